Context: an optimization exercise on an open-source flow, tuned for a short achievable clock period and few clock cycles. The choices shown serve that exercise and are no tape-out recipe.
RTL that was checked went through simulation tests only; none was proved equivalent to the original.
The runs stand in the order in which they began. Some may have run side by side, so a run need not build on the results above it, and the first need not be the original design.
The series may have gaps, and a smaller design here may also do less where the tests do not look.
Only the layout flow was run in run 4; the RTL was not checked for function there.
The flow treats the clock pin as an ideal source, which a real chip does not have.
No activity file was given, so power comes from the tool's default toggle rates.

[run.sh]
#!/bin/bash
# synth_recipe.tcl (not shown) runs the flow's synth.tcl, then flattens the netlist and writes it again
# the make line also repeats each setting of config.mk as NAME=value (left out here)
make -C /OpenROAD-flow-scripts/flow DESIGN_CONFIG=/design/flow/config.mk WORK_HOME=/design/flow/orfs CLKGATE_MAP_FILE= SYNTH_SCRIPT=/design/flow/synth_recipe.tcl finish
[config.mk]
export PLATFORM = sky130hd
export DESIGN_NAME = ARMcore_top
export DESIGN_NICKNAME = ARMcore_top
export VERILOG_FILES = /design/flow/design.v
export SDC_FILE = /design/flow/constraint.sdc
export NUM_CORES = 4
export LEC_CHECK = 0
export CAP_MARGIN = 20
export CORE_MARGIN = 2
export CORE_UTILIZATION = 40
export SLEW_MARGIN = 20
[constraint.sdc]
create_clock -name core_clock -period 28.0 [get_ports {CLK}]
set_input_delay 5.6000 -clock core_clock [delete_from_list [all_inputs] [get_ports {CLK}]]
set_output_delay 5.6000 -clock core_clock [all_outputs]
set_load 0.01 [all_outputs]
[design.v]
module ALU(
    input [31:0] A,
    input [31:0] B,
    input [2:0] ALUControl,
    input CLK,
    input MReset,
    output Busy,
    output reg [31:0] Result,
    output [3:0] ALUFlags
  );
  reg [31:0] AddInA, AddInB;
  wire [31:0] Sum;
  wire Cout;
  reg Cin;
  FullAdder32 fulladder(AddInA, AddInB, Cin, Sum, Cout);
  wire [31:0] MResult, MAddInA, MAddInB;
  wire MCin, MULOp, MUL_EN;
  Multiplier multiplier(
               .CLK(CLK),
               .Reset(MReset),
               .MUL_EN(MUL_EN),
               .MULOp(MULOp),
               .Operand1(A),
               .Operand2(B),
               .Sum(Sum),
               .MAddInA(MAddInA),
               .MAddInB(MAddInB),
               .MCin(MCin),
               .Result(MResult),
               .Busy(Busy)
             );
  assign MUL_EN = ALUControl[2:1] == 2'b10;
  assign MULOp = ALUControl[0];
  always @(*)
    begin
      if (MUL_EN)
        begin
          AddInA = MAddInA;
          AddInB = MAddInB;
          Cin = MCin;
        end
      else
        begin
          Cin = ALUControl[0];
          AddInA = A;
          if (Cin)
            AddInB = ~B;
          else
            AddInB = B;
        end
    end
  always  @(*)
    begin: Result_Define
      case (ALUControl)
        3'b011:
          Result = A | B;
        3'b010:
          Result = A & B;
        3'b100:
          Result = MResult;
        3'b101:
          Result = MResult;
        default:
          Result = Sum;
      endcase
    end
  reg N, Z, C, V;
  always @(*)
    begin: Flags_Set
      Z = ~(|Result);
      N = Result[31];
      C = ~ALUControl[1] & Cout;
      V = ~ALUControl[1] & (A[31] ^ Sum[31]) & ~(A[31] ^ B[31] ^ Cin);
    end
  assign ALUFlags = {N, Z, C, V};
endmodule
module FullAdder1(
    input A,
    input B,
    input Cin,
    output Sum,
    output Cout);
  assign Sum = A ^ B ^ Cin;
  assign Cout = (A & B) | (A ^ B) & Cin;
endmodule
module FullAdder32 (
    input [31:0] A,
    input [31:0] B,
    input Cin,
    output [31:0] Sum,
    output Cout);
  wire [31:0] Cout_tmp;
  FullAdder1 fulladder0(
               A[0],
               B[0],
               Cin,
               Sum[0],
               Cout_tmp[0]);
  genvar i;
  generate
    for(i = 1; i <= 31; i = i + 1)
      begin: adder_gen
        FullAdder1  fulladder(
                      .A(A[i]),
                      .B(B[i]),
                      .Cin(Cout_tmp[i - 1]),
                      .Sum(Sum[i]),
                      .Cout(Cout_tmp[i]))
                    ;
      end
  endgenerate
  assign Cout = Cout_tmp[31];
endmodule
module Multiplier(
    input CLK,  
    input Reset,  
    input MUL_EN,  
    input MULOp,  
    input [31:0] Operand1,  
    input [31:0] Operand2,  
    input [31:0] Sum,  
    output [31:0] MAddInA,  
    output [31:0] MAddInB,
    output MCin,  
    output [31:0] Result,  
    output Busy  
  );
  reg [5:0] counter;
  reg Running;  
  reg Done;  
  reg [63:0] Product;
  always @(posedge CLK)
    if (Reset)
      begin
        Running <= 1'b0;
        Done <= 1'b0;
        counter <= 6'b000000;
        Product <= 64'b0;
      end
    else if (Done)
      Done <= 1'b0;
    else if (Running)
      begin
        Product <= {{MULOp & Operand1[31]}, Sum, Product[31:1]};
        counter <= counter + 6'b000001;
        if (&counter[4:0])
          begin
            Running <= 1'b0;
            Done <= 1'b1;
          end
      end
    else if (MUL_EN)
      begin
        Running <= 1'b1;
        Product <= {{32'b0}, Operand2};
        counter <= 6'b000000;
      end
  assign Busy = MUL_EN & ~Done;
  assign MAddInA = Product[63:32];
  assign MAddInB = ({32{&counter[4:0] & MULOp & Operand2[31]}}) ^ (Operand1 & {32{Product[0]}});
  assign MCin = &counter[4:0] & MULOp & Operand2[31];
  assign Result = Product[31:0];
endmodule
module Extend(
    input [23:0] InstrImm,
    input [1:0] ImmSrc,
    output reg [31:0] ExtImm
  );
  always @(*)
    case (ImmSrc)
      2'b00 :
        ExtImm = {24'b0, InstrImm[7:0]};
      2'b01 :
        ExtImm = {20'b0, InstrImm[11:0]};
      default:
        ExtImm = {{6{InstrImm[23]}}, InstrImm[23:0], 2'b0};
    endcase
endmodule   
module Decoder(
    input [31:0] Instr,
    output reg MemtoReg,
    output reg MemW,
    output reg ALUSrc,
    output reg [1:0] ImmSrc,
    output reg RegW,
    output reg [1:0] RegSrc,
    output reg [2:0] ALUControl,
    output reg [1:0] FlagW,
    output reg PCS
  );
  reg ALUOp;
  reg Branch;
  reg [9:0] Main;
  always @(*)
    begin
      casex ({Instr[27:25], Instr[20]})  
        4'b000x :
          Main = 10'b0000001001;  
        4'b001x :
          Main = 10'b0001001001;  
        4'b01x0 :
          Main = 10'b0011010100;  
        4'b01x1 :
          Main = 10'b0101011000;  
        default:
          Main = 10'b1001100110;  
      endcase
      {Branch, MemtoReg, MemW, ALUSrc, ImmSrc, RegW, RegSrc, ALUOp} = Main;
    end
  reg [4:0] ALU;
  always @(*)
    begin
      case ({ALUOp, Instr[24:20]})  
        6'b101000 :
          ALU = 5'b00000;  
        6'b101001 :
          ALU = 5'b00011;  
        6'b100100 :
          ALU = 5'b00100;  
        6'b100101 :
          ALU = 5'b00111;  
        6'b100000 :
          ALU = 5'b01000;  
        6'b100001 :
          ALU = 5'b01010;  
        6'b111000 :
          ALU = 5'b01100;  
        6'b111001 :
          ALU = 5'b01110;  
        6'b111100:
          ALU = 5'b10100;  
        6'b111101:
          ALU = 5'b10110;  
        6'b101110:
          ALU = 5'b10000;  
        6'b101111:
          ALU = 5'b10010;  
        default:
          ALU = 5'b00000;  
      endcase
      {ALUControl, FlagW} = ALU;
    end
  always @(*)
    PCS = Branch;
endmodule
module CondLogic(
    input CLK,
    input Reset,
    input Stall,  
    input PCS,
    input RegW,
    input MemW,
    input [1:0] FlagW,
    input [3:0] Cond,
    input [3:0] ALUFlags,
    output PCSrc,
    output RegWrite,
    output MemWrite);
  reg CondEx;
  reg N, Z, C, V;
  wire [1:0] FlagWrite = FlagW[1:0] & {2{CondEx & ~Stall}};
  assign {PCSrc, RegWrite, MemWrite} = {PCS, RegW & ~Stall, MemW} & {3{CondEx}};
  always @(posedge CLK)
    begin
      if (Reset)
        {N, Z, C, V} <= 4'b0000;
      else
        begin
          if (FlagWrite[1])
            {N, Z} <= ALUFlags[3:2];
          if (FlagWrite[0])
            {C, V} <= ALUFlags[1:0];
        end
    end
  always @(*)
    case (Cond)
      4'b0000:
        CondEx = Z;  
      4'b0001 :
        CondEx = !Z;  
      4'b0010 :
        CondEx = C;  
      4'b0011 :
        CondEx = !C;  
      4'b0100 :
        CondEx = N;  
      4'b0101 :
        CondEx = !N;  
      4'b0110 :
        CondEx = V;  
      4'b0111 :
        CondEx = !V;  
      4'b1000 :
        CondEx = !V & C;  
      4'b1001 :
        CondEx = Z | !C;  
      4'b1010 :
        CondEx = !(N ^ V);  
      4'b1011 :
        CondEx = N ^ V;  
      4'b1100 :
        CondEx = !Z & !(N ^ V);  
      4'b1101 :
        CondEx = Z | (N ^ V);  
      default:
        CondEx = 1'b1;  
    endcase
endmodule
module ControlUnit(
    input [31:0] Instr,
    input [3:0] ALUFlags,
    input CLK,
    input Reset,
    input Stall,
    output MemtoReg,
    output MemWrite,
    output ALUSrc,
    output [1:0] ImmSrc,
    output RegWrite,
    output [1:0] RegSrc,
    output [2:0] ALUControl,
    output PCSrc);
  wire [3:0] Cond = Instr[31:28];
  wire PCS, RegW, MemW;
  wire [1:0] FlagW;
  CondLogic condLogic(
              CLK,
              Reset,
              Stall,
              PCS,
              RegW,
              MemW,
              FlagW,
              Cond,
              ALUFlags,
              PCSrc,
              RegWrite,
              MemWrite);
  Decoder decoder(
            Instr,
            MemtoReg,
            MemW,
            ALUSrc,
            ImmSrc,
            RegW,
            RegSrc,
            ALUControl,
            FlagW,
            PCS);
endmodule
module ProgramCounter (
    input CLK,
    input Reset,  
    input PCSrc,  
    input [31:0] Result,  
    input Busy,  
    output reg [31:0] PC,
    output [31:0] PC_Plus_4
  );
  reg [31:0] next_PC;
  assign PC_Plus_4 = PC + 4;
  reg [31:0] PC_tmp;
  always @(posedge CLK)
    if (Reset)
      PC <= 0;
    else if (~Busy)
      PC <= next_PC;
  always @(*)
    if (PCSrc == 1'b0)
      next_PC = PC_Plus_4;
    else
      next_PC = Result;
endmodule
module RegisterFile(
    input CLK,
    input WE3,  
    input [3:0] A1,  
    input [3:0] A2,  
    input [3:0] A3,  
    input [31:0] WD3, 
    input [31:0] R15,  
    output reg [31:0] RD1,  
    output reg [31:0] RD2  
  );
  reg [31:0] RegBankCore[0:14];
  always @(posedge CLK)
    if (WE3 && (A3 != 4'b1111))
      RegBankCore[A3] <= WD3;
  always @(*)
    if (A1 == 4'b1111)
      RD1 = R15;
    else
      RD1 = RegBankCore[A1];
  always @(*)
    if (A2 == 4'b1111)
      RD2 = R15;
    else
      RD2 = RegBankCore[A2];
endmodule
module ARMcore_top(
    input wire CLK,
    input wire Reset,  
    output wire [31:0] PC,
    input wire [31:0] Instr,
    output wire [31:0] DataAddr,
    output wire [31:0] WriteData,
    output wire MemWrite,
    input wire [31:0] ReadData
  );
  reg [31:0] SrcA, SrcB;
  wire [2:0] ALUControl;
  wire [31:0] ALUResult;
  wire [3:0] ALUFlags;
  wire Busy;
  ALU alu(
        .A(SrcA),
        .B(SrcB),
        .ALUControl(ALUControl),
        .Result(ALUResult),
        .ALUFlags(ALUFlags),
        .MReset(Reset),
        .CLK(CLK),
        .Busy(Busy)
      );
  wire MemtoReg, ALUSrc;
  wire [1:0] ImmSrc;
  wire RegWrite;
  wire [1:0] RegSrc;
  wire PCSrc;
  ControlUnit controlUnit(
                .Instr(Instr),
                .ALUFlags(ALUFlags),
                .CLK(CLK),
                .Reset(Reset),
                .Stall(Busy),
                .MemtoReg(MemtoReg),
                .MemWrite(MemWrite),
                .ALUSrc(ALUSrc),
                .ImmSrc(ImmSrc),
                .RegWrite(RegWrite),
                .RegSrc(RegSrc),
                .ALUControl(ALUControl),
                .PCSrc(PCSrc)
              );
  wire [23:0] InstrImm = Instr[23:0];
  wire [31:0] ExtImm;
  Extend extend(
           .InstrImm(InstrImm),
           .ImmSrc(ImmSrc),
           .ExtImm(ExtImm)
         );
  wire [31:0] PCPlus4;
  reg [31:0] Result;
  ProgramCounter programCounter(
                   .CLK(CLK),
                   .Reset(Reset),
                   .PCSrc(PCSrc),
                   .Result(Result),
                   .Busy(Busy),
                   .PC(PC),
                   .PC_Plus_4(PCPlus4)
                 );
  reg [3:0] A1, A2;
  wire [3:0] A3 = Instr[15:12];
  wire [31:0] PCPlus8 = PCPlus4 + 4;
  wire [31:0] RD1, RD2;
  RegisterFile registerFile(
                 .CLK(CLK),
                 .WE3(RegWrite),
                 .A1(A1),
                 .A2(A2),
                 .A3(A3),
                 .WD3(Result),
                 .R15(PCPlus8),
                 .RD1(RD1),
                 .RD2(RD2)
               );
  always @(*)
    begin
      if (RegSrc[0])
        A1 = 4'b1111;
      else
        A1 = Instr[19:16];
      if (RegSrc[1])
        A2 = Instr[15:12];
      else
        A2 = Instr[3:0];
      if (ALUSrc)
        SrcB = ExtImm;
      else
        SrcB = RD2;
      SrcA = RD1;
    end
  assign DataAddr = ALUResult;
  assign WriteData = RD2;
  wire [31:0] RD = ReadData;
  always @(*)
    if (MemtoReg)
      Result = RD;
    else
      Result = ALUResult;
endmodule
==> run_results.csv, run 1 <==
group,metric,value,unit
pwr,cellPowerDensity,67.1,nW/µm²
global_route,grt_pass1_vias,32100,
timing,relSlewSlack,0.197,
global_route,grt-ovfl-total,0,
clock_tree,postCtsHoldBufs,0,
timing,min_period_over_period,0.977,
place,hpwl,124,mm
pwr,p_leak,14.2,nW
synth,ys.flop_type,"edfxtp_1",
pwr,peakVddDrop,0.0000434,V
worst_setup_path,rrSetupSlack,8780,ps
layout,finalNetCount,3930,
worst_setup_path,start_kind,"input port",
synth,synth_edf_count,480,
synth,syn_nets,3844,
synth,synth_area_per_cell,9.66,µm²
routing,drt_iter0_drc,5880,
worst_setup_path,crit_slowest_cell,"clkdlybuf4s50_1",
routing,wl_per_cell,35.4,µm
clock_tree,cts_setup_buffers,0,
floorplanning,io_pins,163,
layout,final_common_cell,"edfxtp_1",
global_route,grt_usage,0.374,
layout,n_fill_cell,8392,
pwr,p_sw_frac,0.350,
routing,first_pass_iters,6,
clock_tree,path_clk_slew,50,ps
routing,drc_errors,0,
routing,routed_wl,179,mm
global_route,grt_max_degree,64,
layout,drive_above_1_share,0.124,
run_status,status,"complete, no violations",
layout,area_delta_synth_final,16.1,%
synth,synth_cells,3737,
floorplanning,die_h,304,µm
worst_setup_path,crit_fanout,21,
pwr,pwr-share-seq,0.380,
synth,yosysWarnings,8,
timing,rsz0062_at_grt,"no",
clock_tree,cts_max_path_buffers,3,
clock_tree,clk-insertion-delay-late,660,ps
floorplanning,die-area,92700,µm²
synth,synth_top_family_by_area,"compound AO/OA/AOI/OAI gates",
layout,final_cell_mix,"edfxtp_1 (480), nand2_1 (407), o21ai_0 (259), nor2_1 (258), a21oi_1 (243)",
synth,synth_compound_area_frac,0.213,
pwr,power_frac_comb,0.272,
timing,finalSetupViolations,0,
timing,layout_min_cycle_time,27340,ps
clock_tree,cts_buffers,70,
floorplanning,initial_utilization,0.402,
timing,fin_tns_setup,0,ps
min_path,hp-class,"flop to flop",
synth,synth_simple_gate_area_frac,0.160,
place,io_buffers,162,
routing,ant_nets,0,
worst_setup_path,required,22400,ps
synth,async_reset_ff_frac,0,
global_route,grt_pass1_wl,249,mm
place,gp_congestion,1.05,
synth,seq_area_frac_synth,0.458,
timing,drv_slew,0,
global_route,antenna_found_initial,10,
pwr,p_int,0.00183,W
place,placed_cell_area,39400,µm²
worst_setup_path,cpPeakStageDelay,580,ps
run,maxCapViolCount,0,
routing,vias,35300,
clock_tree,clk_root_buffer_cell,"clkbuf_16",
synth,synth_adder_area_share,0.0234,
timing,timing.fmax,36.6,MHz
pwr,clkPwrFrac,0.347,
synth,synth-xor-area-share,0.0263,
synth,synthMuxAreaShare,0.0751,
worst_setup_path,path_class,"input port to primary output",
worst_setup_path,critical_path.endpoint_type,"primary output",
synth,synth.distinct_cells,104,
floorplanning,rows,110,
timing,tightest_slew,1190,ps
floorplanning,die_x,304,µm
clock_tree,htree_levels,3,
worst_setup_path,crit_arrival,21740,ps
timing,finalHoldViolCount,0,
synth,ys_ff_latch,587,
clock_tree,cts_resized,0,
floorplanning,coreArea,89700,µm²
synth,synth_area,36100,µm²
clock_tree,cts_tree,"done",
pwr,power_switching,0.000984,W
routing,routed_via_density,6.97,
layout,register_area,16600,µm²
layout,final_cell_area,41900,µm²
pwr,p_total,0.00281,W
worst_setup_path,crit_top_cell,"fa_1",
clock_tree,clock-sinks,587,
timing,clock_skew,41.4,ps
layout,multi_input_comb_area,18300,µm²
-- flip-flops by register name, summed over array words and instances, names as in the netlist --
register / count
registerFile.RegBankCore: 480
alu.multiplier.Running: 1
alu.multiplier.counter: 5
alu.multiplier.Product: 64
alu.multiplier.Done: 1
controlUnit.condLogic.V: 1
controlUnit.condLogic.C: 1
controlUnit.condLogic.Z: 1
controlUnit.condLogic.N: 1
programCounter.PC: 32
-- cell type report --
type | count | area share
multi-input combinational | 2764 | 0.436
sequential | 587 | 0.395
timing repair buffer | 335 | 0.0701
clock buffer | 80 | 0.0434
tap | 1176 | 0.0351
clock inverter | 46 | 0.0140
inverter | 65 | 0.00582
antenna | 4 | 0.000239
-- power groups by stage --
stage | Sequential [W] | Combinational, W | Clock, W
final | 0.00107 | 0.000766 | 0.000978
after floorplan | 0.00107 | 0.000357 | 0
after detailed placement | 0.00109 | 0.000728 | 0
after global placement | 0.00109 | 0.000727 | 0
after global routing | 0.00107 | 0.000783 | 0.00101
after CTS | 0.00107 | 0.000730 | 0.000977
-- routing by layer --
| layer | GRT usage | vias to the layer above | share of wire |
|---|---|---|---|
| met4 | 0.255 | 14 | 0.081 |
| met3 | 0.113 | 644 | 0.14 |
| li1 | - | 14400 | - |
| met2 | 0.531 | 3009 | 0.41 |
| met1 | 0.487 | 17200 | 0.37 |
| met5 | 0 | - | 0.00047 |
-- kinds of logic after synthesis --
group	Yosys count
compound gates	1156
flops	587
xor+xnor	106
buf+inv	386
fa+ha+maj	50
mux	241
simple gates	1211
-- worst max-delay path: cells and delay by family --
| kind | cells | cell delay (ps) |
|---|---|---|
| xor+xnor | 1 | 180 |
| buf+inv | 10 | 2310 |
| compound gates | 5 | 980 |
| simple gates | 6 | 980 |
| fa+ha+maj | 32 | 11650 |
-- cells in the mapped netlist (37+ instances only) --
cell type | instances | share of area
a211oi_1 | 109 | 0.023
a31oi_1 | 78 | 0.014
clkbuf_1 | 206 | 0.021
edfxtp_1 | 480 | 0.40
nor3_1 | 43 | 0.0060
and3_1 | 67 | 0.012
nand2_1 | 412 | 0.043
nor2_1 | 282 | 0.029
a22oi_1 | 42 | 0.0087
mux2_2 | 64 | 0.020
inv_1 | 64 | 0.0067
xnor2_1 | 78 | 0.019
o21ai_0 | 260 | 0.036
nand3_1 | 191 | 0.026
dfxtp_1 | 107 | 0.059
mux2i_1 | 159 | 0.044
o221ai_1 | 51 | 0.012
o22ai_1 | 37 | 0.0064
a21oi_1 | 246 | 0.034
buf_2 | 72 | 0.010
-- final timing paths --
kind,startpoint,cells past startpoint,to
worst max register to register,programCounter.PC[2],59,controlUnit.condLogic.Z
worst min-delay path,programCounter.PC[31],2,programCounter.PC[31]
worst min register to register,programCounter.PC[31],2,programCounter.PC[31]
worst max-delay path,Instr[26],54,DataAddr[31]
-- through the flow --
stage	hold WS [ps]	cells	utilization	worst slack, ps
6_report	484	5057	0.467	657
4_1_cts	486	5052	0.466	468
5_1_grt	514	5053	0.467	0.526
3_5_place_dp	479	4926	0.440	544
3_3_place_gp	468	4925	0.439	601
2_1_floorplan	449	3737	-	1470
Testbench counts, summed over its fixed seeds: cycles 41,980.
==> run 2, diff against run 1 <==
==> design.v (replaced) <==
module Multiplier(
    input [31:0] a,
    input [31:0] b,
    output [31:0] s,
    output [31:0] c);
  wire t1 = a[0]&b[0];
  wire t2 = a[0]&b[1];
  wire t3 = a[1]&b[0];
  wire t4 = a[0]&b[2];
  wire t5 = a[1]&b[1];
  wire t6 = a[2]&b[0];
  wire t7 = a[0]&b[3];
  wire t8 = a[1]&b[2];
  wire t9 = a[2]&b[1];
  wire t10 = a[3]&b[0];
  wire t11 = a[0]&b[4];
  wire t12 = a[1]&b[3];
  wire t13 = a[2]&b[2];
  wire t14 = a[3]&b[1];
  wire t15 = a[4]&b[0];
  wire t16 = a[0]&b[5];
  wire t17 = a[1]&b[4];
  wire t18 = a[2]&b[3];
  wire t19 = a[3]&b[2];
  wire t20 = a[4]&b[1];
  wire t21 = a[5]&b[0];
  wire t22 = a[0]&b[6];
  wire t23 = a[1]&b[5];
  wire t24 = a[2]&b[4];
  wire t25 = a[3]&b[3];
  wire t26 = a[4]&b[2];
  wire t27 = a[5]&b[1];
  wire t28 = a[6]&b[0];
  wire t29 = a[0]&b[7];
  wire t30 = a[1]&b[6];
  wire t31 = a[2]&b[5];
  wire t32 = a[3]&b[4];
  wire t33 = a[4]&b[3];
  wire t34 = a[5]&b[2];
  wire t35 = a[6]&b[1];
  wire t36 = a[7]&b[0];
  wire t37 = a[0]&b[8];
  wire t38 = a[1]&b[7];
  wire t39 = a[2]&b[6];
  wire t40 = a[3]&b[5];
  wire t41 = a[4]&b[4];
  wire t42 = a[5]&b[3];
  wire t43 = a[6]&b[2];
  wire t44 = a[7]&b[1];
  wire t45 = a[8]&b[0];
  wire t46 = a[0]&b[9];
  wire t47 = a[1]&b[8];
  wire t48 = a[2]&b[7];
  wire t49 = a[3]&b[6];
  wire t50 = a[4]&b[5];
  wire t51 = a[5]&b[4];
  wire t52 = a[6]&b[3];
  wire t53 = a[7]&b[2];
  wire t54 = a[8]&b[1];
  wire t55 = a[9]&b[0];
  wire t56 = a[0]&b[10];
  wire t57 = a[1]&b[9];
  wire t58 = a[2]&b[8];
  wire t59 = a[3]&b[7];
  wire t60 = a[4]&b[6];
  wire t61 = a[5]&b[5];
  wire t62 = a[6]&b[4];
  wire t63 = a[7]&b[3];
  wire t64 = a[8]&b[2];
  wire t65 = a[9]&b[1];
  wire t66 = a[10]&b[0];
  wire t67 = a[0]&b[11];
  wire t68 = a[1]&b[10];
  wire t69 = a[2]&b[9];
  wire t70 = a[3]&b[8];
  wire t71 = a[4]&b[7];
  wire t72 = a[5]&b[6];
  wire t73 = a[6]&b[5];
  wire t74 = a[7]&b[4];
  wire t75 = a[8]&b[3];
  wire t76 = a[9]&b[2];
  wire t77 = a[10]&b[1];
  wire t78 = a[11]&b[0];
  wire t79 = a[0]&b[12];
  wire t80 = a[1]&b[11];
  wire t81 = a[2]&b[10];
  wire t82 = a[3]&b[9];
  wire t83 = a[4]&b[8];
  wire t84 = a[5]&b[7];
  wire t85 = a[6]&b[6];
  wire t86 = a[7]&b[5];
  wire t87 = a[8]&b[4];
  wire t88 = a[9]&b[3];
  wire t89 = a[10]&b[2];
  wire t90 = a[11]&b[1];
  wire t91 = a[12]&b[0];
  wire t92 = a[0]&b[13];
  wire t93 = a[1]&b[12];
  wire t94 = a[2]&b[11];
  wire t95 = a[3]&b[10];
  wire t96 = a[4]&b[9];
  wire t97 = a[5]&b[8];
  wire t98 = a[6]&b[7];
  wire t99 = a[7]&b[6];
  wire t100 = a[8]&b[5];
  wire t101 = a[9]&b[4];
  wire t102 = a[10]&b[3];
  wire t103 = a[11]&b[2];
  wire t104 = a[12]&b[1];
  wire t105 = a[13]&b[0];
  wire t106 = a[0]&b[14];
  wire t107 = a[1]&b[13];
  wire t108 = a[2]&b[12];
  wire t109 = a[3]&b[11];
  wire t110 = a[4]&b[10];
  wire t111 = a[5]&b[9];
  wire t112 = a[6]&b[8];
  wire t113 = a[7]&b[7];
  wire t114 = a[8]&b[6];
  wire t115 = a[9]&b[5];
  wire t116 = a[10]&b[4];
  wire t117 = a[11]&b[3];
  wire t118 = a[12]&b[2];
  wire t119 = a[13]&b[1];
  wire t120 = a[14]&b[0];
  wire t121 = a[0]&b[15];
  wire t122 = a[1]&b[14];
  wire t123 = a[2]&b[13];
  wire t124 = a[3]&b[12];
  wire t125 = a[4]&b[11];
  wire t126 = a[5]&b[10];
  wire t127 = a[6]&b[9];
  wire t128 = a[7]&b[8];
  wire t129 = a[8]&b[7];
  wire t130 = a[9]&b[6];
  wire t131 = a[10]&b[5];
  wire t132 = a[11]&b[4];
  wire t133 = a[12]&b[3];
  wire t134 = a[13]&b[2];
  wire t135 = a[14]&b[1];
  wire t136 = a[15]&b[0];
  wire t137 = a[0]&b[16];
  wire t138 = a[1]&b[15];
  wire t139 = a[2]&b[14];
  wire t140 = a[3]&b[13];
  wire t141 = a[4]&b[12];
  wire t142 = a[5]&b[11];
  wire t143 = a[6]&b[10];
  wire t144 = a[7]&b[9];
  wire t145 = a[8]&b[8];
  wire t146 = a[9]&b[7];
  wire t147 = a[10]&b[6];
  wire t148 = a[11]&b[5];
  wire t149 = a[12]&b[4];
  wire t150 = a[13]&b[3];
  wire t151 = a[14]&b[2];
  wire t152 = a[15]&b[1];
  wire t153 = a[16]&b[0];
  wire t154 = a[0]&b[17];
  wire t155 = a[1]&b[16];
  wire t156 = a[2]&b[15];
  wire t157 = a[3]&b[14];
  wire t158 = a[4]&b[13];
  wire t159 = a[5]&b[12];
  wire t160 = a[6]&b[11];
  wire t161 = a[7]&b[10];
  wire t162 = a[8]&b[9];
  wire t163 = a[9]&b[8];
  wire t164 = a[10]&b[7];
  wire t165 = a[11]&b[6];
  wire t166 = a[12]&b[5];
  wire t167 = a[13]&b[4];
  wire t168 = a[14]&b[3];
  wire t169 = a[15]&b[2];
  wire t170 = a[16]&b[1];
  wire t171 = a[17]&b[0];
  wire t172 = a[0]&b[18];
  wire t173 = a[1]&b[17];
  wire t174 = a[2]&b[16];
  wire t175 = a[3]&b[15];
  wire t176 = a[4]&b[14];
  wire t177 = a[5]&b[13];
  wire t178 = a[6]&b[12];
  wire t179 = a[7]&b[11];
  wire t180 = a[8]&b[10];
  wire t181 = a[9]&b[9];
  wire t182 = a[10]&b[8];
  wire t183 = a[11]&b[7];
  wire t184 = a[12]&b[6];
  wire t185 = a[13]&b[5];
  wire t186 = a[14]&b[4];
  wire t187 = a[15]&b[3];
  wire t188 = a[16]&b[2];
  wire t189 = a[17]&b[1];
  wire t190 = a[18]&b[0];
  wire t191 = a[0]&b[19];
  wire t192 = a[1]&b[18];
  wire t193 = a[2]&b[17];
  wire t194 = a[3]&b[16];
  wire t195 = a[4]&b[15];
  wire t196 = a[5]&b[14];
  wire t197 = a[6]&b[13];
  wire t198 = a[7]&b[12];
  wire t199 = a[8]&b[11];
  wire t200 = a[9]&b[10];
  wire t201 = a[10]&b[9];
  wire t202 = a[11]&b[8];
  wire t203 = a[12]&b[7];
  wire t204 = a[13]&b[6];
  wire t205 = a[14]&b[5];
  wire t206 = a[15]&b[4];
  wire t207 = a[16]&b[3];
  wire t208 = a[17]&b[2];
  wire t209 = a[18]&b[1];
  wire t210 = a[19]&b[0];
  wire t211 = a[0]&b[20];
  wire t212 = a[1]&b[19];
  wire t213 = a[2]&b[18];
  wire t214 = a[3]&b[17];
  wire t215 = a[4]&b[16];
  wire t216 = a[5]&b[15];
  wire t217 = a[6]&b[14];
  wire t218 = a[7]&b[13];
  wire t219 = a[8]&b[12];
  wire t220 = a[9]&b[11];
  wire t221 = a[10]&b[10];
  wire t222 = a[11]&b[9];
  wire t223 = a[12]&b[8];
  wire t224 = a[13]&b[7];
  wire t225 = a[14]&b[6];
  wire t226 = a[15]&b[5];
  wire t227 = a[16]&b[4];
  wire t228 = a[17]&b[3];
  wire t229 = a[18]&b[2];
  wire t230 = a[19]&b[1];
  wire t231 = a[20]&b[0];
  wire t232 = a[0]&b[21];
  wire t233 = a[1]&b[20];
  wire t234 = a[2]&b[19];
  wire t235 = a[3]&b[18];
  wire t236 = a[4]&b[17];
  wire t237 = a[5]&b[16];
  wire t238 = a[6]&b[15];
  wire t239 = a[7]&b[14];
  wire t240 = a[8]&b[13];
  wire t241 = a[9]&b[12];
  wire t242 = a[10]&b[11];
  wire t243 = a[11]&b[10];
  wire t244 = a[12]&b[9];
  wire t245 = a[13]&b[8];
  wire t246 = a[14]&b[7];
  wire t247 = a[15]&b[6];
  wire t248 = a[16]&b[5];
  wire t249 = a[17]&b[4];
  wire t250 = a[18]&b[3];
  wire t251 = a[19]&b[2];
  wire t252 = a[20]&b[1];
  wire t253 = a[21]&b[0];
  wire t254 = a[0]&b[22];
  wire t255 = a[1]&b[21];
  wire t256 = a[2]&b[20];
  wire t257 = a[3]&b[19];
  wire t258 = a[4]&b[18];
  wire t259 = a[5]&b[17];
  wire t260 = a[6]&b[16];
  wire t261 = a[7]&b[15];
  wire t262 = a[8]&b[14];
  wire t263 = a[9]&b[13];
  wire t264 = a[10]&b[12];
  wire t265 = a[11]&b[11];
  wire t266 = a[12]&b[10];
  wire t267 = a[13]&b[9];
  wire t268 = a[14]&b[8];
  wire t269 = a[15]&b[7];
  wire t270 = a[16]&b[6];
  wire t271 = a[17]&b[5];
  wire t272 = a[18]&b[4];
  wire t273 = a[19]&b[3];
  wire t274 = a[20]&b[2];
  wire t275 = a[21]&b[1];
  wire t276 = a[22]&b[0];
  wire t277 = a[0]&b[23];
  wire t278 = a[1]&b[22];
  wire t279 = a[2]&b[21];
  wire t280 = a[3]&b[20];
  wire t281 = a[4]&b[19];
  wire t282 = a[5]&b[18];
  wire t283 = a[6]&b[17];
  wire t284 = a[7]&b[16];
  wire t285 = a[8]&b[15];
  wire t286 = a[9]&b[14];
  wire t287 = a[10]&b[13];
  wire t288 = a[11]&b[12];
  wire t289 = a[12]&b[11];
  wire t290 = a[13]&b[10];
  wire t291 = a[14]&b[9];
  wire t292 = a[15]&b[8];
  wire t293 = a[16]&b[7];
  wire t294 = a[17]&b[6];
  wire t295 = a[18]&b[5];
  wire t296 = a[19]&b[4];
  wire t297 = a[20]&b[3];
  wire t298 = a[21]&b[2];
  wire t299 = a[22]&b[1];
  wire t300 = a[23]&b[0];
  wire t301 = a[0]&b[24];
  wire t302 = a[1]&b[23];
  wire t303 = a[2]&b[22];
  wire t304 = a[3]&b[21];
  wire t305 = a[4]&b[20];
  wire t306 = a[5]&b[19];
  wire t307 = a[6]&b[18];
  wire t308 = a[7]&b[17];
  wire t309 = a[8]&b[16];
  wire t310 = a[9]&b[15];
  wire t311 = a[10]&b[14];
  wire t312 = a[11]&b[13];
  wire t313 = a[12]&b[12];
  wire t314 = a[13]&b[11];
  wire t315 = a[14]&b[10];
  wire t316 = a[15]&b[9];
  wire t317 = a[16]&b[8];
  wire t318 = a[17]&b[7];
  wire t319 = a[18]&b[6];
  wire t320 = a[19]&b[5];
  wire t321 = a[20]&b[4];
  wire t322 = a[21]&b[3];
  wire t323 = a[22]&b[2];
  wire t324 = a[23]&b[1];
  wire t325 = a[24]&b[0];
  wire t326 = a[0]&b[25];
  wire t327 = a[1]&b[24];
  wire t328 = a[2]&b[23];
  wire t329 = a[3]&b[22];
  wire t330 = a[4]&b[21];
  wire t331 = a[5]&b[20];
  wire t332 = a[6]&b[19];
  wire t333 = a[7]&b[18];
  wire t334 = a[8]&b[17];
  wire t335 = a[9]&b[16];
  wire t336 = a[10]&b[15];
  wire t337 = a[11]&b[14];
  wire t338 = a[12]&b[13];
  wire t339 = a[13]&b[12];
  wire t340 = a[14]&b[11];
  wire t341 = a[15]&b[10];
  wire t342 = a[16]&b[9];
  wire t343 = a[17]&b[8];
  wire t344 = a[18]&b[7];
  wire t345 = a[19]&b[6];
  wire t346 = a[20]&b[5];
  wire t347 = a[21]&b[4];
  wire t348 = a[22]&b[3];
  wire t349 = a[23]&b[2];
  wire t350 = a[24]&b[1];
  wire t351 = a[25]&b[0];
  wire t352 = a[0]&b[26];
  wire t353 = a[1]&b[25];
  wire t354 = a[2]&b[24];
  wire t355 = a[3]&b[23];
  wire t356 = a[4]&b[22];
  wire t357 = a[5]&b[21];
  wire t358 = a[6]&b[20];
  wire t359 = a[7]&b[19];
  wire t360 = a[8]&b[18];
  wire t361 = a[9]&b[17];
  wire t362 = a[10]&b[16];
  wire t363 = a[11]&b[15];
  wire t364 = a[12]&b[14];
  wire t365 = a[13]&b[13];
  wire t366 = a[14]&b[12];
  wire t367 = a[15]&b[11];
  wire t368 = a[16]&b[10];
  wire t369 = a[17]&b[9];
  wire t370 = a[18]&b[8];
  wire t371 = a[19]&b[7];
  wire t372 = a[20]&b[6];
  wire t373 = a[21]&b[5];
  wire t374 = a[22]&b[4];
  wire t375 = a[23]&b[3];
  wire t376 = a[24]&b[2];
  wire t377 = a[25]&b[1];
  wire t378 = a[26]&b[0];
  wire t379 = a[0]&b[27];
  wire t380 = a[1]&b[26];
  wire t381 = a[2]&b[25];
  wire t382 = a[3]&b[24];
  wire t383 = a[4]&b[23];
  wire t384 = a[5]&b[22];
  wire t385 = a[6]&b[21];
  wire t386 = a[7]&b[20];
  wire t387 = a[8]&b[19];
  wire t388 = a[9]&b[18];
  wire t389 = a[10]&b[17];
  wire t390 = a[11]&b[16];
  wire t391 = a[12]&b[15];
  wire t392 = a[13]&b[14];
  wire t393 = a[14]&b[13];
  wire t394 = a[15]&b[12];
  wire t395 = a[16]&b[11];
  wire t396 = a[17]&b[10];
  wire t397 = a[18]&b[9];
  wire t398 = a[19]&b[8];
  wire t399 = a[20]&b[7];
  wire t400 = a[21]&b[6];
  wire t401 = a[22]&b[5];
  wire t402 = a[23]&b[4];
  wire t403 = a[24]&b[3];
  wire t404 = a[25]&b[2];
  wire t405 = a[26]&b[1];
  wire t406 = a[27]&b[0];
  wire t407 = a[0]&b[28];
  wire t408 = a[1]&b[27];
  wire t409 = a[2]&b[26];
  wire t410 = a[3]&b[25];
  wire t411 = a[4]&b[24];
  wire t412 = a[5]&b[23];
  wire t413 = a[6]&b[22];
  wire t414 = a[7]&b[21];
  wire t415 = a[8]&b[20];
  wire t416 = a[9]&b[19];
  wire t417 = a[10]&b[18];
  wire t418 = a[11]&b[17];
  wire t419 = a[12]&b[16];
  wire t420 = a[13]&b[15];
  wire t421 = a[14]&b[14];
  wire t422 = a[15]&b[13];
  wire t423 = a[16]&b[12];
  wire t424 = a[17]&b[11];
  wire t425 = a[18]&b[10];
  wire t426 = a[19]&b[9];
  wire t427 = a[20]&b[8];
  wire t428 = a[21]&b[7];
  wire t429 = a[22]&b[6];
  wire t430 = a[23]&b[5];
  wire t431 = a[24]&b[4];
  wire t432 = a[25]&b[3];
  wire t433 = a[26]&b[2];
  wire t434 = a[27]&b[1];
  wire t435 = a[28]&b[0];
  wire t436 = a[0]&b[29];
  wire t437 = a[1]&b[28];
  wire t438 = a[2]&b[27];
  wire t439 = a[3]&b[26];
  wire t440 = a[4]&b[25];
  wire t441 = a[5]&b[24];
  wire t442 = a[6]&b[23];
  wire t443 = a[7]&b[22];
  wire t444 = a[8]&b[21];
  wire t445 = a[9]&b[20];
  wire t446 = a[10]&b[19];
  wire t447 = a[11]&b[18];
  wire t448 = a[12]&b[17];
  wire t449 = a[13]&b[16];
  wire t450 = a[14]&b[15];
  wire t451 = a[15]&b[14];
  wire t452 = a[16]&b[13];
  wire t453 = a[17]&b[12];
  wire t454 = a[18]&b[11];
  wire t455 = a[19]&b[10];
  wire t456 = a[20]&b[9];
  wire t457 = a[21]&b[8];
  wire t458 = a[22]&b[7];
  wire t459 = a[23]&b[6];
  wire t460 = a[24]&b[5];
  wire t461 = a[25]&b[4];
  wire t462 = a[26]&b[3];
  wire t463 = a[27]&b[2];
  wire t464 = a[28]&b[1];
  wire t465 = a[29]&b[0];
  wire t466 = a[0]&b[30];
  wire t467 = a[1]&b[29];
  wire t468 = a[2]&b[28];
  wire t469 = a[3]&b[27];
  wire t470 = a[4]&b[26];
  wire t471 = a[5]&b[25];
  wire t472 = a[6]&b[24];
  wire t473 = a[7]&b[23];
  wire t474 = a[8]&b[22];
  wire t475 = a[9]&b[21];
  wire t476 = a[10]&b[20];
  wire t477 = a[11]&b[19];
  wire t478 = a[12]&b[18];
  wire t479 = a[13]&b[17];
  wire t480 = a[14]&b[16];
  wire t481 = a[15]&b[15];
  wire t482 = a[16]&b[14];
  wire t483 = a[17]&b[13];
  wire t484 = a[18]&b[12];
  wire t485 = a[19]&b[11];
  wire t486 = a[20]&b[10];
  wire t487 = a[21]&b[9];
  wire t488 = a[22]&b[8];
  wire t489 = a[23]&b[7];
  wire t490 = a[24]&b[6];
  wire t491 = a[25]&b[5];
  wire t492 = a[26]&b[4];
  wire t493 = a[27]&b[3];
  wire t494 = a[28]&b[2];
  wire t495 = a[29]&b[1];
  wire t496 = a[30]&b[0];
  wire t497 = a[0]&b[31];
  wire t498 = a[1]&b[30];
  wire t499 = a[2]&b[29];
  wire t500 = a[3]&b[28];
  wire t501 = a[4]&b[27];
  wire t502 = a[5]&b[26];
  wire t503 = a[6]&b[25];
  wire t504 = a[7]&b[24];
  wire t505 = a[8]&b[23];
  wire t506 = a[9]&b[22];
  wire t507 = a[10]&b[21];
  wire t508 = a[11]&b[20];
  wire t509 = a[12]&b[19];
  wire t510 = a[13]&b[18];
  wire t511 = a[14]&b[17];
  wire t512 = a[15]&b[16];
  wire t513 = a[16]&b[15];
  wire t514 = a[17]&b[14];
  wire t515 = a[18]&b[13];
  wire t516 = a[19]&b[12];
  wire t517 = a[20]&b[11];
  wire t518 = a[21]&b[10];
  wire t519 = a[22]&b[9];
  wire t520 = a[23]&b[8];
  wire t521 = a[24]&b[7];
  wire t522 = a[25]&b[6];
  wire t523 = a[26]&b[5];
  wire t524 = a[27]&b[4];
  wire t525 = a[28]&b[3];
  wire t526 = a[29]&b[2];
  wire t527 = a[30]&b[1];
  wire t528 = a[31]&b[0];
  wire t529 = t407 ^ t408;
  wire t530 = t407 & t408;
  wire t531 = t436 ^ t437 ^ t438;
  wire t532 = (t436 & t437) | (t436 & t438) | (t437 & t438);
  wire t533 = t439 ^ t440;
  wire t534 = t439 & t440;
  wire t535 = t466 ^ t467 ^ t468;
  wire t536 = (t466 & t467) | (t466 & t468) | (t467 & t468);
  wire t537 = t469 ^ t470 ^ t471;
  wire t538 = (t469 & t470) | (t469 & t471) | (t470 & t471);
  wire t539 = t472 ^ t473;
  wire t540 = t472 & t473;
  wire t541 = t497 ^ t498 ^ t499;
  wire t542 = (t497 & t498) | (t497 & t499) | (t498 & t499);
  wire t543 = t500 ^ t501 ^ t502;
  wire t544 = (t500 & t501) | (t500 & t502) | (t501 & t502);
  wire t545 = t503 ^ t504 ^ t505;
  wire t546 = (t503 & t504) | (t503 & t505) | (t504 & t505);
  wire t547 = t506 ^ t507;
  wire t548 = t506 & t507;
  wire t549 = t191 ^ t192;
  wire t550 = t191 & t192;
  wire t551 = t211 ^ t212 ^ t213;
  wire t552 = (t211 & t212) | (t211 & t213) | (t212 & t213);
  wire t553 = t214 ^ t215;
  wire t554 = t214 & t215;
  wire t555 = t232 ^ t233 ^ t234;
  wire t556 = (t232 & t233) | (t232 & t234) | (t233 & t234);
  wire t557 = t235 ^ t236 ^ t237;
  wire t558 = (t235 & t236) | (t235 & t237) | (t236 & t237);
  wire t559 = t238 ^ t239;
  wire t560 = t238 & t239;
  wire t561 = t254 ^ t255 ^ t256;
  wire t562 = (t254 & t255) | (t254 & t256) | (t255 & t256);
  wire t563 = t257 ^ t258 ^ t259;
  wire t564 = (t257 & t258) | (t257 & t259) | (t258 & t259);
  wire t565 = t260 ^ t261 ^ t262;
  wire t566 = (t260 & t261) | (t260 & t262) | (t261 & t262);
  wire t567 = t263 ^ t264;
  wire t568 = t263 & t264;
  wire t569 = t277 ^ t278 ^ t279;
  wire t570 = (t277 & t278) | (t277 & t279) | (t278 & t279);
  wire t571 = t280 ^ t281 ^ t282;
  wire t572 = (t280 & t281) | (t280 & t282) | (t281 & t282);
  wire t573 = t283 ^ t284 ^ t285;
  wire t574 = (t283 & t284) | (t283 & t285) | (t284 & t285);
  wire t575 = t286 ^ t287 ^ t288;
  wire t576 = (t286 & t287) | (t286 & t288) | (t287 & t288);
  wire t577 = t289 ^ t290;
  wire t578 = t289 & t290;
  wire t579 = t301 ^ t302 ^ t303;
  wire t580 = (t301 & t302) | (t301 & t303) | (t302 & t303);
  wire t581 = t304 ^ t305 ^ t306;
  wire t582 = (t304 & t305) | (t304 & t306) | (t305 & t306);
  wire t583 = t307 ^ t308 ^ t309;
  wire t584 = (t307 & t308) | (t307 & t309) | (t308 & t309);
  wire t585 = t310 ^ t311 ^ t312;
  wire t586 = (t310 & t311) | (t310 & t312) | (t311 & t312);
  wire t587 = t313 ^ t314 ^ t315;
  wire t588 = (t313 & t314) | (t313 & t315) | (t314 & t315);
  wire t589 = t316 ^ t317;
  wire t590 = t316 & t317;
  wire t591 = t326 ^ t327 ^ t328;
  wire t592 = (t326 & t327) | (t326 & t328) | (t327 & t328);
  wire t593 = t329 ^ t330 ^ t331;
  wire t594 = (t329 & t330) | (t329 & t331) | (t330 & t331);
  wire t595 = t332 ^ t333 ^ t334;
  wire t596 = (t332 & t333) | (t332 & t334) | (t333 & t334);
  wire t597 = t335 ^ t336 ^ t337;
  wire t598 = (t335 & t336) | (t335 & t337) | (t336 & t337);
  wire t599 = t338 ^ t339 ^ t340;
  wire t600 = (t338 & t339) | (t338 & t340) | (t339 & t340);
  wire t601 = t341 ^ t342 ^ t343;
  wire t602 = (t341 & t342) | (t341 & t343) | (t342 & t343);
  wire t603 = t344 ^ t345;
  wire t604 = t344 & t345;
  wire t605 = t352 ^ t353 ^ t354;
  wire t606 = (t352 & t353) | (t352 & t354) | (t353 & t354);
  wire t607 = t355 ^ t356 ^ t357;
  wire t608 = (t355 & t356) | (t355 & t357) | (t356 & t357);
  wire t609 = t358 ^ t359 ^ t360;
  wire t610 = (t358 & t359) | (t358 & t360) | (t359 & t360);
  wire t611 = t361 ^ t362 ^ t363;
  wire t612 = (t361 & t362) | (t361 & t363) | (t362 & t363);
  wire t613 = t364 ^ t365 ^ t366;
  wire t614 = (t364 & t365) | (t364 & t366) | (t365 & t366);
  wire t615 = t367 ^ t368 ^ t369;
  wire t616 = (t367 & t368) | (t367 & t369) | (t368 & t369);
  wire t617 = t370 ^ t371 ^ t372;
  wire t618 = (t370 & t371) | (t370 & t372) | (t371 & t372);
  wire t619 = t373 ^ t374;
  wire t620 = t373 & t374;
  wire t621 = t379 ^ t380 ^ t381;
  wire t622 = (t379 & t380) | (t379 & t381) | (t380 & t381);
  wire t623 = t382 ^ t383 ^ t384;
  wire t624 = (t382 & t383) | (t382 & t384) | (t383 & t384);
  wire t625 = t385 ^ t386 ^ t387;
  wire t626 = (t385 & t386) | (t385 & t387) | (t386 & t387);
  wire t627 = t388 ^ t389 ^ t390;
  wire t628 = (t388 & t389) | (t388 & t390) | (t389 & t390);
  wire t629 = t391 ^ t392 ^ t393;
  wire t630 = (t391 & t392) | (t391 & t393) | (t392 & t393);
  wire t631 = t394 ^ t395 ^ t396;
  wire t632 = (t394 & t395) | (t394 & t396) | (t395 & t396);
  wire t633 = t397 ^ t398 ^ t399;
  wire t634 = (t397 & t398) | (t397 & t399) | (t398 & t399);
  wire t635 = t400 ^ t401 ^ t402;
  wire t636 = (t400 & t401) | (t400 & t402) | (t401 & t402);
  wire t637 = t403 ^ t404;
  wire t638 = t403 & t404;
  wire t639 = t529 ^ t409 ^ t410;
  wire t640 = (t529 & t409) | (t529 & t410) | (t409 & t410);
  wire t641 = t411 ^ t412 ^ t413;
  wire t642 = (t411 & t412) | (t411 & t413) | (t412 & t413);
  wire t643 = t414 ^ t415 ^ t416;
  wire t644 = (t414 & t415) | (t414 & t416) | (t415 & t416);
  wire t645 = t417 ^ t418 ^ t419;
  wire t646 = (t417 & t418) | (t417 & t419) | (t418 & t419);
  wire t647 = t420 ^ t421 ^ t422;
  wire t648 = (t420 & t421) | (t420 & t422) | (t421 & t422);
  wire t649 = t423 ^ t424 ^ t425;
  wire t650 = (t423 & t424) | (t423 & t425) | (t424 & t425);
  wire t651 = t426 ^ t427 ^ t428;
  wire t652 = (t426 & t427) | (t426 & t428) | (t427 & t428);
  wire t653 = t429 ^ t430 ^ t431;
  wire t654 = (t429 & t430) | (t429 & t431) | (t430 & t431);
  wire t655 = t432 ^ t433 ^ t434;
  wire t656 = (t432 & t433) | (t432 & t434) | (t433 & t434);
  wire t657 = t531 ^ t533 ^ t441;
  wire t658 = (t531 & t533) | (t531 & t441) | (t533 & t441);
  wire t659 = t442 ^ t443 ^ t444;
  wire t660 = (t442 & t443) | (t442 & t444) | (t443 & t444);
  wire t661 = t445 ^ t446 ^ t447;
  wire t662 = (t445 & t446) | (t445 & t447) | (t446 & t447);
  wire t663 = t448 ^ t449 ^ t450;
  wire t664 = (t448 & t449) | (t448 & t450) | (t449 & t450);
  wire t665 = t451 ^ t452 ^ t453;
  wire t666 = (t451 & t452) | (t451 & t453) | (t452 & t453);
  wire t667 = t454 ^ t455 ^ t456;
  wire t668 = (t454 & t455) | (t454 & t456) | (t455 & t456);
  wire t669 = t457 ^ t458 ^ t459;
  wire t670 = (t457 & t458) | (t457 & t459) | (t458 & t459);
  wire t671 = t460 ^ t461 ^ t462;
  wire t672 = (t460 & t461) | (t460 & t462) | (t461 & t462);
  wire t673 = t463 ^ t464 ^ t465;
  wire t674 = (t463 & t464) | (t463 & t465) | (t464 & t465);
  wire t675 = t535 ^ t537 ^ t539;
  wire t676 = (t535 & t537) | (t535 & t539) | (t537 & t539);
  wire t677 = t474 ^ t475 ^ t476;
  wire t678 = (t474 & t475) | (t474 & t476) | (t475 & t476);
  wire t679 = t477 ^ t478 ^ t479;
  wire t680 = (t477 & t478) | (t477 & t479) | (t478 & t479);
  wire t681 = t480 ^ t481 ^ t482;
  wire t682 = (t480 & t481) | (t480 & t482) | (t481 & t482);
  wire t683 = t483 ^ t484 ^ t485;
  wire t684 = (t483 & t484) | (t483 & t485) | (t484 & t485);
  wire t685 = t486 ^ t487 ^ t488;
  wire t686 = (t486 & t487) | (t486 & t488) | (t487 & t488);
  wire t687 = t489 ^ t490 ^ t491;
  wire t688 = (t489 & t490) | (t489 & t491) | (t490 & t491);
  wire t689 = t492 ^ t493 ^ t494;
  wire t690 = (t492 & t493) | (t492 & t494) | (t493 & t494);
  wire t691 = t495 ^ t496 ^ t532;
  wire t692 = (t495 & t496) | (t495 & t532) | (t496 & t532);
  wire t693 = t541 ^ t543 ^ t545;
  wire t694 = (t541 & t543) | (t541 & t545) | (t543 & t545);
  wire t695 = t547 ^ t508 ^ t509;
  wire t696 = (t547 & t508) | (t547 & t509) | (t508 & t509);
  wire t697 = t510 ^ t511 ^ t512;
  wire t698 = (t510 & t511) | (t510 & t512) | (t511 & t512);
  wire t699 = t513 ^ t514 ^ t515;
  wire t700 = (t513 & t514) | (t513 & t515) | (t514 & t515);
  wire t701 = t516 ^ t517 ^ t518;
  wire t702 = (t516 & t517) | (t516 & t518) | (t517 & t518);
  wire t703 = t519 ^ t520 ^ t521;
  wire t704 = (t519 & t520) | (t519 & t521) | (t520 & t521);
  wire t705 = t522 ^ t523 ^ t524;
  wire t706 = (t522 & t523) | (t522 & t524) | (t523 & t524);
  wire t707 = t525 ^ t526 ^ t527;
  wire t708 = (t525 & t526) | (t525 & t527) | (t526 & t527);
  wire t709 = t528 ^ t536 ^ t538;
  wire t710 = (t528 & t536) | (t528 & t538) | (t536 & t538);
  wire t711 = t92 ^ t93;
  wire t712 = t92 & t93;
  wire t713 = t106 ^ t107 ^ t108;
  wire t714 = (t106 & t107) | (t106 & t108) | (t107 & t108);
  wire t715 = t109 ^ t110;
  wire t716 = t109 & t110;
  wire t717 = t121 ^ t122 ^ t123;
  wire t718 = (t121 & t122) | (t121 & t123) | (t122 & t123);
  wire t719 = t124 ^ t125 ^ t126;
  wire t720 = (t124 & t125) | (t124 & t126) | (t125 & t126);
  wire t721 = t127 ^ t128;
  wire t722 = t127 & t128;
  wire t723 = t137 ^ t138 ^ t139;
  wire t724 = (t137 & t138) | (t137 & t139) | (t138 & t139);
  wire t725 = t140 ^ t141 ^ t142;
  wire t726 = (t140 & t141) | (t140 & t142) | (t141 & t142);
  wire t727 = t143 ^ t144 ^ t145;
  wire t728 = (t143 & t144) | (t143 & t145) | (t144 & t145);
  wire t729 = t146 ^ t147;
  wire t730 = t146 & t147;
  wire t731 = t154 ^ t155 ^ t156;
  wire t732 = (t154 & t155) | (t154 & t156) | (t155 & t156);
  wire t733 = t157 ^ t158 ^ t159;
  wire t734 = (t157 & t158) | (t157 & t159) | (t158 & t159);
  wire t735 = t160 ^ t161 ^ t162;
  wire t736 = (t160 & t161) | (t160 & t162) | (t161 & t162);
  wire t737 = t163 ^ t164 ^ t165;
  wire t738 = (t163 & t164) | (t163 & t165) | (t164 & t165);
  wire t739 = t166 ^ t167;
  wire t740 = t166 & t167;
  wire t741 = t172 ^ t173 ^ t174;
  wire t742 = (t172 & t173) | (t172 & t174) | (t173 & t174);
  wire t743 = t175 ^ t176 ^ t177;
  wire t744 = (t175 & t176) | (t175 & t177) | (t176 & t177);
  wire t745 = t178 ^ t179 ^ t180;
  wire t746 = (t178 & t179) | (t178 & t180) | (t179 & t180);
  wire t747 = t181 ^ t182 ^ t183;
  wire t748 = (t181 & t182) | (t181 & t183) | (t182 & t183);
  wire t749 = t184 ^ t185 ^ t186;
  wire t750 = (t184 & t185) | (t184 & t186) | (t185 & t186);
  wire t751 = t187 ^ t188;
  wire t752 = t187 & t188;
  wire t753 = t549 ^ t193 ^ t194;
  wire t754 = (t549 & t193) | (t549 & t194) | (t193 & t194);
  wire t755 = t195 ^ t196 ^ t197;
  wire t756 = (t195 & t196) | (t195 & t197) | (t196 & t197);
  wire t757 = t198 ^ t199 ^ t200;
  wire t758 = (t198 & t199) | (t198 & t200) | (t199 & t200);
  wire t759 = t201 ^ t202 ^ t203;
  wire t760 = (t201 & t202) | (t201 & t203) | (t202 & t203);
  wire t761 = t204 ^ t205 ^ t206;
  wire t762 = (t204 & t205) | (t204 & t206) | (t205 & t206);
  wire t763 = t207 ^ t208 ^ t209;
  wire t764 = (t207 & t208) | (t207 & t209) | (t208 & t209);
  wire t765 = t551 ^ t553 ^ t216;
  wire t766 = (t551 & t553) | (t551 & t216) | (t553 & t216);
  wire t767 = t217 ^ t218 ^ t219;
  wire t768 = (t217 & t218) | (t217 & t219) | (t218 & t219);
  wire t769 = t220 ^ t221 ^ t222;
  wire t770 = (t220 & t221) | (t220 & t222) | (t221 & t222);
  wire t771 = t223 ^ t224 ^ t225;
  wire t772 = (t223 & t224) | (t223 & t225) | (t224 & t225);
  wire t773 = t226 ^ t227 ^ t228;
  wire t774 = (t226 & t227) | (t226 & t228) | (t227 & t228);
  wire t775 = t229 ^ t230 ^ t231;
  wire t776 = (t229 & t230) | (t229 & t231) | (t230 & t231);
  wire t777 = t555 ^ t557 ^ t559;
  wire t778 = (t555 & t557) | (t555 & t559) | (t557 & t559);
  wire t779 = t240 ^ t241 ^ t242;
  wire t780 = (t240 & t241) | (t240 & t242) | (t241 & t242);
  wire t781 = t243 ^ t244 ^ t245;
  wire t782 = (t243 & t244) | (t243 & t245) | (t244 & t245);
  wire t783 = t246 ^ t247 ^ t248;
  wire t784 = (t246 & t247) | (t246 & t248) | (t247 & t248);
  wire t785 = t249 ^ t250 ^ t251;
  wire t786 = (t249 & t250) | (t249 & t251) | (t250 & t251);
  wire t787 = t252 ^ t253 ^ t552;
  wire t788 = (t252 & t253) | (t252 & t552) | (t253 & t552);
  wire t789 = t561 ^ t563 ^ t565;
  wire t790 = (t561 & t563) | (t561 & t565) | (t563 & t565);
  wire t791 = t567 ^ t265 ^ t266;
  wire t792 = (t567 & t265) | (t567 & t266) | (t265 & t266);
  wire t793 = t267 ^ t268 ^ t269;
  wire t794 = (t267 & t268) | (t267 & t269) | (t268 & t269);
  wire t795 = t270 ^ t271 ^ t272;
  wire t796 = (t270 & t271) | (t270 & t272) | (t271 & t272);
  wire t797 = t273 ^ t274 ^ t275;
  wire t798 = (t273 & t274) | (t273 & t275) | (t274 & t275);
  wire t799 = t276 ^ t556 ^ t558;
  wire t800 = (t276 & t556) | (t276 & t558) | (t556 & t558);
  wire t801 = t569 ^ t571 ^ t573;
  wire t802 = (t569 & t571) | (t569 & t573) | (t571 & t573);
  wire t803 = t575 ^ t577 ^ t291;
  wire t804 = (t575 & t577) | (t575 & t291) | (t577 & t291);
  wire t805 = t292 ^ t293 ^ t294;
  wire t806 = (t292 & t293) | (t292 & t294) | (t293 & t294);
  wire t807 = t295 ^ t296 ^ t297;
  wire t808 = (t295 & t296) | (t295 & t297) | (t296 & t297);
  wire t809 = t298 ^ t299 ^ t300;
  wire t810 = (t298 & t299) | (t298 & t300) | (t299 & t300);
  wire t811 = t562 ^ t564 ^ t566;
  wire t812 = (t562 & t564) | (t562 & t566) | (t564 & t566);
  wire t813 = t579 ^ t581 ^ t583;
  wire t814 = (t579 & t581) | (t579 & t583) | (t581 & t583);
  wire t815 = t585 ^ t587 ^ t589;
  wire t816 = (t585 & t587) | (t585 & t589) | (t587 & t589);
  wire t817 = t318 ^ t319 ^ t320;
  wire t818 = (t318 & t319) | (t318 & t320) | (t319 & t320);
  wire t819 = t321 ^ t322 ^ t323;
  wire t820 = (t321 & t322) | (t321 & t323) | (t322 & t323);
  wire t821 = t324 ^ t325 ^ t570;
  wire t822 = (t324 & t325) | (t324 & t570) | (t325 & t570);
  wire t823 = t572 ^ t574 ^ t576;
  wire t824 = (t572 & t574) | (t572 & t576) | (t574 & t576);
  wire t825 = t591 ^ t593 ^ t595;
  wire t826 = (t591 & t593) | (t591 & t595) | (t593 & t595);
  wire t827 = t597 ^ t599 ^ t601;
  wire t828 = (t597 & t599) | (t597 & t601) | (t599 & t601);
  wire t829 = t603 ^ t346 ^ t347;
  wire t830 = (t603 & t346) | (t603 & t347) | (t346 & t347);
  wire t831 = t348 ^ t349 ^ t350;
  wire t832 = (t348 & t349) | (t348 & t350) | (t349 & t350);
  wire t833 = t351 ^ t580 ^ t582;
  wire t834 = (t351 & t580) | (t351 & t582) | (t580 & t582);
  wire t835 = t584 ^ t586 ^ t588;
  wire t836 = (t584 & t586) | (t584 & t588) | (t586 & t588);
  wire t837 = t605 ^ t607 ^ t609;
  wire t838 = (t605 & t607) | (t605 & t609) | (t607 & t609);
  wire t839 = t611 ^ t613 ^ t615;
  wire t840 = (t611 & t613) | (t611 & t615) | (t613 & t615);
  wire t841 = t617 ^ t619 ^ t375;
  wire t842 = (t617 & t619) | (t617 & t375) | (t619 & t375);
  wire t843 = t376 ^ t377 ^ t378;
  wire t844 = (t376 & t377) | (t376 & t378) | (t377 & t378);
  wire t845 = t592 ^ t594 ^ t596;
  wire t846 = (t592 & t594) | (t592 & t596) | (t594 & t596);
  wire t847 = t598 ^ t600 ^ t602;
  wire t848 = (t598 & t600) | (t598 & t602) | (t600 & t602);
  wire t849 = t621 ^ t623 ^ t625;
  wire t850 = (t621 & t623) | (t621 & t625) | (t623 & t625);
  wire t851 = t627 ^ t629 ^ t631;
  wire t852 = (t627 & t629) | (t627 & t631) | (t629 & t631);
  wire t853 = t633 ^ t635 ^ t637;
  wire t854 = (t633 & t635) | (t633 & t637) | (t635 & t637);
  wire t855 = t405 ^ t406 ^ t606;
  wire t856 = (t405 & t406) | (t405 & t606) | (t406 & t606);
  wire t857 = t608 ^ t610 ^ t612;
  wire t858 = (t608 & t610) | (t608 & t612) | (t610 & t612);
  wire t859 = t614 ^ t616 ^ t618;
  wire t860 = (t614 & t616) | (t614 & t618) | (t616 & t618);
  wire t861 = t639 ^ t641 ^ t643;
  wire t862 = (t639 & t641) | (t639 & t643) | (t641 & t643);
  wire t863 = t645 ^ t647 ^ t649;
  wire t864 = (t645 & t647) | (t645 & t649) | (t647 & t649);
  wire t865 = t651 ^ t653 ^ t655;
  wire t866 = (t651 & t653) | (t651 & t655) | (t653 & t655);
  wire t867 = t435 ^ t622 ^ t624;
  wire t868 = (t435 & t622) | (t435 & t624) | (t622 & t624);
  wire t869 = t626 ^ t628 ^ t630;
  wire t870 = (t626 & t628) | (t626 & t630) | (t628 & t630);
  wire t871 = t632 ^ t634 ^ t636;
  wire t872 = (t632 & t634) | (t632 & t636) | (t634 & t636);
  wire t873 = t657 ^ t659 ^ t661;
  wire t874 = (t657 & t659) | (t657 & t661) | (t659 & t661);
  wire t875 = t663 ^ t665 ^ t667;
  wire t876 = (t663 & t665) | (t663 & t667) | (t665 & t667);
  wire t877 = t669 ^ t671 ^ t673;
  wire t878 = (t669 & t671) | (t669 & t673) | (t671 & t673);
  wire t879 = t530 ^ t640 ^ t642;
  wire t880 = (t530 & t640) | (t530 & t642) | (t640 & t642);
  wire t881 = t644 ^ t646 ^ t648;
  wire t882 = (t644 & t646) | (t644 & t648) | (t646 & t648);
  wire t883 = t650 ^ t652 ^ t654;
  wire t884 = (t650 & t652) | (t650 & t654) | (t652 & t654);
  wire t885 = t675 ^ t677 ^ t679;
  wire t886 = (t675 & t677) | (t675 & t679) | (t677 & t679);
  wire t887 = t681 ^ t683 ^ t685;
  wire t888 = (t681 & t683) | (t681 & t685) | (t683 & t685);
  wire t889 = t687 ^ t689 ^ t691;
  wire t890 = (t687 & t689) | (t687 & t691) | (t689 & t691);
  wire t891 = t534 ^ t658 ^ t660;
  wire t892 = (t534 & t658) | (t534 & t660) | (t658 & t660);
  wire t893 = t662 ^ t664 ^ t666;
  wire t894 = (t662 & t664) | (t662 & t666) | (t664 & t666);
  wire t895 = t668 ^ t670 ^ t672;
  wire t896 = (t668 & t670) | (t668 & t672) | (t670 & t672);
  wire t897 = t693 ^ t695 ^ t697;
  wire t898 = (t693 & t695) | (t693 & t697) | (t695 & t697);
  wire t899 = t699 ^ t701 ^ t703;
  wire t900 = (t699 & t701) | (t699 & t703) | (t701 & t703);
  wire t901 = t705 ^ t707 ^ t709;
  wire t902 = (t705 & t707) | (t705 & t709) | (t707 & t709);
  wire t903 = t540 ^ t676 ^ t678;
  wire t904 = (t540 & t676) | (t540 & t678) | (t676 & t678);
  wire t905 = t680 ^ t682 ^ t684;
  wire t906 = (t680 & t682) | (t680 & t684) | (t682 & t684);
  wire t907 = t686 ^ t688 ^ t690;
  wire t908 = (t686 & t688) | (t686 & t690) | (t688 & t690);
  wire t909 = t46 ^ t47;
  wire t910 = t46 & t47;
  wire t911 = t56 ^ t57 ^ t58;
  wire t912 = (t56 & t57) | (t56 & t58) | (t57 & t58);
  wire t913 = t59 ^ t60;
  wire t914 = t59 & t60;
  wire t915 = t67 ^ t68 ^ t69;
  wire t916 = (t67 & t68) | (t67 & t69) | (t68 & t69);
  wire t917 = t70 ^ t71 ^ t72;
  wire t918 = (t70 & t71) | (t70 & t72) | (t71 & t72);
  wire t919 = t73 ^ t74;
  wire t920 = t73 & t74;
  wire t921 = t79 ^ t80 ^ t81;
  wire t922 = (t79 & t80) | (t79 & t81) | (t80 & t81);
  wire t923 = t82 ^ t83 ^ t84;
  wire t924 = (t82 & t83) | (t82 & t84) | (t83 & t84);
  wire t925 = t85 ^ t86 ^ t87;
  wire t926 = (t85 & t86) | (t85 & t87) | (t86 & t87);
  wire t927 = t88 ^ t89;
  wire t928 = t88 & t89;
  wire t929 = t711 ^ t94 ^ t95;
  wire t930 = (t711 & t94) | (t711 & t95) | (t94 & t95);
  wire t931 = t96 ^ t97 ^ t98;
  wire t932 = (t96 & t97) | (t96 & t98) | (t97 & t98);
  wire t933 = t99 ^ t100 ^ t101;
  wire t934 = (t99 & t100) | (t99 & t101) | (t100 & t101);
  wire t935 = t102 ^ t103 ^ t104;
  wire t936 = (t102 & t103) | (t102 & t104) | (t103 & t104);
  wire t937 = t713 ^ t715 ^ t111;
  wire t938 = (t713 & t715) | (t713 & t111) | (t715 & t111);
  wire t939 = t112 ^ t113 ^ t114;
  wire t940 = (t112 & t113) | (t112 & t114) | (t113 & t114);
  wire t941 = t115 ^ t116 ^ t117;
  wire t942 = (t115 & t116) | (t115 & t117) | (t116 & t117);
  wire t943 = t118 ^ t119 ^ t120;
  wire t944 = (t118 & t119) | (t118 & t120) | (t119 & t120);
  wire t945 = t717 ^ t719 ^ t721;
  wire t946 = (t717 & t719) | (t717 & t721) | (t719 & t721);
  wire t947 = t129 ^ t130 ^ t131;
  wire t948 = (t129 & t130) | (t129 & t131) | (t130 & t131);
  wire t949 = t132 ^ t133 ^ t134;
  wire t950 = (t132 & t133) | (t132 & t134) | (t133 & t134);
  wire t951 = t135 ^ t136 ^ t714;
  wire t952 = (t135 & t136) | (t135 & t714) | (t136 & t714);
  wire t953 = t723 ^ t725 ^ t727;
  wire t954 = (t723 & t725) | (t723 & t727) | (t725 & t727);
  wire t955 = t729 ^ t148 ^ t149;
  wire t956 = (t729 & t148) | (t729 & t149) | (t148 & t149);
  wire t957 = t150 ^ t151 ^ t152;
  wire t958 = (t150 & t151) | (t150 & t152) | (t151 & t152);
  wire t959 = t153 ^ t718 ^ t720;
  wire t960 = (t153 & t718) | (t153 & t720) | (t718 & t720);
  wire t961 = t731 ^ t733 ^ t735;
  wire t962 = (t731 & t733) | (t731 & t735) | (t733 & t735);
  wire t963 = t737 ^ t739 ^ t168;
  wire t964 = (t737 & t739) | (t737 & t168) | (t739 & t168);
  wire t965 = t169 ^ t170 ^ t171;
  wire t966 = (t169 & t170) | (t169 & t171) | (t170 & t171);
  wire t967 = t724 ^ t726 ^ t728;
  wire t968 = (t724 & t726) | (t724 & t728) | (t726 & t728);
  wire t969 = t741 ^ t743 ^ t745;
  wire t970 = (t741 & t743) | (t741 & t745) | (t743 & t745);
  wire t971 = t747 ^ t749 ^ t751;
  wire t972 = (t747 & t749) | (t747 & t751) | (t749 & t751);
  wire t973 = t189 ^ t190 ^ t732;
  wire t974 = (t189 & t190) | (t189 & t732) | (t190 & t732);
  wire t975 = t734 ^ t736 ^ t738;
  wire t976 = (t734 & t736) | (t734 & t738) | (t736 & t738);
  wire t977 = t753 ^ t755 ^ t757;
  wire t978 = (t753 & t755) | (t753 & t757) | (t755 & t757);
  wire t979 = t759 ^ t761 ^ t763;
  wire t980 = (t759 & t761) | (t759 & t763) | (t761 & t763);
  wire t981 = t210 ^ t742 ^ t744;
  wire t982 = (t210 & t742) | (t210 & t744) | (t742 & t744);
  wire t983 = t746 ^ t748 ^ t750;
  wire t984 = (t746 & t748) | (t746 & t750) | (t748 & t750);
  wire t985 = t765 ^ t767 ^ t769;
  wire t986 = (t765 & t767) | (t765 & t769) | (t767 & t769);
  wire t987 = t771 ^ t773 ^ t775;
  wire t988 = (t771 & t773) | (t771 & t775) | (t773 & t775);
  wire t989 = t550 ^ t754 ^ t756;
  wire t990 = (t550 & t754) | (t550 & t756) | (t754 & t756);
  wire t991 = t758 ^ t760 ^ t762;
  wire t992 = (t758 & t760) | (t758 & t762) | (t760 & t762);
  wire t993 = t777 ^ t779 ^ t781;
  wire t994 = (t777 & t779) | (t777 & t781) | (t779 & t781);
  wire t995 = t783 ^ t785 ^ t787;
  wire t996 = (t783 & t785) | (t783 & t787) | (t785 & t787);
  wire t997 = t554 ^ t766 ^ t768;
  wire t998 = (t554 & t766) | (t554 & t768) | (t766 & t768);
  wire t999 = t770 ^ t772 ^ t774;
  wire t1000 = (t770 & t772) | (t770 & t774) | (t772 & t774);
  wire t1001 = t789 ^ t791 ^ t793;
  wire t1002 = (t789 & t791) | (t789 & t793) | (t791 & t793);
  wire t1003 = t795 ^ t797 ^ t799;
  wire t1004 = (t795 & t797) | (t795 & t799) | (t797 & t799);
  wire t1005 = t560 ^ t778 ^ t780;
  wire t1006 = (t560 & t778) | (t560 & t780) | (t778 & t780);
  wire t1007 = t782 ^ t784 ^ t786;
  wire t1008 = (t782 & t784) | (t782 & t786) | (t784 & t786);
  wire t1009 = t801 ^ t803 ^ t805;
  wire t1010 = (t801 & t803) | (t801 & t805) | (t803 & t805);
  wire t1011 = t807 ^ t809 ^ t811;
  wire t1012 = (t807 & t809) | (t807 & t811) | (t809 & t811);
  wire t1013 = t568 ^ t790 ^ t792;
  wire t1014 = (t568 & t790) | (t568 & t792) | (t790 & t792);
  wire t1015 = t794 ^ t796 ^ t798;
  wire t1016 = (t794 & t796) | (t794 & t798) | (t796 & t798);
  wire t1017 = t813 ^ t815 ^ t817;
  wire t1018 = (t813 & t815) | (t813 & t817) | (t815 & t817);
  wire t1019 = t819 ^ t821 ^ t823;
  wire t1020 = (t819 & t821) | (t819 & t823) | (t821 & t823);
  wire t1021 = t578 ^ t802 ^ t804;
  wire t1022 = (t578 & t802) | (t578 & t804) | (t802 & t804);
  wire t1023 = t806 ^ t808 ^ t810;
  wire t1024 = (t806 & t808) | (t806 & t810) | (t808 & t810);
  wire t1025 = t825 ^ t827 ^ t829;
  wire t1026 = (t825 & t827) | (t825 & t829) | (t827 & t829);
  wire t1027 = t831 ^ t833 ^ t835;
  wire t1028 = (t831 & t833) | (t831 & t835) | (t833 & t835);
  wire t1029 = t590 ^ t814 ^ t816;
  wire t1030 = (t590 & t814) | (t590 & t816) | (t814 & t816);
  wire t1031 = t818 ^ t820 ^ t822;
  wire t1032 = (t818 & t820) | (t818 & t822) | (t820 & t822);
  wire t1033 = t837 ^ t839 ^ t841;
  wire t1034 = (t837 & t839) | (t837 & t841) | (t839 & t841);
  wire t1035 = t843 ^ t845 ^ t847;
  wire t1036 = (t843 & t845) | (t843 & t847) | (t845 & t847);
  wire t1037 = t604 ^ t826 ^ t828;
  wire t1038 = (t604 & t826) | (t604 & t828) | (t826 & t828);
  wire t1039 = t830 ^ t832 ^ t834;
  wire t1040 = (t830 & t832) | (t830 & t834) | (t832 & t834);
  wire t1041 = t849 ^ t851 ^ t853;
  wire t1042 = (t849 & t851) | (t849 & t853) | (t851 & t853);
  wire t1043 = t855 ^ t857 ^ t859;
  wire t1044 = (t855 & t857) | (t855 & t859) | (t857 & t859);
  wire t1045 = t620 ^ t838 ^ t840;
  wire t1046 = (t620 & t838) | (t620 & t840) | (t838 & t840);
  wire t1047 = t842 ^ t844 ^ t846;
  wire t1048 = (t842 & t844) | (t842 & t846) | (t844 & t846);
  wire t1049 = t861 ^ t863 ^ t865;
  wire t1050 = (t861 & t863) | (t861 & t865) | (t863 & t865);
  wire t1051 = t867 ^ t869 ^ t871;
  wire t1052 = (t867 & t869) | (t867 & t871) | (t869 & t871);
  wire t1053 = t638 ^ t850 ^ t852;
  wire t1054 = (t638 & t850) | (t638 & t852) | (t850 & t852);
  wire t1055 = t854 ^ t856 ^ t858;
  wire t1056 = (t854 & t856) | (t854 & t858) | (t856 & t858);
  wire t1057 = t873 ^ t875 ^ t877;
  wire t1058 = (t873 & t875) | (t873 & t877) | (t875 & t877);
  wire t1059 = t879 ^ t881 ^ t883;
  wire t1060 = (t879 & t881) | (t879 & t883) | (t881 & t883);
  wire t1061 = t656 ^ t862 ^ t864;
  wire t1062 = (t656 & t862) | (t656 & t864) | (t862 & t864);
  wire t1063 = t866 ^ t868 ^ t870;
  wire t1064 = (t866 & t868) | (t866 & t870) | (t868 & t870);
  wire t1065 = t885 ^ t887 ^ t889;
  wire t1066 = (t885 & t887) | (t885 & t889) | (t887 & t889);
  wire t1067 = t891 ^ t893 ^ t895;
  wire t1068 = (t891 & t893) | (t891 & t895) | (t893 & t895);
  wire t1069 = t674 ^ t874 ^ t876;
  wire t1070 = (t674 & t874) | (t674 & t876) | (t874 & t876);
  wire t1071 = t878 ^ t880 ^ t882;
  wire t1072 = (t878 & t880) | (t878 & t882) | (t880 & t882);
  wire t1073 = t897 ^ t899 ^ t901;
  wire t1074 = (t897 & t899) | (t897 & t901) | (t899 & t901);
  wire t1075 = t903 ^ t905 ^ t907;
  wire t1076 = (t903 & t905) | (t903 & t907) | (t905 & t907);
  wire t1077 = t692 ^ t886 ^ t888;
  wire t1078 = (t692 & t886) | (t692 & t888) | (t886 & t888);
  wire t1079 = t890 ^ t892 ^ t894;
  wire t1080 = (t890 & t892) | (t890 & t894) | (t892 & t894);
  wire t1081 = t22 ^ t23;
  wire t1082 = t22 & t23;
  wire t1083 = t29 ^ t30 ^ t31;
  wire t1084 = (t29 & t30) | (t29 & t31) | (t30 & t31);
  wire t1085 = t32 ^ t33;
  wire t1086 = t32 & t33;
  wire t1087 = t37 ^ t38 ^ t39;
  wire t1088 = (t37 & t38) | (t37 & t39) | (t38 & t39);
  wire t1089 = t40 ^ t41 ^ t42;
  wire t1090 = (t40 & t41) | (t40 & t42) | (t41 & t42);
  wire t1091 = t43 ^ t44;
  wire t1092 = t43 & t44;
  wire t1093 = t909 ^ t48 ^ t49;
  wire t1094 = (t909 & t48) | (t909 & t49) | (t48 & t49);
  wire t1095 = t50 ^ t51 ^ t52;
  wire t1096 = (t50 & t51) | (t50 & t52) | (t51 & t52);
  wire t1097 = t53 ^ t54 ^ t55;
  wire t1098 = (t53 & t54) | (t53 & t55) | (t54 & t55);
  wire t1099 = t911 ^ t913 ^ t61;
  wire t1100 = (t911 & t913) | (t911 & t61) | (t913 & t61);
  wire t1101 = t62 ^ t63 ^ t64;
  wire t1102 = (t62 & t63) | (t62 & t64) | (t63 & t64);
  wire t1103 = t65 ^ t66 ^ t910;
  wire t1104 = (t65 & t66) | (t65 & t910) | (t66 & t910);
  wire t1105 = t915 ^ t917 ^ t919;
  wire t1106 = (t915 & t917) | (t915 & t919) | (t917 & t919);
  wire t1107 = t75 ^ t76 ^ t77;
  wire t1108 = (t75 & t76) | (t75 & t77) | (t76 & t77);
  wire t1109 = t78 ^ t912 ^ t914;
  wire t1110 = (t78 & t912) | (t78 & t914) | (t912 & t914);
  wire t1111 = t921 ^ t923 ^ t925;
  wire t1112 = (t921 & t923) | (t921 & t925) | (t923 & t925);
  wire t1113 = t927 ^ t90 ^ t91;
  wire t1114 = (t927 & t90) | (t927 & t91) | (t90 & t91);
  wire t1115 = t916 ^ t918 ^ t920;
  wire t1116 = (t916 & t918) | (t916 & t920) | (t918 & t920);
  wire t1117 = t929 ^ t931 ^ t933;
  wire t1118 = (t929 & t931) | (t929 & t933) | (t931 & t933);
  wire t1119 = t935 ^ t105 ^ t922;
  wire t1120 = (t935 & t105) | (t935 & t922) | (t105 & t922);
  wire t1121 = t924 ^ t926 ^ t928;
  wire t1122 = (t924 & t926) | (t924 & t928) | (t926 & t928);
  wire t1123 = t937 ^ t939 ^ t941;
  wire t1124 = (t937 & t939) | (t937 & t941) | (t939 & t941);
  wire t1125 = t943 ^ t712 ^ t930;
  wire t1126 = (t943 & t712) | (t943 & t930) | (t712 & t930);
  wire t1127 = t932 ^ t934 ^ t936;
  wire t1128 = (t932 & t934) | (t932 & t936) | (t934 & t936);
  wire t1129 = t945 ^ t947 ^ t949;
  wire t1130 = (t945 & t947) | (t945 & t949) | (t947 & t949);
  wire t1131 = t951 ^ t716 ^ t938;
  wire t1132 = (t951 & t716) | (t951 & t938) | (t716 & t938);
  wire t1133 = t940 ^ t942 ^ t944;
  wire t1134 = (t940 & t942) | (t940 & t944) | (t942 & t944);
  wire t1135 = t953 ^ t955 ^ t957;
  wire t1136 = (t953 & t955) | (t953 & t957) | (t955 & t957);
  wire t1137 = t959 ^ t722 ^ t946;
  wire t1138 = (t959 & t722) | (t959 & t946) | (t722 & t946);
  wire t1139 = t948 ^ t950 ^ t952;
  wire t1140 = (t948 & t950) | (t948 & t952) | (t950 & t952);
  wire t1141 = t961 ^ t963 ^ t965;
  wire t1142 = (t961 & t963) | (t961 & t965) | (t963 & t965);
  wire t1143 = t967 ^ t730 ^ t954;
  wire t1144 = (t967 & t730) | (t967 & t954) | (t730 & t954);
  wire t1145 = t956 ^ t958 ^ t960;
  wire t1146 = (t956 & t958) | (t956 & t960) | (t958 & t960);
  wire t1147 = t969 ^ t971 ^ t973;
  wire t1148 = (t969 & t971) | (t969 & t973) | (t971 & t973);
  wire t1149 = t975 ^ t740 ^ t962;
  wire t1150 = (t975 & t740) | (t975 & t962) | (t740 & t962);
  wire t1151 = t964 ^ t966 ^ t968;
  wire t1152 = (t964 & t966) | (t964 & t968) | (t966 & t968);
  wire t1153 = t977 ^ t979 ^ t981;
  wire t1154 = (t977 & t979) | (t977 & t981) | (t979 & t981);
  wire t1155 = t983 ^ t752 ^ t970;
  wire t1156 = (t983 & t752) | (t983 & t970) | (t752 & t970);
  wire t1157 = t972 ^ t974 ^ t976;
  wire t1158 = (t972 & t974) | (t972 & t976) | (t974 & t976);
  wire t1159 = t985 ^ t987 ^ t989;
  wire t1160 = (t985 & t987) | (t985 & t989) | (t987 & t989);
  wire t1161 = t991 ^ t764 ^ t978;
  wire t1162 = (t991 & t764) | (t991 & t978) | (t764 & t978);
  wire t1163 = t980 ^ t982 ^ t984;
  wire t1164 = (t980 & t982) | (t980 & t984) | (t982 & t984);
  wire t1165 = t993 ^ t995 ^ t997;
  wire t1166 = (t993 & t995) | (t993 & t997) | (t995 & t997);
  wire t1167 = t999 ^ t776 ^ t986;
  wire t1168 = (t999 & t776) | (t999 & t986) | (t776 & t986);
  wire t1169 = t988 ^ t990 ^ t992;
  wire t1170 = (t988 & t990) | (t988 & t992) | (t990 & t992);
  wire t1171 = t1001 ^ t1003 ^ t1005;
  wire t1172 = (t1001 & t1003) | (t1001 & t1005) | (t1003 & t1005);
  wire t1173 = t1007 ^ t788 ^ t994;
  wire t1174 = (t1007 & t788) | (t1007 & t994) | (t788 & t994);
  wire t1175 = t996 ^ t998 ^ t1000;
  wire t1176 = (t996 & t998) | (t996 & t1000) | (t998 & t1000);
  wire t1177 = t1009 ^ t1011 ^ t1013;
  wire t1178 = (t1009 & t1011) | (t1009 & t1013) | (t1011 & t1013);
  wire t1179 = t1015 ^ t800 ^ t1002;
  wire t1180 = (t1015 & t800) | (t1015 & t1002) | (t800 & t1002);
  wire t1181 = t1004 ^ t1006 ^ t1008;
  wire t1182 = (t1004 & t1006) | (t1004 & t1008) | (t1006 & t1008);
  wire t1183 = t1017 ^ t1019 ^ t1021;
  wire t1184 = (t1017 & t1019) | (t1017 & t1021) | (t1019 & t1021);
  wire t1185 = t1023 ^ t812 ^ t1010;
  wire t1186 = (t1023 & t812) | (t1023 & t1010) | (t812 & t1010);
  wire t1187 = t1012 ^ t1014 ^ t1016;
  wire t1188 = (t1012 & t1014) | (t1012 & t1016) | (t1014 & t1016);
  wire t1189 = t1025 ^ t1027 ^ t1029;
  wire t1190 = (t1025 & t1027) | (t1025 & t1029) | (t1027 & t1029);
  wire t1191 = t1031 ^ t824 ^ t1018;
  wire t1192 = (t1031 & t824) | (t1031 & t1018) | (t824 & t1018);
  wire t1193 = t1020 ^ t1022 ^ t1024;
  wire t1194 = (t1020 & t1022) | (t1020 & t1024) | (t1022 & t1024);
  wire t1195 = t1033 ^ t1035 ^ t1037;
  wire t1196 = (t1033 & t1035) | (t1033 & t1037) | (t1035 & t1037);
  wire t1197 = t1039 ^ t836 ^ t1026;
  wire t1198 = (t1039 & t836) | (t1039 & t1026) | (t836 & t1026);
  wire t1199 = t1028 ^ t1030 ^ t1032;
  wire t1200 = (t1028 & t1030) | (t1028 & t1032) | (t1030 & t1032);
  wire t1201 = t1041 ^ t1043 ^ t1045;
  wire t1202 = (t1041 & t1043) | (t1041 & t1045) | (t1043 & t1045);
  wire t1203 = t1047 ^ t848 ^ t1034;
  wire t1204 = (t1047 & t848) | (t1047 & t1034) | (t848 & t1034);
  wire t1205 = t1036 ^ t1038 ^ t1040;
  wire t1206 = (t1036 & t1038) | (t1036 & t1040) | (t1038 & t1040);
  wire t1207 = t1049 ^ t1051 ^ t1053;
  wire t1208 = (t1049 & t1051) | (t1049 & t1053) | (t1051 & t1053);
  wire t1209 = t1055 ^ t860 ^ t1042;
  wire t1210 = (t1055 & t860) | (t1055 & t1042) | (t860 & t1042);
  wire t1211 = t1044 ^ t1046 ^ t1048;
  wire t1212 = (t1044 & t1046) | (t1044 & t1048) | (t1046 & t1048);
  wire t1213 = t1057 ^ t1059 ^ t1061;
  wire t1214 = (t1057 & t1059) | (t1057 & t1061) | (t1059 & t1061);
  wire t1215 = t1063 ^ t872 ^ t1050;
  wire t1216 = (t1063 & t872) | (t1063 & t1050) | (t872 & t1050);
  wire t1217 = t1052 ^ t1054 ^ t1056;
  wire t1218 = (t1052 & t1054) | (t1052 & t1056) | (t1054 & t1056);
  wire t1219 = t1065 ^ t1067 ^ t1069;
  wire t1220 = (t1065 & t1067) | (t1065 & t1069) | (t1067 & t1069);
  wire t1221 = t1071 ^ t884 ^ t1058;
  wire t1222 = (t1071 & t884) | (t1071 & t1058) | (t884 & t1058);
  wire t1223 = t1060 ^ t1062 ^ t1064;
  wire t1224 = (t1060 & t1062) | (t1060 & t1064) | (t1062 & t1064);
  wire t1225 = t1073 ^ t1075 ^ t1077;
  wire t1226 = (t1073 & t1075) | (t1073 & t1077) | (t1075 & t1077);
  wire t1227 = t1079 ^ t896 ^ t1066;
  wire t1228 = (t1079 & t896) | (t1079 & t1066) | (t896 & t1066);
  wire t1229 = t1068 ^ t1070 ^ t1072;
  wire t1230 = (t1068 & t1070) | (t1068 & t1072) | (t1070 & t1072);
  wire t1231 = t11 ^ t12;
  wire t1232 = t11 & t12;
  wire t1233 = t16 ^ t17 ^ t18;
  wire t1234 = (t16 & t17) | (t16 & t18) | (t17 & t18);
  wire t1235 = t19 ^ t20;
  wire t1236 = t19 & t20;
  wire t1237 = t1081 ^ t24 ^ t25;
  wire t1238 = (t1081 & t24) | (t1081 & t25) | (t24 & t25);
  wire t1239 = t26 ^ t27 ^ t28;
  wire t1240 = (t26 & t27) | (t26 & t28) | (t27 & t28);
  wire t1241 = t1083 ^ t1085 ^ t34;
  wire t1242 = (t1083 & t1085) | (t1083 & t34) | (t1085 & t34);
  wire t1243 = t35 ^ t36 ^ t1082;
  wire t1244 = (t35 & t36) | (t35 & t1082) | (t36 & t1082);
  wire t1245 = t1087 ^ t1089 ^ t1091;
  wire t1246 = (t1087 & t1089) | (t1087 & t1091) | (t1089 & t1091);
  wire t1247 = t45 ^ t1084 ^ t1086;
  wire t1248 = (t45 & t1084) | (t45 & t1086) | (t1084 & t1086);
  wire t1249 = t1093 ^ t1095 ^ t1097;
  wire t1250 = (t1093 & t1095) | (t1093 & t1097) | (t1095 & t1097);
  wire t1251 = t1088 ^ t1090 ^ t1092;
  wire t1252 = (t1088 & t1090) | (t1088 & t1092) | (t1090 & t1092);
  wire t1253 = t1099 ^ t1101 ^ t1103;
  wire t1254 = (t1099 & t1101) | (t1099 & t1103) | (t1101 & t1103);
  wire t1255 = t1094 ^ t1096 ^ t1098;
  wire t1256 = (t1094 & t1096) | (t1094 & t1098) | (t1096 & t1098);
  wire t1257 = t1105 ^ t1107 ^ t1109;
  wire t1258 = (t1105 & t1107) | (t1105 & t1109) | (t1107 & t1109);
  wire t1259 = t1100 ^ t1102 ^ t1104;
  wire t1260 = (t1100 & t1102) | (t1100 & t1104) | (t1102 & t1104);
  wire t1261 = t1111 ^ t1113 ^ t1115;
  wire t1262 = (t1111 & t1113) | (t1111 & t1115) | (t1113 & t1115);
  wire t1263 = t1106 ^ t1108 ^ t1110;
  wire t1264 = (t1106 & t1108) | (t1106 & t1110) | (t1108 & t1110);
  wire t1265 = t1117 ^ t1119 ^ t1121;
  wire t1266 = (t1117 & t1119) | (t1117 & t1121) | (t1119 & t1121);
  wire t1267 = t1112 ^ t1114 ^ t1116;
  wire t1268 = (t1112 & t1114) | (t1112 & t1116) | (t1114 & t1116);
  wire t1269 = t1123 ^ t1125 ^ t1127;
  wire t1270 = (t1123 & t1125) | (t1123 & t1127) | (t1125 & t1127);
  wire t1271 = t1118 ^ t1120 ^ t1122;
  wire t1272 = (t1118 & t1120) | (t1118 & t1122) | (t1120 & t1122);
  wire t1273 = t1129 ^ t1131 ^ t1133;
  wire t1274 = (t1129 & t1131) | (t1129 & t1133) | (t1131 & t1133);
  wire t1275 = t1124 ^ t1126 ^ t1128;
  wire t1276 = (t1124 & t1126) | (t1124 & t1128) | (t1126 & t1128);
  wire t1277 = t1135 ^ t1137 ^ t1139;
  wire t1278 = (t1135 & t1137) | (t1135 & t1139) | (t1137 & t1139);
  wire t1279 = t1130 ^ t1132 ^ t1134;
  wire t1280 = (t1130 & t1132) | (t1130 & t1134) | (t1132 & t1134);
  wire t1281 = t1141 ^ t1143 ^ t1145;
  wire t1282 = (t1141 & t1143) | (t1141 & t1145) | (t1143 & t1145);
  wire t1283 = t1136 ^ t1138 ^ t1140;
  wire t1284 = (t1136 & t1138) | (t1136 & t1140) | (t1138 & t1140);
  wire t1285 = t1147 ^ t1149 ^ t1151;
  wire t1286 = (t1147 & t1149) | (t1147 & t1151) | (t1149 & t1151);
  wire t1287 = t1142 ^ t1144 ^ t1146;
  wire t1288 = (t1142 & t1144) | (t1142 & t1146) | (t1144 & t1146);
  wire t1289 = t1153 ^ t1155 ^ t1157;
  wire t1290 = (t1153 & t1155) | (t1153 & t1157) | (t1155 & t1157);
  wire t1291 = t1148 ^ t1150 ^ t1152;
  wire t1292 = (t1148 & t1150) | (t1148 & t1152) | (t1150 & t1152);
  wire t1293 = t1159 ^ t1161 ^ t1163;
  wire t1294 = (t1159 & t1161) | (t1159 & t1163) | (t1161 & t1163);
  wire t1295 = t1154 ^ t1156 ^ t1158;
  wire t1296 = (t1154 & t1156) | (t1154 & t1158) | (t1156 & t1158);
  wire t1297 = t1165 ^ t1167 ^ t1169;
  wire t1298 = (t1165 & t1167) | (t1165 & t1169) | (t1167 & t1169);
  wire t1299 = t1160 ^ t1162 ^ t1164;
  wire t1300 = (t1160 & t1162) | (t1160 & t1164) | (t1162 & t1164);
  wire t1301 = t1171 ^ t1173 ^ t1175;
  wire t1302 = (t1171 & t1173) | (t1171 & t1175) | (t1173 & t1175);
  wire t1303 = t1166 ^ t1168 ^ t1170;
  wire t1304 = (t1166 & t1168) | (t1166 & t1170) | (t1168 & t1170);
  wire t1305 = t1177 ^ t1179 ^ t1181;
  wire t1306 = (t1177 & t1179) | (t1177 & t1181) | (t1179 & t1181);
  wire t1307 = t1172 ^ t1174 ^ t1176;
  wire t1308 = (t1172 & t1174) | (t1172 & t1176) | (t1174 & t1176);
  wire t1309 = t1183 ^ t1185 ^ t1187;
  wire t1310 = (t1183 & t1185) | (t1183 & t1187) | (t1185 & t1187);
  wire t1311 = t1178 ^ t1180 ^ t1182;
  wire t1312 = (t1178 & t1180) | (t1178 & t1182) | (t1180 & t1182);
  wire t1313 = t1189 ^ t1191 ^ t1193;
  wire t1314 = (t1189 & t1191) | (t1189 & t1193) | (t1191 & t1193);
  wire t1315 = t1184 ^ t1186 ^ t1188;
  wire t1316 = (t1184 & t1186) | (t1184 & t1188) | (t1186 & t1188);
  wire t1317 = t1195 ^ t1197 ^ t1199;
  wire t1318 = (t1195 & t1197) | (t1195 & t1199) | (t1197 & t1199);
  wire t1319 = t1190 ^ t1192 ^ t1194;
  wire t1320 = (t1190 & t1192) | (t1190 & t1194) | (t1192 & t1194);
  wire t1321 = t1201 ^ t1203 ^ t1205;
  wire t1322 = (t1201 & t1203) | (t1201 & t1205) | (t1203 & t1205);
  wire t1323 = t1196 ^ t1198 ^ t1200;
  wire t1324 = (t1196 & t1198) | (t1196 & t1200) | (t1198 & t1200);
  wire t1325 = t1207 ^ t1209 ^ t1211;
  wire t1326 = (t1207 & t1209) | (t1207 & t1211) | (t1209 & t1211);
  wire t1327 = t1202 ^ t1204 ^ t1206;
  wire t1328 = (t1202 & t1204) | (t1202 & t1206) | (t1204 & t1206);
  wire t1329 = t1213 ^ t1215 ^ t1217;
  wire t1330 = (t1213 & t1215) | (t1213 & t1217) | (t1215 & t1217);
  wire t1331 = t1208 ^ t1210 ^ t1212;
  wire t1332 = (t1208 & t1210) | (t1208 & t1212) | (t1210 & t1212);
  wire t1333 = t1219 ^ t1221 ^ t1223;
  wire t1334 = (t1219 & t1221) | (t1219 & t1223) | (t1221 & t1223);
  wire t1335 = t1214 ^ t1216 ^ t1218;
  wire t1336 = (t1214 & t1216) | (t1214 & t1218) | (t1216 & t1218);
  wire t1337 = t1225 ^ t1227 ^ t1229;
  wire t1338 = (t1225 & t1227) | (t1225 & t1229) | (t1227 & t1229);
  wire t1339 = t1220 ^ t1222 ^ t1224;
  wire t1340 = (t1220 & t1222) | (t1220 & t1224) | (t1222 & t1224);
  wire t1341 = t7 ^ t8;
  wire t1342 = t7 & t8;
  wire t1343 = t1231 ^ t13 ^ t14;
  wire t1344 = (t1231 & t13) | (t1231 & t14) | (t13 & t14);
  wire t1345 = t1233 ^ t1235 ^ t21;
  wire t1346 = (t1233 & t1235) | (t1233 & t21) | (t1235 & t21);
  wire t1347 = t1237 ^ t1239 ^ t1234;
  wire t1348 = (t1237 & t1239) | (t1237 & t1234) | (t1239 & t1234);
  wire t1349 = t1241 ^ t1243 ^ t1238;
  wire t1350 = (t1241 & t1243) | (t1241 & t1238) | (t1243 & t1238);
  wire t1351 = t1245 ^ t1247 ^ t1242;
  wire t1352 = (t1245 & t1247) | (t1245 & t1242) | (t1247 & t1242);
  wire t1353 = t1249 ^ t1251 ^ t1246;
  wire t1354 = (t1249 & t1251) | (t1249 & t1246) | (t1251 & t1246);
  wire t1355 = t1253 ^ t1255 ^ t1250;
  wire t1356 = (t1253 & t1255) | (t1253 & t1250) | (t1255 & t1250);
  wire t1357 = t1257 ^ t1259 ^ t1254;
  wire t1358 = (t1257 & t1259) | (t1257 & t1254) | (t1259 & t1254);
  wire t1359 = t1261 ^ t1263 ^ t1258;
  wire t1360 = (t1261 & t1263) | (t1261 & t1258) | (t1263 & t1258);
  wire t1361 = t1265 ^ t1267 ^ t1262;
  wire t1362 = (t1265 & t1267) | (t1265 & t1262) | (t1267 & t1262);
  wire t1363 = t1269 ^ t1271 ^ t1266;
  wire t1364 = (t1269 & t1271) | (t1269 & t1266) | (t1271 & t1266);
  wire t1365 = t1273 ^ t1275 ^ t1270;
  wire t1366 = (t1273 & t1275) | (t1273 & t1270) | (t1275 & t1270);
  wire t1367 = t1277 ^ t1279 ^ t1274;
  wire t1368 = (t1277 & t1279) | (t1277 & t1274) | (t1279 & t1274);
  wire t1369 = t1281 ^ t1283 ^ t1278;
  wire t1370 = (t1281 & t1283) | (t1281 & t1278) | (t1283 & t1278);
  wire t1371 = t1285 ^ t1287 ^ t1282;
  wire t1372 = (t1285 & t1287) | (t1285 & t1282) | (t1287 & t1282);
  wire t1373 = t1289 ^ t1291 ^ t1286;
  wire t1374 = (t1289 & t1291) | (t1289 & t1286) | (t1291 & t1286);
  wire t1375 = t1293 ^ t1295 ^ t1290;
  wire t1376 = (t1293 & t1295) | (t1293 & t1290) | (t1295 & t1290);
  wire t1377 = t1297 ^ t1299 ^ t1294;
  wire t1378 = (t1297 & t1299) | (t1297 & t1294) | (t1299 & t1294);
  wire t1379 = t1301 ^ t1303 ^ t1298;
  wire t1380 = (t1301 & t1303) | (t1301 & t1298) | (t1303 & t1298);
  wire t1381 = t1305 ^ t1307 ^ t1302;
  wire t1382 = (t1305 & t1307) | (t1305 & t1302) | (t1307 & t1302);
  wire t1383 = t1309 ^ t1311 ^ t1306;
  wire t1384 = (t1309 & t1311) | (t1309 & t1306) | (t1311 & t1306);
  wire t1385 = t1313 ^ t1315 ^ t1310;
  wire t1386 = (t1313 & t1315) | (t1313 & t1310) | (t1315 & t1310);
  wire t1387 = t1317 ^ t1319 ^ t1314;
  wire t1388 = (t1317 & t1319) | (t1317 & t1314) | (t1319 & t1314);
  wire t1389 = t1321 ^ t1323 ^ t1318;
  wire t1390 = (t1321 & t1323) | (t1321 & t1318) | (t1323 & t1318);
  wire t1391 = t1325 ^ t1327 ^ t1322;
  wire t1392 = (t1325 & t1327) | (t1325 & t1322) | (t1327 & t1322);
  wire t1393 = t1329 ^ t1331 ^ t1326;
  wire t1394 = (t1329 & t1331) | (t1329 & t1326) | (t1331 & t1326);
  wire t1395 = t1333 ^ t1335 ^ t1330;
  wire t1396 = (t1333 & t1335) | (t1333 & t1330) | (t1335 & t1330);
  wire t1397 = t1337 ^ t1339 ^ t1334;
  wire t1398 = (t1337 & t1339) | (t1337 & t1334) | (t1339 & t1334);
  wire t1399 = t4 ^ t5;
  wire t1400 = t4 & t5;
  wire t1401 = t1341 ^ t9 ^ t10;
  wire t1402 = (t1341 & t9) | (t1341 & t10) | (t9 & t10);
  wire t1403 = t1343 ^ t15 ^ t1342;
  wire t1404 = (t1343 & t15) | (t1343 & t1342) | (t15 & t1342);
  wire t1405 = t1345 ^ t1232 ^ t1344;
  wire t1406 = (t1345 & t1232) | (t1345 & t1344) | (t1232 & t1344);
  wire t1407 = t1347 ^ t1236 ^ t1346;
  wire t1408 = (t1347 & t1236) | (t1347 & t1346) | (t1236 & t1346);
  wire t1409 = t1349 ^ t1240 ^ t1348;
  wire t1410 = (t1349 & t1240) | (t1349 & t1348) | (t1240 & t1348);
  wire t1411 = t1351 ^ t1244 ^ t1350;
  wire t1412 = (t1351 & t1244) | (t1351 & t1350) | (t1244 & t1350);
  wire t1413 = t1353 ^ t1248 ^ t1352;
  wire t1414 = (t1353 & t1248) | (t1353 & t1352) | (t1248 & t1352);
  wire t1415 = t1355 ^ t1252 ^ t1354;
  wire t1416 = (t1355 & t1252) | (t1355 & t1354) | (t1252 & t1354);
  wire t1417 = t1357 ^ t1256 ^ t1356;
  wire t1418 = (t1357 & t1256) | (t1357 & t1356) | (t1256 & t1356);
  wire t1419 = t1359 ^ t1260 ^ t1358;
  wire t1420 = (t1359 & t1260) | (t1359 & t1358) | (t1260 & t1358);
  wire t1421 = t1361 ^ t1264 ^ t1360;
  wire t1422 = (t1361 & t1264) | (t1361 & t1360) | (t1264 & t1360);
  wire t1423 = t1363 ^ t1268 ^ t1362;
  wire t1424 = (t1363 & t1268) | (t1363 & t1362) | (t1268 & t1362);
  wire t1425 = t1365 ^ t1272 ^ t1364;
  wire t1426 = (t1365 & t1272) | (t1365 & t1364) | (t1272 & t1364);
  wire t1427 = t1367 ^ t1276 ^ t1366;
  wire t1428 = (t1367 & t1276) | (t1367 & t1366) | (t1276 & t1366);
  wire t1429 = t1369 ^ t1280 ^ t1368;
  wire t1430 = (t1369 & t1280) | (t1369 & t1368) | (t1280 & t1368);
  wire t1431 = t1371 ^ t1284 ^ t1370;
  wire t1432 = (t1371 & t1284) | (t1371 & t1370) | (t1284 & t1370);
  wire t1433 = t1373 ^ t1288 ^ t1372;
  wire t1434 = (t1373 & t1288) | (t1373 & t1372) | (t1288 & t1372);
  wire t1435 = t1375 ^ t1292 ^ t1374;
  wire t1436 = (t1375 & t1292) | (t1375 & t1374) | (t1292 & t1374);
  wire t1437 = t1377 ^ t1296 ^ t1376;
  wire t1438 = (t1377 & t1296) | (t1377 & t1376) | (t1296 & t1376);
  wire t1439 = t1379 ^ t1300 ^ t1378;
  wire t1440 = (t1379 & t1300) | (t1379 & t1378) | (t1300 & t1378);
  wire t1441 = t1381 ^ t1304 ^ t1380;
  wire t1442 = (t1381 & t1304) | (t1381 & t1380) | (t1304 & t1380);
  wire t1443 = t1383 ^ t1308 ^ t1382;
  wire t1444 = (t1383 & t1308) | (t1383 & t1382) | (t1308 & t1382);
  wire t1445 = t1385 ^ t1312 ^ t1384;
  wire t1446 = (t1385 & t1312) | (t1385 & t1384) | (t1312 & t1384);
  wire t1447 = t1387 ^ t1316 ^ t1386;
  wire t1448 = (t1387 & t1316) | (t1387 & t1386) | (t1316 & t1386);
  wire t1449 = t1389 ^ t1320 ^ t1388;
  wire t1450 = (t1389 & t1320) | (t1389 & t1388) | (t1320 & t1388);
  wire t1451 = t1391 ^ t1324 ^ t1390;
  wire t1452 = (t1391 & t1324) | (t1391 & t1390) | (t1324 & t1390);
  wire t1453 = t1393 ^ t1328 ^ t1392;
  wire t1454 = (t1393 & t1328) | (t1393 & t1392) | (t1328 & t1392);
  wire t1455 = t1395 ^ t1332 ^ t1394;
  wire t1456 = (t1395 & t1332) | (t1395 & t1394) | (t1332 & t1394);
  wire t1457 = t1397 ^ t1336 ^ t1396;
  wire t1458 = (t1397 & t1336) | (t1397 & t1396) | (t1336 & t1396);
  assign s[0] = t1;
  assign c[0] = 1'b0;
  assign s[1] = t2;
  assign c[1] = t3;
  assign s[2] = t1399;
  assign c[2] = t6;
  assign s[3] = t1401;
  assign c[3] = t1400;
  assign s[4] = t1403;
  assign c[4] = t1402;
  assign s[5] = t1405;
  assign c[5] = t1404;
  assign s[6] = t1407;
  assign c[6] = t1406;
  assign s[7] = t1409;
  assign c[7] = t1408;
  assign s[8] = t1411;
  assign c[8] = t1410;
  assign s[9] = t1413;
  assign c[9] = t1412;
  assign s[10] = t1415;
  assign c[10] = t1414;
  assign s[11] = t1417;
  assign c[11] = t1416;
  assign s[12] = t1419;
  assign c[12] = t1418;
  assign s[13] = t1421;
  assign c[13] = t1420;
  assign s[14] = t1423;
  assign c[14] = t1422;
  assign s[15] = t1425;
  assign c[15] = t1424;
  assign s[16] = t1427;
  assign c[16] = t1426;
  assign s[17] = t1429;
  assign c[17] = t1428;
  assign s[18] = t1431;
  assign c[18] = t1430;
  assign s[19] = t1433;
  assign c[19] = t1432;
  assign s[20] = t1435;
  assign c[20] = t1434;
  assign s[21] = t1437;
  assign c[21] = t1436;
  assign s[22] = t1439;
  assign c[22] = t1438;
  assign s[23] = t1441;
  assign c[23] = t1440;
  assign s[24] = t1443;
  assign c[24] = t1442;
  assign s[25] = t1445;
  assign c[25] = t1444;
  assign s[26] = t1447;
  assign c[26] = t1446;
  assign s[27] = t1449;
  assign c[27] = t1448;
  assign s[28] = t1451;
  assign c[28] = t1450;
  assign s[29] = t1453;
  assign c[29] = t1452;
  assign s[30] = t1455;
  assign c[30] = t1454;
  assign s[31] = t1457;
  assign c[31] = t1456;
endmodule
module ARMcore_top(
    input wire CLK,
    input wire Reset,  
    output wire [31:0] PC,
    input wire [31:0] Instr,
    output wire [31:0] DataAddr,
    output wire [31:0] WriteData,
    output wire MemWrite,
    input wire [31:0] ReadData
  );
  reg [31:0] pcF;           
  reg        eValid;        
  reg [31:0] IR;
  reg [31:0] pc8E;          
  reg        mWrite;        
  reg        mIsLoad;
  reg [3:0]  mRd;
  reg        mSetNZ;        
  reg [31:0] mulS, mulC;    
  reg [31:0] addrM, wdataM;
  reg        weM;
  reg N, Z, C, V;
  reg [32*15-1:0] RF;       
  assign PC = pcF;
  assign DataAddr = addrM;
  assign WriteData = wdataM;
  assign MemWrite = weM;
  wire [3:0] cond = IR[31:28];
  wire isBr  = IR[27];
  wire isMem = ~IR[27] & IR[26];
  wire isDP  = ~IR[27] & ~IR[26];
  wire isLDR = isMem & IR[20];
  wire isSTR = isMem & ~IR[20];
  wire immOp = IR[25];
  wire [3:0] cmd = IR[24:21];
  wire sBit = IR[20];
  wire [3:0] rn = IR[19:16];
  wire [3:0] rd = IR[15:12];
  wire [3:0] rm = IR[3:0];
  wire cAdd = cmd == 4'b0100;
  wire cSub = cmd == 4'b0010;
  wire cAnd = cmd == 4'b0000;
  wire cOrr = cmd == 4'b1100;
  wire cMul = (cmd == 4'b1110) | (cmd == 4'b0111);
  wire isMul = isDP & cMul;
  reg condEx;
  always @(*)
    case (cond)
      4'b0000: condEx = Z;
      4'b0001: condEx = ~Z;
      4'b0010: condEx = C;
      4'b0011: condEx = ~C;
      4'b0100: condEx = N;
      4'b0101: condEx = ~N;
      4'b0110: condEx = V;
      4'b0111: condEx = ~V;
      4'b1000: condEx = ~V & C;
      4'b1001: condEx = Z | ~C;
      4'b1010: condEx = ~(N ^ V);
      4'b1011: condEx = N ^ V;
      4'b1100: condEx = ~Z & ~(N ^ V);
      4'b1101: condEx = Z | (N ^ V);
      default: condEx = 1'b1;
    endcase
  wire usesRn = ~isBr;
  wire usesRm = isDP & ~immOp;
  wire usesRd = isSTR;
  wire hazReg = mWrite & ((usesRn & (rn == mRd)) | (usesRm & (rm == mRd)) |
                          (usesRd & (rd == mRd)));
  wire hazFlag = mSetNZ & (cond[3:1] != 3'b111);
  wire stall = eValid & (hazReg | hazFlag);
  wire go = eValid & ~stall & condEx;    
  reg [31:0] rnV, rmV, rdV;
  integer k;
  always @(*)
    begin
      rnV = {32{rn == 4'd15}} & pc8E;
      rmV = {32{rm == 4'd15}} & pc8E;
      rdV = {32{rd == 4'd15}} & pc8E;
      for (k = 0; k < 15; k = k + 1)
        begin
          rnV = rnV | ({32{rn == k}} & RF[32*k +: 32]);
          rmV = rmV | ({32{rm == k}} & RF[32*k +: 32]);
          rdV = rdV | ({32{rd == k}} & RF[32*k +: 32]);
        end
    end
  wire [31:0] op2 = immOp ? {24'b0, IR[7:0]} : rmV;
  wire [31:0] addB = cSub ? ~op2 : op2;
  wire [33:0] sum34 = {1'b0, rnV, 1'b1} + {1'b0, addB, cSub};
  wire [31:0] sum = sum34[32:1];
  wire cout = sum34[33];
  reg [31:0] aluRes;
  always @(*)
    if (cAnd)
      aluRes = rnV & op2;
    else if (cOrr)
      aluRes = rnV | op2;
    else
      aluRes = sum;
  wire fN = aluRes[31];
  wire fZ = ~(|aluRes);
  wire fC = cout;
  wire fV = (rnV[31] ^ sum[31]) & ~(rnV[31] ^ op2[31] ^ cSub);
  wire wrE = go & isDP & ~cMul & (rd != 4'd15);
  wire fwNZ = go & isDP & sBit & (cAdd | cSub | cAnd | cOrr);
  wire fwCV = go & isDP & sBit & (cAdd | cSub);
  wire [31:0] treeS, treeC;
  Multiplier mul(.a(rnV), .b(op2), .s(treeS), .c(treeC));
  wire [31:0] prodM = mulS + mulC;
  wire [31:0] mData = mIsLoad ? ReadData : prodM;
  wire [31:0] target = pc8E + {{6{IR[23]}}, IR[23:0], 2'b00};
  wire redirect = go & isBr & (IR[23:0] != 24'hFFFFFF);
  always @(posedge CLK)
    if (Reset)
      begin
        pcF <= 32'd0;
        eValid <= 1'b0;
      end
    else if (~stall)
      begin
        if (redirect)
          begin
            pcF <= target;
            eValid <= 1'b0;
          end
        else
          begin
            pcF <= pcF + 32'd4;
            eValid <= 1'b1;
          end
      end
  always @(posedge CLK)
    if (~stall)
      begin
        IR <= Instr;
        pc8E <= pcF + 32'd8;
      end
  always @(posedge CLK)
    if (Reset)
      begin
        mWrite <= 1'b0;
        mSetNZ <= 1'b0;
        weM <= 1'b0;
      end
    else
      begin
        mWrite <= go & (isLDR | isMul) & (rd != 4'd15);
        mSetNZ <= go & isMul & sBit;
        weM <= go & isSTR;
      end
  always @(posedge CLK)
    begin
      mIsLoad <= isLDR;
      mRd <= rd;
      mulS <= treeS;
      mulC <= treeC;
      addrM <= rnV + {20'b0, IR[11:0]};
      wdataM <= rdV;
    end
  always @(posedge CLK)
    if (Reset)
      {N, Z, C, V} <= 4'b0000;
    else
      begin
        if (fwNZ)
          {N, Z} <= {fN, fZ};
        else if (mSetNZ)
          {N, Z} <= {prodM[31], ~(|prodM)};
        if (fwCV)
          {C, V} <= {fC, fV};
      end
  genvar g;
  generate
    for (g = 0; g < 15; g = g + 1)
      begin : rf
        always @(posedge CLK)
          if (wrE && rd == g)
            RF[32*g +: 32] <= aluRes;
          else if (mWrite && mRd == g)
            RF[32*g +: 32] <= mData;
      end
  endgenerate
endmodule
==> run 2 against run 1 <==
  * Critical path depth fell by 26
  * Hold slack got worse by 5.5 ps
  * Fmax grew to 2.7 times the previous value
  * Critical path type is now flop to flop
  * Critical endpoint is now mulS[31]
  * Largest power group is now combinational cells
  * Highest routed layer unchanged
==> run_results.csv, run 2 <==
group,metric,value,unit
layout,final_common_cell,"edfxtp_1",
synth,ys.flop_type,"edfxtp_1",
synth,synth_cells,5792,
clock_tree,cts_setup_buffers,0,
layout,area_delta_synth_final,13.2,%
worst_setup_path,crit_top_cell,"xnor2_1",
floorplanning,initial_utilization,0.402,
global_route,grt_pass1_vias,52800,
synth,seq_area_frac_synth,0.338,
pwr,p_total,0.00622,W
clock_tree,postCtsHoldBufs,0,
timing,finalHoldViolCount,0,
floorplanning,die_h,387,µm
place,io_buffers,162,
routing,first_pass_iters,7,
timing,tightest_slew,1240,ps
floorplanning,coreArea,146000,µm²
routing,wl_per_cell,40.3,µm
routing,drt_iter0_drc,8560,
worst_setup_path,critical_path.endpoint_type,"flop",
clock_tree,path_clk_slew,70,ps
worst_setup_path,crit_fanout,57,
synth,synth_top_area_cell,"edfxtp_1",
layout,drive_above_1_share,0.103,
synth,async_reset_ff_frac,0,
worst_setup_path,regToRegStartpoint,"IR[18]",
floorplanning,rows,140,
worst_setup_path,path_class,"flop to flop",
worst_setup_path,r2r-end,"mulS[31]",
synth,yosysMostFrequentCell,"edfxtp_1",
layout,multi_input_comb_area,35900,µm²
place,gp_congestion,1.08,
synth,ys_ff_latch,716,
synth,yosysWarnings,1,
routing,ant_nets,0,
timing,layout_min_cycle_time,10040,ps
min_path,hold_path_end,"pc8E[1]",
synth,synth_area,58600,µm²
layout,finalNetCount,6437,
clock_tree,clk-insertion-delay-late,760,ps
layout,register_area,19800,µm²
synth,synth.distinct_cells,113,
floorplanning,die_x,387,µm
place,placed_cell_area,63200,µm²
timing,min_period_over_period,0.358,
min_path,hp-class,"flop to flop",
pwr,peakVddDrop,0.0000911,V
synth,synth_common_cells,"edfxtp_1 (544), mux2i_1 (537), inv_1 (443)",
clock_tree,htree_levels,3,
global_route,grt_usage,0.412,
synth,synth_area_per_cell,10.1,µm²
min_path,min_path_cells,0,
pwr,p_leak,27.5,nW
worst_setup_path,required,28670,ps
min_path,worstHoldStart,"pcF[1]",
clock_tree,cts_buffers,84,
clock_tree,cts_resized,0,
timing,finalSetupViolations,0,
floorplanning,die-area,149000,µm²
worst_setup_path,crit_arrival,10700,ps
global_route,grt_pass1_wl,432,mm
routing,drc_errors,0,
global_route,antenna_found_initial,19,
layout,final_cell_mix,"edfxtp_1 (544), mux2i_1 (533), inv_1 (442), nand2_1 (409), fa_1 (409)",
clock_tree,clk_root_buffer_cell,"clkbuf_16",
synth,synth_area_leaders,"edfxtp_1 (28%), fa_1 (14%), mux2i_1 (9.2%), dfxtp_1 (5.9%), a22o_1 (3.2%)",
run,maxCapViolCount,0,
synth,synth_edf_count,544,
synth,syn_nets,6403,
worst_setup_path,rr_worst_depth,28,
worst_setup_path,cpPeakStageDelay,1030,ps
worst_setup_path,rrSetupSlack,17960,ps
clock_tree,clock-sinks,716,
clock_tree,cts_max_path_buffers,3,
timing,drv_slew,0,
timing,fin_tns_setup,0,ps
floorplanning,io_pins,163,
global_route,grt-ovfl-total,0,
pwr,cellPowerDensity,93.8,nW/µm²
place,dpl_worst_slack,18210,ps
timing,clock_skew,74.3,ps
layout,regMostFlops,"RF",
layout,largest_reg_flops,480,
routing,routed_via_density,6.92,
timing,fin_ws,17960,ps
run_status,status,"complete, no violations",
global_route,grt_max_degree,74,
place,hpwl,215,mm
routing,routed_wl,315,mm
layout,n_fill_cell,13600,
worst_setup_path,start_kind,"flop",
synth,synth.top_cell.area_share,0.279,
timing,timing.fmax,99.6,MHz
clock_tree,cts_tree,"done",
timing,relSlewSlack,0.173,
timing,rsz0062_at_grt,"no",
routing,vias,54100,
layout,final_cell_area,66300,µm²
worst_setup_path,crit_slowest_cell,"nor4_4",
-- run 2: worst max-delay path by stage --
stage / depth (start not counted) / start / endpoint
floorplan: 33 / IR[18] / mulS[31]
global placement: 28 / IR[18] / mulS[31]
global route: 28 / IR[18] / mulS[31]
CTS: 28 / IR[18] / mulS[31]
detailed placement: 28 / IR[18] / mulS[31]
finish: 28 / IR[18] / mulS[31]
-- run 2: layer usage --
layer	wire length, µm	global-route usage	up-vias
met2	128000	0.585	4756
li1	-	-	21200
met3	46400	0.167	1222
met1	117000	0.524	27000
met5	420	0.000325	-
met4	23100	0.245	28
-- run 2: through the flow --
| stage | util | cells | hold WS [ps] |
|---|---|---|---|
| 2_1_floorplan | - | 5792 | 375 |
| 3_5_place_dp | 0.434 | 7656 | 477 |
| 6_report | 0.456 | 7820 | 479 |
| 3_3_place_gp | 0.434 | 7656 | 468 |
| 5_1_grt | 0.455 | 7814 | 493 |
| 4_1_cts | 0.455 | 7813 | 482 |
-- run 2: cell type report --
type	instances	area share
multi-input combinational	4159	0.541
sequential	716	0.298
timing repair buffer	412	0.0532
tap	1917	0.0362
clock buffer	114	0.0358
inverter	453	0.0257
clock inverter	43	0.00981
antenna	6	0.000226
-- run 2: cell families after synthesis --
kind of cell,Yosys count,share of synthesized area
multiplexers,580,0.101
AO/OA/AOI/OAI,1311,0.168
AND/OR/NAND/NOR,1484,0.126
XOR/XNOR,238,0.0356
buffers and inverters,917,0.0623
flip-flops,716,0.338
adder cells (fa/ha/maj),546,0.169
-- run 2: worst max-delay path: cells and delay by family (launching register included) --
kind | cells | cell delay, ps
xor gates and xnor gates | 10 | 1700
buffers and inverters | 6 | 1820
DFF | 1 | 330
and+or+nand+nor | 3 | 1800
adders and majority gates | 7 | 3590
AOI/OAI and AO/OA | 2 | 640
-- run 2: report_power, final --
part | leakage [nW] | internal [W] | total [W] | switching [W]
Clock | 1.44 | 0.000698 | 0.00122 | 0.000517
Combinational | 19.6 | 0.00128 | 0.00347 | 0.00219
Sequential | 6.48 | 0.00148 | 0.00154 | 0.0000618
Testbench counts for the RTL of run 2, summed over its fixed seeds: cycles 10,263.
==> run 3, diff against run 2 <==
==> flow/run.sh (new file) <==
#!/bin/bash
# Standard synthesis, then the standard layout steps with timing repair
# aiming for extra setup slack (the SDC is the design's, unchanged).
set -euo pipefail
EXTRA="SETUP_SLACK_MARGIN=${MARGIN:-21} MATCH_CELL_FOOTPRINT=0 TNS_END_PERCENT=100"
bash standard.sh synth > synth.log 2>&1
bash standard.sh $EXTRA finish > layout.log 2>&1
==> standard.sh (new file) <==
#!/bin/bash
# synth_recipe.tcl (not shown) runs the flow's synth.tcl, then flattens the netlist and writes it again
# the make line also repeats each setting of config.mk as NAME=value (left out here)
make -C /OpenROAD-flow-scripts/flow DESIGN_CONFIG=/design/flow/config.mk WORK_HOME=/design/flow/orfs CLKGATE_MAP_FILE= SYNTH_SCRIPT=/design/flow/synth_recipe.tcl "${@:-finish}"
removed: run.sh
==> run 3 against run 2 <==
  * Largest power group unchanged
  * Wire length grew 7.8%
  * Critical path depth is the same
  * Hold slack improved by 2.8 ps
  * Setup slack gained 2300 ps
  * Critical endpoint unchanged
  * Global-route usage grew 2.7 points
  * Core utilization grew 2.1 points
  * Sequential share of layout area shrank 1.3 points
  * Still clean on timing, DRC and antenna
  * Final area rose by 4.7%
  * Sequential power barely moved
==> run_results.csv, run 3 <==
group,metric,value,unit
run_status,status,"complete, no violations",
global_route,grt_pass1_wl,454,mm
synth,yosysWarnings,1,
worst_setup_path,cpPeakStageDelay,540,ps
synth,synth_edf_count,544,
worst_setup_path,crit_fanout,27,
pwr,cellPowerDensity,90.4,nW/µm²
floorplanning,io_pins,163,
clock_tree,path_clk_slew,70,ps
layout,n_fill_cell,13500,
floorplanning,die-area,149000,µm²
timing,layout_min_cycle_time,7710,ps
routing,vias,56100,
layout,register_area,19800,µm²
layout,regMostFlops,"RF",
worst_setup_path,regToRegStartpoint,"IR[1]",
synth,synth_area_leaders,"edfxtp_1 (28%), fa_1 (14%), mux2i_1 (9.2%), dfxtp_1 (5.9%), a22o_1 (3.2%)",
worst_setup_path,startpoint,"IR[1]",
timing,timing.fmax,130,MHz
timing,finalHoldViolCount,0,
global_route,grt_usage,0.439,
place,io_buffers,162,
pwr,p_total,0.00628,W
synth,synth_area_per_cell,10.1,µm²
global_route,grt_pass1_vias,53500,
layout,finalNetCount,6617,
synth,synth_common_cells,"edfxtp_1 (544), mux2i_1 (537), inv_1 (443)",
worst_setup_path,start_kind,"flop",
synth,ys_ff_latch,716,
pwr,p_leak,30.1,nW
synth,seq_area_frac_synth,0.338,
routing,drt_iter0_drc,9920,
layout,final_cell_area,69400,µm²
min_path,hp-class,"flop to flop",
timing,fin_tns_setup,0,ps
floorplanning,rows,140,
synth,synth_top_area_cell,"edfxtp_1",
layout,final_cell_mix,"edfxtp_1 (544), mux2i_1 (531), inv_1 (432), fa_1 (405), nand2_1 (399)",
place,hpwl,225,mm
global_route,antenna_found_initial,23,
floorplanning,die_x,387,µm
synth,yosysMostFrequentCell,"edfxtp_1",
timing,finalSetupViolations,0,
synth,async_reset_ff_frac,0,
global_route,grt_max_degree,71,
worst_setup_path,rrSetupSlack,20290,ps
clock_tree,clk_root_buffer_cell,"clkbuf_16",
clock_tree,cts_max_path_buffers,3,
synth,synth.distinct_cells,113,
floorplanning,coreArea,146000,µm²
routing,wl_per_cell,42.5,µm
worst_setup_path,required,28630,ps
pwr,peakVddDrop,0.000130,V
clock_tree,cts_buffers,83,
routing,ant_nets,0,
place,placed_cell_area,63300,µm²
layout,drive_above_1_share,0.150,
layout,area_delta_synth_final,18.5,%
worst_setup_path,crit_slowest_cell,"fa_1",
clock_tree,cts_tree,"done",
timing,relSlewSlack,0.169,
routing,first_pass_iters,9,
timing,clock_skew,63.5,ps
timing,min_period_over_period,0.275,
routing,routed_wl,340,mm
place,gp_congestion,1.05,
layout,multi_input_comb_area,36400,µm²
layout,largest_reg_flops,480,
floorplanning,initial_utilization,0.402,
layout,final_common_cell,"edfxtp_1",
synth,synth_area,58600,µm²
routing,drc_errors,0,
synth,synth.top_cell.area_share,0.279,
synth,syn_nets,6403,
global_route,grt-ovfl-total,0,
synth,synth_cells,5792,
min_path,worstHoldStart,"pcF[1]",
floorplanning,die_h,387,µm
timing,drv_slew,0,
clock_tree,clock-sinks,716,
timing,rsz0062_at_grt,"yes",
synth,ys.flop_type,"edfxtp_1",
worst_setup_path,critical_path.endpoint_type,"flop",
timing,tightest_slew,1240,ps
clock_tree,htree_levels,3,
routing,routed_via_density,7.01,
worst_setup_path,crit_arrival,8330,ps
clock_tree,clk-insertion-delay-late,770,ps
run,maxCapViolCount,0,
worst_setup_path,path_class,"flop to flop",
worst_setup_path,crit_top_cell,"xnor2_1",
clock_tree,postCtsHoldBufs,0,
[run 3: metrics by stage]
step	hold WS, ps	utilization	setup WS, ps	cells
CTS	488	0.469	20340	7919
floorplan	375	-	20660	5792
detailed placement	474	0.435	18210	7657
global route	499	0.477	20150	7992
global placement	470	0.435	18220	7657
finish	482	0.477	20290	8004
[run 3: final timing paths]
path	endpoint	cells past startpoint
worst max-delay path	mulS[31]	28
worst min-delay path	pc8E[1]	0
worst max register to register	mulS[31]	28
worst min register to register	pc8E[1]	0
[run 3: per-layer routing]
layer	global-route usage	vias up	share of wire
met4	0.262	34	0.075
met5	0	-	0.0015
li1	-	21600	-
met1	0.572	27900	0.38
met2	0.607	5201	0.40
met3	0.176	1388	0.15
[run 3: logic make-up (layout without fill, tap and decap cells)]
kind of cell	count (synthesis)	in the layout	share of synthesized area
AO/OA/AOI/OAI	1311	1311	0.168
XOR/XNOR	238	238	0.0356
adder cells (fa/ha/maj)	546	546	0.169
buffers and inverters	917	1200	0.0623
flip-flops	716	716	0.338
multiplexers	580	580	0.101
other	0	12	0
AND/OR/NAND/NOR	1484	1484	0.126
[run 3: power breakdown]
group | switching, W | internal (W)
clock network | 0.000516 | 0.000623
registers | 0.0000636 | 0.00148
logic | 0.00225 | 0.00134
total | 0.00283 | 0.00344
[run 3: repair_timing]
item | in CTS | in global routing
resized for setup | 369 | 84
cloned | 23 | 8
pin swaps | 19 | 51
setup endpoints to repair | 527 | 83
setup buffers | 85 | 65
[run 3: worst max-delay path, delay by kind of cell (launching register included)]
kind,cells,cell delay (ps)
xor+xnor,10,1620
buf+inv,6,1200
mux,1,230
simple gates,2,510
fa+ha+maj,6,2850
compound gates,3,660
flops,1,460
[run 3: cell type report]
cell class / instances / share of cell area
Clock inverter: 44 / 0.00726
Multi-Input combinational cell: 4159 / 0.524
Timing Repair Buffer: 590 / 0.0893
Inverter: 453 / 0.0255
Antenna cell: 12 / 0.000433
Clock buffer: 110 / 0.0326
Sequential cell: 716 / 0.286
Timing Repair inverter: 3 / 0.000324
Tap cell: 1917 / 0.0346
==> run 4, diff against run 3 <==
--- a/design.v
+++ b/design.v
@@ -1,536 +1,535 @@
-module Multiplier(
+module MulTree1(
     input [31:0] a,
     input [31:0] b,
-    output [31:0] s,
-    output [31:0] c);
-  wire t1 = a[0]&b[0];
-  wire t2 = a[0]&b[1];
-  wire t3 = a[1]&b[0];
-  wire t4 = a[0]&b[2];
-  wire t5 = a[1]&b[1];
-  wire t6 = a[2]&b[0];
-  wire t7 = a[0]&b[3];
-  wire t8 = a[1]&b[2];
-  wire t9 = a[2]&b[1];
-  wire t10 = a[3]&b[0];
-  wire t11 = a[0]&b[4];
-  wire t12 = a[1]&b[3];
-  wire t13 = a[2]&b[2];
-  wire t14 = a[3]&b[1];
-  wire t15 = a[4]&b[0];
-  wire t16 = a[0]&b[5];
-  wire t17 = a[1]&b[4];
-  wire t18 = a[2]&b[3];
-  wire t19 = a[3]&b[2];
-  wire t20 = a[4]&b[1];
-  wire t21 = a[5]&b[0];
-  wire t22 = a[0]&b[6];
-  wire t23 = a[1]&b[5];
-  wire t24 = a[2]&b[4];
-  wire t25 = a[3]&b[3];
-  wire t26 = a[4]&b[2];
-  wire t27 = a[5]&b[1];
-  wire t28 = a[6]&b[0];
-  wire t29 = a[0]&b[7];
-  wire t30 = a[1]&b[6];
-  wire t31 = a[2]&b[5];
-  wire t32 = a[3]&b[4];
-  wire t33 = a[4]&b[3];
-  wire t34 = a[5]&b[2];
-  wire t35 = a[6]&b[1];
-  wire t36 = a[7]&b[0];
-  wire t37 = a[0]&b[8];
-  wire t38 = a[1]&b[7];
-  wire t39 = a[2]&b[6];
-  wire t40 = a[3]&b[5];
-  wire t41 = a[4]&b[4];
-  wire t42 = a[5]&b[3];
-  wire t43 = a[6]&b[2];
-  wire t44 = a[7]&b[1];
-  wire t45 = a[8]&b[0];
-  wire t46 = a[0]&b[9];
-  wire t47 = a[1]&b[8];
-  wire t48 = a[2]&b[7];
-  wire t49 = a[3]&b[6];
-  wire t50 = a[4]&b[5];
-  wire t51 = a[5]&b[4];
-  wire t52 = a[6]&b[3];
-  wire t53 = a[7]&b[2];
-  wire t54 = a[8]&b[1];
-  wire t55 = a[9]&b[0];
-  wire t56 = a[0]&b[10];
-  wire t57 = a[1]&b[9];
-  wire t58 = a[2]&b[8];
-  wire t59 = a[3]&b[7];
-  wire t60 = a[4]&b[6];
-  wire t61 = a[5]&b[5];
-  wire t62 = a[6]&b[4];
-  wire t63 = a[7]&b[3];
-  wire t64 = a[8]&b[2];
-  wire t65 = a[9]&b[1];
-  wire t66 = a[10]&b[0];
-  wire t67 = a[0]&b[11];
-  wire t68 = a[1]&b[10];
-  wire t69 = a[2]&b[9];
-  wire t70 = a[3]&b[8];
-  wire t71 = a[4]&b[7];
-  wire t72 = a[5]&b[6];
-  wire t73 = a[6]&b[5];
-  wire t74 = a[7]&b[4];
-  wire t75 = a[8]&b[3];
-  wire t76 = a[9]&b[2];
-  wire t77 = a[10]&b[1];
-  wire t78 = a[11]&b[0];
-  wire t79 = a[0]&b[12];
-  wire t80 = a[1]&b[11];
-  wire t81 = a[2]&b[10];
-  wire t82 = a[3]&b[9];
-  wire t83 = a[4]&b[8];
-  wire t84 = a[5]&b[7];
-  wire t85 = a[6]&b[6];
-  wire t86 = a[7]&b[5];
-  wire t87 = a[8]&b[4];
-  wire t88 = a[9]&b[3];
-  wire t89 = a[10]&b[2];
-  wire t90 = a[11]&b[1];
-  wire t91 = a[12]&b[0];
-  wire t92 = a[0]&b[13];
-  wire t93 = a[1]&b[12];
-  wire t94 = a[2]&b[11];
-  wire t95 = a[3]&b[10];
-  wire t96 = a[4]&b[9];
-  wire t97 = a[5]&b[8];
-  wire t98 = a[6]&b[7];
-  wire t99 = a[7]&b[6];
-  wire t100 = a[8]&b[5];
-  wire t101 = a[9]&b[4];
-  wire t102 = a[10]&b[3];
-  wire t103 = a[11]&b[2];
-  wire t104 = a[12]&b[1];
-  wire t105 = a[13]&b[0];
-  wire t106 = a[0]&b[14];
-  wire t107 = a[1]&b[13];
-  wire t108 = a[2]&b[12];
-  wire t109 = a[3]&b[11];
-  wire t110 = a[4]&b[10];
-  wire t111 = a[5]&b[9];
-  wire t112 = a[6]&b[8];
-  wire t113 = a[7]&b[7];
-  wire t114 = a[8]&b[6];
-  wire t115 = a[9]&b[5];
-  wire t116 = a[10]&b[4];
-  wire t117 = a[11]&b[3];
-  wire t118 = a[12]&b[2];
-  wire t119 = a[13]&b[1];
-  wire t120 = a[14]&b[0];
-  wire t121 = a[0]&b[15];
-  wire t122 = a[1]&b[14];
-  wire t123 = a[2]&b[13];
-  wire t124 = a[3]&b[12];
-  wire t125 = a[4]&b[11];
-  wire t126 = a[5]&b[10];
-  wire t127 = a[6]&b[9];
-  wire t128 = a[7]&b[8];
-  wire t129 = a[8]&b[7];
-  wire t130 = a[9]&b[6];
-  wire t131 = a[10]&b[5];
-  wire t132 = a[11]&b[4];
-  wire t133 = a[12]&b[3];
-  wire t134 = a[13]&b[2];
-  wire t135 = a[14]&b[1];
-  wire t136 = a[15]&b[0];
-  wire t137 = a[0]&b[16];
-  wire t138 = a[1]&b[15];
-  wire t139 = a[2]&b[14];
-  wire t140 = a[3]&b[13];
-  wire t141 = a[4]&b[12];
-  wire t142 = a[5]&b[11];
-  wire t143 = a[6]&b[10];
-  wire t144 = a[7]&b[9];
-  wire t145 = a[8]&b[8];
-  wire t146 = a[9]&b[7];
-  wire t147 = a[10]&b[6];
-  wire t148 = a[11]&b[5];
-  wire t149 = a[12]&b[4];
-  wire t150 = a[13]&b[3];
-  wire t151 = a[14]&b[2];
-  wire t152 = a[15]&b[1];
-  wire t153 = a[16]&b[0];
-  wire t154 = a[0]&b[17];
-  wire t155 = a[1]&b[16];
-  wire t156 = a[2]&b[15];
-  wire t157 = a[3]&b[14];
-  wire t158 = a[4]&b[13];
-  wire t159 = a[5]&b[12];
-  wire t160 = a[6]&b[11];
-  wire t161 = a[7]&b[10];
-  wire t162 = a[8]&b[9];
-  wire t163 = a[9]&b[8];
-  wire t164 = a[10]&b[7];
-  wire t165 = a[11]&b[6];
-  wire t166 = a[12]&b[5];
-  wire t167 = a[13]&b[4];
-  wire t168 = a[14]&b[3];
-  wire t169 = a[15]&b[2];
-  wire t170 = a[16]&b[1];
-  wire t171 = a[17]&b[0];
-  wire t172 = a[0]&b[18];
-  wire t173 = a[1]&b[17];
-  wire t174 = a[2]&b[16];
-  wire t175 = a[3]&b[15];
-  wire t176 = a[4]&b[14];
-  wire t177 = a[5]&b[13];
-  wire t178 = a[6]&b[12];
-  wire t179 = a[7]&b[11];
-  wire t180 = a[8]&b[10];
-  wire t181 = a[9]&b[9];
-  wire t182 = a[10]&b[8];
-  wire t183 = a[11]&b[7];
-  wire t184 = a[12]&b[6];
-  wire t185 = a[13]&b[5];
-  wire t186 = a[14]&b[4];
-  wire t187 = a[15]&b[3];
-  wire t188 = a[16]&b[2];
-  wire t189 = a[17]&b[1];
-  wire t190 = a[18]&b[0];
-  wire t191 = a[0]&b[19];
-  wire t192 = a[1]&b[18];
-  wire t193 = a[2]&b[17];
-  wire t194 = a[3]&b[16];
-  wire t195 = a[4]&b[15];
-  wire t196 = a[5]&b[14];
-  wire t197 = a[6]&b[13];
-  wire t198 = a[7]&b[12];
-  wire t199 = a[8]&b[11];
-  wire t200 = a[9]&b[10];
-  wire t201 = a[10]&b[9];
-  wire t202 = a[11]&b[8];
-  wire t203 = a[12]&b[7];
-  wire t204 = a[13]&b[6];
-  wire t205 = a[14]&b[5];
-  wire t206 = a[15]&b[4];
-  wire t207 = a[16]&b[3];
-  wire t208 = a[17]&b[2];
-  wire t209 = a[18]&b[1];
-  wire t210 = a[19]&b[0];
-  wire t211 = a[0]&b[20];
-  wire t212 = a[1]&b[19];
-  wire t213 = a[2]&b[18];
-  wire t214 = a[3]&b[17];
-  wire t215 = a[4]&b[16];
-  wire t216 = a[5]&b[15];
-  wire t217 = a[6]&b[14];
-  wire t218 = a[7]&b[13];
-  wire t219 = a[8]&b[12];
-  wire t220 = a[9]&b[11];
-  wire t221 = a[10]&b[10];
-  wire t222 = a[11]&b[9];
-  wire t223 = a[12]&b[8];
-  wire t224 = a[13]&b[7];
-  wire t225 = a[14]&b[6];
-  wire t226 = a[15]&b[5];
-  wire t227 = a[16]&b[4];
-  wire t228 = a[17]&b[3];
-  wire t229 = a[18]&b[2];
-  wire t230 = a[19]&b[1];
-  wire t231 = a[20]&b[0];
-  wire t232 = a[0]&b[21];
-  wire t233 = a[1]&b[20];
-  wire t234 = a[2]&b[19];
-  wire t235 = a[3]&b[18];
-  wire t236 = a[4]&b[17];
-  wire t237 = a[5]&b[16];
-  wire t238 = a[6]&b[15];
-  wire t239 = a[7]&b[14];
-  wire t240 = a[8]&b[13];
-  wire t241 = a[9]&b[12];
-  wire t242 = a[10]&b[11];
-  wire t243 = a[11]&b[10];
-  wire t244 = a[12]&b[9];
-  wire t245 = a[13]&b[8];
-  wire t246 = a[14]&b[7];
-  wire t247 = a[15]&b[6];
-  wire t248 = a[16]&b[5];
-  wire t249 = a[17]&b[4];
-  wire t250 = a[18]&b[3];
-  wire t251 = a[19]&b[2];
-  wire t252 = a[20]&b[1];
-  wire t253 = a[21]&b[0];
-  wire t254 = a[0]&b[22];
-  wire t255 = a[1]&b[21];
-  wire t256 = a[2]&b[20];
-  wire t257 = a[3]&b[19];
-  wire t258 = a[4]&b[18];
-  wire t259 = a[5]&b[17];
-  wire t260 = a[6]&b[16];
-  wire t261 = a[7]&b[15];
-  wire t262 = a[8]&b[14];
-  wire t263 = a[9]&b[13];
-  wire t264 = a[10]&b[12];
-  wire t265 = a[11]&b[11];
-  wire t266 = a[12]&b[10];
-  wire t267 = a[13]&b[9];
-  wire t268 = a[14]&b[8];
-  wire t269 = a[15]&b[7];
-  wire t270 = a[16]&b[6];
-  wire t271 = a[17]&b[5];
-  wire t272 = a[18]&b[4];
-  wire t273 = a[19]&b[3];
-  wire t274 = a[20]&b[2];
-  wire t275 = a[21]&b[1];
-  wire t276 = a[22]&b[0];
-  wire t277 = a[0]&b[23];
-  wire t278 = a[1]&b[22];
-  wire t279 = a[2]&b[21];
-  wire t280 = a[3]&b[20];
-  wire t281 = a[4]&b[19];
-  wire t282 = a[5]&b[18];
-  wire t283 = a[6]&b[17];
-  wire t284 = a[7]&b[16];
-  wire t285 = a[8]&b[15];
-  wire t286 = a[9]&b[14];
-  wire t287 = a[10]&b[13];
-  wire t288 = a[11]&b[12];
-  wire t289 = a[12]&b[11];
-  wire t290 = a[13]&b[10];
-  wire t291 = a[14]&b[9];
-  wire t292 = a[15]&b[8];
-  wire t293 = a[16]&b[7];
-  wire t294 = a[17]&b[6];
-  wire t295 = a[18]&b[5];
-  wire t296 = a[19]&b[4];
-  wire t297 = a[20]&b[3];
-  wire t298 = a[21]&b[2];
-  wire t299 = a[22]&b[1];
-  wire t300 = a[23]&b[0];
-  wire t301 = a[0]&b[24];
-  wire t302 = a[1]&b[23];
-  wire t303 = a[2]&b[22];
-  wire t304 = a[3]&b[21];
-  wire t305 = a[4]&b[20];
-  wire t306 = a[5]&b[19];
-  wire t307 = a[6]&b[18];
-  wire t308 = a[7]&b[17];
-  wire t309 = a[8]&b[16];
-  wire t310 = a[9]&b[15];
-  wire t311 = a[10]&b[14];
-  wire t312 = a[11]&b[13];
-  wire t313 = a[12]&b[12];
-  wire t314 = a[13]&b[11];
-  wire t315 = a[14]&b[10];
-  wire t316 = a[15]&b[9];
-  wire t317 = a[16]&b[8];
-  wire t318 = a[17]&b[7];
-  wire t319 = a[18]&b[6];
-  wire t320 = a[19]&b[5];
-  wire t321 = a[20]&b[4];
-  wire t322 = a[21]&b[3];
-  wire t323 = a[22]&b[2];
-  wire t324 = a[23]&b[1];
-  wire t325 = a[24]&b[0];
-  wire t326 = a[0]&b[25];
-  wire t327 = a[1]&b[24];
-  wire t328 = a[2]&b[23];
-  wire t329 = a[3]&b[22];
-  wire t330 = a[4]&b[21];
-  wire t331 = a[5]&b[20];
-  wire t332 = a[6]&b[19];
-  wire t333 = a[7]&b[18];
-  wire t334 = a[8]&b[17];
-  wire t335 = a[9]&b[16];
-  wire t336 = a[10]&b[15];
-  wire t337 = a[11]&b[14];
-  wire t338 = a[12]&b[13];
-  wire t339 = a[13]&b[12];
-  wire t340 = a[14]&b[11];
-  wire t341 = a[15]&b[10];
-  wire t342 = a[16]&b[9];
-  wire t343 = a[17]&b[8];
-  wire t344 = a[18]&b[7];
-  wire t345 = a[19]&b[6];
-  wire t346 = a[20]&b[5];
-  wire t347 = a[21]&b[4];
-  wire t348 = a[22]&b[3];
-  wire t349 = a[23]&b[2];
-  wire t350 = a[24]&b[1];
-  wire t351 = a[25]&b[0];
-  wire t352 = a[0]&b[26];
-  wire t353 = a[1]&b[25];
-  wire t354 = a[2]&b[24];
-  wire t355 = a[3]&b[23];
-  wire t356 = a[4]&b[22];
-  wire t357 = a[5]&b[21];
-  wire t358 = a[6]&b[20];
-  wire t359 = a[7]&b[19];
-  wire t360 = a[8]&b[18];
-  wire t361 = a[9]&b[17];
-  wire t362 = a[10]&b[16];
-  wire t363 = a[11]&b[15];
-  wire t364 = a[12]&b[14];
-  wire t365 = a[13]&b[13];
-  wire t366 = a[14]&b[12];
-  wire t367 = a[15]&b[11];
-  wire t368 = a[16]&b[10];
-  wire t369 = a[17]&b[9];
-  wire t370 = a[18]&b[8];
-  wire t371 = a[19]&b[7];
-  wire t372 = a[20]&b[6];
-  wire t373 = a[21]&b[5];
-  wire t374 = a[22]&b[4];
-  wire t375 = a[23]&b[3];
-  wire t376 = a[24]&b[2];
-  wire t377 = a[25]&b[1];
-  wire t378 = a[26]&b[0];
-  wire t379 = a[0]&b[27];
-  wire t380 = a[1]&b[26];
-  wire t381 = a[2]&b[25];
-  wire t382 = a[3]&b[24];
-  wire t383 = a[4]&b[23];
-  wire t384 = a[5]&b[22];
-  wire t385 = a[6]&b[21];
-  wire t386 = a[7]&b[20];
-  wire t387 = a[8]&b[19];
-  wire t388 = a[9]&b[18];
-  wire t389 = a[10]&b[17];
-  wire t390 = a[11]&b[16];
-  wire t391 = a[12]&b[15];
-  wire t392 = a[13]&b[14];
-  wire t393 = a[14]&b[13];
-  wire t394 = a[15]&b[12];
-  wire t395 = a[16]&b[11];
-  wire t396 = a[17]&b[10];
-  wire t397 = a[18]&b[9];
-  wire t398 = a[19]&b[8];
-  wire t399 = a[20]&b[7];
-  wire t400 = a[21]&b[6];
-  wire t401 = a[22]&b[5];
-  wire t402 = a[23]&b[4];
-  wire t403 = a[24]&b[3];
-  wire t404 = a[25]&b[2];
-  wire t405 = a[26]&b[1];
-  wire t406 = a[27]&b[0];
-  wire t407 = a[0]&b[28];
-  wire t408 = a[1]&b[27];
-  wire t409 = a[2]&b[26];
-  wire t410 = a[3]&b[25];
-  wire t411 = a[4]&b[24];
-  wire t412 = a[5]&b[23];
-  wire t413 = a[6]&b[22];
-  wire t414 = a[7]&b[21];
-  wire t415 = a[8]&b[20];
-  wire t416 = a[9]&b[19];
-  wire t417 = a[10]&b[18];
-  wire t418 = a[11]&b[17];
-  wire t419 = a[12]&b[16];
-  wire t420 = a[13]&b[15];
-  wire t421 = a[14]&b[14];
-  wire t422 = a[15]&b[13];
-  wire t423 = a[16]&b[12];
-  wire t424 = a[17]&b[11];
-  wire t425 = a[18]&b[10];
-  wire t426 = a[19]&b[9];
-  wire t427 = a[20]&b[8];
-  wire t428 = a[21]&b[7];
-  wire t429 = a[22]&b[6];
-  wire t430 = a[23]&b[5];
-  wire t431 = a[24]&b[4];
-  wire t432 = a[25]&b[3];
-  wire t433 = a[26]&b[2];
-  wire t434 = a[27]&b[1];
-  wire t435 = a[28]&b[0];
-  wire t436 = a[0]&b[29];
-  wire t437 = a[1]&b[28];
-  wire t438 = a[2]&b[27];
-  wire t439 = a[3]&b[26];
-  wire t440 = a[4]&b[25];
-  wire t441 = a[5]&b[24];
-  wire t442 = a[6]&b[23];
-  wire t443 = a[7]&b[22];
-  wire t444 = a[8]&b[21];
-  wire t445 = a[9]&b[20];
-  wire t446 = a[10]&b[19];
-  wire t447 = a[11]&b[18];
-  wire t448 = a[12]&b[17];
-  wire t449 = a[13]&b[16];
-  wire t450 = a[14]&b[15];
-  wire t451 = a[15]&b[14];
-  wire t452 = a[16]&b[13];
-  wire t453 = a[17]&b[12];
-  wire t454 = a[18]&b[11];
-  wire t455 = a[19]&b[10];
-  wire t456 = a[20]&b[9];
-  wire t457 = a[21]&b[8];
-  wire t458 = a[22]&b[7];
-  wire t459 = a[23]&b[6];
-  wire t460 = a[24]&b[5];
-  wire t461 = a[25]&b[4];
-  wire t462 = a[26]&b[3];
-  wire t463 = a[27]&b[2];
-  wire t464 = a[28]&b[1];
-  wire t465 = a[29]&b[0];
-  wire t466 = a[0]&b[30];
-  wire t467 = a[1]&b[29];
-  wire t468 = a[2]&b[28];
-  wire t469 = a[3]&b[27];
-  wire t470 = a[4]&b[26];
-  wire t471 = a[5]&b[25];
-  wire t472 = a[6]&b[24];
-  wire t473 = a[7]&b[23];
-  wire t474 = a[8]&b[22];
-  wire t475 = a[9]&b[21];
-  wire t476 = a[10]&b[20];
-  wire t477 = a[11]&b[19];
-  wire t478 = a[12]&b[18];
-  wire t479 = a[13]&b[17];
-  wire t480 = a[14]&b[16];
-  wire t481 = a[15]&b[15];
-  wire t482 = a[16]&b[14];
-  wire t483 = a[17]&b[13];
-  wire t484 = a[18]&b[12];
-  wire t485 = a[19]&b[11];
-  wire t486 = a[20]&b[10];
-  wire t487 = a[21]&b[9];
-  wire t488 = a[22]&b[8];
-  wire t489 = a[23]&b[7];
-  wire t490 = a[24]&b[6];
-  wire t491 = a[25]&b[5];
-  wire t492 = a[26]&b[4];
-  wire t493 = a[27]&b[3];
-  wire t494 = a[28]&b[2];
-  wire t495 = a[29]&b[1];
-  wire t496 = a[30]&b[0];
-  wire t497 = a[0]&b[31];
-  wire t498 = a[1]&b[30];
-  wire t499 = a[2]&b[29];
-  wire t500 = a[3]&b[28];
-  wire t501 = a[4]&b[27];
-  wire t502 = a[5]&b[26];
-  wire t503 = a[6]&b[25];
-  wire t504 = a[7]&b[24];
-  wire t505 = a[8]&b[23];
-  wire t506 = a[9]&b[22];
-  wire t507 = a[10]&b[21];
-  wire t508 = a[11]&b[20];
-  wire t509 = a[12]&b[19];
-  wire t510 = a[13]&b[18];
-  wire t511 = a[14]&b[17];
-  wire t512 = a[15]&b[16];
-  wire t513 = a[16]&b[15];
-  wire t514 = a[17]&b[14];
-  wire t515 = a[18]&b[13];
-  wire t516 = a[19]&b[12];
-  wire t517 = a[20]&b[11];
-  wire t518 = a[21]&b[10];
-  wire t519 = a[22]&b[9];
-  wire t520 = a[23]&b[8];
-  wire t521 = a[24]&b[7];
-  wire t522 = a[25]&b[6];
-  wire t523 = a[26]&b[5];
-  wire t524 = a[27]&b[4];
-  wire t525 = a[28]&b[3];
-  wire t526 = a[29]&b[2];
-  wire t527 = a[30]&b[1];
-  wire t528 = a[31]&b[0];
+    output [191:0] rows);
+  wire t1 = a[0] & b[0];
+  wire t2 = a[0] & b[1];
+  wire t3 = a[1] & b[0];
+  wire t4 = a[0] & b[2];
+  wire t5 = a[1] & b[1];
+  wire t6 = a[2] & b[0];
+  wire t7 = a[0] & b[3];
+  wire t8 = a[1] & b[2];
+  wire t9 = a[2] & b[1];
+  wire t10 = a[3] & b[0];
+  wire t11 = a[0] & b[4];
+  wire t12 = a[1] & b[3];
+  wire t13 = a[2] & b[2];
+  wire t14 = a[3] & b[1];
+  wire t15 = a[4] & b[0];
+  wire t16 = a[0] & b[5];
+  wire t17 = a[1] & b[4];
+  wire t18 = a[2] & b[3];
+  wire t19 = a[3] & b[2];
+  wire t20 = a[4] & b[1];
+  wire t21 = a[5] & b[0];
+  wire t22 = a[0] & b[6];
+  wire t23 = a[1] & b[5];
+  wire t24 = a[2] & b[4];
+  wire t25 = a[3] & b[3];
+  wire t26 = a[4] & b[2];
+  wire t27 = a[5] & b[1];
+  wire t28 = a[6] & b[0];
+  wire t29 = a[0] & b[7];
+  wire t30 = a[1] & b[6];
+  wire t31 = a[2] & b[5];
+  wire t32 = a[3] & b[4];
+  wire t33 = a[4] & b[3];
+  wire t34 = a[5] & b[2];
+  wire t35 = a[6] & b[1];
+  wire t36 = a[7] & b[0];
+  wire t37 = a[0] & b[8];
+  wire t38 = a[1] & b[7];
+  wire t39 = a[2] & b[6];
+  wire t40 = a[3] & b[5];
+  wire t41 = a[4] & b[4];
+  wire t42 = a[5] & b[3];
+  wire t43 = a[6] & b[2];
+  wire t44 = a[7] & b[1];
+  wire t45 = a[8] & b[0];
+  wire t46 = a[0] & b[9];
+  wire t47 = a[1] & b[8];
+  wire t48 = a[2] & b[7];
+  wire t49 = a[3] & b[6];
+  wire t50 = a[4] & b[5];
+  wire t51 = a[5] & b[4];
+  wire t52 = a[6] & b[3];
+  wire t53 = a[7] & b[2];
+  wire t54 = a[8] & b[1];
+  wire t55 = a[9] & b[0];
+  wire t56 = a[0] & b[10];
+  wire t57 = a[1] & b[9];
+  wire t58 = a[2] & b[8];
+  wire t59 = a[3] & b[7];
+  wire t60 = a[4] & b[6];
+  wire t61 = a[5] & b[5];
+  wire t62 = a[6] & b[4];
+  wire t63 = a[7] & b[3];
+  wire t64 = a[8] & b[2];
+  wire t65 = a[9] & b[1];
+  wire t66 = a[10] & b[0];
+  wire t67 = a[0] & b[11];
+  wire t68 = a[1] & b[10];
+  wire t69 = a[2] & b[9];
+  wire t70 = a[3] & b[8];
+  wire t71 = a[4] & b[7];
+  wire t72 = a[5] & b[6];
+  wire t73 = a[6] & b[5];
+  wire t74 = a[7] & b[4];
+  wire t75 = a[8] & b[3];
+  wire t76 = a[9] & b[2];
+  wire t77 = a[10] & b[1];
+  wire t78 = a[11] & b[0];
+  wire t79 = a[0] & b[12];
+  wire t80 = a[1] & b[11];
+  wire t81 = a[2] & b[10];
+  wire t82 = a[3] & b[9];
+  wire t83 = a[4] & b[8];
+  wire t84 = a[5] & b[7];
+  wire t85 = a[6] & b[6];
+  wire t86 = a[7] & b[5];
+  wire t87 = a[8] & b[4];
+  wire t88 = a[9] & b[3];
+  wire t89 = a[10] & b[2];
+  wire t90 = a[11] & b[1];
+  wire t91 = a[12] & b[0];
+  wire t92 = a[0] & b[13];
+  wire t93 = a[1] & b[12];
+  wire t94 = a[2] & b[11];
+  wire t95 = a[3] & b[10];
+  wire t96 = a[4] & b[9];
+  wire t97 = a[5] & b[8];
+  wire t98 = a[6] & b[7];
+  wire t99 = a[7] & b[6];
+  wire t100 = a[8] & b[5];
+  wire t101 = a[9] & b[4];
+  wire t102 = a[10] & b[3];
+  wire t103 = a[11] & b[2];
+  wire t104 = a[12] & b[1];
+  wire t105 = a[13] & b[0];
+  wire t106 = a[0] & b[14];
+  wire t107 = a[1] & b[13];
+  wire t108 = a[2] & b[12];
+  wire t109 = a[3] & b[11];
+  wire t110 = a[4] & b[10];
+  wire t111 = a[5] & b[9];
+  wire t112 = a[6] & b[8];
+  wire t113 = a[7] & b[7];
+  wire t114 = a[8] & b[6];
+  wire t115 = a[9] & b[5];
+  wire t116 = a[10] & b[4];
+  wire t117 = a[11] & b[3];
+  wire t118 = a[12] & b[2];
+  wire t119 = a[13] & b[1];
+  wire t120 = a[14] & b[0];
+  wire t121 = a[0] & b[15];
+  wire t122 = a[1] & b[14];
+  wire t123 = a[2] & b[13];
+  wire t124 = a[3] & b[12];
+  wire t125 = a[4] & b[11];
+  wire t126 = a[5] & b[10];
+  wire t127 = a[6] & b[9];
+  wire t128 = a[7] & b[8];
+  wire t129 = a[8] & b[7];
+  wire t130 = a[9] & b[6];
+  wire t131 = a[10] & b[5];
+  wire t132 = a[11] & b[4];
+  wire t133 = a[12] & b[3];
+  wire t134 = a[13] & b[2];
+  wire t135 = a[14] & b[1];
+  wire t136 = a[15] & b[0];
+  wire t137 = a[0] & b[16];
+  wire t138 = a[1] & b[15];
+  wire t139 = a[2] & b[14];
+  wire t140 = a[3] & b[13];
+  wire t141 = a[4] & b[12];
+  wire t142 = a[5] & b[11];
+  wire t143 = a[6] & b[10];
+  wire t144 = a[7] & b[9];
+  wire t145 = a[8] & b[8];
+  wire t146 = a[9] & b[7];
+  wire t147 = a[10] & b[6];
+  wire t148 = a[11] & b[5];
+  wire t149 = a[12] & b[4];
+  wire t150 = a[13] & b[3];
+  wire t151 = a[14] & b[2];
+  wire t152 = a[15] & b[1];
+  wire t153 = a[16] & b[0];
+  wire t154 = a[0] & b[17];
+  wire t155 = a[1] & b[16];
+  wire t156 = a[2] & b[15];
+  wire t157 = a[3] & b[14];
+  wire t158 = a[4] & b[13];
+  wire t159 = a[5] & b[12];
+  wire t160 = a[6] & b[11];
+  wire t161 = a[7] & b[10];
+  wire t162 = a[8] & b[9];
+  wire t163 = a[9] & b[8];
+  wire t164 = a[10] & b[7];
+  wire t165 = a[11] & b[6];
+  wire t166 = a[12] & b[5];
+  wire t167 = a[13] & b[4];
+  wire t168 = a[14] & b[3];
+  wire t169 = a[15] & b[2];
+  wire t170 = a[16] & b[1];
+  wire t171 = a[17] & b[0];
+  wire t172 = a[0] & b[18];
+  wire t173 = a[1] & b[17];
+  wire t174 = a[2] & b[16];
+  wire t175 = a[3] & b[15];
+  wire t176 = a[4] & b[14];
+  wire t177 = a[5] & b[13];
+  wire t178 = a[6] & b[12];
+  wire t179 = a[7] & b[11];
+  wire t180 = a[8] & b[10];
+  wire t181 = a[9] & b[9];
+  wire t182 = a[10] & b[8];
+  wire t183 = a[11] & b[7];
+  wire t184 = a[12] & b[6];
+  wire t185 = a[13] & b[5];
+  wire t186 = a[14] & b[4];
+  wire t187 = a[15] & b[3];
+  wire t188 = a[16] & b[2];
+  wire t189 = a[17] & b[1];
+  wire t190 = a[18] & b[0];
+  wire t191 = a[0] & b[19];
+  wire t192 = a[1] & b[18];
+  wire t193 = a[2] & b[17];
+  wire t194 = a[3] & b[16];
+  wire t195 = a[4] & b[15];
+  wire t196 = a[5] & b[14];
+  wire t197 = a[6] & b[13];
+  wire t198 = a[7] & b[12];
+  wire t199 = a[8] & b[11];
+  wire t200 = a[9] & b[10];
+  wire t201 = a[10] & b[9];
+  wire t202 = a[11] & b[8];
+  wire t203 = a[12] & b[7];
+  wire t204 = a[13] & b[6];
+  wire t205 = a[14] & b[5];
+  wire t206 = a[15] & b[4];
+  wire t207 = a[16] & b[3];
+  wire t208 = a[17] & b[2];
+  wire t209 = a[18] & b[1];
+  wire t210 = a[19] & b[0];
+  wire t211 = a[0] & b[20];
+  wire t212 = a[1] & b[19];
+  wire t213 = a[2] & b[18];
+  wire t214 = a[3] & b[17];
+  wire t215 = a[4] & b[16];
+  wire t216 = a[5] & b[15];
+  wire t217 = a[6] & b[14];
+  wire t218 = a[7] & b[13];
+  wire t219 = a[8] & b[12];
+  wire t220 = a[9] & b[11];
+  wire t221 = a[10] & b[10];
+  wire t222 = a[11] & b[9];
+  wire t223 = a[12] & b[8];
+  wire t224 = a[13] & b[7];
+  wire t225 = a[14] & b[6];
+  wire t226 = a[15] & b[5];
+  wire t227 = a[16] & b[4];
+  wire t228 = a[17] & b[3];
+  wire t229 = a[18] & b[2];
+  wire t230 = a[19] & b[1];
+  wire t231 = a[20] & b[0];
+  wire t232 = a[0] & b[21];
+  wire t233 = a[1] & b[20];
+  wire t234 = a[2] & b[19];
+  wire t235 = a[3] & b[18];
+  wire t236 = a[4] & b[17];
+  wire t237 = a[5] & b[16];
+  wire t238 = a[6] & b[15];
+  wire t239 = a[7] & b[14];
+  wire t240 = a[8] & b[13];
+  wire t241 = a[9] & b[12];
+  wire t242 = a[10] & b[11];
+  wire t243 = a[11] & b[10];
+  wire t244 = a[12] & b[9];
+  wire t245 = a[13] & b[8];
+  wire t246 = a[14] & b[7];
+  wire t247 = a[15] & b[6];
+  wire t248 = a[16] & b[5];
+  wire t249 = a[17] & b[4];
+  wire t250 = a[18] & b[3];
+  wire t251 = a[19] & b[2];
+  wire t252 = a[20] & b[1];
+  wire t253 = a[21] & b[0];
+  wire t254 = a[0] & b[22];
+  wire t255 = a[1] & b[21];
+  wire t256 = a[2] & b[20];
+  wire t257 = a[3] & b[19];
+  wire t258 = a[4] & b[18];
+  wire t259 = a[5] & b[17];
+  wire t260 = a[6] & b[16];
+  wire t261 = a[7] & b[15];
+  wire t262 = a[8] & b[14];
+  wire t263 = a[9] & b[13];
+  wire t264 = a[10] & b[12];
+  wire t265 = a[11] & b[11];
+  wire t266 = a[12] & b[10];
+  wire t267 = a[13] & b[9];
+  wire t268 = a[14] & b[8];
+  wire t269 = a[15] & b[7];
+  wire t270 = a[16] & b[6];
+  wire t271 = a[17] & b[5];
+  wire t272 = a[18] & b[4];
+  wire t273 = a[19] & b[3];
+  wire t274 = a[20] & b[2];
+  wire t275 = a[21] & b[1];
+  wire t276 = a[22] & b[0];
+  wire t277 = a[0] & b[23];
+  wire t278 = a[1] & b[22];
+  wire t279 = a[2] & b[21];
+  wire t280 = a[3] & b[20];
+  wire t281 = a[4] & b[19];
+  wire t282 = a[5] & b[18];
+  wire t283 = a[6] & b[17];
+  wire t284 = a[7] & b[16];
+  wire t285 = a[8] & b[15];
+  wire t286 = a[9] & b[14];
+  wire t287 = a[10] & b[13];
+  wire t288 = a[11] & b[12];
+  wire t289 = a[12] & b[11];
+  wire t290 = a[13] & b[10];
+  wire t291 = a[14] & b[9];
+  wire t292 = a[15] & b[8];
+  wire t293 = a[16] & b[7];
+  wire t294 = a[17] & b[6];
+  wire t295 = a[18] & b[5];
+  wire t296 = a[19] & b[4];
+  wire t297 = a[20] & b[3];
+  wire t298 = a[21] & b[2];
+  wire t299 = a[22] & b[1];
+  wire t300 = a[23] & b[0];
+  wire t301 = a[0] & b[24];
+  wire t302 = a[1] & b[23];
+  wire t303 = a[2] & b[22];
+  wire t304 = a[3] & b[21];
+  wire t305 = a[4] & b[20];
+  wire t306 = a[5] & b[19];
+  wire t307 = a[6] & b[18];
+  wire t308 = a[7] & b[17];
+  wire t309 = a[8] & b[16];
+  wire t310 = a[9] & b[15];
+  wire t311 = a[10] & b[14];
+  wire t312 = a[11] & b[13];
+  wire t313 = a[12] & b[12];
+  wire t314 = a[13] & b[11];
+  wire t315 = a[14] & b[10];
+  wire t316 = a[15] & b[9];
+  wire t317 = a[16] & b[8];
+  wire t318 = a[17] & b[7];
+  wire t319 = a[18] & b[6];
+  wire t320 = a[19] & b[5];
+  wire t321 = a[20] & b[4];
+  wire t322 = a[21] & b[3];
+  wire t323 = a[22] & b[2];
+  wire t324 = a[23] & b[1];
+  wire t325 = a[24] & b[0];
+  wire t326 = a[0] & b[25];
+  wire t327 = a[1] & b[24];
+  wire t328 = a[2] & b[23];
+  wire t329 = a[3] & b[22];
+  wire t330 = a[4] & b[21];
+  wire t331 = a[5] & b[20];
+  wire t332 = a[6] & b[19];
+  wire t333 = a[7] & b[18];
+  wire t334 = a[8] & b[17];
+  wire t335 = a[9] & b[16];
+  wire t336 = a[10] & b[15];
+  wire t337 = a[11] & b[14];
+  wire t338 = a[12] & b[13];
+  wire t339 = a[13] & b[12];
+  wire t340 = a[14] & b[11];
+  wire t341 = a[15] & b[10];
+  wire t342 = a[16] & b[9];
+  wire t343 = a[17] & b[8];
+  wire t344 = a[18] & b[7];
+  wire t345 = a[19] & b[6];
+  wire t346 = a[20] & b[5];
+  wire t347 = a[21] & b[4];
+  wire t348 = a[22] & b[3];
+  wire t349 = a[23] & b[2];
+  wire t350 = a[24] & b[1];
+  wire t351 = a[25] & b[0];
+  wire t352 = a[0] & b[26];
+  wire t353 = a[1] & b[25];
+  wire t354 = a[2] & b[24];
+  wire t355 = a[3] & b[23];
+  wire t356 = a[4] & b[22];
+  wire t357 = a[5] & b[21];
+  wire t358 = a[6] & b[20];
+  wire t359 = a[7] & b[19];
+  wire t360 = a[8] & b[18];
+  wire t361 = a[9] & b[17];
+  wire t362 = a[10] & b[16];
+  wire t363 = a[11] & b[15];
+  wire t364 = a[12] & b[14];
+  wire t365 = a[13] & b[13];
+  wire t366 = a[14] & b[12];
+  wire t367 = a[15] & b[11];
+  wire t368 = a[16] & b[10];
+  wire t369 = a[17] & b[9];
+  wire t370 = a[18] & b[8];
+  wire t371 = a[19] & b[7];
+  wire t372 = a[20] & b[6];
+  wire t373 = a[21] & b[5];
+  wire t374 = a[22] & b[4];
+  wire t375 = a[23] & b[3];
+  wire t376 = a[24] & b[2];
+  wire t377 = a[25] & b[1];
+  wire t378 = a[26] & b[0];
+  wire t379 = a[0] & b[27];
+  wire t380 = a[1] & b[26];
+  wire t381 = a[2] & b[25];
+  wire t382 = a[3] & b[24];
+  wire t383 = a[4] & b[23];
+  wire t384 = a[5] & b[22];
+  wire t385 = a[6] & b[21];
+  wire t386 = a[7] & b[20];
+  wire t387 = a[8] & b[19];
+  wire t388 = a[9] & b[18];
+  wire t389 = a[10] & b[17];
+  wire t390 = a[11] & b[16];
+  wire t391 = a[12] & b[15];
+  wire t392 = a[13] & b[14];
+  wire t393 = a[14] & b[13];
+  wire t394 = a[15] & b[12];
+  wire t395 = a[16] & b[11];
+  wire t396 = a[17] & b[10];
+  wire t397 = a[18] & b[9];
+  wire t398 = a[19] & b[8];
+  wire t399 = a[20] & b[7];
+  wire t400 = a[21] & b[6];
+  wire t401 = a[22] & b[5];
+  wire t402 = a[23] & b[4];
+  wire t403 = a[24] & b[3];
+  wire t404 = a[25] & b[2];
+  wire t405 = a[26] & b[1];
+  wire t406 = a[27] & b[0];
+  wire t407 = a[0] & b[28];
+  wire t408 = a[1] & b[27];
+  wire t409 = a[2] & b[26];
+  wire t410 = a[3] & b[25];
+  wire t411 = a[4] & b[24];
+  wire t412 = a[5] & b[23];
+  wire t413 = a[6] & b[22];
+  wire t414 = a[7] & b[21];
+  wire t415 = a[8] & b[20];
+  wire t416 = a[9] & b[19];
+  wire t417 = a[10] & b[18];
+  wire t418 = a[11] & b[17];
+  wire t419 = a[12] & b[16];
+  wire t420 = a[13] & b[15];
+  wire t421 = a[14] & b[14];
+  wire t422 = a[15] & b[13];
+  wire t423 = a[16] & b[12];
+  wire t424 = a[17] & b[11];
+  wire t425 = a[18] & b[10];
+  wire t426 = a[19] & b[9];
+  wire t427 = a[20] & b[8];
+  wire t428 = a[21] & b[7];
+  wire t429 = a[22] & b[6];
+  wire t430 = a[23] & b[5];
+  wire t431 = a[24] & b[4];
+  wire t432 = a[25] & b[3];
+  wire t433 = a[26] & b[2];
+  wire t434 = a[27] & b[1];
+  wire t435 = a[28] & b[0];
+  wire t436 = a[0] & b[29];
+  wire t437 = a[1] & b[28];
+  wire t438 = a[2] & b[27];
+  wire t439 = a[3] & b[26];
+  wire t440 = a[4] & b[25];
+  wire t441 = a[5] & b[24];
+  wire t442 = a[6] & b[23];
+  wire t443 = a[7] & b[22];
+  wire t444 = a[8] & b[21];
+  wire t445 = a[9] & b[20];
+  wire t446 = a[10] & b[19];
+  wire t447 = a[11] & b[18];
+  wire t448 = a[12] & b[17];
+  wire t449 = a[13] & b[16];
+  wire t450 = a[14] & b[15];
+  wire t451 = a[15] & b[14];
+  wire t452 = a[16] & b[13];
+  wire t453 = a[17] & b[12];
+  wire t454 = a[18] & b[11];
+  wire t455 = a[19] & b[10];
+  wire t456 = a[20] & b[9];
+  wire t457 = a[21] & b[8];
+  wire t458 = a[22] & b[7];
+  wire t459 = a[23] & b[6];
+  wire t460 = a[24] & b[5];
+  wire t461 = a[25] & b[4];
+  wire t462 = a[26] & b[3];
+  wire t463 = a[27] & b[2];
+  wire t464 = a[28] & b[1];
+  wire t465 = a[29] & b[0];
+  wire t466 = a[0] & b[30];
+  wire t467 = a[1] & b[29];
+  wire t468 = a[2] & b[28];
+  wire t469 = a[3] & b[27];
+  wire t470 = a[4] & b[26];
+  wire t471 = a[5] & b[25];
+  wire t472 = a[6] & b[24];
+  wire t473 = a[7] & b[23];
+  wire t474 = a[8] & b[22];
+  wire t475 = a[9] & b[21];
+  wire t476 = a[10] & b[20];
+  wire t477 = a[11] & b[19];
+  wire t478 = a[12] & b[18];
+  wire t479 = a[13] & b[17];
+  wire t480 = a[14] & b[16];
+  wire t481 = a[15] & b[15];
+  wire t482 = a[16] & b[14];
+  wire t483 = a[17] & b[13];
+  wire t484 = a[18] & b[12];
+  wire t485 = a[19] & b[11];
+  wire t486 = a[20] & b[10];
+  wire t487 = a[21] & b[9];
+  wire t488 = a[22] & b[8];
+  wire t489 = a[23] & b[7];
+  wire t490 = a[24] & b[6];
+  wire t491 = a[25] & b[5];
+  wire t492 = a[26] & b[4];
+  wire t493 = a[27] & b[3];
+  wire t494 = a[28] & b[2];
+  wire t495 = a[29] & b[1];
+  wire t496 = a[30] & b[0];
+  wire t497 = a[0] & b[31];
+  wire t498 = a[1] & b[30];
+  wire t499 = a[2] & b[29];
+  wire t500 = a[3] & b[28];
+  wire t501 = a[4] & b[27];
+  wire t502 = a[5] & b[26];
+  wire t503 = a[6] & b[25];
+  wire t504 = a[7] & b[24];
+  wire t505 = a[8] & b[23];
+  wire t506 = a[9] & b[22];
+  wire t507 = a[10] & b[21];
+  wire t508 = a[11] & b[20];
+  wire t509 = a[12] & b[19];
+  wire t510 = a[13] & b[18];
+  wire t511 = a[14] & b[17];
+  wire t512 = a[15] & b[16];
+  wire t513 = a[16] & b[15];
+  wire t514 = a[17] & b[14];
+  wire t515 = a[18] & b[13];
+  wire t516 = a[19] & b[12];
+  wire t517 = a[20] & b[11];
+  wire t518 = a[21] & b[10];
+  wire t519 = a[22] & b[9];
+  wire t520 = a[23] & b[8];
+  wire t521 = a[24] & b[7];
+  wire t522 = a[25] & b[6];
+  wire t523 = a[26] & b[5];
+  wire t524 = a[27] & b[4];
+  wire t525 = a[28] & b[3];
+  wire t526 = a[29] & b[2];
+  wire t527 = a[30] & b[1];
+  wire t528 = a[31] & b[0];
   wire t529 = t407 ^ t408;
   wire t530 = t407 & t408;
   wire t531 = t436 ^ t437 ^ t438;
@@ -1233,122 +1232,319 @@
   wire t1228 = (t1079 & t896) | (t1079 & t1066) | (t896 & t1066);
   wire t1229 = t1068 ^ t1070 ^ t1072;
   wire t1230 = (t1068 & t1070) | (t1068 & t1072) | (t1070 & t1072);
-  wire t1231 = t11 ^ t12;
-  wire t1232 = t11 & t12;
-  wire t1233 = t16 ^ t17 ^ t18;
-  wire t1234 = (t16 & t17) | (t16 & t18) | (t17 & t18);
-  wire t1235 = t19 ^ t20;
-  wire t1236 = t19 & t20;
-  wire t1237 = t1081 ^ t24 ^ t25;
-  wire t1238 = (t1081 & t24) | (t1081 & t25) | (t24 & t25);
-  wire t1239 = t26 ^ t27 ^ t28;
-  wire t1240 = (t26 & t27) | (t26 & t28) | (t27 & t28);
-  wire t1241 = t1083 ^ t1085 ^ t34;
-  wire t1242 = (t1083 & t1085) | (t1083 & t34) | (t1085 & t34);
-  wire t1243 = t35 ^ t36 ^ t1082;
-  wire t1244 = (t35 & t36) | (t35 & t1082) | (t36 & t1082);
-  wire t1245 = t1087 ^ t1089 ^ t1091;
-  wire t1246 = (t1087 & t1089) | (t1087 & t1091) | (t1089 & t1091);
-  wire t1247 = t45 ^ t1084 ^ t1086;
-  wire t1248 = (t45 & t1084) | (t45 & t1086) | (t1084 & t1086);
-  wire t1249 = t1093 ^ t1095 ^ t1097;
-  wire t1250 = (t1093 & t1095) | (t1093 & t1097) | (t1095 & t1097);
-  wire t1251 = t1088 ^ t1090 ^ t1092;
-  wire t1252 = (t1088 & t1090) | (t1088 & t1092) | (t1090 & t1092);
-  wire t1253 = t1099 ^ t1101 ^ t1103;
-  wire t1254 = (t1099 & t1101) | (t1099 & t1103) | (t1101 & t1103);
-  wire t1255 = t1094 ^ t1096 ^ t1098;
-  wire t1256 = (t1094 & t1096) | (t1094 & t1098) | (t1096 & t1098);
-  wire t1257 = t1105 ^ t1107 ^ t1109;
-  wire t1258 = (t1105 & t1107) | (t1105 & t1109) | (t1107 & t1109);
-  wire t1259 = t1100 ^ t1102 ^ t1104;
-  wire t1260 = (t1100 & t1102) | (t1100 & t1104) | (t1102 & t1104);
-  wire t1261 = t1111 ^ t1113 ^ t1115;
-  wire t1262 = (t1111 & t1113) | (t1111 & t1115) | (t1113 & t1115);
-  wire t1263 = t1106 ^ t1108 ^ t1110;
-  wire t1264 = (t1106 & t1108) | (t1106 & t1110) | (t1108 & t1110);
-  wire t1265 = t1117 ^ t1119 ^ t1121;
-  wire t1266 = (t1117 & t1119) | (t1117 & t1121) | (t1119 & t1121);
-  wire t1267 = t1112 ^ t1114 ^ t1116;
-  wire t1268 = (t1112 & t1114) | (t1112 & t1116) | (t1114 & t1116);
-  wire t1269 = t1123 ^ t1125 ^ t1127;
-  wire t1270 = (t1123 & t1125) | (t1123 & t1127) | (t1125 & t1127);
-  wire t1271 = t1118 ^ t1120 ^ t1122;
-  wire t1272 = (t1118 & t1120) | (t1118 & t1122) | (t1120 & t1122);
-  wire t1273 = t1129 ^ t1131 ^ t1133;
-  wire t1274 = (t1129 & t1131) | (t1129 & t1133) | (t1131 & t1133);
-  wire t1275 = t1124 ^ t1126 ^ t1128;
-  wire t1276 = (t1124 & t1126) | (t1124 & t1128) | (t1126 & t1128);
-  wire t1277 = t1135 ^ t1137 ^ t1139;
-  wire t1278 = (t1135 & t1137) | (t1135 & t1139) | (t1137 & t1139);
-  wire t1279 = t1130 ^ t1132 ^ t1134;
-  wire t1280 = (t1130 & t1132) | (t1130 & t1134) | (t1132 & t1134);
-  wire t1281 = t1141 ^ t1143 ^ t1145;
-  wire t1282 = (t1141 & t1143) | (t1141 & t1145) | (t1143 & t1145);
-  wire t1283 = t1136 ^ t1138 ^ t1140;
-  wire t1284 = (t1136 & t1138) | (t1136 & t1140) | (t1138 & t1140);
-  wire t1285 = t1147 ^ t1149 ^ t1151;
-  wire t1286 = (t1147 & t1149) | (t1147 & t1151) | (t1149 & t1151);
-  wire t1287 = t1142 ^ t1144 ^ t1146;
-  wire t1288 = (t1142 & t1144) | (t1142 & t1146) | (t1144 & t1146);
-  wire t1289 = t1153 ^ t1155 ^ t1157;
-  wire t1290 = (t1153 & t1155) | (t1153 & t1157) | (t1155 & t1157);
-  wire t1291 = t1148 ^ t1150 ^ t1152;
-  wire t1292 = (t1148 & t1150) | (t1148 & t1152) | (t1150 & t1152);
-  wire t1293 = t1159 ^ t1161 ^ t1163;
-  wire t1294 = (t1159 & t1161) | (t1159 & t1163) | (t1161 & t1163);
-  wire t1295 = t1154 ^ t1156 ^ t1158;
-  wire t1296 = (t1154 & t1156) | (t1154 & t1158) | (t1156 & t1158);
-  wire t1297 = t1165 ^ t1167 ^ t1169;
-  wire t1298 = (t1165 & t1167) | (t1165 & t1169) | (t1167 & t1169);
-  wire t1299 = t1160 ^ t1162 ^ t1164;
-  wire t1300 = (t1160 & t1162) | (t1160 & t1164) | (t1162 & t1164);
-  wire t1301 = t1171 ^ t1173 ^ t1175;
-  wire t1302 = (t1171 & t1173) | (t1171 & t1175) | (t1173 & t1175);
-  wire t1303 = t1166 ^ t1168 ^ t1170;
-  wire t1304 = (t1166 & t1168) | (t1166 & t1170) | (t1168 & t1170);
-  wire t1305 = t1177 ^ t1179 ^ t1181;
-  wire t1306 = (t1177 & t1179) | (t1177 & t1181) | (t1179 & t1181);
-  wire t1307 = t1172 ^ t1174 ^ t1176;
-  wire t1308 = (t1172 & t1174) | (t1172 & t1176) | (t1174 & t1176);
-  wire t1309 = t1183 ^ t1185 ^ t1187;
-  wire t1310 = (t1183 & t1185) | (t1183 & t1187) | (t1185 & t1187);
-  wire t1311 = t1178 ^ t1180 ^ t1182;
-  wire t1312 = (t1178 & t1180) | (t1178 & t1182) | (t1180 & t1182);
-  wire t1313 = t1189 ^ t1191 ^ t1193;
-  wire t1314 = (t1189 & t1191) | (t1189 & t1193) | (t1191 & t1193);
-  wire t1315 = t1184 ^ t1186 ^ t1188;
-  wire t1316 = (t1184 & t1186) | (t1184 & t1188) | (t1186 & t1188);
-  wire t1317 = t1195 ^ t1197 ^ t1199;
-  wire t1318 = (t1195 & t1197) | (t1195 & t1199) | (t1197 & t1199);
-  wire t1319 = t1190 ^ t1192 ^ t1194;
-  wire t1320 = (t1190 & t1192) | (t1190 & t1194) | (t1192 & t1194);
-  wire t1321 = t1201 ^ t1203 ^ t1205;
-  wire t1322 = (t1201 & t1203) | (t1201 & t1205) | (t1203 & t1205);
-  wire t1323 = t1196 ^ t1198 ^ t1200;
-  wire t1324 = (t1196 & t1198) | (t1196 & t1200) | (t1198 & t1200);
-  wire t1325 = t1207 ^ t1209 ^ t1211;
-  wire t1326 = (t1207 & t1209) | (t1207 & t1211) | (t1209 & t1211);
-  wire t1327 = t1202 ^ t1204 ^ t1206;
-  wire t1328 = (t1202 & t1204) | (t1202 & t1206) | (t1204 & t1206);
-  wire t1329 = t1213 ^ t1215 ^ t1217;
-  wire t1330 = (t1213 & t1215) | (t1213 & t1217) | (t1215 & t1217);
-  wire t1331 = t1208 ^ t1210 ^ t1212;
-  wire t1332 = (t1208 & t1210) | (t1208 & t1212) | (t1210 & t1212);
-  wire t1333 = t1219 ^ t1221 ^ t1223;
-  wire t1334 = (t1219 & t1221) | (t1219 & t1223) | (t1221 & t1223);
-  wire t1335 = t1214 ^ t1216 ^ t1218;
-  wire t1336 = (t1214 & t1216) | (t1214 & t1218) | (t1216 & t1218);
-  wire t1337 = t1225 ^ t1227 ^ t1229;
-  wire t1338 = (t1225 & t1227) | (t1225 & t1229) | (t1227 & t1229);
-  wire t1339 = t1220 ^ t1222 ^ t1224;
-  wire t1340 = (t1220 & t1222) | (t1220 & t1224) | (t1222 & t1224);
-  wire t1341 = t7 ^ t8;
-  wire t1342 = t7 & t8;
-  wire t1343 = t1231 ^ t13 ^ t14;
-  wire t1344 = (t1231 & t13) | (t1231 & t14) | (t13 & t14);
-  wire t1345 = t1233 ^ t1235 ^ t21;
-  wire t1346 = (t1233 & t1235) | (t1233 & t21) | (t1235 & t21);
+  assign rows[0] = t1;
+  assign rows[32] = 1'b0;
+  assign rows[64] = 1'b0;
+  assign rows[96] = 1'b0;
+  assign rows[128] = 1'b0;
+  assign rows[160] = 1'b0;
+  assign rows[1] = t2;
+  assign rows[33] = t3;
+  assign rows[65] = 1'b0;
+  assign rows[97] = 1'b0;
+  assign rows[129] = 1'b0;
+  assign rows[161] = 1'b0;
+  assign rows[2] = t4;
+  assign rows[34] = t5;
+  assign rows[66] = t6;
+  assign rows[98] = 1'b0;
+  assign rows[130] = 1'b0;
+  assign rows[162] = 1'b0;
+  assign rows[3] = t7;
+  assign rows[35] = t8;
+  assign rows[67] = t9;
+  assign rows[99] = t10;
+  assign rows[131] = 1'b0;
+  assign rows[163] = 1'b0;
+  assign rows[4] = t11;
+  assign rows[36] = t12;
+  assign rows[68] = t13;
+  assign rows[100] = t14;
+  assign rows[132] = t15;
+  assign rows[164] = 1'b0;
+  assign rows[5] = t16;
+  assign rows[37] = t17;
+  assign rows[69] = t18;
+  assign rows[101] = t19;
+  assign rows[133] = t20;
+  assign rows[165] = t21;
+  assign rows[6] = t1081;
+  assign rows[38] = t24;
+  assign rows[70] = t25;
+  assign rows[102] = t26;
+  assign rows[134] = t27;
+  assign rows[166] = t28;
+  assign rows[7] = t1083;
+  assign rows[39] = t1085;
+  assign rows[71] = t34;
+  assign rows[103] = t35;
+  assign rows[135] = t36;
+  assign rows[167] = t1082;
+  assign rows[8] = t1087;
+  assign rows[40] = t1089;
+  assign rows[72] = t1091;
+  assign rows[104] = t45;
+  assign rows[136] = t1084;
+  assign rows[168] = t1086;
+  assign rows[9] = t1093;
+  assign rows[41] = t1095;
+  assign rows[73] = t1097;
+  assign rows[105] = t1088;
+  assign rows[137] = t1090;
+  assign rows[169] = t1092;
+  assign rows[10] = t1099;
+  assign rows[42] = t1101;
+  assign rows[74] = t1103;
+  assign rows[106] = t1094;
+  assign rows[138] = t1096;
+  assign rows[170] = t1098;
+  assign rows[11] = t1105;
+  assign rows[43] = t1107;
+  assign rows[75] = t1109;
+  assign rows[107] = t1100;
+  assign rows[139] = t1102;
+  assign rows[171] = t1104;
+  assign rows[12] = t1111;
+  assign rows[44] = t1113;
+  assign rows[76] = t1115;
+  assign rows[108] = t1106;
+  assign rows[140] = t1108;
+  assign rows[172] = t1110;
+  assign rows[13] = t1117;
+  assign rows[45] = t1119;
+  assign rows[77] = t1121;
+  assign rows[109] = t1112;
+  assign rows[141] = t1114;
+  assign rows[173] = t1116;
+  assign rows[14] = t1123;
+  assign rows[46] = t1125;
+  assign rows[78] = t1127;
+  assign rows[110] = t1118;
+  assign rows[142] = t1120;
+  assign rows[174] = t1122;
+  assign rows[15] = t1129;
+  assign rows[47] = t1131;
+  assign rows[79] = t1133;
+  assign rows[111] = t1124;
+  assign rows[143] = t1126;
+  assign rows[175] = t1128;
+  assign rows[16] = t1135;
+  assign rows[48] = t1137;
+  assign rows[80] = t1139;
+  assign rows[112] = t1130;
+  assign rows[144] = t1132;
+  assign rows[176] = t1134;
+  assign rows[17] = t1141;
+  assign rows[49] = t1143;
+  assign rows[81] = t1145;
+  assign rows[113] = t1136;
+  assign rows[145] = t1138;
+  assign rows[177] = t1140;
+  assign rows[18] = t1147;
+  assign rows[50] = t1149;
+  assign rows[82] = t1151;
+  assign rows[114] = t1142;
+  assign rows[146] = t1144;
+  assign rows[178] = t1146;
+  assign rows[19] = t1153;
+  assign rows[51] = t1155;
+  assign rows[83] = t1157;
+  assign rows[115] = t1148;
+  assign rows[147] = t1150;
+  assign rows[179] = t1152;
+  assign rows[20] = t1159;
+  assign rows[52] = t1161;
+  assign rows[84] = t1163;
+  assign rows[116] = t1154;
+  assign rows[148] = t1156;
+  assign rows[180] = t1158;
+  assign rows[21] = t1165;
+  assign rows[53] = t1167;
+  assign rows[85] = t1169;
+  assign rows[117] = t1160;
+  assign rows[149] = t1162;
+  assign rows[181] = t1164;
+  assign rows[22] = t1171;
+  assign rows[54] = t1173;
+  assign rows[86] = t1175;
+  assign rows[118] = t1166;
+  assign rows[150] = t1168;
+  assign rows[182] = t1170;
+  assign rows[23] = t1177;
+  assign rows[55] = t1179;
+  assign rows[87] = t1181;
+  assign rows[119] = t1172;
+  assign rows[151] = t1174;
+  assign rows[183] = t1176;
+  assign rows[24] = t1183;
+  assign rows[56] = t1185;
+  assign rows[88] = t1187;
+  assign rows[120] = t1178;
+  assign rows[152] = t1180;
+  assign rows[184] = t1182;
+  assign rows[25] = t1189;
+  assign rows[57] = t1191;
+  assign rows[89] = t1193;
+  assign rows[121] = t1184;
+  assign rows[153] = t1186;
+  assign rows[185] = t1188;
+  assign rows[26] = t1195;
+  assign rows[58] = t1197;
+  assign rows[90] = t1199;
+  assign rows[122] = t1190;
+  assign rows[154] = t1192;
+  assign rows[186] = t1194;
+  assign rows[27] = t1201;
+  assign rows[59] = t1203;
+  assign rows[91] = t1205;
+  assign rows[123] = t1196;
+  assign rows[155] = t1198;
+  assign rows[187] = t1200;
+  assign rows[28] = t1207;
+  assign rows[60] = t1209;
+  assign rows[92] = t1211;
+  assign rows[124] = t1202;
+  assign rows[156] = t1204;
+  assign rows[188] = t1206;
+  assign rows[29] = t1213;
+  assign rows[61] = t1215;
+  assign rows[93] = t1217;
+  assign rows[125] = t1208;
+  assign rows[157] = t1210;
+  assign rows[189] = t1212;
+  assign rows[30] = t1219;
+  assign rows[62] = t1221;
+  assign rows[94] = t1223;
+  assign rows[126] = t1214;
+  assign rows[158] = t1216;
+  assign rows[190] = t1218;
+  assign rows[31] = t1225;
+  assign rows[63] = t1227;
+  assign rows[95] = t1229;
+  assign rows[127] = t1220;
+  assign rows[159] = t1222;
+  assign rows[191] = t1224;
+endmodule
+module MulTree2(
+    input [191:0] rows,
+    output [31:0] s,
+    output [31:0] c);
+  wire t1231 = rows[4] ^ rows[36];
+  wire t1232 = rows[4] & rows[36];
+  wire t1233 = rows[5] ^ rows[37] ^ rows[69];
+  wire t1234 = (rows[5] & rows[37]) | (rows[5] & rows[69]) | (rows[37] & rows[69]);
+  wire t1235 = rows[101] ^ rows[133];
+  wire t1236 = rows[101] & rows[133];
+  wire t1237 = rows[6] ^ rows[38] ^ rows[70];
+  wire t1238 = (rows[6] & rows[38]) | (rows[6] & rows[70]) | (rows[38] & rows[70]);
+  wire t1239 = rows[102] ^ rows[134] ^ rows[166];
+  wire t1240 = (rows[102] & rows[134]) | (rows[102] & rows[166]) | (rows[134] & rows[166]);
+  wire t1241 = rows[7] ^ rows[39] ^ rows[71];
+  wire t1242 = (rows[7] & rows[39]) | (rows[7] & rows[71]) | (rows[39] & rows[71]);
+  wire t1243 = rows[103] ^ rows[135] ^ rows[167];
+  wire t1244 = (rows[103] & rows[135]) | (rows[103] & rows[167]) | (rows[135] & rows[167]);
+  wire t1245 = rows[8] ^ rows[40] ^ rows[72];
+  wire t1246 = (rows[8] & rows[40]) | (rows[8] & rows[72]) | (rows[40] & rows[72]);
+  wire t1247 = rows[104] ^ rows[136] ^ rows[168];
+  wire t1248 = (rows[104] & rows[136]) | (rows[104] & rows[168]) | (rows[136] & rows[168]);
+  wire t1249 = rows[9] ^ rows[41] ^ rows[73];
+  wire t1250 = (rows[9] & rows[41]) | (rows[9] & rows[73]) | (rows[41] & rows[73]);
+  wire t1251 = rows[105] ^ rows[137] ^ rows[169];
+  wire t1252 = (rows[105] & rows[137]) | (rows[105] & rows[169]) | (rows[137] & rows[169]);
+  wire t1253 = rows[10] ^ rows[42] ^ rows[74];
+  wire t1254 = (rows[10] & rows[42]) | (rows[10] & rows[74]) | (rows[42] & rows[74]);
+  wire t1255 = rows[106] ^ rows[138] ^ rows[170];
+  wire t1256 = (rows[106] & rows[138]) | (rows[106] & rows[170]) | (rows[138] & rows[170]);
+  wire t1257 = rows[11] ^ rows[43] ^ rows[75];
+  wire t1258 = (rows[11] & rows[43]) | (rows[11] & rows[75]) | (rows[43] & rows[75]);
+  wire t1259 = rows[107] ^ rows[139] ^ rows[171];
+  wire t1260 = (rows[107] & rows[139]) | (rows[107] & rows[171]) | (rows[139] & rows[171]);
+  wire t1261 = rows[12] ^ rows[44] ^ rows[76];
+  wire t1262 = (rows[12] & rows[44]) | (rows[12] & rows[76]) | (rows[44] & rows[76]);
+  wire t1263 = rows[108] ^ rows[140] ^ rows[172];
+  wire t1264 = (rows[108] & rows[140]) | (rows[108] & rows[172]) | (rows[140] & rows[172]);
+  wire t1265 = rows[13] ^ rows[45] ^ rows[77];
+  wire t1266 = (rows[13] & rows[45]) | (rows[13] & rows[77]) | (rows[45] & rows[77]);
+  wire t1267 = rows[109] ^ rows[141] ^ rows[173];
+  wire t1268 = (rows[109] & rows[141]) | (rows[109] & rows[173]) | (rows[141] & rows[173]);
+  wire t1269 = rows[14] ^ rows[46] ^ rows[78];
+  wire t1270 = (rows[14] & rows[46]) | (rows[14] & rows[78]) | (rows[46] & rows[78]);
+  wire t1271 = rows[110] ^ rows[142] ^ rows[174];
+  wire t1272 = (rows[110] & rows[142]) | (rows[110] & rows[174]) | (rows[142] & rows[174]);
+  wire t1273 = rows[15] ^ rows[47] ^ rows[79];
+  wire t1274 = (rows[15] & rows[47]) | (rows[15] & rows[79]) | (rows[47] & rows[79]);
+  wire t1275 = rows[111] ^ rows[143] ^ rows[175];
+  wire t1276 = (rows[111] & rows[143]) | (rows[111] & rows[175]) | (rows[143] & rows[175]);
+  wire t1277 = rows[16] ^ rows[48] ^ rows[80];
+  wire t1278 = (rows[16] & rows[48]) | (rows[16] & rows[80]) | (rows[48] & rows[80]);
+  wire t1279 = rows[112] ^ rows[144] ^ rows[176];
+  wire t1280 = (rows[112] & rows[144]) | (rows[112] & rows[176]) | (rows[144] & rows[176]);
+  wire t1281 = rows[17] ^ rows[49] ^ rows[81];
+  wire t1282 = (rows[17] & rows[49]) | (rows[17] & rows[81]) | (rows[49] & rows[81]);
+  wire t1283 = rows[113] ^ rows[145] ^ rows[177];
+  wire t1284 = (rows[113] & rows[145]) | (rows[113] & rows[177]) | (rows[145] & rows[177]);
+  wire t1285 = rows[18] ^ rows[50] ^ rows[82];
+  wire t1286 = (rows[18] & rows[50]) | (rows[18] & rows[82]) | (rows[50] & rows[82]);
+  wire t1287 = rows[114] ^ rows[146] ^ rows[178];
+  wire t1288 = (rows[114] & rows[146]) | (rows[114] & rows[178]) | (rows[146] & rows[178]);
+  wire t1289 = rows[19] ^ rows[51] ^ rows[83];
+  wire t1290 = (rows[19] & rows[51]) | (rows[19] & rows[83]) | (rows[51] & rows[83]);
+  wire t1291 = rows[115] ^ rows[147] ^ rows[179];
+  wire t1292 = (rows[115] & rows[147]) | (rows[115] & rows[179]) | (rows[147] & rows[179]);
+  wire t1293 = rows[20] ^ rows[52] ^ rows[84];
+  wire t1294 = (rows[20] & rows[52]) | (rows[20] & rows[84]) | (rows[52] & rows[84]);
+  wire t1295 = rows[116] ^ rows[148] ^ rows[180];
+  wire t1296 = (rows[116] & rows[148]) | (rows[116] & rows[180]) | (rows[148] & rows[180]);
+  wire t1297 = rows[21] ^ rows[53] ^ rows[85];
+  wire t1298 = (rows[21] & rows[53]) | (rows[21] & rows[85]) | (rows[53] & rows[85]);
+  wire t1299 = rows[117] ^ rows[149] ^ rows[181];
+  wire t1300 = (rows[117] & rows[149]) | (rows[117] & rows[181]) | (rows[149] & rows[181]);
+  wire t1301 = rows[22] ^ rows[54] ^ rows[86];
+  wire t1302 = (rows[22] & rows[54]) | (rows[22] & rows[86]) | (rows[54] & rows[86]);
+  wire t1303 = rows[118] ^ rows[150] ^ rows[182];
+  wire t1304 = (rows[118] & rows[150]) | (rows[118] & rows[182]) | (rows[150] & rows[182]);
+  wire t1305 = rows[23] ^ rows[55] ^ rows[87];
+  wire t1306 = (rows[23] & rows[55]) | (rows[23] & rows[87]) | (rows[55] & rows[87]);
+  wire t1307 = rows[119] ^ rows[151] ^ rows[183];
+  wire t1308 = (rows[119] & rows[151]) | (rows[119] & rows[183]) | (rows[151] & rows[183]);
+  wire t1309 = rows[24] ^ rows[56] ^ rows[88];
+  wire t1310 = (rows[24] & rows[56]) | (rows[24] & rows[88]) | (rows[56] & rows[88]);
+  wire t1311 = rows[120] ^ rows[152] ^ rows[184];
+  wire t1312 = (rows[120] & rows[152]) | (rows[120] & rows[184]) | (rows[152] & rows[184]);
+  wire t1313 = rows[25] ^ rows[57] ^ rows[89];
+  wire t1314 = (rows[25] & rows[57]) | (rows[25] & rows[89]) | (rows[57] & rows[89]);
+  wire t1315 = rows[121] ^ rows[153] ^ rows[185];
+  wire t1316 = (rows[121] & rows[153]) | (rows[121] & rows[185]) | (rows[153] & rows[185]);
+  wire t1317 = rows[26] ^ rows[58] ^ rows[90];
+  wire t1318 = (rows[26] & rows[58]) | (rows[26] & rows[90]) | (rows[58] & rows[90]);
+  wire t1319 = rows[122] ^ rows[154] ^ rows[186];
+  wire t1320 = (rows[122] & rows[154]) | (rows[122] & rows[186]) | (rows[154] & rows[186]);
+  wire t1321 = rows[27] ^ rows[59] ^ rows[91];
+  wire t1322 = (rows[27] & rows[59]) | (rows[27] & rows[91]) | (rows[59] & rows[91]);
+  wire t1323 = rows[123] ^ rows[155] ^ rows[187];
+  wire t1324 = (rows[123] & rows[155]) | (rows[123] & rows[187]) | (rows[155] & rows[187]);
+  wire t1325 = rows[28] ^ rows[60] ^ rows[92];
+  wire t1326 = (rows[28] & rows[60]) | (rows[28] & rows[92]) | (rows[60] & rows[92]);
+  wire t1327 = rows[124] ^ rows[156] ^ rows[188];
+  wire t1328 = (rows[124] & rows[156]) | (rows[124] & rows[188]) | (rows[156] & rows[188]);
+  wire t1329 = rows[29] ^ rows[61] ^ rows[93];
+  wire t1330 = (rows[29] & rows[61]) | (rows[29] & rows[93]) | (rows[61] & rows[93]);
+  wire t1331 = rows[125] ^ rows[157] ^ rows[189];
+  wire t1332 = (rows[125] & rows[157]) | (rows[125] & rows[189]) | (rows[157] & rows[189]);
+  wire t1333 = rows[30] ^ rows[62] ^ rows[94];
+  wire t1334 = (rows[30] & rows[62]) | (rows[30] & rows[94]) | (rows[62] & rows[94]);
+  wire t1335 = rows[126] ^ rows[158] ^ rows[190];
+  wire t1336 = (rows[126] & rows[158]) | (rows[126] & rows[190]) | (rows[158] & rows[190]);
+  wire t1337 = rows[31] ^ rows[63] ^ rows[95];
+  wire t1338 = (rows[31] & rows[63]) | (rows[31] & rows[95]) | (rows[63] & rows[95]);
+  wire t1339 = rows[127] ^ rows[159] ^ rows[191];
+  wire t1340 = (rows[127] & rows[159]) | (rows[127] & rows[191]) | (rows[159] & rows[191]);
+  wire t1341 = rows[3] ^ rows[35];
+  wire t1342 = rows[3] & rows[35];
+  wire t1343 = t1231 ^ rows[68] ^ rows[100];
+  wire t1344 = (t1231 & rows[68]) | (t1231 & rows[100]) | (rows[68] & rows[100]);
+  wire t1345 = t1233 ^ t1235 ^ rows[165];
+  wire t1346 = (t1233 & t1235) | (t1233 & rows[165]) | (t1235 & rows[165]);
   wire t1347 = t1237 ^ t1239 ^ t1234;
   wire t1348 = (t1237 & t1239) | (t1237 & t1234) | (t1239 & t1234);
   wire t1349 = t1241 ^ t1243 ^ t1238;
@@ -1401,12 +1597,12 @@
   wire t1396 = (t1333 & t1335) | (t1333 & t1330) | (t1335 & t1330);
   wire t1397 = t1337 ^ t1339 ^ t1334;
   wire t1398 = (t1337 & t1339) | (t1337 & t1334) | (t1339 & t1334);
-  wire t1399 = t4 ^ t5;
-  wire t1400 = t4 & t5;
-  wire t1401 = t1341 ^ t9 ^ t10;
-  wire t1402 = (t1341 & t9) | (t1341 & t10) | (t9 & t10);
-  wire t1403 = t1343 ^ t15 ^ t1342;
-  wire t1404 = (t1343 & t15) | (t1343 & t1342) | (t15 & t1342);
+  wire t1399 = rows[2] ^ rows[34];
+  wire t1400 = rows[2] & rows[34];
+  wire t1401 = t1341 ^ rows[67] ^ rows[99];
+  wire t1402 = (t1341 & rows[67]) | (t1341 & rows[99]) | (rows[67] & rows[99]);
+  wire t1403 = t1343 ^ rows[132] ^ t1342;
+  wire t1404 = (t1343 & rows[132]) | (t1343 & t1342) | (rows[132] & t1342);
   wire t1405 = t1345 ^ t1232 ^ t1344;
   wire t1406 = (t1345 & t1232) | (t1345 & t1344) | (t1232 & t1344);
   wire t1407 = t1347 ^ t1236 ^ t1346;
@@ -1461,12 +1657,12 @@
   wire t1456 = (t1395 & t1332) | (t1395 & t1394) | (t1332 & t1394);
   wire t1457 = t1397 ^ t1336 ^ t1396;
   wire t1458 = (t1397 & t1336) | (t1397 & t1396) | (t1336 & t1396);
-  assign s[0] = t1;
+  assign s[0] = rows[0];
   assign c[0] = 1'b0;
-  assign s[1] = t2;
-  assign c[1] = t3;
+  assign s[1] = rows[1];
+  assign c[1] = rows[33];
   assign s[2] = t1399;
-  assign c[2] = t6;
+  assign c[2] = rows[66];
   assign s[3] = t1401;
   assign c[3] = t1400;
   assign s[4] = t1403;
@@ -1536,17 +1732,26 @@
     output wire MemWrite,
     input wire [31:0] ReadData
   );
+  localparam MH = 6;        
   reg [31:0] pcF;           
   reg        eValid;        
   reg [31:0] IR;
   reg [31:0] pc8E;          
-  reg        mWrite;        
-  reg        mIsLoad;
+  reg [31:0] pc4E;          
+  reg [11:2] pcE;           
+  reg [63:0] btbValid;
+  reg [4*64-1:0] btbTag;    
+  reg [10*64-1:0] btbTgt;   
+  reg        mLoad;         
+  reg        mMul;          
   reg [3:0]  mRd;
   reg        mSetNZ;        
-  reg [31:0] mulS, mulC;    
+  reg [32*MH-1:0] mulRows;  
   reg [31:0] addrM, wdataM;
   reg        weM;
+  reg        wLoad;         
+  reg [3:0]  wRd;
+  reg [31:0] ldData;
   reg N, Z, C, V;
   reg [32*15-1:0] RF;       
   assign PC = pcF;
@@ -1590,6 +1795,7 @@
       4'b1101: condEx = Z | (N ^ V);
       default: condEx = 1'b1;
     endcase
+  wire mWrite = mLoad | mMul;
   wire usesRn = ~isBr;
   wire usesRm = isDP & ~immOp;
   wire usesRd = isSTR;
@@ -1598,18 +1804,21 @@
   wire hazFlag = mSetNZ & (cond[3:1] != 3'b111);
   wire stall = eValid & (hazReg | hazFlag);
   wire go = eValid & ~stall & condEx;    
+  wire fwdN = wLoad & (rn == wRd);
+  wire fwdM = wLoad & (rm == wRd);
+  wire fwdD = wLoad & (rd == wRd);
   reg [31:0] rnV, rmV, rdV;
   integer k;
   always @(*)
     begin
-      rnV = {32{rn == 4'd15}} & pc8E;
-      rmV = {32{rm == 4'd15}} & pc8E;
-      rdV = {32{rd == 4'd15}} & pc8E;
+      rnV = ({32{rn == 4'd15}} & pc8E) | ({32{fwdN}} & ldData);
+      rmV = ({32{rm == 4'd15}} & pc8E) | ({32{fwdM}} & ldData);
+      rdV = ({32{rd == 4'd15}} & pc8E) | ({32{fwdD}} & ldData);
       for (k = 0; k < 15; k = k + 1)
         begin
-          rnV = rnV | ({32{rn == k}} & RF[32*k +: 32]);
-          rmV = rmV | ({32{rm == k}} & RF[32*k +: 32]);
-          rdV = rdV | ({32{rd == k}} & RF[32*k +: 32]);
+          rnV = rnV | ({32{~fwdN & (rn == k)}} & RF[32*k +: 32]);
+          rmV = rmV | ({32{~fwdM & (rm == k)}} & RF[32*k +: 32]);
+          rdV = rdV | ({32{~fwdD & (rd == k)}} & RF[32*k +: 32]);
         end
     end
   wire [31:0] op2 = immOp ? {24'b0, IR[7:0]} : rmV;
@@ -1625,19 +1834,50 @@
       aluRes = rnV | op2;
     else
       aluRes = sum;
+  wire [31:0] addP = rnV ^ addB;
+  wire [31:0] addO = rnV | addB;
+  wire zAdd = (addP[0] == cSub) & (&(addP[31:1] ~^ addO[30:0]));
+  wire zAnd = ~(|(rnV & op2));
+  wire zOrr = ~(|(rnV | op2));
   wire fN = aluRes[31];
-  wire fZ = ~(|aluRes);
+  wire fZ = cAnd ? zAnd : cOrr ? zOrr : zAdd;
   wire fC = cout;
   wire fV = (rnV[31] ^ sum[31]) & ~(rnV[31] ^ op2[31] ^ cSub);
   wire wrE = go & isDP & ~cMul & (rd != 4'd15);
   wire fwNZ = go & isDP & sBit & (cAdd | cSub | cAnd | cOrr);
   wire fwCV = go & isDP & sBit & (cAdd | cSub);
-  wire [31:0] treeS, treeC;
-  Multiplier mul(.a(rnV), .b(op2), .s(treeS), .c(treeC));
+  wire [32*MH-1:0] treeRows;
+  MulTree1 mulTree1(.a(rnV), .b(op2), .rows(treeRows));
+  wire [31:0] mulS, mulC;
+  MulTree2 mulTree2(.rows(mulRows), .s(mulS), .c(mulC));
   wire [31:0] prodM = mulS + mulC;
-  wire [31:0] mData = mIsLoad ? ReadData : prodM;
+  wire [31:0] mulP = mulS ^ mulC;
+  wire [31:0] mulO = mulS | mulC;
+  wire zProd = ~mulP[0] & (&(mulP[31:1] ~^ mulO[30:0]));
   wire [31:0] target = pc8E + {{6{IR[23]}}, IR[23:0], 2'b00};
-  wire redirect = go & isBr & (IR[23:0] != 24'hFFFFFF);
+  wire taken = go & isBr;
+  wire [31:0] nextE = taken ? target : pc4E;    
+  wire resolve = eValid & ~stall;
+  wire redirect = resolve & (nextE != pcF);
+  wire [5:0] fIdx = pcF[7:2];
+  wire fHit = btbValid[fIdx] & (btbTag[4*fIdx +: 4] == pcF[11:8]);
+  wire [31:0] predNext = fHit ? {pcF[31:12], btbTgt[10*fIdx +: 10], 2'b00} : pcF + 32'd4;
+  wire [5:0] eIdx = pcE[7:2];
+  wire btbSet = resolve & taken;
+  wire btbClr = redirect & ~taken;
+  always @(posedge CLK)
+    if (Reset)
+      btbValid <= 64'd0;
+    else if (btbSet)
+      btbValid[eIdx] <= 1'b1;
+    else if (btbClr)
+      btbValid[eIdx] <= 1'b0;
+  always @(posedge CLK)
+    if (btbSet)
+      begin
+        btbTag[4*eIdx +: 4] <= pcE[11:8];
+        btbTgt[10*eIdx +: 10] <= target[11:2];
+      end
   always @(posedge CLK)
     if (Reset)
       begin
@@ -1648,12 +1888,12 @@
       begin
         if (redirect)
           begin
-            pcF <= target;
+            pcF <= nextE;
             eValid <= 1'b0;
           end
         else
           begin
-            pcF <= pcF + 32'd4;
+            pcF <= predNext;
             eValid <= 1'b1;
           end
       end
@@ -1662,28 +1902,34 @@
       begin
         IR <= Instr;
         pc8E <= pcF + 32'd8;
+        pc4E <= pcF + 32'd4;
+        pcE <= pcF[11:2];
       end
   always @(posedge CLK)
     if (Reset)
       begin
-        mWrite <= 1'b0;
+        mLoad <= 1'b0;
+        mMul <= 1'b0;
         mSetNZ <= 1'b0;
         weM <= 1'b0;
+        wLoad <= 1'b0;
       end
     else
       begin
-        mWrite <= go & (isLDR | isMul) & (rd != 4'd15);
+        mLoad <= go & isLDR & (rd != 4'd15);
+        mMul <= go & isMul & (rd != 4'd15);
         mSetNZ <= go & isMul & sBit;
         weM <= go & isSTR;
+        wLoad <= mLoad & ~(wrE & (rd == mRd));
       end
   always @(posedge CLK)
     begin
-      mIsLoad <= isLDR;
       mRd <= rd;
-      mulS <= treeS;
-      mulC <= treeC;
+      mulRows <= treeRows;
       addrM <= rnV + {20'b0, IR[11:0]};
       wdataM <= rdV;
+      wRd <= mRd;
+      ldData <= ReadData;
     end
   always @(posedge CLK)
     if (Reset)
@@ -1693,7 +1939,7 @@
         if (fwNZ)
           {N, Z} <= {fN, fZ};
         else if (mSetNZ)
-          {N, Z} <= {prodM[31], ~(|prodM)};
+          {N, Z} <= {prodM[31], zProd};
         if (fwCV)
           {C, V} <= {fC, fV};
       end
@@ -1704,8 +1950,10 @@
         always @(posedge CLK)
           if (wrE && rd == g)
             RF[32*g +: 32] <= aluRes;
-          else if (mWrite && mRd == g)
-            RF[32*g +: 32] <= mData;
+          else if (mMul && mRd == g)
+            RF[32*g +: 32] <= prodM;
+          else if (wLoad && wRd == g)
+            RF[32*g +: 32] <= ldData;
       end
   endgenerate
 endmodule
--- a/config.mk
+++ b/config.mk
@@ -5,6 +5,7 @@
 export SDC_FILE = /design/flow/constraint.sdc
 export NUM_CORES = 4
 export LEC_CHECK = 0
+export ABC_CLOCK_PERIOD_IN_PS = 5000
 export CAP_MARGIN = 20
 export CORE_MARGIN = 2
 export CORE_UTILIZATION = 40
==> run 4 against run 3 <==
  * First-iteration DRC count increased by 91%
  * Register-to-register slack gained 730 ps
  * Still clean on timing, DRC and antenna
  * Non-clock buffer count is 54 higher
==> run_results.csv, run 4 <==
group,metric,value,unit
run_status,status,"complete, no violations",
clock_tree,cts_max_path_buffers,4,
synth,ys.flop_type,"edfxtp_1",
synth,seq_area_frac_synth,0.436,
place,gp_congestion,1.04,
pwr,cellPowerDensity,104,nW/µm²
synth,yosysMostFrequentCell,"edfxtp_1",
place,hpwl,392,mm
routing,drc_errors,0,
timing,relSlewSlack,0.0967,
synth,ys_ff_latch,1866,
timing,layout_min_cycle_time,7070,ps
routing,ant_nets,0,
place,dpl_worst_slack,19820,ps
timing,drv_slew,0,
synth,synth_edf_count,1479,
worst_setup_path,rrSetupSlack,21020,ps
synth,synth_area_leaders,"edfxtp_1 (37%), fa_1 (6.9%), dfxtp_1 (6.5%), mux4_2 (4.6%), nor2_1 (3.8%)",
timing,clock_skew,130,ps
worst_setup_path,crit_chain,"buf_8",
timing,fin_ws,20930,ps
synth,yosysWarnings,1,
pwr,pwr-share-seq,0.233,
routing,first_pass_iters,12,
synth,syn_nets,12300,
worst_setup_path,cpPeakStageDelay,370,ps
pwr,p_leak,49.4,nW
clock_tree,postCtsHoldBufs,0,
worst_setup_path,rr_worst_depth,26,
global_route,grt_pass1_wl,825,mm
floorplanning,die_x,551,µm
timing,worst_hold_slack,467,ps
timing,rsz0062_at_grt,"yes",
routing,wl_per_cell,38.5,µm
synth,synth_cells,11600,
pwr,clkPwrFrac,0.207,
floorplanning,initial_utilization,0.403,
worst_setup_path,crit_fanout,2,
synth,synth_area_per_cell,10.3,µm²
layout,area_delta_synth_final,12.9,%
min_path,min_path_cells,2,
pwr,power_switching,0.00724,W
clock_tree,htree_levels,4,
worst_setup_path,r2r-end,"RF[27]",
clock_tree,cts_buffers,217,
timing,finalHoldViolCount,0,
timing,fin_tns_setup,0,ps
min_path,hp-class,"flop to flop",
synth,synth_top_area_cell,"edfxtp_1",
floorplanning,die-area,304000,µm²
worst_setup_path,crit_slowest_cell,"dfxtp_4",
layout,largestRegisters,"btbTgt (640), RF (480), btbTag (256)",
pwr,power_frac_comb,0.560,
global_route,grt_pass1_vias,104000,
floorplanning,rows,200,
layout,regMostFlops,"btbTgt",
layout,finalNetCount,12200,
floorplanning,die_h,551,µm
clock_tree,path_clk_slew,60,ps
layout,final_cells,15600,
synth,synth_common_cells,"edfxtp_1 (1479), nor2_1 (1211), nand2_1 (1177)",
place,io_buffers,162,
timing,finalSetupViolations,0,
worst_setup_path,crit_arrival,1470,ps
synth,async_reset_ff_frac,0,
layout,final_common_cell,"edfxtp_1",
pwr,peakVddDrop,0.000409,V
worst_setup_path,path_class,"flop to primary output",
clock_tree,cts_tree,"done",
global_route,antenna_found_initial,44,
layout,final_cell_mix,"edfxtp_1 (1479), nand2_1 (1163), nor2_1 (1146), a21oi_1 (633), o21ai_0 (615)",
floorplanning,io_pins,163,
run,maxCapViolCount,0,
worst_setup_path,required,22400,ps
worst_setup_path,crit_family,"flip-flops",
routing,vias,109000,
synth,synth_area,120000,µm²
synth,synth.top_cell.area_share,0.371,
worst_setup_path,critical_path.endpoint_type,"primary output",
clock_tree,clk_root_buffer_cell,"clkbuf_16",
clock_tree,clk-insertion-delay-late,1010,ps
layout,largest_reg_flops,640,
place,dp.cells,15100,
pwr,p_sw_frac,0.514,
routing,routed_wl,602,mm
worst_setup_path,critPathBufInv,1,
worst_setup_path,start_kind,"flop",
global_route,grt_max_degree,198,
layout,drive_above_1_share,0.156,
floorplanning,coreArea,297000,µm²
timing,timing.fmax,142,MHz
synth,synth.distinct_cells,108,
timing,min_period_over_period,0.252,
clock_tree,clock-sinks,1866,
global_route,grt_usage,0.386,
routing,routed_via_density,6.94,
pwr,p_int,0.00684,W
worst_setup_path,regToRegStartpoint,"IR[0]",
routing,drt_iter0_drc,19000,
global_route,grt-ovfl-total,0,
timing,tightest_slew,1340,ps
run 4: cell count changes in the layout (fill, tap and decap cells not counted), sizes merged, moves of 240 or more:
cell    before   now
nor2       364  1211
mux2i      539   121
nand2      424  1178
a22oi      174   506
edfxtp     544  1479
a21oi      209   642
a211oi      21   386
mux2        38   330
mux4         3   243
o21ai      133   657
run 4: kinds of logic after synthesis:
group | count (synthesis) | synth area share
xor gates and xnor gates | 420 | 0.0310
and+or+nand+nor | 3245 | 0.120
DFF | 1866 | 0.436
AOI/OAI and AO/OA | 3237 | 0.186
muxes | 694 | 0.0870
buffers and inverters | 1523 | 0.0502
adders and majority gates | 621 | 0.0907
run 4: worst reg2reg max path: cells and delay by family (launching register included):
| kind | cells | cell delay, ps |
|---|---|---|
| AO/OA/AOI/OAI | 14 | 3160 |
| buffers and inverters | 5 | 1700 |
| AND/OR/NAND/NOR | 3 | 670 |
| XOR/XNOR | 3 | 480 |
| flip-flops | 1 | 330 |
| adder cells (fa/ha/maj) | 1 | 280 |
run 4: area by class of cell:
| cell class | count | area (µm²) |
|---|---|---|
| multi-input combinational | 8217 | 63200 |
| inverter | 542 | 2040 |
| antenna | 46 | 115 |
| tap | 3939 | 4930 |
| fill | 27400 | 162000 |
| clock buffer | 289 | 5930 |
| timing repair buffer | 644 | 5570 |
| clock inverter | 104 | 1100 |
| sequential | 1866 | 52300 |
run 4: metrics by stage:
stage,power (W),utilization,instance area [µm²]
final,0.0141,0.455,135000
after global routing,0.0145,0.454,135000
after CTS,0.0138,0.453,135000
after detailed placement,0.0109,0.427,127000
after global placement,0.0107,0.426,127000
after floorplan,0.00718,-,120000
run 4: worst max path at each step:
stage                     slack (ps)       to  cells past startpoint    start
after global placement         19840  RF[272]                     25    IR[2]
after global routing           20900   PC[16]                      1  pcF[16]
after CTS                      20900   PC[23]                      1  pcF[23]
after floorplan                21210  pcF[25]                      4    Reset
final                          20930   PC[16]                      1  pcF[16]
after detailed placement       19820  RF[272]                     23   wRd[1]
run 4: what timing repair did:
item / in CTS / in global routing
pin swaps: 4 / 6
setup buffers: 50 / 23
setup endpoints to repair: 468 / 246
gates cloned: 0 / 1
resized for setup: 421 / 49
run 4: metal layers:
| metal | part of all wire | vias up | routed length (µm) | global-route usage |
|---|---|---|---|---|
| li1 | - | 42800 | - | - |
| met1 | 0.35 | 53600 | 213000 | 0.476 |
| met2 | 0.42 | 9477 | 250000 | 0.558 |
| met3 | 0.14 | 2661 | 82900 | 0.131 |
| met4 | 0.092 | 30 | 55700 | 0.287 |
| met5 | 0.00050 | - | 303 | 0.00235 |
run 4: power groups by stage:
stage | combinational, W | sequential (W) | clock (W)
floorplan | 0.00388 | 0.00330 | 0
global placement | 0.00740 | 0.00335 | 0
detailed placement | 0.00752 | 0.00335 | 0
CTS | 0.00758 | 0.00328 | 0.00291
global route | 0.00814 | 0.00330 | 0.00302
finish | 0.00788 | 0.00329 | 0.00291
==> run 5, diff against run 4 <==
--- a/design.v
+++ b/design.v
@@ -1736,16 +1736,22 @@
   reg [31:0] pcF;           
   reg        eValid;        
   reg [31:0] IR;
+  reg [15:0] selN, selM, selD;  
   reg [31:0] pc8E;          
   reg [31:0] pc4E;          
-  reg [11:2] pcE;           
-  reg [63:0] btbValid;
-  reg [4*64-1:0] btbTag;    
-  reg [10*64-1:0] btbTgt;   
+  reg [BI+BT+1:2] pcE;      
+  localparam BI = 5;
+  localparam BT = 2;
+  localparam TB = 8;
+  localparam BN = 1 << BI;
+  reg [BN-1:0] btbValid;
+  reg [BT*BN-1:0] btbTag;
+  reg [TB*BN-1:0] btbTgt;
+  reg        rstQ;          
   reg        mLoad;         
   reg        mMul;          
   reg [3:0]  mRd;
-  reg        mSetNZ;        
+  reg        mSetN;         
   reg [32*MH-1:0] mulRows;  
   reg [31:0] addrM, wdataM;
   reg        weM;
@@ -1801,27 +1807,31 @@
   wire usesRd = isSTR;
   wire hazReg = mWrite & ((usesRn & (rn == mRd)) | (usesRm & (rm == mRd)) |
                           (usesRd & (rd == mRd)));
-  wire hazFlag = mSetNZ & (cond[3:1] != 3'b111);
+  wire condN = (cond[3:1] == 3'b010) | (cond[3:1] == 3'b101) | (cond[3:1] == 3'b110);
+  wire hazFlag = mSetN & condN;
   wire stall = eValid & (hazReg | hazFlag);
   wire go = eValid & ~stall & condEx;    
   wire fwdN = wLoad & (rn == wRd);
-  wire fwdM = wLoad & (rm == wRd);
+  wire fwdM = wLoad & ~immOp & (rm == wRd);
   wire fwdD = wLoad & (rd == wRd);
-  reg [31:0] rnV, rmV, rdV;
+  reg [31:0] rfN, rfM, rfD;
   integer k;
   always @(*)
     begin
-      rnV = ({32{rn == 4'd15}} & pc8E) | ({32{fwdN}} & ldData);
-      rmV = ({32{rm == 4'd15}} & pc8E) | ({32{fwdM}} & ldData);
-      rdV = ({32{rd == 4'd15}} & pc8E) | ({32{fwdD}} & ldData);
+      rfN = {32{selN[15]}} & pc8E;
+      rfM = {32{selM[15]}} & pc8E;
+      rfD = {32{selD[15]}} & pc8E;
       for (k = 0; k < 15; k = k + 1)
         begin
-          rnV = rnV | ({32{~fwdN & (rn == k)}} & RF[32*k +: 32]);
-          rmV = rmV | ({32{~fwdM & (rm == k)}} & RF[32*k +: 32]);
-          rdV = rdV | ({32{~fwdD & (rd == k)}} & RF[32*k +: 32]);
+          rfN = rfN | ({32{selN[k]}} & RF[32*k +: 32]);
+          rfM = rfM | ({32{selM[k]}} & RF[32*k +: 32]);
+          rfD = rfD | ({32{selD[k]}} & RF[32*k +: 32]);
         end
     end
-  wire [31:0] op2 = immOp ? {24'b0, IR[7:0]} : rmV;
+  wire [31:0] rnV = fwdN ? ldData : rfN;
+  wire [31:0] rmV = fwdM ? ldData : rfM;
+  wire [31:0] rdV = fwdD ? ldData : rfD;
+  wire [31:0] op2 = rmV | {24'b0, IR[7:0] & {8{immOp}}};
   wire [31:0] addB = cSub ? ~op2 : op2;
   wire [33:0] sum34 = {1'b0, rnV, 1'b1} + {1'b0, addB, cSub};
   wire [31:0] sum = sum34[32:1];
@@ -1851,23 +1861,38 @@
   wire [31:0] mulS, mulC;
   MulTree2 mulTree2(.rows(mulRows), .s(mulS), .c(mulC));
   wire [31:0] prodM = mulS + mulC;
-  wire [31:0] mulP = mulS ^ mulC;
-  wire [31:0] mulO = mulS | mulC;
-  wire zProd = ~mulP[0] & (&(mulP[31:1] ~^ mulO[30:0]));
+  wire [31:0] tza, tzb;    
+  genvar t;
+  generate
+    for (t = 0; t < 32; t = t + 1)
+      begin : tz
+        assign tza[t] = ~(|rnV[t:0]);
+        assign tzb[t] = ~(|op2[t:0]);
+      end
+  endgenerate
+  wire [30:0] tzPair;
+  generate
+    for (t = 1; t < 32; t = t + 1)
+      begin : tzp
+        assign tzPair[t-1] = tza[t-1] & tzb[31-t];
+      end
+  endgenerate
+  wire zMul = tza[31] | tzb[31] | (|tzPair);
+  wire fwZmul = go & isMul & sBit;
   wire [31:0] target = pc8E + {{6{IR[23]}}, IR[23:0], 2'b00};
   wire taken = go & isBr;
   wire [31:0] nextE = taken ? target : pc4E;    
   wire resolve = eValid & ~stall;
   wire redirect = resolve & (nextE != pcF);
-  wire [5:0] fIdx = pcF[7:2];
-  wire fHit = btbValid[fIdx] & (btbTag[4*fIdx +: 4] == pcF[11:8]);
-  wire [31:0] predNext = fHit ? {pcF[31:12], btbTgt[10*fIdx +: 10], 2'b00} : pcF + 32'd4;
-  wire [5:0] eIdx = pcE[7:2];
+  wire [BI-1:0] fIdx = pcF[BI+1:2];
+  wire fHit = ~rstQ & btbValid[fIdx] & (btbTag[BT*fIdx +: BT] == pcF[BI+BT+1:BI+2]);
+  wire [31:0] predNext = fHit ? {pcF[31:TB+2], btbTgt[TB*fIdx +: TB], 2'b00} : pcF + 32'd4;
+  wire [BI-1:0] eIdx = pcE[BI+1:2];
   wire btbSet = resolve & taken;
   wire btbClr = redirect & ~taken;
   always @(posedge CLK)
-    if (Reset)
-      btbValid <= 64'd0;
+    if (rstQ)
+      btbValid <= {BN{1'b0}};
     else if (btbSet)
       btbValid[eIdx] <= 1'b1;
     else if (btbClr)
@@ -1875,8 +1900,8 @@
   always @(posedge CLK)
     if (btbSet)
       begin
-        btbTag[4*eIdx +: 4] <= pcE[11:8];
-        btbTgt[10*eIdx +: 10] <= target[11:2];
+        btbTag[BT*eIdx +: BT] <= pcE[BI+BT+1:BI+2];
+        btbTgt[TB*eIdx +: TB] <= target[TB+1:2];
       end
   always @(posedge CLK)
     if (Reset)
@@ -1901,25 +1926,33 @@
     if (~stall)
       begin
         IR <= Instr;
+        selN <= 16'd1 << Instr[19:16];
+        selM <= Instr[25] ? 16'd0 : 16'd1 << Instr[3:0];
+        selD <= 16'd1 << Instr[15:12];
         pc8E <= pcF + 32'd8;
         pc4E <= pcF + 32'd4;
-        pcE <= pcF[11:2];
+        pcE <= pcF[BI+BT+1:2];
       end
   always @(posedge CLK)
+    rstQ <= Reset;
+  always @(posedge CLK)
     if (Reset)
+      weM <= 1'b0;
+    else
+      weM <= go & isSTR;
+  always @(posedge CLK)
+    if (rstQ)
       begin
         mLoad <= 1'b0;
         mMul <= 1'b0;
-        mSetNZ <= 1'b0;
-        weM <= 1'b0;
+        mSetN <= 1'b0;
         wLoad <= 1'b0;
       end
     else
       begin
         mLoad <= go & isLDR & (rd != 4'd15);
         mMul <= go & isMul & (rd != 4'd15);
-        mSetNZ <= go & isMul & sBit;
-        weM <= go & isSTR;
+        mSetN <= go & isMul & sBit;
         wLoad <= mLoad & ~(wrE & (rd == mRd));
       end
   always @(posedge CLK)
@@ -1932,14 +1965,18 @@
       ldData <= ReadData;
     end
   always @(posedge CLK)
-    if (Reset)
+    if (rstQ)
       {N, Z, C, V} <= 4'b0000;
     else
       begin
         if (fwNZ)
-          {N, Z} <= {fN, fZ};
-        else if (mSetNZ)
-          {N, Z} <= {prodM[31], zProd};
+          N <= fN;
+        else if (mSetN)
+          N <= prodM[31];
+        if (fwNZ)
+          Z <= fZ;
+        else if (fwZmul)
+          Z <= zMul;
         if (fwCV)
           {C, V} <= {fC, fV};
       end
@@ -1948,7 +1985,7 @@
     for (g = 0; g < 15; g = g + 1)
       begin : rf
         always @(posedge CLK)
-          if (wrE && rd == g)
+          if (wrE && selD[g])
             RF[32*g +: 32] <= aluRes;
           else if (mMul && mRd == g)
             RF[32*g +: 32] <= prodM;
==> flow/run.sh (replaced) <==
#!/bin/bash
# Standard synthesis, then the standard layout steps with timing repair
# aiming for extra setup slack (the SDC is the design's, unchanged).
set -euo pipefail
EXTRA="SETUP_SLACK_MARGIN=${MARGIN:-21.5} MATCH_CELL_FOOTPRINT=0 TNS_END_PERCENT=100"
bash standard.sh synth > synth.log 2>&1
bash standard.sh $EXTRA finish > layout.log 2>&1
==> run 5 against run 4 <==
  * Critical path depth did not move
  * Synthesized cell count fell by 21%
  * Clock power fell by 28%
  * First-iteration DRC count fell by 22%
  * Highest routed layer unchanged
  * Sequential power fell by about 30%
  * Sequential share of layout area fell by 2.7 points
  * Final area fell by 26%
  * Core utilization rose by 0.24 points
  * Critical endpoint is now PC[3]
  * Power fell by 32%
  * Flip-flop and latch count fell by 562
==> run_results.csv, run 5 <==
group,metric,value,unit
clock_tree,clock-sinks,1304,
global_route,grt.met3_usage,0.150,
timing,clock_skew,56.8,ps
worst_setup_path,path_depth,1,
layout,final_cell_area,99400,µm²
place,placed_cell_area,92800,µm²
synth,synth_area_per_cell,9.54,µm²
synth,seq_area_frac_synth,0.406,
worst_setup_path,start_kind,"flop",
min_path,min_path_cells,2,
worst_setup_path,path_class,"flop to primary output",
worst_setup_path,crit_family,"flip-flops",
timing,drv_slew,0,
layout,multi_input_comb_area,48100,µm²
global_route,grt_busiest_layer,"met2",
synth,ys.flop_type,"edfxtp_1",
layout,n_fill_cell,20300,
layout,area_delta_synth_final,13.4,%
synth,synthMuxAreaShare,0.0464,
synth,synth_top_area_cell,"edfxtp_1",
synth,synth_adder_area_share,0.118,
clock_tree,clk-insertion-delay-late,870,ps
synth,async_reset_ff_frac,0,
timing,min_period_over_period,0.247,
synth,synth-xor-area-share,0.0358,
synth,synth_cells,9194,
layout,final_common_cell,"nand2_1",
floorplanning,initial_utilization,0.403,
worst_setup_path,crit_slowest_cell,"dfxtp_4",
timing,relSlewSlack,0.148,
synth,yosysMostFrequentCell,"nand2_1",
synth,synth.top_cell.area_share,0.325,
floorplanning,die_h,472,µm
layout,regMostFlops,"RF",
timing,fin_tns_setup,0,ps
clock_tree,cts_buffers,155,
worst_setup_path,crit_arrival,1320,ps
clock_tree,path_clk_slew,60,ps
run_status,status,"complete, no violations",
synth,synth_common_cells,"nand2_1 (1178), edfxtp_1 (948), nor2_1 (913)",
clock_tree,htree_levels,4,
worst_setup_path,required,22400,ps
min_path,hp-class,"flop to flop",
worst_setup_path,critical_path.endpoint_type,"primary output",
routing,drt_iter0_drc,14800,
layout,register_area,35800,µm²
timing,layout_min_cycle_time,6920,ps
routing,drc_errors,0,
floorplanning,io_pins,163,
synth,synth_area,87700,µm²
layout,largestRegisters,"RF (480), btbTgt (256), mulRows (177)",
global_route,grt_max_degree,158,
global_route,antenna_found_initial,19,
synth,synth.distinct_cells,107,
worst_setup_path,rr_worst_depth,23,
clock_tree,clk_root_buffer_cell,"clkbuf_16",
worst_setup_path,crit_fanout,2,
pwr,peakVddDrop,0.000356,V
worst_setup_path,rrSetupSlack,21420,ps
global_route,grt_pass1_wl,594,mm
clock_tree,postCtsHoldBufs,0,
pwr,cellPowerDensity,96.7,nW/µm²
layout,drive_above_1_share,0.131,
timing,finalHoldViolCount,0,
timing,rsz0062_at_grt,"yes",
place,hpwl,261,mm
floorplanning,die_x,472,µm
global_route,grt_usage,0.373,
routing,vias,82700,
routing,routed_via_density,6.83,
floorplanning,die-area,223000,µm²
synth,synth_top_family_by_area,"compound AO/OA/AOI/OAI gates",
timing,tightest_slew,1280,ps
routing,ant_nets,0,
layout,finalNetCount,9759,
clock_tree,cts_max_path_buffers,3,
floorplanning,coreArea,218000,µm²
synth,synth_simple_gate_area_frac,0.142,
synth,synth_compound_area_frac,0.197,
global_route,grt_pass1_vias,78500,
worst_setup_path,crit_chain,"buf_6",
clock_tree,cts_tree,"done",
worst_setup_path,cpPeakStageDelay,360,ps
synth,synth_area_leaders,"edfxtp_1 (32%), fa_1 (9.3%), dfxtp_1 (8.1%), nand2_1 (5.0%), o21ai_0 (4.1%)",
synth,syn_nets,9841,
run,maxCapViolCount,0,
worst_setup_path,critPathBufInv,1,
pwr,p_leak,39.1,nW
layout,largest_reg_flops,480,
floorplanning,rows,171,
global_route,grt-ovfl-total,0,
routing,routed_wl,430,mm
routing,wl_per_cell,35.5,µm
synth,synth_edf_count,948,
place,gp_congestion,1.03,
place,io_buffers,162,
timing,finalSetupViolations,0,
layout,final_cell_mix,"nand2_1 (1152), edfxtp_1 (948), nor2_1 (903), o21ai_0 (710), inv_1 (460)",
synth,yosysWarnings,1,
global_route,met1_usage,0.462,
global_route,met2_usage,0.534,
routing,first_pass_iters,15,
synth,ys_ff_latch,1304,
timing,timing.fmax,145,MHz
==> run 5: cell count changes after synthesis, moves of 75 or more <==
cell	previous run	this run
a211oi_1	378	43
a21oi_1	642	381
a221oi_1	91	203
a222oi_1	88	6
a22oi_1	506	385
buf_2	111	36
edfxtp_1	1479	948
mux2_2	328	88
mux4_2	243	94
nor2_1	1211	913
o21ai_0	619	722
==> run 5: area by class of cell <==
class                           instances  area share
Multi-Input combinational cell       6617       0.484
Tap cell                             2854      0.0359
Inverter                              472      0.0182
Timing Repair Buffer                  562      0.0506
Antenna cell                           14    0.000352
Sequential cell                      1304       0.360
Clock buffer                          207      0.0429
Clock inverter                         82     0.00878
==> run 5: worst paths after layout <==
kind	startpoint	endpoint
worst max-delay path	pcF[3]	PC[3]
worst max register to register	selN[5]	RF[378]
worst min register to register	flop	flop
worst min-delay path	flop	flop
==> run 5: cells by family (layout without fill, tap and decap cells) <==
logic type	count (synthesis)	in the layout
mux	278	279
fa+ha+maj	581	581
compound gates	2548	2548
flops	1304	1304
buf+inv	1275	1323
xor+xnor	354	354
other cells	0	14
simple gates	2854	2855
==> run 5: metal layers <==
metal  up-vias  share of wire
li1      32900              -
met1     40100           0.35
met2      7502           0.41
met3      2114           0.16
met4        18          0.085
met5         -         0.0015
==> run 5: repair_timing <==
| item | in CTS | in global routing |
|---|---|---|
| gates resized for setup | 468 | 117 |
| buffers inserted | 47 | 30 |
| pin swaps | 3 | 9 |
| endpoints found under the setup margin | 248 | 188 |
| hold endpoints to repair | 0 | 0 |
| cloned | 2 | 7 |
==> run 5: per-stage QoR <==
| step | cells | hold slack (ps) | setup slack, ps | power [W] | utilization |
|---|---|---|---|---|---|
| floorplan | 9194 | 329 | 21650 | 0.00490 | - |
| global placement | 11700 | 454 | 20540 | 0.00713 | 0.426 |
| detailed placement | 11700 | 461 | 20460 | 0.00722 | 0.427 |
| CTS | 12100 | 469 | 21050 | 0.00938 | 0.453 |
| global route | 12100 | 489 | 21070 | 0.00990 | 0.457 |
| finish | 12100 | 472 | 21080 | 0.00961 | 0.457 |
==> run 5: worst reg2reg max path: cells and delay by family, from the launching register on <==
kind	cells	cell delay [ps]
AOI/OAI and AO/OA	13	2800
buffers and inverters	4	1620
DFF	1	820
and+or+nand+nor	5	680
adders and majority gates	1	380
==> run 5: power breakdown <==
group	leakage (nW)	internal, W	total [W]	switching [W]
combinational	24.7	0.00142	0.00520	0.00378
clock	2.52	0.00117	0.00210	0.000925
sequential	11.9	0.00221	0.00231	0.000106
Testbench counts for the RTL of run 5, summed over its fixed seeds: cycles 9,931.
==> run 6, diff against run 5 <==
==> flow/run.sh (replaced) <==
#!/bin/bash
# Standard synthesis, then the standard layout steps with timing repair
# aiming for extra setup slack (the SDC is the design's, unchanged), and
# after CTS the clock root split in 4 (flow/split_root.tcl).
set -euo pipefail
export FLOW_CLOCK_PORT=CLK
EXTRA="SETUP_SLACK_MARGIN=${MARGIN:-21.5} MATCH_CELL_FOOTPRINT=0 TNS_END_PERCENT=100 POST_CTS_TCL=$PWD/flow/split_root.tcl"
bash standard.sh synth > synth.log 2>&1
bash standard.sh $EXTRA finish > layout.log 2>&1
==> flow/split_root.tcl (new file) <==
proc split_clock_root {} {
  set block [ord::get_db_block]
  set db [ord::get_db]
  set clk [$block findNet $::env(FLOW_CLOCK_PORT)]
  set roots [$clk getITerms]
  if {[llength $roots] != 1} {
    puts "split_clock_root: clock port drives [llength $roots] pins, left as it is"
    return
  }
  set root [[lindex $roots 0] getInst]
  set master [$root getMaster]
  set out ""
  foreach it [$root getITerms] {
    if {[$it isOutputSignal]} { set out [$it getNet] }
  }
  set loads {}
  foreach it [$out getITerms] {
    if {[$it isInputSignal]} { lappend loads $it }
  }
  if {[llength $loads] < 8} {
    puts "split_clock_root: root drives [llength $loads] pins, left as it is"
    return
  }
  # quadrants around the centre of the loads
  set sx 0; set sy 0
  foreach it $loads {
    set loc [[$it getInst] getLocation]
    set sx [expr {$sx + [lindex $loc 0]}]
    set sy [expr {$sy + [lindex $loc 1]}]
  }
  set cx [expr {$sx / [llength $loads]}]
  set cy [expr {$sy / [llength $loads]}]
  array set grp {}
  foreach it $loads {
    set loc [[$it getInst] getLocation]
    set q [expr {([lindex $loc 0] >= $cx ? 1 : 0) + ([lindex $loc 1] >= $cy ? 2 : 0)}]
    lappend grp($q) $it
  }
  set n 0
  foreach q [lsort [array names grp]] {
    set its $grp($q)
    set gx 0; set gy 0
    foreach it $its {
      set loc [[$it getInst] getLocation]
      set gx [expr {$gx + [lindex $loc 0]}]
      set gy [expr {$gy + [lindex $loc 1]}]
    }
    set gx [expr {$gx / [llength $its]}]
    set gy [expr {$gy / [llength $its]}]
    if {$n == 0} {
      # the original root keeps the first group
      foreach it $loads {
        if {[lsearch -exact $its $it] < 0} { $it disconnect }
      }
      $root setLocation $gx $gy
      $root setPlacementStatus PLACED
    } else {
      set buf [odb::dbInst_create $block $master "clkbuf_root_$n\_CLK"]
      set net [odb::dbNet_create $block "clknet_root_$n\_CLK"]
      $net setSigType CLOCK
      [$buf findITerm A] connect $clk
      [$buf findITerm X] connect $net
      foreach it $its { $it connect $net }
      $buf setLocation $gx $gy
      $buf setPlacementStatus PLACED
    }
    puts "split_clock_root: root $n drives [llength $its] pins at $gx $gy"
    incr n
  }
  global_connect
  detailed_placement
  check_placement -verbose
}
split_clock_root
==> run 6 against run 5 <==
  * Critical path type unchanged
  * Sequential power is essentially flat
  * First-iteration DRC count about the same
  * Area after synthesis is the same
  * Largest power group unchanged
  * Setup slack improved by 270 ps
  * Register-to-register slack improved by 60 ps
==> run_results.csv, run 6 <==
group,metric,value,unit
pwr,p_leak,39.0,nW
layout,largestRegisters,"RF (480), btbTgt (256), mulRows (177)",
timing,layout_min_cycle_time,6650,ps
layout,final_common_cell,"nand2_1",
timing,tightest_slew,1300,ps
routing,drc_errors,0,
timing,fin_ws,21350,ps
routing,vias,82600,
synth,async_reset_ff_frac,0,
floorplanning,io_pins,163,
timing,min_period_over_period,0.237,
clock_tree,clk-insertion-delay-late,610,ps
timing,relSlewSlack,0.113,
worst_setup_path,regToRegStartpoint,"selN[5]",
timing,timing.fmax,150,MHz
routing,dr_wl_met2,174,mm
run,maxCapViolCount,0,
synth,synthMuxAreaShare,0.0464,
worst_setup_path,crit_fanout,2,
floorplanning,coreArea,218000,µm²
routing,ant_nets,0,
clock_tree,path_clk_slew,60,ps
worst_setup_path,r2r-end,"RF[378]",
layout,largest_reg_flops,480,
place,dpl_worst_slack,20460,ps
pwr,p_total,0.00958,W
worst_setup_path,crit_slowest_cell,"dfxtp_4",
synth,synth_cells,9194,
routing,routed_wl,427,mm
layout,multi_input_comb_area,48100,µm²
worst_setup_path,path_class,"flop to primary output",
floorplanning,die_h,472,µm
layout,finalNetCount,9746,
worst_setup_path,start_kind,"flop",
synth,yosysMostFrequentCell,"nand2_1",
min_path,hp-class,"flop to flop",
layout,area_delta_synth_final,13.2,%
synth,synth.distinct_cells,107,
synth,seq_area_frac_synth,0.406,
pwr,cellPowerDensity,96.5,nW/µm²
place,hpwl,261,mm
timing,fin_tns_setup,0,ps
synth,synth_area_per_cell,9.54,µm²
worst_setup_path,crit_family,"flip-flops",
worst_setup_path,rrSetupSlack,21480,ps
synth,synth_adder_area_share,0.118,
timing,finalHoldViolCount,0,
routing,first_pass_iters,13,
timing,rsz0062_at_grt,"yes",
routing,top_layer,"met5",
worst_setup_path,cpPeakStageDelay,360,ps
timing,drv_slew,0,
global_route,grt-ovfl-total,0,
layout,final_cell_mix,"nand2_1 (1152), edfxtp_1 (948), nor2_1 (903), o21ai_0 (710), inv_1 (461)",
layout,final_cell_area,99300,µm²
layout,regMostFlops,"RF",
floorplanning,die_x,472,µm
synth,synth_area,87700,µm²
routing,drt_iter0_drc,14800,
layout,drive_above_1_share,0.129,
synth,synth-xor-area-share,0.0358,
routing,wl_per_cell,35.3,µm
worst_setup_path,crit_arrival,1050,ps
layout,n_fill_cell,20300,
synth,synth_area_leaders,"edfxtp_1 (32%), fa_1 (9.3%), dfxtp_1 (8.1%), nand2_1 (5.0%), o21ai_0 (4.1%)",
worst_setup_path,crit_chain,"buf_6",
worst_setup_path,critPathBufInv,1,
synth,synth.top_cell.area_share,0.325,
floorplanning,rows,171,
run_status,status,"complete, no violations",
global_route,grt_usage,0.372,
synth,ys.flop_type,"edfxtp_1",
synth,ys_ff_latch,1304,
synth,synth_top_area_cell,"edfxtp_1",
clock_tree,cts_tree,"done",
worst_setup_path,critical_path.endpoint_type,"primary output",
synth,syn_nets,9841,
global_route,antenna_found_initial,21,
synth,synth_compound_area_frac,0.197,
floorplanning,initial_utilization,0.403,
worst_setup_path,rr_worst_depth,22,
routing,dr_wl_met3,66.9,mm
min_path,min_path_cells,2,
synth,synth_simple_gate_area_frac,0.142,
place,gp_congestion,1.03,
global_route,grt_max_degree,158,
global_route,grt_pass1_wl,594,mm
pwr,peakVddDrop,0.000347,V
layout,register_area,35800,µm²
routing,wl_met1,150,mm
place,io_buffers,162,
worst_setup_path,required,22400,ps
synth,synth_common_cells,"nand2_1 (1178), edfxtp_1 (948), nor2_1 (913)",
place,placed_cell_area,92800,µm²
timing,finalSetupViolations,0,
synth,yosysWarnings,1,
floorplanning,die-area,223000,µm²
global_route,grt_pass1_vias,78600,
clock_tree,clock-sinks,1304,
synth,synth_top_family_by_area,"compound AO/OA/AOI/OAI gates",
timing,clock_skew,61.2,ps
routing,routed_via_density,6.83,
synth,synth_edf_count,948,
run 6: cell counts after synthesis:
No cell type changed its count.
run 6: kinds of logic after synthesis:
| kind of cell | count (synthesis) |
|---|---|
| and+or+nand+nor | 2854 |
| adders and majority gates | 581 |
| xor gates and xnor gates | 354 |
| muxes | 278 |
| DFF | 1304 |
| AOI/OAI and AO/OA | 2548 |
| buffers and inverters | 1275 |
run 6: final cells by class, clock buffers not listed:
type / count / area share
Antenna cell: 15 / 0.000378
Buffer: 3 / 0.000756
Clock inverter: 82 / 0.00880
Inverter: 472 / 0.0182
Multi-Input combinational cell: 6617 / 0.484
Sequential cell: 1304 / 0.360
Tap cell: 2854 / 0.0360
Timing Repair Buffer: 546 / 0.0483
run 6: how the worst max path moves through the flow:
stage / slack [ps] / start / depth (start not counted) / endpoint
after floorplan: 21650 / Reset / 3 / pcF[5]
after global placement: 20540 / wRd[0] / 20 / RF[252]
after detailed placement: 20460 / wRd[0] / 20 / RF[92]
after global routing: 21340 / pcF[16] / 1 / PC[16]
final: 21350 / pcF[8] / 1 / PC[8]
run 6: power breakdown:
part / internal (W) / total [W] / switching, W / leakage, nW
clock network: 0.00119 / 0.00211 / 0.000915 / 2.55
registers: 0.00221 / 0.00231 / 0.000106 / 11.9
logic: 0.00142 / 0.00515 / 0.00374 / 24.5
total: 0.00482 / 0.00958 / 0.00476 / 39.0
run 6: routing by layer:
metal  up-vias  GRT usage
met5         -     0.0158
met2      7528      0.534
met4        30      0.238
met3      2102      0.144
li1      32900          -
met1     40000      0.463
run 6: stage by stage:
step           cells   util  hold slack (ps)
5_1_grt        12100  0.456              489
6_report       12100  0.456              471
2_1_floorplan   9194      -              329
3_3_place_gp   11700  0.426              454
3_5_place_dp   11700  0.427              461
==> run 7, diff against run 6 <==
--- a/design.v
+++ b/design.v
@@ -1740,7 +1740,7 @@
   reg [31:0] pc8E;          
   reg [31:0] pc4E;          
   reg [BI+BT+1:2] pcE;      
-  localparam BI = 5;
+  localparam BI = 6;
   localparam BT = 2;
   localparam TB = 8;
   localparam BN = 1 << BI;
==> run 7 against run 6 <==
  * Sequential power rose by 27%
  * Cell count up 17%
  * Die area rose by 19%
  * Critical path depth stayed put
  * Via count is 13% higher
  * Global-route usage is 1.8 points lower
  * Setup slack got worse by 150 ps
  * Power rose by 16%
  * Clock power up 27%
  * Flip-flop and latch count grew 353
  * Sequential share of layout area increased by 3.0 points
  * Final area up 19%
  * Critical path type unchanged
  * Critical endpoint is now MemWrite
  * Largest cell class unchanged
==> run_results.csv, run 7 <==
group,metric,value,unit
run_status,status,"complete, no violations",
min_path,hp-class,"flop to flop",
worst_setup_path,cpPeakStageDelay,430,ps
place,io_buffers,162,
timing,rsz0062_at_grt,"yes",
place,hpwl,309,mm
worst_setup_path,crit_family,"flip-flops",
routing,routed_wl,482,mm
floorplanning,initial_utilization,0.402,
layout,final_cell_mix,"nand2_1 (1655), edfxtp_1 (1269), nor2_1 (1036), o21ai_0 (709), a21oi_1 (611)",
synth,synth_edf_count,1269,
timing,relSlewSlack,0.141,
worst_setup_path,crit_arrival,1200,ps
layout,largestRegisters,"btbTgt (512), RF (480), mulRows (177)",
global_route,grt-ovfl-total,0,
global_route,grt_usage,0.354,
synth,async_reset_ff_frac,0,
timing,timing.fmax,147,MHz
timing,fin_tns_setup,0,ps
routing,first_pass_iters,13,
timing,worst_hold_slack,472,ps
worst_setup_path,critical_path.endpoint_type,"primary output",
place,gp_congestion,1.03,
pwr,cellPowerDensity,94.5,nW/µm²
routing,drt_iter0_drc,15700,
clock_tree,clk-insertion-delay-late,670,ps
min_path,min_path_cells,2,
routing,drc_errors,0,
floorplanning,die_h,515,µm
floorplanning,die-area,265000,µm²
clock_tree,clock-sinks,1657,
layout,utilization,0.455,
floorplanning,rows,187,
floorplanning,coreArea,259000,µm²
layout,final_common_cell,"nand2_1",
worst_setup_path,crit_chain,"buf_6",
routing,routed_via_density,6.60,
synth,synth.top_cell.area_share,0.365,
routing,vias,93600,
synth,synth_cells,10700,
worst_setup_path,path_class,"flop to primary output",
timing,tightest_slew,1290,ps
synth,synth_common_cells,"nand2_1 (1673), edfxtp_1 (1269), nor2_1 (1045)",
clock_tree,path_clk_slew,60,ps
timing,layout_min_cycle_time,6800,ps
layout,largest_reg_flops,512,
timing,min_period_over_period,0.243,
timing,finalSetupViolations,0,
worst_setup_path,crit_fanout,1,
synth,syn_nets,11400,
synth,synth_area_leaders,"edfxtp_1 (37%), fa_1 (7.8%), dfxtp_1 (7.4%), nand2_1 (6.0%), nor2_1 (3.8%)",
floorplanning,die_x,515,µm
synth,synth_area,104000,µm²
worst_setup_path,path_depth,1,
layout,drive_above_1_share,0.129,
synth,ys_ff_latch,1657,
synth,synth_area_per_cell,9.72,µm²
floorplanning,io_pins,163,
synth,yosysMostFrequentCell,"nand2_1",
layout,finalNetCount,11200,
global_route,grt_pass1_vias,89000,
run,maxCapViolCount,0,
global_route,antenna_found_initial,25,
worst_setup_path,crit_slowest_cell,"dfxtp_4",
worst_setup_path,critPathBufInv,1,
worst_setup_path,required,22400,ps
synth,synth_top_area_cell,"edfxtp_1",
layout,regMostFlops,"btbTgt",
synth,ys.flop_type,"edfxtp_1",
clock_tree,cts_tree,"done",
synth,seq_area_frac_synth,0.439,
routing,ant_nets,0,
timing,drv_slew,0,
timing,finalHoldViolCount,0,
worst_setup_path,rr_worst_depth,20,
global_route,grt_pass1_wl,673,mm
timing,clock_skew,94.3,ps
pwr,peakVddDrop,0.000388,V
worst_setup_path,start_kind,"flop",
pwr,p_leak,44.9,nW
synth,yosysWarnings,1,
global_route,grt_max_degree,185,
synth,synth.distinct_cells,97,
layout,area_delta_synth_final,13.1,%
routing,wl_per_cell,34.0,µm
[run 7: cell types whose count changed after synthesis, moves of 43 or more]
| cell | before | now |
|---|---|---|
| nor2_1 | 913 | 1045 |
| mux4_2 | 94 | 166 |
| a221oi_1 | 203 | 251 |
| mux2i_1 | 95 | 138 |
| clkbuf_1 | 694 | 773 |
| nand2_1 | 1178 | 1673 |
| edfxtp_1 | 948 | 1269 |
| a22o_1 | 373 | 237 |
| a211oi_1 | 43 | 304 |
| a21oi_1 | 381 | 623 |
[run 7: metrics by stage]
step | setup WS [ps] | power (W) | instances | instance area, µm²
3_3_place_gp | 20500 | 0.00820 | 13700 | 110000
3_5_place_dp | 20560 | 0.00828 | 13700 | 110000
5_1_grt | 21190 | 0.0115 | 14200 | 118000
6_report | 21200 | 0.0111 | 14200 | 118000
2_1_floorplan | 21590 | 0.00574 | 10700 | 104000
[run 7: where the power goes]
part | switching [W] | total [W] | internal (W)
logic | 0.00405 | 0.00555 | 0.00150
registers | 0.000118 | 0.00293 | 0.00281
clock network | 0.00114 | 0.00267 | 0.00153
total | 0.00531 | 0.0111 | 0.00584
[run 7: area by class of cell, clock buffers not listed]
class / instances / area, µm²
well taps: 3402 / 4260
repair buffers: 573 / 4990
clock inverters: 107 / 1320
fillers: 24100 / 141000
diodes: 30 / 75.1
multi-input cells: 7687 / 54100
plain buffers: 3 / 75.1
flip-flops and latches: 1657 / 46100
inverters: 475 / 1810
[run 7: logic make-up after synthesis]
logic type | share of synthesized area
adder cells (fa/ha/maj) | 0.0987
buffers and inverters | 0.0511
XOR/XNOR | 0.0296
AND/OR/NAND/NOR | 0.142
multiplexers | 0.0575
flip-flops | 0.439
AO/OA/AOI/OAI | 0.182
[run 7: layer usage]
metal	up-vias	part of all wire	global-route usage
met5	-	0.00042	0.00274
met4	18	0.078	0.213
met3	2037	0.14	0.131
met2	7607	0.41	0.511
met1	45500	0.36	0.449
li1	38400	-	-
[run 7: path summary, 6_finish.rpt]
path         startpoint        to  slack, ps
min reg2reg        flop      flop        470
min                flop      flop        470
max                 weM  MemWrite      21200
max reg2reg    selN[11]   RF[158]      21580
Testbench counts for the RTL of run 7, summed over its fixed seeds: cycles 9,887.
==> run 8, diff against run 7 <==
--- a/design.v
+++ b/design.v
@@ -1740,7 +1740,7 @@
   reg [31:0] pc8E;          
   reg [31:0] pc4E;          
   reg [BI+BT+1:2] pcE;      
-  localparam BI = 6;
+  localparam BI = 5;
   localparam BT = 2;
   localparam TB = 8;
   localparam BN = 1 << BI;
--- a/config.mk
+++ b/config.mk
@@ -8,5 +8,5 @@
 export ABC_CLOCK_PERIOD_IN_PS = 5000
 export CAP_MARGIN = 20
 export CORE_MARGIN = 2
-export CORE_UTILIZATION = 40
+export CORE_UTILIZATION = 50
 export SLEW_MARGIN = 20
==> run 8 against run 7 <==
  * Critical endpoint is now RF[188]
  * Fmax up 1.8%
  * Combinational power is 3% lower
  * Critical path type is now flop to flop
  * Global-route usage rose by 11 points
  * Largest cell class unchanged
  * Still clean
  * Clock skew decreased by 50 ps
  * Cell count is 18% lower
  * Area after synthesis fell by 16%
==> run_results.csv, run 8 <==
group,metric,value,unit
run_status,status,"complete, no violations",
worst_setup_path,cpPeakStageDelay,600,ps
synth,seq_area_frac_synth,0.406,
synth,synth_area,87700,µm²
timing,timing.fmax,150,MHz
synth,synth_edf_count,948,
floorplanning,die_h,423,µm
pwr,p_leak,39.2,nW
clock_tree,cts_tree,"done",
timing,clock_skew,44.4,ps
pwr,pwr-share-seq,0.236,
routing,wl_per_cell,36.9,µm
floorplanning,die-area,179000,µm²
timing,drv_slew,0,
synth,synth.top_cell.area_share,0.325,
layout,n_fill_cell,15200,
clock_tree,clock-sinks,1304,
worst_setup_path,critical_path.endpoint_type,"flop",
timing,tightest_slew,1270,ps
pwr,p_sw_frac,0.498,
run,maxCapViolCount,0,
timing,min_period_over_period,0.238,
pwr,clkPwrFrac,0.215,
routing,routed_wl,428,mm
worst_setup_path,rr_worst_depth,24,
global_route,grt_usage,0.467,
layout,drive_above_1_share,0.132,
floorplanning,io_pins,163,
layout,final_cell_mix,"nand2_1 (1151), edfxtp_1 (948), nor2_1 (900), o21ai_0 (710), inv_1 (462)",
synth,yosysMostFrequentCell,"nand2_1",
synth,synth.distinct_cells,107,
timing,rsz0062_at_grt,"yes",
synth,ys.flop_type,"edfxtp_1",
layout,utilization,0.568,
routing,vias,82900,
pwr,cellPowerDensity,98.8,nW/µm²
routing,first_pass_iters,14,
timing,layout_min_cycle_time,6670,ps
worst_setup_path,crit_fanout,20,
floorplanning,coreArea,174000,µm²
worst_setup_path,r2r-end,"RF[188]",
global_route,grt_pass1_wl,593,mm
synth,synth_common_cells,"nand2_1 (1178), edfxtp_1 (948), nor2_1 (913)",
worst_setup_path,required,28350,ps
pwr,p_int,0.00491,W
place,gp_congestion,1.05,
layout,largestRegisters,"RF (480), btbTgt (256), mulRows (177)",
worst_setup_path,crit_chain,"buf_4 -> buf_6 -> a22o_1 -> a221oi_1 -> nand4_1 -> mux2_4 -> nor2_2 -> xnor2_1 -> ha_1 -> a21o_1 -> a21oi_2 -> a31oi_2 -> and4_1 -> o31a_1 -> o311a_1 -> o31a_1 -> o41ai_4 -> buf_4 -> mux2_2 -> nand3_2 -> o221ai_4 -> buf_4 -> nor2_1 -> a31o_2",
synth,ys_ff_latch,1304,
worst_setup_path,rrSetupSlack,21330,ps
worst_setup_path,crit_slowest_cell,"nand4_1",
routing,ant_nets,0,
min_path,hp-class,"flop to flop",
routing,drt_iter0_drc,15800,
synth,synth_area_per_cell,9.54,µm²
place,placed_cell_area,92300,µm²
min_path,min_path_cells,2,
pwr,power_frac_comb,0.549,
place,io_buffers,162,
routing,drc_errors,0,
synth,synth_cells,9194,
layout,regMostFlops,"RF",
pwr,peakVddDrop,0.000299,V
layout,area_delta_synth_final,12.8,%
layout,final_cell_area,98900,µm²
place,hpwl,262,mm
synth,yosysWarnings,1,
worst_setup_path,start_kind,"flop",
global_route,grt_pass1_vias,78600,
pwr,power_switching,0.00487,W
layout,final_common_cell,"nand2_1",
clock_tree,clk-insertion-delay-late,600,ps
timing,finalHoldViolCount,0,
synth,synth_area_leaders,"edfxtp_1 (32%), fa_1 (9.3%), dfxtp_1 (8.1%), nand2_1 (5.0%), o21ai_0 (4.1%)",
timing,relSlewSlack,0.152,
floorplanning,rows,153,
synth,synth_top_area_cell,"edfxtp_1",
timing,fin_tns_setup,0,ps
synth,syn_nets,9841,
global_route,grt_max_degree,124,
global_route,grt-ovfl-total,0,
floorplanning,initial_utilization,0.504,
routing,routed_via_density,7.15,
worst_setup_path,crit_top_cell,"buf_4",
worst_setup_path,path_class,"flop to flop",
floorplanning,die_x,423,µm
timing,finalSetupViolations,0,
layout,finalNetCount,9755,
worst_setup_path,regToRegStartpoint,"selM[12]",
clock_tree,path_clk_slew,60,ps
synth,async_reset_ff_frac,0,
global_route,antenna_found_initial,34,
layout,largest_reg_flops,480,
worst_setup_path,crit_arrival,7020,ps
-- run 8: through the flow --
step / std cells / setup WS, ps / hold WS (ps) / power [W]
final: 11600 / 21330 / 477 / 0.00977
after global routing: 11600 / 21320 / 494 / 0.0100
after floorplan: 9194 / 21650 / 329 / 0.00490
after global placement: 11200 / 20080 / 455 / 0.00722
after detailed placement: 11200 / 20070 / 465 / 0.00736
-- run 8: cell type report, clock buffers not listed --
cell class	instances	area [µm²]	area share
Multi-Input combinational cell	6616	48200	0.487
Clock inverter	76	856	0.00865
Sequential cell	1304	35800	0.362
Antenna cell	39	97.6	0.000987
Tap cell	2325	2910	0.0294
Timing Repair Buffer	561	4990	0.0505
Buffer	3	75.1	0.000759
Inverter	472	1800	0.0182
-- run 8: cells by family (layout without fill, tap and decap cells) --
kind of cell	Yosys count	count (layout)	share of synthesized area
AOI/OAI and AO/OA	2548	2548	0.197
xor gates and xnor gates	354	354	0.0358
adders and majority gates	581	581	0.118
buffers and inverters	1275	1312	0.0554
DFF	1304	1304	0.406
muxes	278	279	0.0464
other	0	39	0
and+or+nand+nor	2854	2854	0.142
-- run 8: critical path, delay by kind of cell (launching register included) --
| family | cells | cell delay [ps] |
|---|---|---|
| xor+xnor | 1 | 110 |
| buf+inv | 4 | 1000 |
| fa+ha+maj | 1 | 260 |
| flops | 1 | 360 |
| compound gates | 11 | 2810 |
| simple gates | 5 | 1120 |
| mux | 2 | 720 |
-- run 8: metal layers --
layer | routed length, µm | GRT usage | vias up
met1 | 148000 | 0.577 | 39900
met4 | 40400 | 0.325 | 22
met3 | 67500 | 0.202 | 2358
met5 | 589 | 0.0110 | -
li1 | - | - | 33000
met2 | 172000 | 0.651 | 7589
-- run 8: worst max path at each step --
| stage | to | start |
|---|---|---|
| floorplan | pcF[5] | Reset |
| global placement | RF[414] | wRd[1] |
| detailed placement | RF[378] | wRd[0] |
| global route | PC[3] | pcF[3] |
| finish | RF[188] | selM[12] |
-- run 8: power groups by stage --
stage          combinational, W  clock, W  sequential (W)
6_report                0.00537   0.00210         0.00231
5_1_grt                 0.00555   0.00217         0.00232
3_3_place_gp            0.00487         0         0.00235
2_1_floorplan           0.00259         0         0.00231
3_5_place_dp            0.00501         0         0.00235
Testbench counts for the RTL of run 8, summed over its fixed seeds: cycles 9,931.
==> run 9, diff against run 8 <==
--- a/config.mk
+++ b/config.mk
@@ -8,5 +8,5 @@
 export ABC_CLOCK_PERIOD_IN_PS = 5000
 export CAP_MARGIN = 20
 export CORE_MARGIN = 2
-export CORE_UTILIZATION = 50
+export CORE_UTILIZATION = 58
 export SLEW_MARGIN = 20
==> run 9 against run 8 <==
  * Critical path depth decreased by 2
  * Wire length decreased by 2.9%
  * Highest routed layer unchanged
  * Sequential power about the same
  * Clock skew increased by 62 ps
  * Largest power group unchanged
  * Synthesized cell count unchanged
  * Area after synthesis unchanged
  * First-iteration DRC count increased by 1.3%
  * Fmax about the same
  * Clock power about the same
==> run_results.csv, run 9 <==
group,metric,value,unit
clock_tree,cts_tree,"done",
worst_setup_path,critical_path.endpoint_type,"flop",
run,maxCapViolCount,0,
timing,worst_hold_slack,466,ps
layout,largest_reg_flops,480,
synth,synth_area,87700,µm²
routing,wl_per_cell,36.9,µm
floorplanning,die_h,393,µm
timing,fin_ws,21330,ps
timing,fin_tns_setup,0,ps
floorplanning,rows,142,
layout,regMostFlops,"RF",
floorplanning,die-area,154000,µm²
clock_tree,path_clk_slew,60,ps
synth,synth_area_leaders,"edfxtp_1 (32%), fa_1 (9.3%), dfxtp_1 (8.1%), nand2_1 (5.0%), o21ai_0 (4.1%)",
worst_setup_path,crit_fanout,24,
place,hpwl,258,mm
synth,yosysMostFrequentCell,"nand2_1",
timing,timing.fmax,150,MHz
synth,synth.distinct_cells,107,
layout,final_cell_mix,"nand2_1 (1151), edfxtp_1 (948), nor2_1 (903), o21ai_0 (710), inv_1 (460)",
synth,synth.top_cell.area_share,0.325,
layout,largestRegisters,"RF (480), btbTgt (256), mulRows (177)",
routing,routed_via_density,7.47,
pwr,cellPowerDensity,99.6,nW/µm²
worst_setup_path,rrSetupSlack,21330,ps
routing,top_layer,"met5",
timing,layout_min_cycle_time,6670,ps
global_route,grt-ovfl-total,0,
worst_setup_path,required,28430,ps
timing,drv_slew,0,
pwr,p_total,0.00979,W
place,placed_cell_area,91800,µm²
routing,routed_wl,416,mm
floorplanning,coreArea,150000,µm²
pwr,p_leak,39.0,nW
routing,dr_wl_met2,161,mm
routing,drt_iter0_drc,16000,
routing,dr_wl_met3,73.9,mm
routing,vias,84100,
clock_tree,clk-insertion-delay-late,630,ps
layout,drive_above_1_share,0.130,
global_route,grt_max_degree,123,
timing,finalHoldViolCount,0,
run_status,status,"complete, no violations",
global_route,grt_pass1_vias,78600,
synth,yosysWarnings,1,
global_route,grt_pass1_wl,573,mm
routing,ant_nets,0,
global_route,antenna_found_initial,24,
timing,relSlewSlack,0.138,
floorplanning,die_x,393,µm
synth,synth_edf_count,948,
synth,syn_nets,9841,
timing,clock_skew,106,ps
clock_tree,clock-sinks,1304,
synth,synth_cells,9194,
layout,final_common_cell,"nand2_1",
synth,ys.flop_type,"edfxtp_1",
routing,wl_met1,137,mm
synth,async_reset_ff_frac,0,
floorplanning,initial_utilization,0.585,
floorplanning,io_pins,163,
synth,seq_area_frac_synth,0.406,
worst_setup_path,start_kind,"flop",
synth,synth_common_cells,"nand2_1 (1178), edfxtp_1 (948), nor2_1 (913)",
layout,final_cell_area,98300,µm²
place,gp_congestion,1.05,
layout,area_delta_synth_final,12.1,%
pwr,peakVddDrop,0.000388,V
synth,synth_area_per_cell,9.54,µm²
synth,ys_ff_latch,1304,
timing,min_period_over_period,0.238,
routing,first_pass_iters,17,
layout,finalNetCount,9750,
timing,finalSetupViolations,0,
global_route,grt_usage,0.526,
timing,tightest_slew,1290,ps
layout,n_fill_cell,11900,
min_path,hp-class,"flop to flop",
synth,synth_top_area_cell,"edfxtp_1",
worst_setup_path,crit_arrival,7100,ps
place,dpl_worst_slack,20640,ps
timing,rsz0062_at_grt,"yes",
worst_setup_path,path_class,"flop to flop",
place,io_buffers,162,
routing,drc_errors,0,
-- run 9: worst max-delay path, cell delays in order (launching register included) --
cell	delay, ps
edfxtp_1	360
buf_4	290
buf_6	310
a22o_1	250
a221oi_1	240
nand4_1	520
mux2i_4	340
buf_8	290
xnor2_1	130
ha_1	450
inv_1	160
o21ba_2	150
a21oi_1	50
o31a_1	370
o311a_1	410
o31a_1	350
o41ai_4	470
buf_4	210
mux2_2	350
nand3_4	180
o221ai_2	270
nor2_1	190
a31o_2	120
-- run 9: kinds of logic (layout without fill, tap and decap cells) --
logic type / Yosys count / after routing / synth area share
xor gates and xnor gates: 354 / 354 / 0.0358
and+or+nand+nor: 2854 / 2854 / 0.142
DFF: 1304 / 1304 / 0.406
adders and majority gates: 581 / 581 / 0.118
buffers and inverters: 1275 / 1309 / 0.0554
other: 0 / 25 / 0
muxes: 278 / 278 / 0.0464
AOI/OAI and AO/OA: 2548 / 2549 / 0.197
-- run 9: final timing paths --
path | cells past startpoint | to | from
setup / recovery | 22 | RF[220] | selM[2]
hold / removal | 2 | flop | flop
setup reg to reg | 22 | RF[220] | selM[2]
hold reg to reg | 2 | flop | flop
-- run 9: power breakdown --
part           total, W  internal [W]  switching (W)
Clock           0.00209       0.00119       0.000906
Combinational   0.00538       0.00145        0.00393
Sequential      0.00231       0.00221       0.000106
-- run 9: per-stage QoR --
stage | cells | util
finish | 11300 | 0.655
global route | 11200 | 0.655
detailed placement | 10900 | 0.612
global placement | 10900 | 0.612
floorplan | 9194 | -
-- run 9: metal layers --
metal  track usage  vias up
met3         0.256     2538
met2         0.710     8758
met1         0.640    39800
met5        0.0488        -
met4         0.393       52
li1              -    32900
-- run 9: final cells by class, clock buffers not listed --
cell class,count,area [µm²],area share
Inverter,472,1810,0.0184
Tap cell,2016,2520,0.0257
Sequential cell,1304,35700,0.364
Multi-Input combinational cell,6616,48000,0.489
Buffer,3,75.1,0.000764
Clock inverter,90,1180,0.0120
Antenna cell,25,62.6,0.000637
Timing Repair Buffer,559,4860,0.0495

==> separate check: timing with driven ports <==
No port has a modelled driver above. Below, the same layouts with a new extraction and two added sets of constraints. Step 1, drivers: a clkbuf_16 drives CLK and a buf_2 each remaining input, both assumed. Step 2 moves the port delays by t, midway between the first and last clock arrival at a register: inputs arrive t later, outputs are due t later. That takes back most of the time a late clock gives input paths. Three values: no drivers, after step 1, after step 2; two values: the first two.
| run | t, ns | setup WS [ns] | worst hold slack (ns) |
|---|---|---|---|
| run 1 | 0.708 | 0.657 / 0.629 / 0.629 | 0.484 / 0.484 / 0.484 |
| run 2 | 0.819 | 17.963 / 17.963 / 17.963 | 0.479 / 0.479 / 0.479 |
| run 3 | 0.823 | 20.292 / 20.292 / 20.108 | 0.482 / 0.482 / 0.482 |
| run 4 | 1.046 | 20.933 / 20.828 / 20.244 | 0.467 / 0.467 / 0.467 |
| run 5 | 0.934 | 21.085 / 20.992 / 20.794 | 0.472 / 0.472 / 0.472 |
| run 6 | 0.770 | 21.351 / 21.162 / 20.886 | 0.471 / 0.471 / 0.471 |
| run 7 | 0.831 | 21.205 / 20.994 / 20.776 | 0.472 / 0.472 / 0.472 |
| run 8 | 0.783 | 21.327 / 21.133 / 20.851 | 0.477 / 0.477 / 0.477 |
| run 9 | 0.773 | 21.328 / 21.134 / 20.924 | 0.466 / 0.466 / 0.466 |
After both steps every run listed still meets setup and hold. For run 4, which loses most, drivers alone change the setup slack by -0.105 ns; drivers and shift together by -0.689 ns.
